What follows belongs to an exercise in optimizing a design on an open flow for small area; a production flow would make more cautious choices.
At most, simulation tests tie the RTL to the original design; equivalence was not proved.
Runs are listed by start time; runs that overlapped did not see each other's results, and the first one shown may already differ from the original design.
The series may have gaps, and a smaller design here may also do less where the tests do not look.
No functional check of the RTL was part of runs 11 and 12.
No driver is modelled on the clock port, so clocking that relies on it looks cheaper here than on a real chip.
No activity file was given, so power comes from the tool's default toggle rates.

==> flow/design.v <==
module exam1(rst,key_in,clk,rw,rs,en,data,intr_n,cs_n,rd_n,wr_n,data_reg,adata,key);
 input clk,rst;
 input[7:0] adata;
 input intr_n;
 output cs_n,rd_n,wr_n;
 output rs,en,rw;
 output reg[7:0] data;
 output reg[7:0] data_reg;
 input [1:0]key_in;
 output key;
 assign key=1'b0;
 localparam LCD_DIV = 5;
 localparam SEC_DIV = 4;
 reg rs,en_sel;
 reg [7:0] shi,fen,miao;
 reg [31:0]count,count1; 
 reg lcd_clk;
 wire lcd_tick;
 wire [7:0] one_1,one_2,one_3,one_4,one_5,one_6,one_7,one_8,one_9,one_10,one_12,one_15,one_16;
 reg  [7:0] one_11,one_13,one_14;
 wire [7:0] two_1,two_2,two_3,two_4,two_5,two_6,two_9,two_12,two_15,two_16;
 reg  [7:0] two_7,two_8,two_10,two_11,two_13,two_14;
 reg [7:0] next;
 localparam [1:0] idle=2'd0, start=2'd1, start_wait=2'd2, convert=2'd3;
 reg[1:0] acurrent_state,anext_state;
 reg[15:0] delay;
 reg cs_n,rd_n,wr_n;
 reg read_flag;
 integer xval; 
 reg flag;
 reg flag_now;
 parameter state0  =8'h00,
    state1  =8'h01, 
    state2  =8'h02,
    state3  =8'h03,  
    state4  =8'h04,  
    state5  =8'h05, 
    scan =8'h06,  
    nul  =8'h07; 
 parameter data0  =8'h10, 
    data1  =8'h11,
    data2  =8'h12,
    data3  =8'h13,
    data4  =8'h14,
    data5  =8'h15,
    data6  =8'h16,
    data7  =8'h17,
    data8  =8'h18,
    data9  =8'h19,
    data10  =8'h20,
    data11  =8'h21,
    data12  =8'h22,
    data13  =8'h23,
    data14  =8'h24,
    data15  =8'h25,
    data16  =8'h26,
    data17 =8'h27,
    data18 =8'h28,
    data19 =8'h29,
    data20 =8'h30,
    data21  =8'h31,
    data22  =8'h32,
    data23  =8'h33,
    data24  =8'h34,
    data25  =8'h35,
    data26  =8'h36,
    data27  =8'h37,
    data28  =8'h38,
    data29  =8'h39,
    data30  =8'h40,
    data31  =8'h41;
 assign one_1="H"; assign one_2="E"; assign one_3="L"; assign one_4="L"; assign one_5="O"; assign one_6=" "; assign one_7="A"; assign one_8="D";
 assign one_9="C"; assign one_10=":"; assign one_12="."; assign one_15="V"; assign one_16=" ";
 assign two_1="C"; assign two_2="l"; assign two_3="o"; assign two_4="c"; assign two_5="k"; assign two_6=":";
 assign two_9="-"; assign two_12="-"; assign two_15=" "; assign two_16=" ";
 assign lcd_tick = (count==LCD_DIV) && !lcd_clk;
   always @ (posedge clk or negedge rst) begin
              if(!rst) begin
                     acurrent_state <= 0;     
                     delay <= 0;
                     data_reg  <= 0;
                     end
              else if(lcd_tick) begin
                     case(acurrent_state)
                            idle: begin
                             if(delay<10) begin
                               delay <= delay+1; end                                  
                              else begin
                                  acurrent_state <= anext_state;                                    
                                  delay <= 0; end
                                          end
                            start:  begin
                                acurrent_state <= anext_state;
                                end
                            start_wait: begin
                               acurrent_state <= anext_state;
                               end
                           convert:  begin
                               if(delay<2) begin
                                 delay <= delay+1; end
                                  else begin
                                    data_reg <= adata;
                                    acurrent_state <= anext_state;
                                    delay <= 0; end
                                    end
                            default: ;
                            endcase
                     end
       end 
       always @ (*) begin
                     cs_n = 1;
                     wr_n = 1;
                     rd_n = 1;
                     read_flag = 0;
                     anext_state = idle;
                     case (acurrent_state)
                            idle: begin
                                   cs_n = 1;
                                   wr_n = 1;
                                   rd_n = 1;
                                   read_flag = 0;
                                   anext_state = start; end
                            start: begin
                                   cs_n = 0;
                                   wr_n = 0;
                                   rd_n = 1;
                                   read_flag = 0;
                                   anext_state = start_wait; end
                            start_wait: begin
                                   wr_n = 1;
                                   cs_n = 1;
                                   rd_n = 1;
                                   read_flag = 0;
                         if(!intr_n)       anext_state = convert;
                           else anext_state = start_wait;
                                   end
                            convert: begin
                                   cs_n = 0;
                                   rd_n = 0;
                                   wr_n = 1;
                                   read_flag = 1;
                                  anext_state = idle; end
                            default: anext_state = idle;
                            endcase
       end 
       always @(posedge clk or negedge rst) begin
        if(!rst) begin
          one_11 <= 8'h30; one_13 <= 8'h30; one_14 <= 8'h30;
        end
        else begin
        xval = data_reg*2;
        case (xval%10) 
0 : one_14 <= 8'h30;
1 : one_14 <= 8'h31;
2 : one_14 <= 8'h32;
3 : one_14 <= 8'h33;
4 : one_14 <= 8'h34;
5 : one_14 <= 8'h35;
6 : one_14 <= 8'h36;
7 : one_14 <= 8'h37;
8 : one_14 <= 8'h38;
9 : one_14 <= 8'h39;
default: ;
endcase
xval = xval/10;
case (xval%10) 
0 : one_13 <= 8'h30;
1 : one_13 <= 8'h31;
2 : one_13 <= 8'h32;
3 : one_13 <= 8'h33;
4 : one_13 <= 8'h34;
5 : one_13 <= 8'h35;
6 : one_13 <= 8'h36;
7 : one_13 <= 8'h37;
8 : one_13 <= 8'h38;
9 : one_13 <= 8'h39;
default: ;
endcase
xval = xval/10;
case (xval%10) 
0 : one_11 <= 8'h30;
1 : one_11 <= 8'h31;
2 : one_11 <= 8'h32;
3 : one_11 <= 8'h33;
4 : one_11 <= 8'h34;
5 : one_11 <= 8'h35;
6 : one_11 <= 8'h36;
7 : one_11 <= 8'h37;
8 : one_11 <= 8'h38;
9 : one_11 <= 8'h39;
default: ;
endcase
        end
end
 always @(posedge clk or negedge rst) 
 begin
  if(!rst)
  begin
   count<=0;
   lcd_clk<=0;
  end
  else
  begin
  count<=count+1;
  if(count==LCD_DIV)
  begin
   count<=0;
   lcd_clk<=~lcd_clk;
  end
  end
 end
 always @(*) begin
   flag_now = flag;
   if(key_in == 2'b10)flag_now = 1; 
   if(key_in == 2'b01)flag_now = 0;
 end
 always @(posedge clk or negedge rst )
 begin
  if(!rst)
  begin
   shi<=0;fen<=0;miao<=0;
   count1<=0;
   flag<=1;
   en_sel<=0;
   two_7<=8'h30; two_8<=8'h30; two_10<=8'h30; two_11<=8'h30; two_13<=8'h30; two_14<=8'h30;
  end
  else
  begin
   en_sel<=1;
   two_7<= (shi/10)+8'b00110000;
   two_8<= (shi%10)+8'b00110000;
   two_10<=(fen/10)+8'b00110000;
   two_11<=(fen%10)+8'b00110000;
   two_13<=(miao/10)+8'b00110000;
   two_14<=(miao%10)+8'b00110000;
   flag<=flag_now;
   if(flag_now)count1<=count1+1'b1;
   if(count1==SEC_DIV)
   begin
    count1<=0;
    miao<=miao+1;
    if(miao==59)
    begin
     miao<=0;
     fen<=fen+1;
     if(fen==59)
     begin
      fen<=0;
      shi<=shi+1;
      if(shi==23)
      begin
       shi<=0;
       end
      end
     end
    end
   end
  end 
 always @(posedge clk or negedge rst)
 begin
  if(!rst)
  begin
   next<=state0; rs<=0; data<=8'h00;
  end
  else if(lcd_tick)
  begin
   case(next)
    state0 :
     begin rs<=0; data<=8'h38; next<=state1; end   
    state1 :
     begin rs<=0; data<=8'h0e; next<=state2; end
    state2 :
     begin rs<=0; data<=8'h06; next<=state3; end
    state3 :
     begin rs<=0; data<=8'h01; next<=state4; end 
    state4 :
     begin rs<=0; data<=8'h80; next<=data0; end 
    data0 :
     begin rs<=1; data<=one_1; next<=data1 ; end
    data1 :
     begin rs<=1; data<=one_2; next<=data2 ; end
    data2 :
     begin rs<=1; data<=one_3; next<=data3 ; end
    data3 :
     begin rs<=1; data<=one_4; next<=data4 ; end
    data4 :
     begin rs<=1; data<=one_5; next<=data5 ; end
    data5 :
     begin rs<=1; data<=one_6; next<=data6 ; end
    data6 :
     begin rs<=1; data<=one_7; next<=data7 ; end
    data7 :
     begin rs<=1; data<=one_8; next<=data8 ; end
    data8 :
     begin rs<=1; data<=one_9; next<=data9 ; end
    data9 :
     begin rs<=1; data<=one_10; next<=data10 ; end
    data10 :
     begin rs<=1; data<=one_11; next<=data11 ; end
    data11 :
     begin rs<=1; data<=one_12; next<=data12 ; end
    data12 :
     begin rs<=1; data<=one_13; next<=data13 ; end
    data13 :
     begin rs<=1; data<=one_14; next<=data14 ; end
    data14 :
     begin rs<=1; data<=one_15; next<=data15 ; end
    data15 :
     begin rs<=1; data<=one_16; next<=state5 ; end
    state5:  
     begin rs<=0;data<=8'hC0; next<=data16; end 
    data16 :
     begin rs<=1; data<=two_1; next<=data17 ; end
    data17 :
     begin rs<=1; data<=two_2; next<=data18 ; end
    data18 :
     begin rs<=1; data<=two_3; next<=data19 ; end
    data19 :
     begin rs<=1; data<=two_4; next<=data20 ; end
    data20 :
     begin rs<=1; data<=two_5; next<=data21 ; end
    data21 :
     begin rs<=1; data<=two_6; next<=data22 ; end
    data22 :
     begin rs<=1; data<=two_7; next<=data23 ; end
    data23 :
     begin rs<=1; data<=two_8; next<=data24 ; end
    data24 :
     begin rs<=1; data<=two_9; next<=data25 ; end
    data25 :
     begin rs<=1; data<=two_10; next<=data26 ; end
    data26 :
     begin rs<=1; data<=two_11; next<=data27 ; end
    data27 :
     begin rs<=1; data<=two_12; next<=data28 ; end
    data28 :
     begin rs<=1; data<=two_13; next<=data29 ; end
    data29 :
     begin rs<=1; data<=two_14; next<=data30 ; end
    data30 :
     begin rs<=1; data<=two_15; next<=data31 ; end
    data31 :
     begin rs<=1; data<=two_16; next<=scan ; end
    scan :  
    begin
     next<=state4;
    end
    default:   next<=state0;
   endcase
  end
 end
 assign en=lcd_clk && en_sel;
 assign rw=0;
endmodule
==> flow/run.sh <==
#!/bin/bash
# synth_recipe.tcl (not shown) runs the flow's synth.tcl, then flattens the netlist and writes it again
# the make line also repeats each setting of config.mk as NAME=value (left out here)
make -C /OpenROAD-flow-scripts/flow DESIGN_CONFIG=/design/flow/config.mk WORK_HOME=/design/flow/orfs CLKGATE_MAP_FILE= SYNTH_SCRIPT=/design/flow/synth_recipe.tcl finish
==> flow/config.mk <==
export PLATFORM = sky130hd
export DESIGN_NAME = exam1
export DESIGN_NICKNAME = exam1
export VERILOG_FILES = /design/flow/design.v
export SDC_FILE = /design/flow/constraint.sdc
export NUM_CORES = 4
export LEC_CHECK = 0
export CAP_MARGIN = 20
export CORE_MARGIN = 2
export CORE_UTILIZATION = 40
export SLEW_MARGIN = 20
==> flow/constraint.sdc <==
create_clock -name core_clock -period 20.0 [get_ports {clk}]
set_input_delay 4.0000 -clock core_clock [delete_from_list [all_inputs] [get_ports {clk}]]
set_output_delay 4.0000 -clock core_clock [all_outputs]
set_load 0.01 [all_outputs]
==> results of run 1 <==
[worst paths after layout]
kind	startpoint	end	slack, ns	depth (start not counted)
worst max register to register	data_reg[5]	one_13[0]	13.47	20
worst max-delay path	data_reg[5]	one_13[0]	13.47	20
worst min register to register	fen[0]	two_11[0]	0.44	0
worst min-delay path	fen[0]	two_11[0]	0.44	0
min in group asynchronous	rst	data_reg[4]	3.58	1
max in group asynchronous	rst	count[6]	15.26	2
[kinds of logic after synthesis]
group                      Yosys count
and+or+nand+nor                    662
AOI/OAI and AO/OA                  426
DFF                                185
buffers and inverters              150
xor gates and xnor gates           111
adders and majority gates           54
muxes                               23
other                                2
[routing by layer]
layer	up-vias	part of all wire	GRT usage
met5	-	0	0
met4	0	0.023	0.0635
met3	48	0.042	0.0326
met2	289	0.46	0.295
met1	5623	0.47	0.252
li1	5803	-	-
[cell usage in the layout, fill, tap and decap left out, types with 33 or more instances in the layout]
cell     Yosys  final
o21ai_0    112    112
nor4_1      33     33
ha_1        41     41
nand4_1     36     36
nand2_1    145    145
nor2_1     173    173
xnor2_1     88     88
inv_1       53     53
nor3_1      47     47
a21oi_1     94     93
nand3_1     59     59
dfrtp_1    175    175
[stage by stage]
step | total power [mW] | instance area, um2 | std cells | setup WS (ns) | utilization
floorplan | 0.488 | 13400 | 1614 | 14.13 | -
global placement | 0.516 | 14000 | 2012 | 13.42 | 0.420
detailed placement | 0.518 | 14000 | 2012 | 13.38 | 0.420
CTS | 0.876 | 14600 | 2044 | 13.55 | 0.438
global route | 0.906 | 14600 | 2044 | 12.99 | 0.438
finish | 0.860 | 14600 | 2044 | 13.47 | 0.438
[cells in the mapped netlist, drive strengths merged (6+ instances only)]
cell | count | area, um2
o311ai | 6 | 52.6
a222oi | 7 | 70.1
nor4 | 34 | 228
a31o | 6 | 52.6
nor3b | 8 | 65.1
and2 | 16 | 103
a221oi | 8 | 70.1
nand4 | 37 | 238
clkbuf | 60 | 225
or2 | 17 | 106
nand2 | 146 | 556
and3 | 23 | 144
inv | 59 | 224
a21boi | 10 | 86.3
ha | 41 | 513
o2111ai | 7 | 61.3
o31ai | 9 | 67.6
o22ai | 7 | 43.8
o21a | 12 | 90.1
o211ai | 6 | 58.8
nor3 | 50 | 265
xor2 | 23 | 201
nand3 | 59 | 295
and4 | 9 | 78.8
xnor2 | 88 | 771
mux2 | 7 | 82.6
a22o | 6 | 52.6
a21o | 12 | 90.1
nor2 | 173 | 649
nand2b | 25 | 156
buf | 29 | 159
a2111oi | 6 | 73.8
a22oi | 12 | 95.1
maj3 | 13 | 131
a211oi | 23 | 210
or3 | 12 | 75.1
dfstp | 10 | 263
dfrtp | 175 | 4380
nor2b | 27 | 169
o21ai | 114 | 571
a31oi | 23 | 150
a21oi | 96 | 488
mux2i | 16 | 164
[worst max-delay path: cells and delay by family (launching register included)]
kind / cells / cell delay [ns]
flip-flops: 1 / 0.55
multiplexers: 1 / 0.32
buffers and inverters: 1 / 0.49
AND/OR/NAND/NOR: 7 / 2.41
AO/OA/AOI/OAI: 8 / 1.85
XOR/XNOR: 1 / 0.20
adder cells (fa/ha/maj): 2 / 0.59
[area by class of cell]
class / count / area [um2] / area share
clock buffers: 19 / 453 / 0.0311
clock inverters: 13 / 151 / 0.0104
inverters: 61 / 231 / 0.0159
multi-input cells: 1279 / 8160 / 0.560
flip-flops and latches: 185 / 4640 / 0.318
well taps: 448 / 561 / 0.0385
repair buffers: 39 / 379 / 0.0260
[report_power, final]
group | switching [mW] | leakage [nW] | internal [mW]
logic | 0.0493 | 3.31 | 0.0419
clock network | 0.165 | 0.296 | 0.185
registers | 0.0280 | 2.45 | 0.392
==> impl_metrics.json, run 1 <==
{
  "status": "no timing/DRC/antenna violations",
  "htree_levels": 4,
  "nets": 1637,
  "post-cts-setup-buffers": 0,
  "cts_buffers": 17,
  "wl_per_cell_um": 15.8,
  "vias_per_cell": 5.75,
  "fin_setup_tns_ns": 0,
  "grt_usage": 0.185,
  "worstPathCellList": "or2_2, ha_1, and2b_1, o221ai_1, or2_1, nor4_1, a221o_1, nand3_1, inv_1, nand4_2, nand2_1, xnor2_1, ha_1, a31oi_1, o211a_1, o311a_1, a31oi_1, a21boi_1, a311o_1, mux2_1",
  "synth_top_family_by_area": "simple AND/OR/NAND/NOR gates",
  "syn_area_per_cell_um2": 8.31,
  "muxShareOfSynthArea": 0.0184,
  "setup_viol": 0,
  "synth_edf_count": 0,
  "grt_pass1_vias": 10900,
  "drt-initial-drc-count": 862,
  "yosys.area_share.simple": 0.251,
  "drt-total-wl_um": 32300,
  "place_congestion": 0.915,
  "cts_root_buffer": "clkbuf_16",
  "arrival_ns": 6.86,
  "postRouteAntennaNets": 0,
  "clk_latency_ns": 0.45,
  "clock_skew_ns": 0.0125,
  "dieHeight_um": 187,
  "synthDistinctLibCells": 107,
  "clk_pin_slew_ns": 0.07,
  "cts_tree": "built",
  "leakagePower_nw": 6.06,
  "crit_type": "flop to flop",
  "area_growth_pct": 8.71,
  "worst_pin_slew_ns": 0.925,
  "period_needed_ns": 6.53,
  "synth_fa_ha_area_frac": 0.0481,
  "clock_sinks": 185,
  "fillers": 3292,
  "crit_path_end_kind": "flop",
  "initial_utilization": 0.403,
  "vias": 11800,
  "port_buffers": 33,
  "syn_inst": 1613,
  "die-area_mm2": 0.0350,
  "rsz0062_at_grt": "false",
  "synth_compound_area_frac": 0.217,
  "p_per_area_mw_per_mm2": 59.0,
  "worstHoldPathType": "flop to flop",
  "hold_slack_ns": 0.443,
  "crit_path_max_incr_delay_ns": 0.55,
  "grt_max_degree": 82,
  "hold_buffers": 0,
  "diodes": 0,
  "max-vdd-ir-drop_mv": 0.0635,
  "slew_violations": 0,
  "ios": 36,
  "remaining_drc_errors": 0,
  "crit_slowest_cell": "dfrtp_1",
  "cp_max_fo": 17,
  "hpwl_um": 22700,
  "die_w_um": 187,
  "hold_viol": 0,
  "cts-resized-gates": 0,
  "dr.pass1.iters": 5,
  "cap_violations": 0,
  "slew_headroom": 0.379,
  "rows": 67,
  "max_clock_freq_mhz": 153,
  "yosysSeqAreaShare": 0.346,
  "synth-xor-area-share": 0.0725,
  "synthFlopType": "dfrtp_1",
  "syn_area_mm2": 0.0134,
  "worstPathRequired_ns": 20.33,
  "ys_ff_latch": 185,
  "antenna_found_initial": 0,
  "core_mm2": 0.0333,
  "grt_pass1_wl_um": 54500,
  "clk_path_buf_depth": 2,
  "finalCritPeriodShare": 0.327,
  "globalRouteOverflowTotal": 0,
  "cp-start-kind": "flop",
  "final_layout_size_suffix_gt1_frac": 0.0683,
  "async_reset_ff_frac": 1.00,
  "synth_warnings": 1
}
==> inputs of run 2 (changes only) <==
==> flow/design.v (replaced) <==
module exam1(rst,key_in,clk,rw,rs,en,data,intr_n,cs_n,rd_n,wr_n,data_reg,adata,key);
 input clk,rst;
 input [7:0] adata;
 input intr_n;
 output cs_n,rd_n,wr_n;
 output rs,en,rw;
 output [7:0] data;
 output reg [7:0] data_reg;
 input [1:0] key_in;
 output key;
 assign key = 1'b0;
 assign rw  = 1'b0;
 reg [2:0] cj;
 reg lcd_clk;
 wire c5 = cj[2] & ~cj[1];
 wire lcd_tick = c5 & ~lcd_clk;
 assign en = lcd_clk;
 always @(posedge clk or negedge rst)
   if (!rst) begin
     cj <= 3'b000;
     lcd_clk <= 1'b0;
   end else begin
     cj <= {cj[1:0], ~cj[2]};
     if (c5) lcd_clk <= ~lcd_clk;
   end
 reg [3:0] ast;
 wire a_start = (ast == 4'd11);
 wire a_wait  = (ast == 4'd12);
 wire a_read  = ast[3] & ast[2] & (ast[1] | ast[0]);
 assign wr_n = ~a_start;
 assign rd_n = ~a_read;
 assign cs_n = ~(a_start | a_read);
 always @(posedge clk or negedge rst)
   if (!rst) begin
     ast <= 4'd0;
     data_reg <= 8'd0;
   end else if (lcd_tick) begin
     if (!(a_wait & intr_n)) ast <= ast + 4'd1;
     if (ast == 4'd15) data_reg <= adata;
   end
 reg flag;
 reg [2:0] cnt;
 reg [3:0] s0, m0, h0;
 reg [2:0] s1, m1;
 reg [1:0] h1;
 wire flag_now = (key_in == 2'b10) ? 1'b1 : (key_in == 2'b01) ? 1'b0 : flag;
 wire inc = (cnt == 3'd5);
 wire s0w = (s0 == 4'd9);
 wire s1w = (s1 == 3'd5);
 wire m0w = (m0 == 4'd9);
 wire m1w = (m1 == 3'd5);
 wire hw  = (h1 == 2'd2) & (h0 == 4'd3);
 always @(posedge clk or negedge rst)
   if (!rst) begin
     flag <= 1'b1;
     cnt <= 3'd0;
     s0 <= 0; s1 <= 0; m0 <= 0; m1 <= 0; h0 <= 0; h1 <= 0;
   end else begin
     flag <= flag_now;
     if (cnt == 3'd4) cnt <= 3'd5;
     else if (cnt == 3'd5) cnt <= {2'b00, flag_now};
     else if (flag_now) cnt <= cnt + 3'd1;
     if (inc) begin
       s0 <= s0w ? 4'd0 : s0 + 4'd1;
       if (s0w) begin
         s1 <= s1w ? 3'd0 : s1 + 3'd1;
         if (s1w) begin
           m0 <= m0w ? 4'd0 : m0 + 4'd1;
           if (m0w) begin
             m1 <= m1w ? 3'd0 : m1 + 3'd1;
             if (m1w) begin
               if (hw) begin
                 h0 <= 4'd0; h1 <= 2'd0;
               end else if (h0 == 4'd9) begin
                 h0 <= 4'd0; h1 <= h1 + 2'd1;
               end else
                 h0 <= h0 + 4'd1;
             end
           end
         end
       end
     end
   end
 wire [8:0] x2 = {data_reg, 1'b0};
 wire [3:0] ad_h = x2 / 9'd100;
 wire [3:0] ad_t = (x2 / 9'd10) % 9'd10;
 wire [3:0] ad_o = x2 % 9'd10;
 reg ln;
 reg [4:0] col;
 reg [3:0] dig;
 always @(posedge clk or negedge rst)
   if (!rst) begin
     ln <= 1'b0;
     col <= 5'd26;
   end else if (lcd_tick) begin
     if ((!ln && col == 5'd15) || (ln && col == 5'd16)) begin
       ln <= ~ln;
       col <= 5'd31;
     end else
       col <= col + 5'd1;
   end
 reg [3:0] dsel;
 always @(*) begin
   case ({ln, col[3:0]})
     5'h09: dsel = ad_h;
     5'h0b: dsel = ad_t;
     5'h0c: dsel = ad_o;
     5'h15: dsel = {2'b00, h1};
     5'h16: dsel = h0;
     5'h18: dsel = {1'b0, m1};
     5'h19: dsel = m0;
     5'h1b: dsel = {1'b0, s1};
     default: dsel = s0;
   endcase
 end
 always @(posedge clk)
   if (lcd_tick) dig <= dsel;
 reg [8:0] rd;   
 always @(*) begin
   rd = {1'b1, 4'h3, dig};
   if (col[4]) begin
     case (col[3:0])
       4'd10: rd = 9'h000;
       4'd11: rd = 9'h038;
       4'd12: rd = 9'h00e;
       4'd13: rd = 9'h006;
       4'd14: rd = 9'h001;
       4'd15: rd = ln ? 9'h0c0 : 9'h080;
       default: rd = 9'h120;
     endcase
   end else if (!ln) begin
     case (col[3:0])
       4'd0: rd = 9'h100 | "H";
       4'd1: rd = 9'h100 | "E";
       4'd2: rd = 9'h100 | "L";
       4'd3: rd = 9'h100 | "L";
       4'd4: rd = 9'h100 | "O";
       4'd5: rd = 9'h100 | " ";
       4'd6: rd = 9'h100 | "A";
       4'd7: rd = 9'h100 | "D";
       4'd8: rd = 9'h100 | "C";
       4'd9: rd = 9'h100 | ":";
       4'd11: rd = 9'h100 | ".";
       4'd14: rd = 9'h100 | "V";
       4'd15: rd = 9'h100 | " ";
       default: ;
     endcase
   end else begin
     case (col[3:0])
       4'd0: rd = 9'h100 | "C";
       4'd1: rd = 9'h100 | "l";
       4'd2: rd = 9'h100 | "o";
       4'd3: rd = 9'h100 | "c";
       4'd4: rd = 9'h100 | "k";
       4'd5: rd = 9'h100 | ":";
       4'd8: rd = 9'h100 | "-";
       4'd11: rd = 9'h100 | "-";
       4'd14: rd = 9'h100 | " ";
       4'd15: rd = 9'h100 | " ";
       default: ;
     endcase
   end
 end
 assign rs = rd[8];
 assign data = rd[7:0];
endmodule
--- a/flow/config.mk
+++ b/flow/config.mk
@@ -5,6 +5,7 @@
 export SDC_FILE = /design/flow/constraint.sdc
 export NUM_CORES = 4
 export LEC_CHECK = 0
+export ABC_AREA = 1
 export CAP_MARGIN = 20
 export CORE_MARGIN = 2
 export CORE_UTILIZATION = 40
==> run 2 against run 1 <==
  * Still clean on timing, DRC and antenna
  * Worst hold slack got worse by 0.083 ns
  * Utilization increased by 2.1 points
  * Area after synthesis decreased by 69%
  * Clock power decreased by 79%
  * Sequential share of layout area decreased by 4.4 points
  * Clock skew decreased by 0.0013 ns
  * Non-clock buffer count decreased by 5
  * Fmax decreased by 9.0%
  * Register-to-register slack improved by 2.0 ns
  * Via count decreased by 67%
  * First-iteration DRC count decreased by 79%
  * Critical path type is now flop to output port
  * Largest power group unchanged
  * Highest routed layer unchanged
==> impl_metrics.json, run 2 <==
{
  "status": "no timing/DRC/antenna violations",
  "slew_violations": 0,
  "fin_total_pwr_mw": 0.265,
  "r2r_start": "col[0]",
  "worstHoldPathType": "flop to flop",
  "clk_latency_ns": 0.31,
  "max-vdd-ir-drop_mv": 0.0370,
  "htree_levels": 2,
  "crit_path_start": "col[1]",
  "drt-total-wl_um": 9900,
  "core_mm2": 0.0101,
  "worst_pin_slew_ns": 0.724,
  "hold_buffers": 0,
  "grt_pass1_vias": 3610,
  "crit_type": "flop to output port",
  "syn_area_per_cell_um2": 6.88,
  "fin_util": 0.459,
  "cts_tree": "built",
  "globalRouteOverflowTotal": 0,
  "rows": 37,
  "cp_max_fo": 5,
  "ios": 36,
  "crit_family": "buffers and inverters",
  "arrival_ns": 3.17,
  "crit_path_max_incr_delay_ns": 0.57,
  "worstPathRequired_ns": 16.00,
  "synth_top_area_frac": 0.256,
  "cts_root_buffer": "clkbuf_8",
  "crit_slowest_cell": "clkdlybuf4s50_1",
  "hpwl_um": 7740,
  "vias_per_cell": 5.03,
  "p_per_area_mw_per_mm2": 57.0,
  "place_congestion": 0.838,
  "synthFlopType": "dfrtp_1",
  "die-area_mm2": 0.0111,
  "final_layout_size_suffix_gt1_frac": 0.114,
  "worstPathCellList": "inv_1, ha_1, inv_1, nor2_1, inv_1, nand2_1, nor2_1, o2111ai_1, nor2_1, nand2_1, nand3_1, nand2_1, a22oi_1, clkdlybuf4s50_1",
  "layout_commonest_cell": "nand2_1",
  "max_clock_freq_mhz": 139,
  "vias": 3851,
  "grt_max_degree": 47,
  "postRouteAntennaNets": 0,
  "finalCritPeriodShare": 0.359,
  "wl_per_cell_um": 12.9,
  "hold_start": "cj[0]",
  "cp-start-kind": "flop",
  "nets": 653,
  "period_needed_ns": 7.17,
  "yosysTopAreaCell": "dfrtp_1",
  "slew_headroom": 0.516,
  "setup_slack_ns": 12.83,
  "pre_cts_ws_ns": 13.21,
  "async_reset_ff_frac": 0.920,
  "rsz0062_at_grt": "false",
  "dieHeight_um": 105,
  "setup_viol": 0,
  "drt-initial-drc-count": 185,
  "synth_area_leaders": "dfrtp_1 26%, nand2_1 10%, inv_1 8.4%, nor2_1 6.4%, nand3_1 6.2%",
  "cts_buffers": 5,
  "grt_usage": 0.180,
  "yosysSeqAreaShare": 0.311,
  "synth_edf_count": 4,
  "leakagePower_nw": 2.22,
  "initial_utilization": 0.405,
  "grt_pass1_wl_um": 16600,
  "diodes": 0,
  "ys_top_cells_by_count": "113 x nand2_1, 92 x inv_1, 70 x nor2_1",
  "die_w_um": 105,
  "dr.pass1.iters": 4,
  "remaining_drc_errors": 0,
  "worst-path-buf-inv": 4,
  "area_growth_pct": 13.3,
  "clock_skew_ns": 0.0112,
  "clk_pin_slew_ns": 0.10,
  "crit_path_end_kind": "output port",
  "largest_reg_flops": 8,
  "cap_violations": 0,
  "syn_inst": 597,
  "ys_ff_latch": 50,
  "yosysMostFrequentCell": "nand2_1",
  "final_cell_mix": "113 x nand2_1, 92 x inv_1, 70 x nor2_1, 51 x nand3_1, 42 x dfrtp_1",
  "post-cts-setup-buffers": 0,
  "hold_viol": 0,
  "port_buffers": 33,
  "clock_sinks": 50,
  "syn_area_mm2": 0.00411,
  "fin_setup_tns_ns": 0,
  "antenna_found_initial": 0,
  "synth_warnings": 1,
  "clk_path_buf_depth": 2,
  "synthDistinctLibCells": 56,
  "cts-resized-gates": 0
}
## run 2: cell families after synthesis
logic type,count (synthesis),share of synthesized area
other,1,0.000912
adder cells (fa/ha/maj),12,0.0365
XOR/XNOR,14,0.0298
multiplexers,1,0.00244
flip-flops,50,0.311
AO/OA/AOI/OAI,105,0.161
AND/OR/NAND/NOR,302,0.348
buffers and inverters,112,0.111
## run 2: routing by layer
layer | share of wire | global-route usage | wire [um]
met1 | 0.50 | 0.252 | 4910
met2 | 0.46 | 0.295 | 4590
met3 | 0.034 | 0.0260 | 335
met4 | 0.0074 | 0.0410 | 73
met5 | 0 | 0 | 0
## run 2: power by group
part	switching, mW	internal, mW
Combinational	0.0442	0.0275
Sequential	0.00769	0.112
Clock	0.0364	0.0376
## run 2: through the flow
stage	instance area (um2)	hold slack, ns	instances
finish	4660	0.360	765
global route	4660	0.374	765
CTS	4650	0.368	765
detailed placement	4540	0.340	757
global placement	4540	0.339	757
floorplan	4110	0.331	598
## run 2: worst register-to-register path: cells and delay by family, from the launching register on
kind	cells	cell delay [ns]
compound gates	1	0.15
fa+ha+maj	3	0.69
simple gates	24	2.79
flops	1	0.41
buf+inv	3	0.28
## run 2: final cells by class
class | instances | area (um2)
fillers | 1024 | 5480
flip-flops and latches | 50 | 1280
repair buffers | 34 | 335
inverters | 101 | 379
well taps | 136 | 170
clock buffers | 5 | 68.8
clock inverters | 3 | 43.8
multi-input cells | 436 | 2380
## run 2: final timing paths
kind	to	cells past startpoint	slack (ns)
worst min register to register	cj[1]	0	0.36
worst max-delay path	data[0]	14	12.83
max in group asynchronous	s1[1]	1	15.89
worst min-delay path	cj[1]	0	0.36
worst max register to register	dig[3]	31	15.42
min in group asynchronous	cj[2]	1	3.69
==> inputs of run 3 (changes only) <==
==> flow/design.v (replaced) <==
module exam1(rst,key_in,clk,rw,rs,en,data,intr_n,cs_n,rd_n,wr_n,data_reg,adata,key);
 input clk,rst;
 input [7:0] adata;
 input intr_n;
 output cs_n,rd_n,wr_n;
 output rs,en,rw;
 output [7:0] data;
 output reg [7:0] data_reg;
 input [1:0] key_in;
 output key;
 assign key = 1'b0;
 assign rw  = 1'b0;
 reg [2:0] cj;
 reg lcd_clk;
 wire c5 = cj[2] & ~cj[1];
 wire lcd_tick = c5 & ~lcd_clk;
 assign en = lcd_clk;
 always @(posedge clk or negedge rst)
   if (!rst) begin
     cj <= 3'b000;
     lcd_clk <= 1'b0;
   end else begin
     cj <= {cj[1:0], ~cj[2]};
     lcd_clk <= lcd_clk ^ c5;
   end
 reg [3:0] ast;
 wire a_start = (ast == 4'd11);
 wire a_wait  = (ast == 4'd12);
 wire a_read  = (ast == 4'd13) | (ast == 4'd14) | (ast == 4'd15);
 assign wr_n = ~a_start;
 assign rd_n = ~a_read;
 assign cs_n = ~(a_start | a_read);
 always @(posedge clk or negedge rst)
   if (!rst) begin
     ast <= 4'd0;
     data_reg <= 8'd0;
   end else if (lcd_tick) begin
     if (!(a_wait & intr_n)) ast <= ast + 4'd1;
     if (ast == 4'd15) data_reg <= adata;
   end
 reg flag;
 reg [2:0] cnt;
 reg [3:0] s0, m0, h0;
 reg [2:0] s1, m1;
 reg [1:0] h1;
 wire flag_now = key_in[1] & ~key_in[0] | flag & ~(~key_in[1] & key_in[0]);
 wire e0 = (cnt == 3'd5);
 wire e1 = e0 & s0[0] & s0[3];
 wire e2 = e1 & s1[0] & s1[2];
 wire e3 = e2 & m0[0] & m0[3];
 wire e4 = e3 & m1[0] & m1[2];
 always @(posedge clk or negedge rst)
   if (!rst) begin
     flag <= 1'b1;
     cnt <= 3'd0;
     s0 <= 0; s1 <= 0; m0 <= 0; m1 <= 0; h0 <= 0; h1 <= 0;
   end else begin
     flag <= flag_now;
     if (cnt == 3'd4) cnt <= 3'd5;
     else if (cnt == 3'd5) cnt <= {2'b00, flag_now};
     else if (flag_now) cnt <= cnt + 3'd1;
     s0[0] <= s0[0] ^ e0;
     s0[1] <= s0[1] ^ (e0 & s0[0] & ~s0[3]);
     s0[2] <= s0[2] ^ (e0 & s0[0] & s0[1]);
     s0[3] <= s0[3] ^ (e0 & s0[0] & (s0[3] | s0[1] & s0[2]));
     s1[0] <= s1[0] ^ e1;
     s1[1] <= s1[1] ^ (e1 & s1[0] & ~s1[2]);
     s1[2] <= s1[2] ^ (e1 & s1[0] & (s1[1] | s1[2]));
     m0[0] <= m0[0] ^ e2;
     m0[1] <= m0[1] ^ (e2 & m0[0] & ~m0[3]);
     m0[2] <= m0[2] ^ (e2 & m0[0] & m0[1]);
     m0[3] <= m0[3] ^ (e2 & m0[0] & (m0[3] | m0[1] & m0[2]));
     m1[0] <= m1[0] ^ e3;
     m1[1] <= m1[1] ^ (e3 & m1[0] & ~m1[2]);
     m1[2] <= m1[2] ^ (e3 & m1[0] & (m1[1] | m1[2]));
     h0[0] <= h0[0] ^ e4;
     h0[1] <= h0[1] ^ (e4 & h0[0] & ~h0[3]);
     h0[2] <= h0[2] ^ (e4 & h0[0] & h0[1] & ~h1[1]);
     h0[3] <= h0[3] ^ (e4 & h0[0] & (h0[3] | h0[1] & h0[2]));
     h1[0] <= h1[0] ^ (e4 & h0[0] & h0[3]);
     h1[1] <= h1[1] ^ (e4 & h0[0] & (h0[3] & h1[0] | h0[1] & h1[1]));
   end
 function [3:0] d5;    
   input [3:0] t;
   d5 = (t >= 4'd5) ? {1'b1, t[2:0] - 3'd5} : {1'b0, t[2:0]};
 endfunction
 function [4:0] d10;   
   input [4:0] t;
   d10 = (t >= 5'd10) ? {1'b1, t[3:0] - 4'd10} : {1'b0, t[3:0]};
 endfunction
 wire [3:0] r5 = d5({1'b0, data_reg[7:5]});
 wire [3:0] r4 = d5({r5[2:0], data_reg[4]});
 wire [3:0] r3 = d5({r4[2:0], data_reg[3]});
 wire [3:0] r2 = d5({r3[2:0], data_reg[2]});
 wire [3:0] r1 = d5({r2[2:0], data_reg[1]});
 wire [3:0] r0 = d5({r1[2:0], data_reg[0]});
 wire [5:0] q = {r5[3], r4[3], r3[3], r2[3], r1[3], r0[3]};
 wire [4:0] u2 = d10({1'b0, q[5:2]});
 wire [4:0] u1 = d10({u2[3:0], q[1]});
 wire [4:0] u0 = d10({u1[3:0], q[0]});
 wire [3:0] ad_h = {1'b0, u2[4], u1[4], u0[4]};
 wire [3:0] ad_t = u0[3:0];
 wire [3:0] ad_o = {r0[2:0], 1'b0};
 reg [5:0] p;
 wire [6:0] pi = {1'b0, p} + 7'd1;
 always @(posedge clk or negedge rst)
   if (!rst) p <= 6'd24;
   else if (lcd_tick) p <= pi[5:0] | (pi[6] ? 6'd29 : 6'd0);
 reg [3:0] dig;
 assign rs = ~((~p[5] & ~p[2]) | (~p[5] & ~p[1]) | (~p[4] & p[3] & p[2] & p[1] & ~p[0]));
 assign data[4] = ~((~p[5] & ~p[0]) | (~p[5] & p[1]) | (~p[3] & ~p[2]) | (~p[4] & ~p[1] & p[0]) | (p[3] & p[2] & p[0]) | (p[3] & p[2] & p[1]) | (~p[4] & ~p[3] & ~p[0]) | (p[4] & ~p[3] & p[1] & p[0]) | (p[4] & p[3] & p[1] & ~p[0]));
 assign data[5] = (~p[3] & p[1] & p[0]) | (p[5] & p[4]) | (p[5] & p[3] & ~p[2]) | (p[5] & p[3] & ~p[1] & p[0]) | (p[3] & ~p[2] & ~p[1] & p[0]);
 assign data[6] = ~((p[3] & ~p[2]) | (p[3] & ~p[1] & p[0]) | (p[5] & p[4] & p[2]) | (~p[4] & ~p[3] & p[1] & p[0]) | (~p[5] & ~p[1]));
 assign data[7] = (~p[5] & p[2] & ~p[1] & p[0]) | (~p[4] & p[3] & p[2] & p[1] & ~p[0]);
 wire isdig = ~((~p[5]) | (~p[4] & ~p[1] & p[0]) | (~p[4] & p[2]) | (~p[3] & ~p[2]) | (~p[3] & ~p[1] & ~p[0]) | (p[3] & p[2] & p[0]) | (p[4] & p[3] & p[1] & ~p[0]) | (~p[3] & p[1] & p[0]));
 wire lo0 = (~p[4] & ~p[3] & p[2] & ~p[0]) | (~p[4] & p[3] & p[1] & p[0]) | (~p[5] & p[2] & p[1] & p[0]) | (p[4] & ~p[3] & p[0]) | (p[5] & ~p[2] & p[1] & ~p[0]) | (~p[5] & p[2] & ~p[1] & ~p[0]);
 wire lo1 = (~p[5] & ~p[2] & p[1]) | (~p[3] & p[1] & ~p[0]) | (p[5] & p[4] & ~p[2] & p[0]) | (~p[4] & p[2] & p[1] & p[0]) | (~p[4] & p[3] & ~p[2]) | (p[4] & ~p[3] & p[2] & ~p[0]) | (p[5] & p[3] & ~p[1] & ~p[0]);
 wire lo2 = (~p[4] & ~p[2] & ~p[0]) | (~p[3] & ~p[1] & p[0]) | (~p[5] & p[1] & p[0]) | (p[3] & ~p[2] & p[1]) | (p[5] & ~p[2] & ~p[1]) | (p[5] & p[3] & ~p[1] & ~p[0]) | (p[4] & ~p[3] & p[2] & p[1]);
 wire lo3 = (~p[4] & ~p[2] & ~p[0]) | (~p[3] & p[2] & p[1] & p[0]) | (~p[2] & ~p[1] & p[0]) | (~p[5] & p[1] & ~p[0]) | (p[4] & ~p[3] & ~p[1]) | (p[5] & p[3] & ~p[2]) | (p[4] & ~p[3] & p[0]);
 assign data[3:0] = isdig ? dig : {lo3, lo2, lo1, lo0};
 wire sel_ad_h = (~p[4] & ~p[3]);
 wire sel_ad_t = (~p[4] & ~p[1]);
 wire sel_ad_o = (~p[4] & ~p[0]);
 wire sel_h1 = (p[2] & ~p[0]);
 wire sel_h0 = (p[2] & ~p[1] & p[0]);
 wire sel_m1 = (p[4] & p[2] & p[1]);
 wire sel_m0 = (p[3] & ~p[1] & ~p[0]);
 wire sel_s1 = (p[4] & p[1] & ~p[0]);
 wire sel_s0 = (p[3] & p[1] & p[0]);
 wire [3:0] dsel = ({4{sel_ad_h}} & ad_h) | ({4{sel_ad_t}} & ad_t) | ({4{sel_ad_o}} & ad_o) | ({4{sel_h1}} & h1) | ({4{sel_h0}} & h0) | ({4{sel_m1}} & m1) | ({4{sel_m0}} & m0) | ({4{sel_s1}} & s1) | ({4{sel_s0}} & s0);
 always @(posedge clk)
   if (lcd_tick) dig <= dsel;
endmodule
==> flow/flow/run.sh (new file) <==
#!/bin/bash
# Own layout flow: the standard ORFS flow, with two changes:
#  - synthesis maps the logic with an area-oriented ABC script (flow/area.abc)
#    and skips the half/full-adder extraction; registers are mapped exactly
#    as in the standard synthesis (same passes, same dfflibmap).
#  - ports are buffered with sky130_fd_sc_hd__buf_1.
set -euo pipefail
W=$PWD
sed 's|log_cmd abc {\*}$abc_args|log_cmd abc {*}[lreplace $abc_args 1 1 $::env(MY_ABC_SCRIPT)]|' \
  "$FLOW_HOME/scripts/synth.tcl" > "$W/my_synth_core.tcl"
grep -q MY_ABC_SCRIPT "$W/my_synth_core.tcl"
sed "s|\$::env(SCRIPTS_DIR)/synth.tcl|$W/my_synth_core.tcl|" synth_recipe.tcl > "$W/my_synth.tcl"
grep -q my_synth_core "$W/my_synth.tcl"
export MY_ABC_SCRIPT="$W/flow/area.abc"
ARGS=(SYNTH_SCRIPT="$W/my_synth.tcl" ADDER_MAP_FILE= "BUFFER_PORTS_ARGS=-buffer_cell sky130_fd_sc_hd__buf_1")
bash standard.sh "${ARGS[@]}" synth > "$W/synth.log" 2>&1
bash standard.sh "${ARGS[@]}" finish > "$W/finish.log" 2>&1
==> flow/flow/area.abc (new file) <==
strash
&get -n
&dch -f
&nf -R 1000
&put
==> flow/standard.sh (new file) <==
#!/bin/bash
# synth_recipe.tcl (not shown) runs the flow's synth.tcl, then flattens the netlist and writes it again
# the make line also repeats each setting of config.mk as NAME=value (left out here)
make -C /OpenROAD-flow-scripts/flow DESIGN_CONFIG=/design/flow/config.mk WORK_HOME=/design/flow/orfs CLKGATE_MAP_FILE= SYNTH_SCRIPT=/design/flow/synth_recipe.tcl "${@:-finish}"
removed: flow/run.sh
==> run 3 against run 2 <==
  * Still clean on timing, DRC and antenna
  * Via count fell by 35%
  * Final cell count fell by 39%
  * Sequential power barely moved
  * Total power fell by 19%
  * Setup slack improved by 0.61 ns
  * First-iteration DRC count fell by 26%
  * Clock skew fell by 0.0043 ns
  * Combinational power fell by 73%
  * Area after synthesis fell by 30%
  * Critical endpoint unchanged
  * Largest cell class unchanged
  * Largest power group unchanged
==> impl_metrics.json, run 3 <==
{
  "yosysMostFrequentCell": "dfrtp_1",
  "grt_max_degree": 47,
  "syn_area_mm2": 0.00289,
  "post-cts-setup-buffers": 0,
  "drt-total-wl_um": 6210,
  "leakagePower_nw": 1.31,
  "grt_pass1_wl_um": 10700,
  "worstHoldPathType": "flop to flop",
  "clock_sinks": 50,
  "max-vdd-ir-drop_mv": 0.0286,
  "grt_usage": 0.173,
  "max_clock_freq_mhz": 152,
  "core_mm2": 0.00691,
  "yosysSeqAreaShare": 0.442,
  "cap_violations": 0,
  "cts_buffers": 5,
  "syn_inst": 328,
  "dr.pass1.iters": 5,
  "p_per_area_mw_per_mm2": 65.8,
  "antenna_found_initial": 0,
  "postRouteAntennaNets": 0,
  "drt-initial-drc-count": 136,
  "cts_root_buffer": "clkbuf_8",
  "clk_path_buf_depth": 2,
  "port_buffers": 33,
  "synth_area_leaders": "dfrtp_1 37%, a21oi_1 5.0%, xnor2_1 4.5%, nand2_1 4.4%, nor2_1 4.4%",
  "worstPathRequired_ns": 16.00,
  "ios": 36,
  "finalCritPeriodShare": 0.328,
  "holdPathStages": 0,
  "nets": 382,
  "layout_commonest_cell": "dfrtp_1",
  "htree_levels": 2,
  "crit_type": "flop to output port",
  "rows": 30,
  "crit_path_end_kind": "output port",
  "clk_latency_ns": 0.31,
  "slew_headroom": 0.542,
  "area_growth_pct": 12.5,
  "globalRouteOverflowTotal": 0,
  "fin_setup_tns_ns": 0,
  "grt_pass1_vias": 2228,
  "cp_max_fo": 24,
  "ys_ff_latch": 50,
  "vias": 2495,
  "period_needed_ns": 6.57,
  "rr_worst_depth": 24,
  "wl_per_cell_um": 13.3,
  "cp-start-kind": "flop",
  "dieHeight_um": 89.0,
  "cts_tree": "built",
  "hpwl_um": 4490,
  "fin_total_pwr_mw": 0.214,
  "synthDistinctLibCells": 43,
  "largest_reg_flops": 8,
  "setup_viol": 0,
  "yosysTopAreaCell": "dfrtp_1",
  "synth_warnings": 1,
  "final_cell_mix": "43 x dfrtp_1, 34 x nand2_1, 34 x nor2_1, 32 x buf_1, 29 x a21oi_1",
  "worst_pin_slew_ns": 0.687,
  "diodes": 0,
  "final_layout_size_suffix_gt1_frac": 0.0378,
  "die_w_um": 89.0,
  "hold_viol": 0,
  "hold_buffers": 0,
  "status": "no timing/DRC/antenna violations",
  "synth_top_area_frac": 0.373,
  "place_congestion": 0.902,
  "initial_utilization": 0.418,
  "rsz0062_at_grt": "false",
  "ys_top_cells_by_count": "43 x dfrtp_1, 34 x nand2_1, 34 x nor2_1",
  "synth_edf_count": 4,
  "slew_violations": 0,
  "clock_skew_ns": 0.00690,
  "clk_pin_slew_ns": 0.10,
  "remaining_drc_errors": 0,
  "die-area_mm2": 0.00791,
  "vias_per_cell": 5.35,
  "async_reset_ff_frac": 0.920,
  "synthFlopType": "dfrtp_1",
  "syn_area_per_cell_um2": 8.80,
  "cts-resized-gates": 0,
  "arrival_ns": 2.57
}
[run 3: cells by family (layout without fill, tap and decap cells)]
family,Yosys count,after routing,synth area share
AND/OR/NAND/NOR,150,150,0.254
AO/OA/AOI/OAI,88,88,0.192
flip-flops,50,50,0.442
XOR/XNOR,19,19,0.0576
multiplexers,10,10,0.0373
buffers and inverters,10,51,0.0156
other,1,2,0.00130
[run 3: path summary, 6_finish.rpt]
| check | start | to | slack, ns |
|---|---|---|---|
| max | p[0] | data[0] | 13.43 |
| min | cj[0] | cj[1] | 0.37 |
| max reg2reg | data_reg[5] | dig[1] | 14.29 |
| min reg2reg | cj[0] | cj[1] | 0.37 |
| max in group asynchronous | rst | p[3] | 15.84 |
| min in group asynchronous | rst | s1[2] | 3.77 |
[run 3: routing by layer]
layer,part of all wire,GRT usage,vias to the layer above
met1,0.52,0.262,1165
met2,0.43,0.256,50
met5,0,0,-
met3,0.039,0.0295,7
li1,-,-,1273
met4,0.013,0.0488,0
[run 3: worst max-delay path: stages, from the launching register on]
cell and delay, ns:
dfrtp_1 0.80, nand2b_1 0.26, o221ai_1 0.18, nor3_1 0.52
mux2_1 0.37, buf_1 0.13
[run 3: where the power goes]
part           leakage [nW]  switching, mW  internal (mW)
Combinational         0.627        0.00997        0.00921
Clock                0.0585         0.0359         0.0375
Sequential            0.622        0.00976          0.112
[run 3: final cells by class]
cell class              instances  area, um2
fillers                       707       3660
multi-input cells             269       1570
flip-flops and latches         50       1270
repair buffers                 35        140
well taps                      96        120
clock buffers                   5       68.8
clock inverters                 3       43.8
inverters                       8       30.0
[run 3: stage by stage]
stage	instance area, um2	util	worst slack [ns]	instances	hold WS, ns
global route	3250	0.470	13.22	466	0.373
CTS	3250	0.470	13.45	466	0.368
detailed placement	3140	0.454	13.81	458	0.336
global placement	3140	0.454	13.86	458	0.337
finish	3250	0.470	13.43	466	0.365
floorplan	2890	-	14.18	329	0.331
==> inputs of run 4 (changes only) <==
--- a/flow/flow/run.sh
+++ b/flow/flow/run.sh
@@ -12,6 +12,6 @@
 sed "s|\$::env(SCRIPTS_DIR)/synth.tcl|$W/my_synth_core.tcl|" synth_recipe.tcl > "$W/my_synth.tcl"
 grep -q my_synth_core "$W/my_synth.tcl"
 export MY_ABC_SCRIPT="$W/flow/area.abc"
-ARGS=(SYNTH_SCRIPT="$W/my_synth.tcl" ADDER_MAP_FILE= "BUFFER_PORTS_ARGS=-buffer_cell sky130_fd_sc_hd__buf_1")
+ARGS=(SYNTH_SCRIPT="$W/my_synth.tcl" ADDER_MAP_FILE= "BUFFER_PORTS_ARGS=-buffer_cell sky130_fd_sc_hd__buf_1" "CTS_ARGS=-sink_clustering_enable -repair_clock_nets -dont_use_dummy_load -sink_clustering_size 64 -sink_clustering_max_diameter 400 -buf_list sky130_fd_sc_hd__clkbuf_8 -root_buf sky130_fd_sc_hd__clkbuf_8")
 bash standard.sh "${ARGS[@]}" synth > "$W/synth.log" 2>&1
 bash standard.sh "${ARGS[@]}" finish > "$W/finish.log" 2>&1
==> run 4 against run 3 <==
  * Routed wire length is 0.15% lower
  * Register-to-register slack better by 0.02 ns
  * Critical path depth stayed put
  * Sequential share of layout area is 0.54 points higher
  * Final cell count is 0.64% lower
  * Non-clock buffer count stayed put
  * Global-route usage is 0.078 points lower
  * Utilization is 0.63 points lower
  * Synthesized cell count stayed put
  * Die area stayed put
  * Highest routed layer unchanged
==> impl_metrics.json, run 4 <==
{
  "status": "no timing/DRC/antenna violations",
  "slew_headroom": 0.550,
  "synthFlopType": "dfrtp_1",
  "clock_skew_ns": 0.0193,
  "crit_type": "flop to output port",
  "hold_viol": 0,
  "port_buffers": 33,
  "dieHeight_um": 89.0,
  "period_needed_ns": 6.53,
  "clk_path_buf_depth": 2,
  "arrival_ns": 2.53,
  "htree_levels": 2,
  "rsz0062_at_grt": "false",
  "ys_ff_latch": 50,
  "async_reset_ff_frac": 0.920,
  "max_clock_freq_mhz": 153,
  "drt-initial-drc-count": 139,
  "rrSetupSlack_ns": 14.31,
  "ys_top_cells_by_count": "43 x dfrtp_1, 34 x nand2_1, 34 x nor2_1",
  "yosysSeqAreaShare": 0.442,
  "layout_commonest_cell": "dfrtp_1",
  "area_growth_pct": 11.0,
  "worst_pin_slew_ns": 0.674,
  "place_congestion": 0.902,
  "fin_setup_tns_ns": 0,
  "clk_pin_slew_ns": 0.10,
  "initial_utilization": 0.418,
  "hold_start": "cj[0]",
  "cap_violations": 0,
  "hold_end": "cj[1]",
  "synth_area_leaders": "dfrtp_1 37%, a21oi_1 5.0%, xnor2_1 4.5%, nand2_1 4.4%, nor2_1 4.4%",
  "grt_pass1_wl_um": 10700,
  "rows": 30,
  "drt-total-wl_um": 6200,
  "dr.pass1.iters": 4,
  "remaining_drc_errors": 0,
  "diodes": 0,
  "largest_reg_flops": 8,
  "slew_violations": 0,
  "grt_pass1_vias": 2215,
  "synth_edf_count": 4,
  "postRouteAntennaNets": 0,
  "cts-resized-gates": 0,
  "post-cts-setup-buffers": 0,
  "synth_warnings": 1,
  "holdPathStages": 0,
  "vias": 2510,
  "synth_top_area_frac": 0.373,
  "rr_worst_depth": 24,
  "final_layout_size_suffix_gt1_frac": 0.0300,
  "globalRouteOverflowTotal": 0,
  "syn_area_mm2": 0.00289,
  "yosysTopAreaCell": "dfrtp_1",
  "synthDistinctLibCells": 43,
  "worstPathRequired_ns": 16.00,
  "leakagePower_nw": 1.28,
  "rr_endpoint": "dig[1]",
  "max-vdd-ir-drop_mv": 0.0278,
  "clock_sinks": 50,
  "hold_buffers": 0,
  "vias_per_cell": 5.42,
  "cp-start-kind": "flop",
  "hpwl_um": 4490,
  "dp.cells": 458,
  "ios": 36,
  "yosysMostFrequentCell": "dfrtp_1",
  "cts_tree": "built",
  "cts_buffers": 5,
  "final_cell_mix": "43 x dfrtp_1, 34 x nand2_1, 34 x nor2_1, 32 x buf_1, 29 x a21oi_1",
  "wl_per_cell_um": 13.4,
  "finalCritPeriodShare": 0.327,
  "grt_usage": 0.173,
  "crit_path_end_kind": "output port",
  "antenna_found_initial": 0,
  "syn_area_per_cell_um2": 8.80,
  "grt_max_degree": 47,
  "syn_inst": 328,
  "die_w_um": 89.0,
  "stdcell_count": 463,
  "r2r_start": "data_reg[6]",
  "cp_max_fo": 24,
  "clk_latency_ns": 0.31,
  "worstHoldPathType": "flop to flop",
  "cts_root_buffer": "clkbuf_8",
  "p_per_area_mw_per_mm2": 60.7,
  "core_mm2": 0.00691,
  "setup_viol": 0,
  "die-area_mm2": 0.00791,
  "nets": 382
}
run 4: critical path, stage by stage (launching register included):
cell	delay [ns]
dfrtp_1	0.79
nand2b_1	0.25
o221ai_1	0.18
nor3_1	0.50
mux2_1	0.37
buf_1	0.13
run 4: routing by layer:
layer / vias up / global-route usage / part of all wire
li1: 1277 / - / -
met1: 1152 / 0.260 / 0.51
met2: 72 / 0.256 / 0.42
met3: 9 / 0.0295 / 0.047
met4: 0 / 0.0488 / 0.017
met5: - / 0 / 0
run 4: report_power, final:
group	switching (mW)	internal (mW)	total (mW)
Clock	0.0313	0.0227	0.0540
Combinational	0.0101	0.00921	0.0193
Sequential	0.00974	0.112	0.121
Total	0.0511	0.143	0.195
run 4: cell type report:
type | instances | area (um2)
inverter | 8 | 30.0
sequential | 50 | 1270
fill | 713 | 3700
timing repair buffer | 35 | 140
clock buffer | 5 | 68.8
multi-input combinational | 269 | 1570
tap | 96 | 120
run 4: worst max-delay path by stage:
| stage | from | endpoint | slack, ns |
|---|---|---|---|
| finish | p[0] | data[0] | 13.47 |
| global route | p[0] | data[0] | 13.22 |
| CTS | p[0] | data[0] | 13.45 |
| detailed placement | p[0] | data[0] | 13.81 |
| global placement | p[0] | data[0] | 13.86 |
| floorplan | p[4] | data[0] | 14.18 |
run 4: cell families (layout without fill, tap and decap cells):
kind of cell | after synthesis | count (layout) | share of synthesized area
AND/OR/NAND/NOR | 150 | 150 | 0.254
buffers and inverters | 10 | 48 | 0.0156
XOR/XNOR | 19 | 19 | 0.0576
AO/OA/AOI/OAI | 88 | 88 | 0.192
other | 1 | 2 | 0.00130
multiplexers | 10 | 10 | 0.0373
flip-flops | 50 | 50 | 0.442
run 4: through the flow:
step                cell area [um2]  setup slack (ns)  utilization  power, mW  hold WS [ns]
floorplan                      2890             14.18            -      0.135         0.331
global placement               3140             13.86        0.454      0.142         0.337
detailed placement             3140             13.81        0.454      0.143         0.336
CTS                            3210             13.45        0.464      0.198         0.365
global route                   3210             13.22        0.464      0.206         0.370
finish                         3210             13.47        0.464      0.195         0.362
==> inputs of run 5 (changes only) <==
==> flow/flow/run.sh (replaced) <==
#!/bin/bash
# Own layout flow: the standard ORFS flow, with these changes:
#  - synthesis maps the logic with an area-oriented ABC script (flow/area.abc)
#    and skips the half/full-adder extraction; registers are mapped exactly
#    as in the standard synthesis (same passes, same dfflibmap).
#  - ports are buffered with sky130_fd_sc_hd__buf_1.
#  - the clock reaches all flip-flops through a single clock buffer
#    (flow/cts1.tcl) instead of the CTS H-tree.
set -euo pipefail
W=$PWD
sed 's|log_cmd abc {\*}$abc_args|log_cmd abc {*}[lreplace $abc_args 1 1 $::env(MY_ABC_SCRIPT)]|' \
  "$FLOW_HOME/scripts/synth.tcl" > "$W/my_synth_core.tcl"
grep -q MY_ABC_SCRIPT "$W/my_synth_core.tcl"
sed "s|\$::env(SCRIPTS_DIR)/synth.tcl|$W/my_synth_core.tcl|" synth_recipe.tcl > "$W/my_synth.tcl"
grep -q my_synth_core "$W/my_synth.tcl"
export MY_ABC_SCRIPT="$W/flow/area.abc"
export MY_CLK_BUF=${MY_CLK_BUF:-sky130_fd_sc_hd__clkbuf_8}
export MY_CLK_K=${MY_CLK_K:-3}
ARGS=(SYNTH_SCRIPT="$W/my_synth.tcl" ADDER_MAP_FILE= "BUFFER_PORTS_ARGS=-buffer_cell sky130_fd_sc_hd__buf_1")
bash standard.sh "${ARGS[@]}" synth > "$W/synth.log" 2>&1
bash standard.sh "${ARGS[@]}" place > "$W/place.log" 2>&1
R=$W/orfs/results/sky130hd/exam1/base
export RESULTS_DIR=$R
export LIB_FILES=$FLOW_HOME/platforms/sky130hd/lib/sky130_fd_sc_hd__tt_025C_1v80.lib
export PLATFORM_DIR=$FLOW_HOME/platforms/sky130hd
openroad -no_init -exit "$W/flow/cts1.tcl" > "$W/cts1.log" 2>&1
bash standard.sh "${ARGS[@]}" finish > "$W/finish.log" 2>&1
==> flow/flow/cts1.tcl (new file) <==
set R $::env(RESULTS_DIR)
read_liberty $::env(LIB_FILES)
read_db $R/3_place.odb
read_sdc $R/3_place.sdc
source $::env(PLATFORM_DIR)/setRC.tcl
set K $::env(MY_CLK_K)
set block [ord::get_db_block]
set net [$block findNet clk]
set dbu [[ord::get_db_tech] getDbUnitsPerMicron]
set pins {}
set pts {}
foreach it [$net getITerms] {
  set inst [$it getInst]
  set loc [$inst getLocation]
  lappend pins "[$inst getName]/[[$it getMTerm] getName]"
  lappend pts [list [expr {double([lindex $loc 0]) / $dbu}] [expr {double([lindex $loc 1]) / $dbu}]]
}
set n [llength $pts]
# k-means, initial centres spread along x
set order [lsort -real -index 0 [lmap p $pts {set p}]]
set cs {}
for {set k 0} {$k < $K} {incr k} {
  lappend cs [lindex $order [expr {int(($k + 0.5) * $n / $K)}]]
}
for {set iter 0} {$iter < 50} {incr iter} {
  set asg {}
  foreach p $pts {
    set best 0; set bd 1e18
    for {set k 0} {$k < $K} {incr k} {
      set c [lindex $cs $k]
      set d [expr {pow([lindex $p 0] - [lindex $c 0], 2) + pow([lindex $p 1] - [lindex $c 1], 2)}]
      if {$d < $bd} { set bd $d; set best $k }
    }
    lappend asg $best
  }
  set ncs {}
  for {set k 0} {$k < $K} {incr k} {
    set sx 0; set sy 0; set m 0
    foreach p $pts a $asg {
      if {$a == $k} { set sx [expr {$sx + [lindex $p 0]}]; set sy [expr {$sy + [lindex $p 1]}]; incr m }
    }
    if {$m > 0} { lappend ncs [list [expr {$sx / $m}] [expr {$sy / $m}]] } else { lappend ncs [lindex $cs $k] }
  }
  set cs $ncs
}
for {set k 0} {$k < $K} {incr k} {
  set lp {}
  foreach pn $pins a $asg { if {$a == $k} { lappend lp [get_pins $pn] } }
  if {[llength $lp] == 0} continue
  puts "cluster $k: [llength $lp] sinks at [lindex $cs $k]"
  insert_buffer -buffer_cell $::env(MY_CLK_BUF) -load_pins $lp -location [lindex $cs $k] -buffer_name clkbuf_leaf_$k -net_name clknet_leaf_$k
}
set_propagated_clock [all_clocks]
detailed_placement
check_placement -verbose
estimate_parasitics -placement
report_clock_skew
report_checks -path_delay min
report_checks -path_delay max
report_check_types -max_slew -max_capacitance -violators
write_db $R/4_1_cts.odb
write_db $R/4_cts.odb
write_sdc $R/4_cts.sdc
==> run 5 against run 4 <==
  * Non-clock buffer count is the same
  * Critical path type unchanged
  * Global-route usage shrank 1.1 points
  * Sequential share of layout area grew 0.34 points
  * Still clean
  * Utilization shrank 0.40 points
  * Synthesized cell count is the same
  * Total power shrank 7.8%
  * First-iteration DRC count grew 5.8%
  * Die area is the same
==> impl_metrics.json, run 5 <==
{
  "synth_top_area_frac": 0.373,
  "initial_utilization": 0.418,
  "status": "no timing/DRC/antenna violations",
  "die-area_mm2": 0.00791,
  "grt_max_degree": 47,
  "antenna_found_initial": 0,
  "rows": 30,
  "max_clock_freq_mhz": 156,
  "ios": 36,
  "grt_usage": 0.162,
  "nets": 380,
  "setup_viol": 0,
  "grt_pass1_vias": 2190,
  "clk_pin_slew_ns": 0.10,
  "pre_cts_ws_ns": 13.81,
  "rsz0062_at_grt": "false",
  "fin_setup_tns_ns": 0,
  "stdcell_count": 461,
  "globalRouteOverflowTotal": 0,
  "place_congestion": 0.902,
  "worstPathRequired_ns": 16.00,
  "crit_slowest_cell": "dfstp_2",
  "async_reset_ff_frac": 0.920,
  "clock_skew_ns": 0.0110,
  "top_usage_layer": "met1",
  "largest_reg_flops": 8,
  "dieHeight_um": 89.0,
  "dp.cells": 458,
  "leakagePower_nw": 1.27,
  "diodes": 0,
  "synth_warnings": 1,
  "fin_total_pwr_mw": 0.179,
  "grtUsageMet1": 0.259,
  "cp_max_fo": 22,
  "syn_inst": 328,
  "yosysTopAreaCell": "dfrtp_1",
  "fin_util": 0.460,
  "ys_ff_latch": 50,
  "synth_compound_area_frac": 0.192,
  "slew_headroom": 0.545,
  "cp-start-kind": "flop",
  "synth_area_leaders": "dfrtp_1 37%, a21oi_1 5.0%, xnor2_1 4.5%, nand2_1 4.4%, nor2_1 4.4%",
  "arrival_ns": 2.42,
  "slew_violations": 0,
  "period_needed_ns": 6.42,
  "synth-xor-area-share": 0.0576,
  "clk_latency_ns": 0.16,
  "setup_slack_ns": 13.58,
  "synth_edf_count": 4,
  "drt-initial-drc-count": 147,
  "crit_family": "simple AND/OR/NAND/NOR gates",
  "dr.pass1.iters": 4,
  "syn_area_per_cell_um2": 8.80,
  "crit_type": "flop to output port",
  "remaining_drc_errors": 0,
  "grt_pass1_wl_um": 10500,
  "yosysSeqAreaShare": 0.442,
  "worstHoldPathType": "flop to flop",
  "crit_path_end_kind": "output port",
  "vias_per_cell": 5.40,
  "final_layout_size_suffix_gt1_frac": 0.0247,
  "port_buffers": 33,
  "syn_area_mm2": 0.00289,
  "use_met3": 0.00831,
  "area_growth_pct": 10.1,
  "synth_fa_ha_area_frac": 0,
  "worst-path-buf-inv": 1,
  "layout_commonest_cell": "dfrtp_1",
  "finalCritPeriodShare": 0.321,
  "muxShareOfSynthArea": 0.0373,
  "drt-total-wl_um": 6140,
  "vias": 2488,
  "worst_pin_slew_ns": 0.681,
  "yosysMostFrequentCell": "dfrtp_1",
  "crit_path_max_incr_delay_ns": 0.78,
  "met2_usage": 0.252,
  "ys_top_cells_by_count": "43 x dfrtp_1, 34 x nand2_1, 34 x nor2_1",
  "max-vdd-ir-drop_mv": 0.0502,
  "hpwl_um": 4490,
  "synthFlopType": "dfrtp_1",
  "synthDistinctLibCells": 43,
  "core_mm2": 0.00691,
  "die_w_um": 89.0,
  "p_per_area_mw_per_mm2": 56.4,
  "postRouteAntennaNets": 0,
  "worstPathCellList": "and2_0, o22ai_1, nor3_1, mux2_1, buf_1",
  "yosys.area_share.simple": 0.254,
  "wl_per_cell_um": 13.3,
  "cap_violations": 0,
  "hold_viol": 0,
  "final_cell_mix": "43 x dfrtp_1, 34 x nand2_1, 34 x nor2_1, 32 x buf_1, 29 x a21oi_1",
  "synth_top_family_by_area": "simple AND/OR/NAND/NOR gates"
}
## run 5: worst register-to-register path, cell delays in order, from the launching register on
cell	delay [ns]
dfrtp_1	0.43
o21ai_0	0.41
xnor2_1	0.21
nor2_1	0.08
o21ai_0	0.37
nand2_1	0.13
nand2_1	0.12
nor2_1	0.08
o21a_1	0.24
xnor2_1	0.16
nor2_1	0.23
clkinv_1	0.10
a21o_1	0.25
xor2_1	0.25
nor2_1	0.10
o21ai_0	0.52
xnor2_1	0.15
or2_0	0.26
and2_0	0.16
or2_0	0.28
xnor2_1	0.19
o31ai_1	0.09
a221o_1	0.29
a221oi_1	0.24
nand3_1	0.13
## run 5: layout make-up
| type | instances | area [um2] |
|---|---|---|
| clock buffers | 3 | 41.3 |
| fillers | 715 | 3730 |
| inverters | 8 | 30.0 |
| multi-input cells | 269 | 1570 |
| flip-flops and latches | 50 | 1270 |
| well taps | 96 | 120 |
| repair buffers | 35 | 140 |
## run 5: per-layer routing
metal	routed length (um)	part of all wire	vias up
met1	3130	0.51	1151
li1	-	-	1271
met2	2660	0.43	60
met3	265	0.043	6
met5	0	0	-
met4	80	0.013	0
## run 5: logic make-up (layout without fill, tap and decap cells)
group                     count (synthesis)  in the layout
DFF                                      50             50
buffers and inverters                    10             46
and+or+nand+nor                         150            150
AOI/OAI and AO/OA                        88             88
xor gates and xnor gates                 19             19
muxes                                    10             10
other                                     1              2
## run 5: stage by stage
stage	hold WS, ns	area (um2)
2_1_floorplan	0.331	2890
5_1_grt	0.376	3180
6_report	0.367	3180
3_5_place_dp	0.336	3140
3_3_place_gp	0.337	3140
## run 5: power by group
part	switching (mW)	total (mW)	internal [mW]
Combinational	0.0100	0.0193	0.00921
Clock	0.0250	0.0389	0.0139
Sequential	0.00966	0.121	0.112
Total	0.0447	0.179	0.135
## run 5: final timing paths
path / cells after the start / endpoint / slack [ns] / startpoint
min in group asynchronous: 2 / s1[2] / 3.92 / rst
max in group asynchronous: 2 / data_reg[3] / 15.69 / rst
min reg2reg: 0 / cj[1] / 0.37 / cj[0]
max reg2reg: 24 / dig[1] / 14.29 / data_reg[6]
min: 0 / cj[1] / 0.37 / cj[0]
max: 5 / data[0] / 13.58 / p[4]
==> inputs of run 6 (changes only) <==
--- a/flow/flow/run.sh
+++ b/flow/flow/run.sh
@@ -14,8 +14,8 @@
 sed "s|\$::env(SCRIPTS_DIR)/synth.tcl|$W/my_synth_core.tcl|" synth_recipe.tcl > "$W/my_synth.tcl"
 grep -q my_synth_core "$W/my_synth.tcl"
 export MY_ABC_SCRIPT="$W/flow/area.abc"
-export MY_CLK_BUF=${MY_CLK_BUF:-sky130_fd_sc_hd__clkbuf_8}
-export MY_CLK_K=${MY_CLK_K:-3}
+export MY_CLK_BUF=${MY_CLK_BUF:-sky130_fd_sc_hd__clkbuf_16}
+export MY_CLK_K=${MY_CLK_K:-2}
 ARGS=(SYNTH_SCRIPT="$W/my_synth.tcl" ADDER_MAP_FILE= "BUFFER_PORTS_ARGS=-buffer_cell sky130_fd_sc_hd__buf_1")
 bash standard.sh "${ARGS[@]}" synth > "$W/synth.log" 2>&1
 bash standard.sh "${ARGS[@]}" place > "$W/place.log" 2>&1
==> run 6 against run 5 <==
  * Utilization up 0.13 points
  * Combinational power about the same
  * Cell area up 0.28%
  * Critical path depth unchanged
  * Setup slack better by 0.014 ns
  * Area after synthesis unchanged
  * Clock power up 12%
  * First-iteration DRC count down 18%
  * Sequential share of layout area down 0.11 points
  * Fmax up 0.21%
  * Critical path type unchanged
==> impl_metrics.json, run 6 <==
{
  "vias_per_cell": 5.38,
  "drt-total-wl_um": 6120,
  "synth_edf_count": 4,
  "clock_skew_ns": 0.0337,
  "drt-initial-drc-count": 120,
  "syn_area_per_cell_um2": 8.80,
  "p_sw_frac": 0.244,
  "place_congestion": 0.902,
  "hold_viol": 0,
  "use_met3": 0.00831,
  "antenna_found_initial": 0,
  "crit_path_end_kind": "output port",
  "dieHeight_um": 89.0,
  "syn_inst": 328,
  "layout_commonest_cell": "dfrtp_1",
  "yosysSeqAreaShare": 0.442,
  "status": "no timing/DRC/antenna violations",
  "top_usage_layer": "met1",
  "r2r_start": "data_reg[6]",
  "rr_endpoint": "dig[1]",
  "final_cell_mix": "43 x dfrtp_1, 34 x nand2_1, 34 x nor2_1, 32 x buf_1, 29 x a21oi_1",
  "grt_max_degree": 47,
  "internal_power_mw": 0.139,
  "synth_top_area_frac": 0.373,
  "vias": 2476,
  "die_w_um": 89.0,
  "slew_violations": 0,
  "ys_ff_latch": 50,
  "dr.pass1.iters": 4,
  "leakagePower_nw": 1.27,
  "period_needed_ns": 6.41,
  "clkPwrFrac": 0.236,
  "arrival_ns": 2.41,
  "hold_start": "cj[0]",
  "largest_reg_flops": 8,
  "yosysMostFrequentCell": "dfrtp_1",
  "rr_worst_depth": 24,
  "rows": 30,
  "worst_pin_slew_ns": 0.674,
  "finalCritPeriodShare": 0.320,
  "grtUsageMet1": 0.260,
  "nets": 379,
  "cp_max_fo": 24,
  "dp.cells": 458,
  "worstHoldPathType": "flop to flop",
  "multi_input_area_mm2": 0.00157,
  "max-vdd-ir-drop_mv": 0.0488,
  "switching_power_mw": 0.0450,
  "max_clock_freq_mhz": 156,
  "regArea_mm2": 0.00127,
  "clk_latency_ns": 0.17,
  "clk_pin_slew_ns": 0.11,
  "fin_setup_tns_ns": 0,
  "cp-start-kind": "flop",
  "setup_viol": 0,
  "crit_type": "flop to output port",
  "grt_usage": 0.161,
  "met2_usage": 0.250,
  "slew_headroom": 0.551,
  "pwr-share-seq": 0.659,
  "postRouteAntennaNets": 0,
  "synth_warnings": 1,
  "stdcell_count": 460,
  "core_mm2": 0.00691,
  "holdPathStages": 0,
  "rsz0062_at_grt": "false",
  "async_reset_ff_frac": 0.920,
  "rrSetupSlack_ns": 14.33,
  "ios": 36,
  "synthDistinctLibCells": 43,
  "diodes": 0,
  "area_growth_pct": 10.4,
  "syn_area_mm2": 0.00289,
  "yosysTopAreaCell": "dfrtp_1",
  "p_per_area_mw_per_mm2": 57.8,
  "power_frac_comb": 0.105,
  "synth_area_leaders": "dfrtp_1 37%, a21oi_1 5.0%, xnor2_1 4.5%, nand2_1 4.4%, nor2_1 4.4%",
  "hold_end": "cj[1]",
  "die-area_mm2": 0.00791,
  "remaining_drc_errors": 0,
  "ys_top_cells_by_count": "43 x dfrtp_1, 34 x nand2_1, 34 x nor2_1",
  "grt_pass1_wl_um": 10500,
  "worstPathRequired_ns": 16.00,
  "globalRouteOverflowTotal": 0,
  "hpwl_um": 4490,
  "synthFlopType": "dfrtp_1",
  "port_buffers": 33,
  "grt_pass1_vias": 2184,
  "cap_violations": 0,
  "final_layout_size_suffix_gt1_frac": 0.0220,
  "wl_per_cell_um": 13.3,
  "fillers": 712,
  "initial_utilization": 0.418
}
-- run 6: cell counts after synthesis --
No cell type changed its count.
-- run 6: layer usage --
layer / up-vias / wire length (um)
met5: - / 0
met4: 0 / 59
met3: 4 / 284
met2: 63 / 2590
met1: 1137 / 3190
li1: 1272 / -
-- run 6: stage by stage --
step                      worst slack, ns  area, um2  hold WS [ns]  utilization  power [mW]
after global placement              13.86       3140         0.337        0.454       0.142
after detailed placement            13.81       3140         0.336        0.454       0.143
after floorplan                     14.18       2890         0.331            -       0.135
after global routing                13.35       3190         0.368        0.461       0.195
final                               13.59       3190         0.361        0.461       0.184
-- run 6: worst max-delay path: stages, from the launching register on --
cell and delay, ns:
dfrtp_1 0.79, nand2b_1 0.26, o221ai_1 0.18, nor3_1 0.50, mux2_1 0.37, buf_1 0.13
-- run 6: layout make-up --
type | instances | share of cell area
Inverter | 8 | 0.00942
Clock buffer | 2 | 0.0157
Multi-Input combinational cell | 269 | 0.493
Sequential cell | 50 | 0.400
Tap cell | 96 | 0.0377
Timing Repair Buffer | 35 | 0.0440
-- run 6: worst max path at each step --
stage / cells after the start / from / to
final: 5 / p[0] / data[0]
after global routing: 5 / p[0] / data[0]
after detailed placement: 5 / p[0] / data[0]
after global placement: 5 / p[0] / data[0]
after floorplan: 4 / p[4] / data[0]
-- run 6: logic make-up (layout without fill, tap and decap cells) --
logic type / after synthesis / count (layout) / synth area share
and+or+nand+nor: 150 / 150 / 0.254
AOI/OAI and AO/OA: 88 / 88 / 0.192
DFF: 50 / 50 / 0.442
xor gates and xnor gates: 19 / 19 / 0.0576
muxes: 10 / 10 / 0.0373
buffers and inverters: 10 / 45 / 0.0156
other: 1 / 2 / 0.00130
-- run 6: power by group through the flow --
stage,logic (mW),clock network [mW],registers [mW]
3_3_place_gp,0.0190,0,0.123
5_1_grt,0.0225,0.0491,0.123
6_report,0.0193,0.0434,0.121
3_5_place_dp,0.0197,0,0.123
2_1_floorplan,0.0151,0,0.120
==> inputs of run 7 (changes only) <==
--- a/flow/flow/run.sh
+++ b/flow/flow/run.sh
@@ -14,8 +14,8 @@
 sed "s|\$::env(SCRIPTS_DIR)/synth.tcl|$W/my_synth_core.tcl|" synth_recipe.tcl > "$W/my_synth.tcl"
 grep -q my_synth_core "$W/my_synth.tcl"
 export MY_ABC_SCRIPT="$W/flow/area.abc"
-export MY_CLK_BUF=${MY_CLK_BUF:-sky130_fd_sc_hd__clkbuf_16}
-export MY_CLK_K=${MY_CLK_K:-2}
+export MY_CLK_BUF=${MY_CLK_BUF:-sky130_fd_sc_hd__clkbuf_8}
+export MY_CLK_K=${MY_CLK_K:-3}
 ARGS=(SYNTH_SCRIPT="$W/my_synth.tcl" ADDER_MAP_FILE= "BUFFER_PORTS_ARGS=-buffer_cell sky130_fd_sc_hd__buf_1")
 bash standard.sh "${ARGS[@]}" synth > "$W/synth.log" 2>&1
 bash standard.sh "${ARGS[@]}" place > "$W/place.log" 2>&1
--- a/flow/config.mk
+++ b/flow/config.mk
@@ -8,5 +8,5 @@
 export ABC_AREA = 1
 export CAP_MARGIN = 20
 export CORE_MARGIN = 2
-export CORE_UTILIZATION = 40
+export CORE_UTILIZATION = 70
 export SLEW_MARGIN = 20
==> run 7 against run 6 <==
  * Still clean
  * Clock skew rose by 0.0011 ns
  * Area after synthesis stayed put
  * Utilization is 32 points higher
  * Combinational power increased by 5%
  * Fmax fell by 0.62%
  * Clock-buffer cell count rose by 1
  * Sequential share of layout area is 0.85 points higher
  * Synthesized cell count did not move
  * Die area decreased by 41%
  * Non-clock buffer count unchanged
==> impl_metrics.json, run 7 <==
{
  "final_cell_mix": "43 x dfrtp_1, 34 x nand2_1, 34 x nor2_1, 32 x buf_1, 29 x a21oi_1",
  "max-vdd-ir-drop_mv": 0.0650,
  "grt_pass1_vias": 2374,
  "crit_type": "flop to output port",
  "status": "no timing/DRC/antenna violations",
  "nets": 380,
  "diodes": 0,
  "syn_area_per_cell_um2": 8.80,
  "synth_edf_count": 4,
  "multi_input_area_mm2": 0.00157,
  "finalCritPeriodShare": 0.322,
  "cap_violations": 0,
  "fillers": 273,
  "drt-total-wl_um": 6390,
  "rr_endpoint": "dig[1]",
  "rows": 23,
  "synth_warnings": 1,
  "regArea_mm2": 0.00127,
  "drt-initial-drc-count": 331,
  "grt_usage": 0.285,
  "port_buffers": 33,
  "hold_viol": 0,
  "core_mm2": 0.00397,
  "grt_pass1_wl_um": 10400,
  "rrSetupSlack_ns": 14.37,
  "r2r_start": "data_reg[5]",
  "synth_area_leaders": "dfrtp_1 37%, a21oi_1 5.0%, xnor2_1 4.5%, nand2_1 4.4%, nor2_1 4.4%",
  "yosysTopAreaCell": "dfrtp_1",
  "worst_pin_slew_ns": 0.687,
  "hpwl_um": 4650,
  "p_per_area_mw_per_mm2": 57.8,
  "place_congestion": 0.919,
  "worstHoldPathType": "flop to flop",
  "clk_pin_slew_ns": 0.11,
  "async_reset_ff_frac": 0.920,
  "remaining_drc_errors": 0,
  "dpl-instance-area_mm2": 0.00308,
  "slew_violations": 0,
  "clk_latency_ns": 0.17,
  "synth_top_area_frac": 0.373,
  "crit_path_end_kind": "output port",
  "worstPathRequired_ns": 16.00,
  "final_layout_size_suffix_gt1_frac": 0.0247,
  "cp-start-kind": "flop",
  "synthDistinctLibCells": 43,
  "postRouteAntennaNets": 0,
  "final_area_mm2": 0.00312,
  "period_needed_ns": 6.45,
  "leakagePower_nw": 1.27,
  "slew_headroom": 0.537,
  "die-area_mm2": 0.00466,
  "syn_area_mm2": 0.00289,
  "hold_start": "cj[0]",
  "ys_top_cells_by_count": "43 x dfrtp_1, 34 x nand2_1, 34 x nor2_1",
  "globalRouteOverflowTotal": 0,
  "vias": 2598,
  "synthFlopType": "dfrtp_1",
  "largest_reg_flops": 8,
  "yosysMostFrequentCell": "dfrtp_1",
  "rsz0062_at_grt": "false",
  "arrival_ns": 2.45,
  "hold_end": "cj[1]",
  "dr.pass1.iters": 5,
  "rr_worst_depth": 24,
  "clock_skew_ns": 0.0348,
  "holdPathStages": 0,
  "fin_setup_tns_ns": 0,
  "crit_path_max_incr_delay_ns": 0.81,
  "crit_slowest_cell": "dfrtp_1",
  "wl_per_cell_um": 15.4,
  "ios": 36,
  "yosysSeqAreaShare": 0.442,
  "grt_max_degree": 47,
  "max_clock_freq_mhz": 155,
  "syn_inst": 328,
  "area_growth_pct": 8.06,
  "worstPathCellList": "nand2b_1, o221ai_1, nor3_1, mux2_1, buf_1",
  "cp_max_fo": 24,
  "vias_per_cell": 6.26,
  "ys_ff_latch": 50,
  "layout_commonest_cell": "dfrtp_1",
  "setup_viol": 0,
  "die_w_um": 68.2,
  "initial_utilization": 0.727,
  "dieHeight_um": 68.2,
  "antenna_found_initial": 0
}
## run 7: area by class of cell
type	instances	share of cell area
multi-input combinational	269	0.504
sequential	50	0.409
timing repair buffer	35	0.0449
tap	50	0.0200
clock buffer	3	0.0132
inverter	8	0.00962
## run 7: how the worst max path moves through the flow
stage,slack [ns],to,from,cells after the start
2_1_floorplan,14.18,data[0],p[4],4
3_3_place_gp,13.80,data[0],p[0],5
3_5_place_dp,13.78,data[0],p[0],5
5_1_grt,13.28,data[0],p[0],5
6_report,13.55,data[0],p[0],5
## run 7: worst max-delay path: cells and delay by family, from the launching register on
family / cells / cell delay, ns
flip-flops: 1 / 0.81
buffers and inverters: 1 / 0.13
multiplexers: 1 / 0.37
AND/OR/NAND/NOR: 2 / 0.77
AO/OA/AOI/OAI: 1 / 0.21
## run 7: layer usage
metal | vias to the layer above | routed length, um | track usage
li1 | 1267 | - | -
met1 | 1228 | 2830 | 0.414
met2 | 92 | 3150 | 0.488
met3 | 11 | 331 | 0.0132
met4 | 0 | 75 | 0.0400
met5 | - | 0 | 0
## run 7: logic make-up after synthesis
kind of cell | Yosys count | synth area share
mux | 10 | 0.0373
xor+xnor | 19 | 0.0576
compound gates | 88 | 0.192
other cells | 1 | 0.00130
simple gates | 150 | 0.254
buf+inv | 10 | 0.0156
flops | 50 | 0.442
## run 7: per-stage QoR
step           hold slack, ns  cells  setup WS (ns)   util  power, mW
6_report                0.364    415          13.55  0.786      0.180
5_1_grt                 0.373    415          13.28  0.786      0.189
3_5_place_dp            0.352    412          13.78  0.775      0.143
3_3_place_gp            0.333    412          13.80  0.775      0.141
2_1_floorplan           0.331    329          14.18      -      0.135
## run 7: report_power, final
part | internal (mW) | total, mW | switching (mW) | leakage, nW
registers | 0.112 | 0.121 | 0.00943 | 0.622
clock network | 0.0139 | 0.0390 | 0.0250 | 0.0216
logic | 0.00923 | 0.0203 | 0.0111 | 0.627
total | 0.135 | 0.180 | 0.0456 | 1.27
==> inputs of run 8 (changes only) <==
--- a/flow/design.v
+++ b/flow/design.v
@@ -80,27 +80,29 @@
      h1[0] <= h1[0] ^ (e4 & h0[0] & h0[3]);
      h1[1] <= h1[1] ^ (e4 & h0[0] & (h0[3] & h1[0] | h0[1] & h1[1]));
    end
- function [3:0] d5;    
-   input [3:0] t;
-   d5 = (t >= 4'd5) ? {1'b1, t[2:0] - 3'd5} : {1'b0, t[2:0]};
- endfunction
  function [4:0] d10;   
    input [4:0] t;
    d10 = (t >= 5'd10) ? {1'b1, t[3:0] - 4'd10} : {1'b0, t[3:0]};
  endfunction
- wire [3:0] r5 = d5({1'b0, data_reg[7:5]});
- wire [3:0] r4 = d5({r5[2:0], data_reg[4]});
- wire [3:0] r3 = d5({r4[2:0], data_reg[3]});
- wire [3:0] r2 = d5({r3[2:0], data_reg[2]});
- wire [3:0] r1 = d5({r2[2:0], data_reg[1]});
- wire [3:0] r0 = d5({r1[2:0], data_reg[0]});
- wire [5:0] q = {r5[3], r4[3], r3[3], r2[3], r1[3], r0[3]};
+ wire k5 = ~((~data_reg[7]) | (~data_reg[6] & ~data_reg[5]));
+ wire [2:0] v5 = {(data_reg[7] & ~data_reg[6] & ~data_reg[5]), ~((~data_reg[6]) | (data_reg[7] & ~data_reg[5])), (~data_reg[7] & data_reg[5]) | (data_reg[7] & ~data_reg[5])};
+ wire k4 = ~((~v5[2] & ~v5[1]) | (~v5[0] & ~data_reg[4]));
+ wire [2:0] v4 = {(v5[2] & data_reg[4]) | (v5[1] & ~v5[0] & ~data_reg[4]), ~((~v5[0]) | (v5[2] & data_reg[4]) | (v5[1] & ~data_reg[4])), ~((~v5[2] & ~v5[1] & ~data_reg[4]) | (v5[1] & data_reg[4]))};
+ wire k3 = ~((~v4[2] & ~v4[1]) | (~v4[0] & ~data_reg[3]));
+ wire [2:0] v3 = {(v4[2] & data_reg[3]) | (v4[1] & ~v4[0] & ~data_reg[3]), ~((~v4[0]) | (v4[2] & data_reg[3]) | (v4[1] & ~data_reg[3])), ~((~v4[2] & ~v4[1] & ~data_reg[3]) | (v4[1] & data_reg[3]))};
+ wire k2 = ~((~v3[2] & ~v3[1]) | (~v3[0] & ~data_reg[2]));
+ wire [2:0] v2 = {(v3[2] & data_reg[2]) | (v3[1] & ~v3[0] & ~data_reg[2]), ~((~v3[0]) | (v3[2] & data_reg[2]) | (v3[1] & ~data_reg[2])), ~((~v3[2] & ~v3[1] & ~data_reg[2]) | (v3[1] & data_reg[2]))};
+ wire k1 = ~((~v2[2] & ~v2[1]) | (~v2[0] & ~data_reg[1]));
+ wire [2:0] v1 = {(v2[2] & data_reg[1]) | (v2[1] & ~v2[0] & ~data_reg[1]), ~((~v2[0]) | (v2[2] & data_reg[1]) | (v2[1] & ~data_reg[1])), ~((~v2[2] & ~v2[1] & ~data_reg[1]) | (v2[1] & data_reg[1]))};
+ wire k0 = ~((~v1[2] & ~v1[1]) | (~v1[0] & ~data_reg[0]));
+ wire [2:0] v0 = {(v1[2] & data_reg[0]) | (v1[1] & ~v1[0] & ~data_reg[0]), ~((~v1[0]) | (v1[2] & data_reg[0]) | (v1[1] & ~data_reg[0])), (v1[2] & ~data_reg[0]) | (~v1[2] & ~v1[1] & data_reg[0]) | (v1[1] & v1[0] & ~data_reg[0])};
+ wire [5:0] q = {k5, k4, k3, k2, k1, k0};
  wire [4:0] u2 = d10({1'b0, q[5:2]});
  wire [4:0] u1 = d10({u2[3:0], q[1]});
  wire [4:0] u0 = d10({u1[3:0], q[0]});
  wire [3:0] ad_h = {1'b0, u2[4], u1[4], u0[4]};
  wire [3:0] ad_t = u0[3:0];
- wire [3:0] ad_o = {r0[2:0], 1'b0};
+ wire [3:0] ad_o = {v0, 1'b0};
  reg [5:0] p;
  wire [6:0] pi = {1'b0, p} + 7'd1;
  always @(posedge clk or negedge rst)
==> flow/flow/area.abc (replaced) <==
strash
&get -n
&deepsyn -I 4 -J 50
&dch -f
&nf -R 1000
&put
--- a/flow/config.mk
+++ b/flow/config.mk
@@ -8,5 +8,5 @@
 export ABC_AREA = 1
 export CAP_MARGIN = 20
 export CORE_MARGIN = 2
-export CORE_UTILIZATION = 70
+export CORE_UTILIZATION = 40
 export SLEW_MARGIN = 20
==> run 8 against run 7 <==
  * Routed wire length decreased by 6.6%
  * Via count fell by 7.0%
  * Cell area shrank 2.0%
  * Sequential share of layout area grew 0.84 points
  * Final cell count grew 4.1%
  * Setup slack lost 0.015 ns
  * Global-route usage decreased by 12 points
  * First-iteration DRC count down 65%
  * Die area is 64% higher
  * Total power grew 10%
  * Utilization is 33 points lower
  * Critical endpoint is now data[1]
==> impl_metrics.json, run 8 <==
{
  "grt_max_degree": 47,
  "hold_viol": 0,
  "rsz0062_at_grt": "false",
  "area_growth_pct": 9.69,
  "r2r_start": "data_reg[7]",
  "crit_slowest_cell": "dfrtp_1",
  "crit_family": "simple AND/OR/NAND/NOR gates",
  "yosysTopAreaCell": "dfrtp_1",
  "syn_area_per_cell_um2": 8.85,
  "dr.pass1.iters": 4,
  "drt-total-wl_um": 5970,
  "internal_power_mw": 0.142,
  "synthFlopType": "dfrtp_1",
  "rrSetupSlack_ns": 16.24,
  "stdcell_count": 432,
  "cap_violations": 0,
  "ys_top_cells_by_count": "53 x nor2_1, 43 x dfrtp_1, 32 x nand2_1",
  "yosys.area_share.simple": 0.248,
  "async_reset_ff_frac": 0.920,
  "final_layout_size_suffix_gt1_frac": 0.0256,
  "clk_pin_slew_ns": 0.12,
  "fin_setup_tns_ns": 0,
  "diodes": 0,
  "yosysSeqAreaShare": 0.457,
  "pwr-share-seq": 0.606,
  "synth_top_family_by_area": "simple AND/OR/NAND/NOR gates",
  "die_w_um": 87.5,
  "grt_pass1_wl_um": 10200,
  "worst_pin_slew_ns": 0.585,
  "largest_reg_flops": 8,
  "p_sw_frac": 0.283,
  "die-area_mm2": 0.00765,
  "cp-start-kind": "flop",
  "port_buffers": 33,
  "antenna_found_initial": 0,
  "worstPathRequired_ns": 16.00,
  "synth_compound_area_frac": 0.192,
  "remaining_drc_errors": 0,
  "initial_utilization": 0.413,
  "clk_latency_ns": 0.18,
  "max_clock_freq_mhz": 155,
  "holdPathStages": 0,
  "power_frac_comb": 0.198,
  "hold_start": "cj[0]",
  "hold_end": "cj[1]",
  "postRouteAntennaNets": 0,
  "hpwl_um": 4400,
  "crit_path_max_incr_delay_ns": 0.61,
  "muxShareOfSynthArea": 0.0319,
  "clkPwrFrac": 0.196,
  "drt-initial-drc-count": 116,
  "leakagePower_nw": 1.26,
  "synthDistinctLibCells": 45,
  "clock_skew_ns": 0.0289,
  "grt_usage": 0.160,
  "worstPathCellList": "clkinv_1, nor2_1, nand2_1, a21o_1, and4_1, nand3_1, o211ai_1, o21a_1, buf_1",
  "arrival_ns": 2.46,
  "vias": 2416,
  "slew_violations": 0,
  "crit_type": "flop to output port",
  "ios": 36,
  "yosysMostFrequentCell": "nor2_1",
  "crit_path_end_kind": "output port",
  "switching_power_mw": 0.0563,
  "core_mm2": 0.00676,
  "p_per_area_mw_per_mm2": 65.0,
  "setup_slack_ns": 13.54,
  "grt_pass1_vias": 2174,
  "syn_area_mm2": 0.00279,
  "dp.cells": 429,
  "synth_edf_count": 4,
  "syn_inst": 315,
  "rr_endpoint": "dig[1]",
  "fillers": 690,
  "worst-path-buf-inv": 2,
  "ys_ff_latch": 50,
  "cp_max_fo": 15,
  "wl_per_cell_um": 13.8,
  "synth_fa_ha_area_frac": 0,
  "synth-xor-area-share": 0.0534,
  "place_congestion": 0.861,
  "nets": 367,
  "dieHeight_um": 87.5,
  "vias_per_cell": 5.59,
  "rr_worst_depth": 18,
  "layout_commonest_cell": "nor2_1",
  "worstHoldPathType": "flop to flop",
  "pre_cts_ws_ns": 13.73,
  "globalRouteOverflowTotal": 0,
  "final_cell_mix": "53 x nor2_1, 43 x dfrtp_1, 32 x nand2_1, 32 x buf_1, 24 x a21oi_1",
  "setup_viol": 0,
  "synth_area_leaders": "dfrtp_1 39%, nor2_1 7.1%, a21oi_1 4.3%, edfxtp_1 4.3%, nand2_1 4.3%",
  "period_needed_ns": 6.46,
  "max-vdd-ir-drop_mv": 0.0649,
  "finalCritPeriodShare": 0.323,
  "slew_headroom": 0.610,
  "hold_slack_ns": 0.368,
  "status": "no timing/DRC/antenna violations",
  "synth_warnings": 1,
  "synth_top_area_frac": 0.386,
  "rows": 30
}
==> run 8: worst max path at each step <==
stage | from | end | slack (ns) | depth (start not counted)
floorplan | p[1] | data[3] | 14.06 | 8
global placement | p[1] | data[3] | 13.83 | 9
detailed placement | p[1] | data[3] | 13.73 | 9
global route | p[1] | data[0] | 13.23 | 9
finish | p[1] | data[1] | 13.54 | 9
==> run 8: area by class of cell <==
cell class / instances / area (um2) / area share
Inverter: 8 / 30.0 / 0.00982
Multi-Input combinational cell: 256 / 1470 / 0.481
Sequential cell: 50 / 1270 / 0.417
Timing Repair Buffer: 35 / 140 / 0.0458
Clock buffer: 3 / 41.3 / 0.0135
Tap cell: 80 / 100 / 0.0327
==> run 8: cells by family after synthesis <==
group,count (synthesis)
AND/OR/NAND/NOR,146
AO/OA/AOI/OAI,83
flip-flops,50
XOR/XNOR,17
buffers and inverters,10
multiplexers,8
other,1
==> run 8: metal layers <==
layer  share of wire  wire (um)  vias up  track usage
met5               0          0        -            0
met4           0.021        125        0       0.0294
met3           0.040        237       11      0.00758
met2            0.45       2710       58        0.258
met1            0.49       2900     1131        0.241
li1                -          -     1216            -
==> run 8: metrics by stage <==
stage               utilization  total power, mW  area [um2]
global placement          0.446            0.161        3020
finish                    0.453            0.199        3060
floorplan                     -            0.150        2790
detailed placement        0.446            0.162        3020
global route              0.453            0.213        3060
==> run 8: power by group through the flow <==
stage / Clock [mW] / Combinational, mW / Sequential (mW)
after floorplan: 0 / 0.0305 / 0.120
after global placement: 0 / 0.0386 / 0.122
after detailed placement: 0 / 0.0394 / 0.123
after global routing: 0.0454 / 0.0455 / 0.122
final: 0.0390 / 0.0393 / 0.120
==> inputs of run 9 (changes only) <==
--- a/flow/flow/run.sh
+++ b/flow/flow/run.sh
@@ -15,7 +15,7 @@
 grep -q my_synth_core "$W/my_synth.tcl"
 export MY_ABC_SCRIPT="$W/flow/area.abc"
 export MY_CLK_BUF=${MY_CLK_BUF:-sky130_fd_sc_hd__clkbuf_8}
-export MY_CLK_K=${MY_CLK_K:-3}
+export MY_CLK_K=${MY_CLK_K:-4}
 ARGS=(SYNTH_SCRIPT="$W/my_synth.tcl" ADDER_MAP_FILE= "BUFFER_PORTS_ARGS=-buffer_cell sky130_fd_sc_hd__buf_1")
 bash standard.sh "${ARGS[@]}" synth > "$W/synth.log" 2>&1
 bash standard.sh "${ARGS[@]}" place > "$W/place.log" 2>&1
--- a/flow/config.mk
+++ b/flow/config.mk
@@ -6,7 +6,7 @@
 export NUM_CORES = 4
 export LEC_CHECK = 0
 export ABC_AREA = 1
-export CAP_MARGIN = 20
+export CAP_MARGIN = 0
 export CORE_MARGIN = 2
 export CORE_UTILIZATION = 40
-export SLEW_MARGIN = 20
+export SLEW_MARGIN = 0
==> run 9 against run 8 <==
  * Global-route usage rose by 0.099 points
  * Setup slack better by 0.018 ns
  * Critical path depth did not move
  * Still clean
  * Combinational power about the same
  * Synthesized cell count unchanged
  * Highest routed layer unchanged
==> impl_metrics.json, run 9 <==
{
  "place_congestion": 0.861,
  "grt_max_degree": 47,
  "cp-start-kind": "flop",
  "remaining_drc_errors": 0,
  "final_layout_size_suffix_gt1_frac": 0.0283,
  "clkPwrFrac": 0.217,
  "r2r_start": "data_reg[7]",
  "crit_path_start": "p[1]",
  "initial_utilization": 0.413,
  "ios": 36,
  "hpwl_um": 4400,
  "regArea_mm2": 0.00127,
  "max-vdd-ir-drop_mv": 0.0582,
  "fin_setup_tns_ns": 0,
  "yosysMostFrequentCell": "nor2_1",
  "synthDistinctLibCells": 45,
  "cap_violations": 0,
  "rr_worst_depth": 18,
  "slew_violations": 0,
  "crit_path_max_incr_delay_ns": 0.61,
  "nets": 368,
  "dr.pass1.iters": 4,
  "clk_latency_ns": 0.16,
  "die_w_um": 87.5,
  "synth_area_leaders": "dfrtp_1 39%, nor2_1 7.1%, a21oi_1 4.3%, edfxtp_1 4.3%, nand2_1 4.3%",
  "core_mm2": 0.00676,
  "cp_max_fo": 15,
  "port_buffers": 33,
  "hold_viol": 0,
  "status": "no timing/DRC/antenna violations",
  "p_sw_frac": 0.280,
  "syn_area_per_cell_um2": 8.85,
  "power_frac_comb": 0.192,
  "ys_ff_latch": 50,
  "holdPathStages": 0,
  "route.met2.wl_um": 2710,
  "clock_skew_ns": 0.0293,
  "vias": 2420,
  "rows": 30,
  "dr.max_layer_used": "met4",
  "grt_usage": 0.161,
  "hold_end": "cj[1]",
  "clk_pin_slew_ns": 0.11,
  "worstHoldPathType": "flop to flop",
  "worstPathCellList": "clkinv_1, nor2_1, nand2_1, a21o_1, and4_1, nand3_1, o211ai_1, o21a_1, buf_1",
  "worst-path-buf-inv": 2,
  "hold_start": "cj[0]",
  "vias_per_cell": 5.59,
  "final_cell_mix": "53 x nor2_1, 43 x dfrtp_1, 32 x nand2_1, 32 x buf_1, 24 x a21oi_1",
  "largest_reg_flops": 8,
  "crit_family": "simple AND/OR/NAND/NOR gates",
  "max_clock_freq_mhz": 155,
  "rsz0062_at_grt": "false",
  "p_per_area_mw_per_mm2": 66.4,
  "area_growth_pct": 10.2,
  "synth_edf_count": 4,
  "crit_path_end_kind": "output port",
  "dieHeight_um": 87.5,
  "syn_area_mm2": 0.00279,
  "arrival_ns": 2.44,
  "crit_type": "flop to output port",
  "rr_endpoint": "dig[1]",
  "grt_pass1_vias": 2180,
  "wl_per_cell_um": 13.9,
  "grt_pass1_wl_um": 10300,
  "fillers": 689,
  "multi_input_area_mm2": 0.00147,
  "dp.cells": 429,
  "ys_top_cells_by_count": "53 x nor2_1, 43 x dfrtp_1, 32 x nand2_1",
  "synth_warnings": 1,
  "layout_commonest_cell": "nor2_1",
  "pwr-share-seq": 0.591,
  "period_needed_ns": 6.44,
  "slew_headroom": 0.609,
  "antenna_found_initial": 0,
  "rrSetupSlack_ns": 16.24,
  "yosysSeqAreaShare": 0.457,
  "worstPathRequired_ns": 16.00,
  "syn_inst": 315,
  "wl_met3_um": 260,
  "stdcell_count": 433,
  "yosysTopAreaCell": "dfrtp_1",
  "worst_pin_slew_ns": 0.586,
  "postRouteAntennaNets": 0,
  "switching_power_mw": 0.0571,
  "drt-total-wl_um": 6020,
  "synth_top_area_frac": 0.386,
  "globalRouteOverflowTotal": 0,
  "met1_length_um": 2900,
  "leakagePower_nw": 1.27,
  "setup_viol": 0,
  "die-area_mm2": 0.00765,
  "internal_power_mw": 0.147,
  "finalCritPeriodShare": 0.322,
  "async_reset_ff_frac": 0.920,
  "diodes": 0,
  "synthFlopType": "dfrtp_1",
  "crit_slowest_cell": "dfrtp_1",
  "drt-initial-drc-count": 143
}
## run 9: changes by cell type in the layout (fill, tap and decap cells not counted), sizes merged
cell	previous run	this run
clkbuf	4	5
## run 9: cells by family (layout without fill, tap and decap cells)
group | after synthesis | count (layout) | synth area share
and+or+nand+nor | 146 | 146 | 0.248
DFF | 50 | 50 | 0.457
xor gates and xnor gates | 17 | 17 | 0.0534
muxes | 8 | 8 | 0.0319
AOI/OAI and AO/OA | 83 | 83 | 0.192
other | 1 | 2 | 0.00135
buffers and inverters | 10 | 47 | 0.0162
## run 9: final cells by class
| cell class | instances | area share |
|---|---|---|
| multi-input cells | 256 | 0.479 |
| flip-flops and latches | 50 | 0.415 |
| repair buffers | 35 | 0.0456 |
| well taps | 80 | 0.0326 |
| clock buffers | 4 | 0.0179 |
| inverters | 8 | 0.00978 |
## run 9: how the worst max path moves through the flow
stage                   end  slack (ns)  cells past startpoint
floorplan           data[3]       14.06                      8
global route        data[0]       13.26                      9
global placement    data[3]       13.83                      9
detailed placement  data[3]       13.73                      9
finish              data[1]       13.56                      9
## run 9: per-layer routing
metal,up-vias,global-route usage
met4,0,0.0280
met2,57,0.258
met1,1133,0.241
met5,-,0
li1,1218,-
met3,12,0.0133
## run 9: per-stage QoR
stage	hold WS, ns	setup WS [ns]	total power [mW]	cell area [um2]	util
2_1_floorplan	0.331	14.06	0.150	2790	-
3_3_place_gp	0.333	13.83	0.161	3020	0.446
3_5_place_dp	0.341	13.73	0.162	3020	0.446
5_1_grt	0.392	13.26	0.217	3070	0.455
6_report	0.363	13.56	0.204	3070	0.455
## run 9: power groups by stage
stage	combinational (mW)	clock, mW	sequential [mW]
detailed placement	0.0394	0	0.123
floorplan	0.0305	0	0.120
global route	0.0455	0.0498	0.122
finish	0.0392	0.0443	0.121
global placement	0.0386	0	0.122
==> inputs of run 10 (changes only) <==
--- a/flow/flow/cts1.tcl
+++ b/flow/flow/cts1.tcl
@@ -16,32 +16,34 @@
   lappend pts [list [expr {double([lindex $loc 0]) / $dbu}] [expr {double([lindex $loc 1]) / $dbu}]]
 }
 set n [llength $pts]
-# k-means, initial centres spread along x
-set order [lsort -real -index 0 [lmap p $pts {set p}]]
+# balanced clusters: split the sinks recursively along the longer side of
+# their bounding box, in proportion to the number of buffers on each side
+proc split_sinks {idx pts k} {
+  if {$k <= 1} { return [list $idx] }
+  set xs {}; set ys {}
+  foreach i $idx { lappend xs [lindex $pts $i 0]; lappend ys [lindex $pts $i 1] }
+  set xs [lsort -real $xs]; set ys [lsort -real $ys]
+  set axis [expr {([lindex $xs end] - [lindex $xs 0]) >= ([lindex $ys end] - [lindex $ys 0]) ? 0 : 1}]
+  set keyed {}
+  foreach i $idx { lappend keyed [list [lindex $pts $i $axis] $i] }
+  set srt {}
+  foreach e [lsort -real -index 0 $keyed] { lappend srt [lindex $e 1] }
+  set k1 [expr {$k / 2}]
+  set n1 [expr {int(round(double([llength $idx]) * $k1 / $k))}]
+  return [concat [split_sinks [lrange $srt 0 [expr {$n1 - 1}]] $pts $k1] \
+                 [split_sinks [lrange $srt $n1 end] $pts [expr {$k - $k1}]]]
+}
+set idxs {}
+for {set i 0} {$i < $n} {incr i} { lappend idxs $i }
+set groups [split_sinks $idxs $pts $K]
+set asg [lrepeat $n 0]
 set cs {}
-for {set k 0} {$k < $K} {incr k} {
-  lappend cs [lindex $order [expr {int(($k + 0.5) * $n / $K)}]]
-}
-for {set iter 0} {$iter < 50} {incr iter} {
-  set asg {}
-  foreach p $pts {
-    set best 0; set bd 1e18
-    for {set k 0} {$k < $K} {incr k} {
-      set c [lindex $cs $k]
-      set d [expr {pow([lindex $p 0] - [lindex $c 0], 2) + pow([lindex $p 1] - [lindex $c 1], 2)}]
-      if {$d < $bd} { set bd $d; set best $k }
-    }
-    lappend asg $best
-  }
-  set ncs {}
-  for {set k 0} {$k < $K} {incr k} {
-    set sx 0; set sy 0; set m 0
-    foreach p $pts a $asg {
-      if {$a == $k} { set sx [expr {$sx + [lindex $p 0]}]; set sy [expr {$sy + [lindex $p 1]}]; incr m }
-    }
-    if {$m > 0} { lappend ncs [list [expr {$sx / $m}] [expr {$sy / $m}]] } else { lappend ncs [lindex $cs $k] }
-  }
-  set cs $ncs
+set k 0
+foreach g $groups {
+  set sx 0; set sy 0
+  foreach i $g { lset asg $i $k; set sx [expr {$sx + [lindex $pts $i 0]}]; set sy [expr {$sy + [lindex $pts $i 1]}] }
+  lappend cs [list [expr {$sx / [llength $g]}] [expr {$sy / [llength $g]}]]
+  incr k
 }
 for {set k 0} {$k < $K} {incr k} {
   set lp {}
--- a/flow/config.mk
+++ b/flow/config.mk
@@ -6,7 +6,7 @@
 export NUM_CORES = 4
 export LEC_CHECK = 0
 export ABC_AREA = 1
-export CAP_MARGIN = 0
+export CAP_MARGIN = 20
 export CORE_MARGIN = 2
 export CORE_UTILIZATION = 40
-export SLEW_MARGIN = 0
+export SLEW_MARGIN = 20
==> run 10 against run 9 <==
  * Global-route usage grew 0.080 points
  * Highest routed layer unchanged
  * Total power is essentially flat
  * Clock skew shrank 0.018 ns
==> impl_metrics.json, run 10 <==
{
  "max_clock_freq_mhz": 155,
  "yosysSeqAreaShare": 0.457,
  "cap_violations": 0,
  "period_needed_ns": 6.46,
  "remaining_drc_errors": 0,
  "diodes": 0,
  "crit_end": "data[1]",
  "stdcell_count": 433,
  "grt_usage": 0.162,
  "final_layout_size_suffix_gt1_frac": 0.0283,
  "layout_commonest_cell": "nor2_1",
  "fin_setup_tns_ns": 0,
  "syn_area_mm2": 0.00279,
  "cp_max_fo": 15,
  "vias": 2428,
  "rrSetupSlack_ns": 16.25,
  "r2r_start": "data_reg[7]",
  "setup_slack_ns": 13.54,
  "crit_path_end_kind": "output port",
  "arrival_ns": 2.46,
  "slew_violations": 0,
  "hold_slack_ns": 0.356,
  "clk_pin_slew_ns": 0.08,
  "synth_top_area_frac": 0.386,
  "ys_ff_latch": 50,
  "setup_viol": 0,
  "rr_endpoint": "dig[1]",
  "clk_latency_ns": 0.15,
  "syn_inst": 315,
  "slew_headroom": 0.610,
  "worstHoldPathType": "flop to flop",
  "crit_path_start": "p[1]",
  "die-area_mm2": 0.00765,
  "synth_edf_count": 4,
  "postRouteAntennaNets": 0,
  "ios": 36,
  "grt_pass1_vias": 2193,
  "yosysTopAreaCell": "dfrtp_1",
  "pre_cts_ws_ns": 13.73,
  "fillers": 692,
  "drt-total-wl_um": 6040,
  "drt-initial-drc-count": 127,
  "worstPathRequired_ns": 16.00,
  "globalRouteOverflowTotal": 0,
  "port_buffers": 33,
  "leakagePower_nw": 1.27,
  "largest_reg_flops": 8,
  "ys_top_cells_by_count": "53 x nor2_1, 43 x dfrtp_1, 32 x nand2_1",
  "core_mm2": 0.00676,
  "crit_type": "flop to output port",
  "grt_max_degree": 47,
  "final_area_mm2": 0.00307,
  "vias_per_cell": 5.61,
  "dpl-instance-area_mm2": 0.00302,
  "wl_per_cell_um": 14.0,
  "area_growth_pct": 10.2,
  "cp-start-kind": "flop",
  "antenna_found_initial": 0,
  "rsz0062_at_grt": "false",
  "max-vdd-ir-drop_mv": 0.0484,
  "die_w_um": 87.5,
  "initial_utilization": 0.413,
  "rows": 30,
  "rr_worst_depth": 18,
  "synth_warnings": 1,
  "synthDistinctLibCells": 45,
  "fin_util": 0.455,
  "synth_area_leaders": "dfrtp_1 39%, nor2_1 7.1%, a21oi_1 4.3%, edfxtp_1 4.3%, nand2_1 4.3%",
  "hpwl_um": 4400,
  "p_per_area_mw_per_mm2": 66.5,
  "dr.pass1.iters": 4,
  "grt_pass1_wl_um": 10300,
  "finalCritPeriodShare": 0.323,
  "status": "no timing/DRC/antenna violations",
  "async_reset_ff_frac": 0.920,
  "worst_pin_slew_ns": 0.585,
  "nets": 368,
  "dp.cells": 429,
  "dieHeight_um": 87.5,
  "hold_viol": 0,
  "yosysMostFrequentCell": "nor2_1",
  "clock_skew_ns": 0.0109,
  "final_cell_mix": "53 x nor2_1, 43 x dfrtp_1, 32 x nand2_1, 32 x buf_1, 24 x a21oi_1",
  "fin_total_pwr_mw": 0.204,
  "syn_area_per_cell_um2": 8.85,
  "place_congestion": 0.861,
  "synthFlopType": "dfrtp_1"
}
## run 10: area by class of cell
class | count | area (um2) | share of cell area
clock buffer | 4 | 55.1 | 0.0179
inverter | 8 | 30.0 | 0.00978
sequential | 50 | 1270 | 0.415
timing repair buffer | 35 | 140 | 0.0456
tap | 80 | 100 | 0.0326
multi-input combinational | 256 | 1470 | 0.479
## run 10: worst max-delay path: stages, from the launching register on
cell and delay, ns:
dfrtp_1 0.62, clkinv_1 0.24, nor2_1 0.40, nand2_1 0.10
a21o_1 0.19, and4_1 0.19, nand3_1 0.21, o211ai_1 0.12
o21a_1 0.12, buf_1 0.12
## run 10: where the power goes
part | total [mW] | internal [mW] | switching [mW]
sequential | 0.121 | 0.111 | 0.00957
clock | 0.0443 | 0.0184 | 0.0259
combinational | 0.0392 | 0.0174 | 0.0218
## run 10: how the worst min path moves through the flow
stage,start,end,cells past startpoint
floorplan,cj[0],cj[1],0
global placement,cj[0],cj[1],0
detailed placement,cj[0],cj[1],0
global route,cj[0],cj[1],0
finish,cj[0],cj[1],0
## run 10: cell families (layout without fill, tap and decap cells)
kind of cell / Yosys count / after routing / share of synthesized area
xor gates and xnor gates: 17 / 17 / 0.0534
muxes: 8 / 8 / 0.0319
DFF: 50 / 50 / 0.457
buffers and inverters: 10 / 47 / 0.0162
other: 1 / 2 / 0.00135
AOI/OAI and AO/OA: 83 / 83 / 0.192
and+or+nand+nor: 146 / 146 / 0.248
## run 10: per-layer routing
layer  GRT usage  part of all wire  wire, um
met1       0.244              0.49      2930
met2       0.258              0.45      2740
met3      0.0123             0.045       273
met4      0.0280             0.016        96
met5           0                 0         0
==> inputs of run 11 (changes only) <==
--- a/flow/design.v
+++ b/flow/design.v
@@ -40,45 +40,30 @@
    end
  reg flag;
  reg [2:0] cnt;
- reg [3:0] s0, m0, h0;
- reg [2:0] s1, m1;
- reg [1:0] h1;
+ reg [5:0] sec, mins;
+ reg [4:0] hr;
  wire flag_now = key_in[1] & ~key_in[0] | flag & ~(~key_in[1] & key_in[0]);
- wire e0 = (cnt == 3'd5);
- wire e1 = e0 & s0[0] & s0[3];
- wire e2 = e1 & s1[0] & s1[2];
- wire e3 = e2 & m0[0] & m0[3];
- wire e4 = e3 & m1[0] & m1[2];
+ wire e0 = (cnt == 3'd6);
+ wire sw = (sec == 6'd59);
+ wire mw = (mins == 6'd59);
+ wire hw = (hr == 5'd23);
  always @(posedge clk or negedge rst)
    if (!rst) begin
      flag <= 1'b1;
      cnt <= 3'd0;
-     s0 <= 0; s1 <= 0; m0 <= 0; m1 <= 0; h0 <= 0; h1 <= 0;
+     sec <= 0; mins <= 0; hr <= 0;
    end else begin
      flag <= flag_now;
-     if (cnt == 3'd4) cnt <= 3'd5;
-     else if (cnt == 3'd5) cnt <= {2'b00, flag_now};
+     if (cnt == 3'd4) cnt <= 3'd6;
+     else if (cnt == 3'd6) cnt <= {2'b00, flag_now};
      else if (flag_now) cnt <= cnt + 3'd1;
-     s0[0] <= s0[0] ^ e0;
-     s0[1] <= s0[1] ^ (e0 & s0[0] & ~s0[3]);
-     s0[2] <= s0[2] ^ (e0 & s0[0] & s0[1]);
-     s0[3] <= s0[3] ^ (e0 & s0[0] & (s0[3] | s0[1] & s0[2]));
-     s1[0] <= s1[0] ^ e1;
-     s1[1] <= s1[1] ^ (e1 & s1[0] & ~s1[2]);
-     s1[2] <= s1[2] ^ (e1 & s1[0] & (s1[1] | s1[2]));
-     m0[0] <= m0[0] ^ e2;
-     m0[1] <= m0[1] ^ (e2 & m0[0] & ~m0[3]);
-     m0[2] <= m0[2] ^ (e2 & m0[0] & m0[1]);
-     m0[3] <= m0[3] ^ (e2 & m0[0] & (m0[3] | m0[1] & m0[2]));
-     m1[0] <= m1[0] ^ e3;
-     m1[1] <= m1[1] ^ (e3 & m1[0] & ~m1[2]);
-     m1[2] <= m1[2] ^ (e3 & m1[0] & (m1[1] | m1[2]));
-     h0[0] <= h0[0] ^ e4;
-     h0[1] <= h0[1] ^ (e4 & h0[0] & ~h0[3]);
-     h0[2] <= h0[2] ^ (e4 & h0[0] & h0[1] & ~h1[1]);
-     h0[3] <= h0[3] ^ (e4 & h0[0] & (h0[3] | h0[1] & h0[2]));
-     h1[0] <= h1[0] ^ (e4 & h0[0] & h0[3]);
-     h1[1] <= h1[1] ^ (e4 & h0[0] & (h0[3] & h1[0] | h0[1] & h1[1]));
+     if (e0) begin
+       sec <= sw ? 6'd0 : sec + 6'd1;
+       if (sw) begin
+         mins <= mw ? 6'd0 : mins + 6'd1;
+         if (mw) hr <= hw ? 5'd0 : hr + 5'd1;
+       end
+     end
    end
  function [4:0] d10;   
    input [4:0] t;
@@ -120,16 +105,18 @@
  wire lo2 = (~p[4] & ~p[2] & ~p[0]) | (~p[3] & ~p[1] & p[0]) | (~p[5] & p[1] & p[0]) | (p[3] & ~p[2] & p[1]) | (p[5] & ~p[2] & ~p[1]) | (p[5] & p[3] & ~p[1] & ~p[0]) | (p[4] & ~p[3] & p[2] & p[1]);
  wire lo3 = (~p[4] & ~p[2] & ~p[0]) | (~p[3] & p[2] & p[1] & p[0]) | (~p[2] & ~p[1] & p[0]) | (~p[5] & p[1] & ~p[0]) | (p[4] & ~p[3] & ~p[1]) | (p[5] & p[3] & ~p[2]) | (p[4] & ~p[3] & p[0]);
  assign data[3:0] = isdig ? dig : {lo3, lo2, lo1, lo0};
- wire sel_ad_h = (~p[4] & ~p[3]);
- wire sel_ad_t = (~p[4] & ~p[1]);
- wire sel_ad_o = (~p[4] & ~p[0]);
- wire sel_h1 = (p[2] & ~p[0]);
- wire sel_h0 = (p[2] & ~p[1] & p[0]);
- wire sel_m1 = (p[4] & p[2] & p[1]);
- wire sel_m0 = (p[3] & ~p[1] & ~p[0]);
- wire sel_s1 = (p[4] & p[1] & ~p[0]);
- wire sel_s0 = (p[3] & p[1] & p[0]);
- wire [3:0] dsel = ({4{sel_ad_h}} & ad_h) | ({4{sel_ad_t}} & ad_t) | ({4{sel_ad_o}} & ad_o) | ({4{sel_h1}} & h1) | ({4{sel_h0}} & h0) | ({4{sel_m1}} & m1) | ({4{sel_m0}} & m0) | ({4{sel_s1}} & s1) | ({4{sel_s0}} & s0);
+ wire f_h = (p[2] & ~p[1]);
+ wire f_m = (p[4] & p[2] & p[1]) | (p[3] & ~p[1] & ~p[0]);
+ wire f_s = (p[4] & ~p[2] & p[1]);
+ wire f_q = (~p[4] & p[0]);
+ wire p_t = (p[4] & p[1] & ~p[0]) | (p[2] & p[1]) | (p[2] & ~p[0]);
+ wire p_o = (~p[1] & p[0]) | (p[3] & ~p[1]) | (p[3] & p[0]);
+ wire p_a = (~p[4] & ~p[0]);
+ wire [5:0] fv = ({6{f_h}} & {1'b0, hr}) | ({6{f_m}} & mins) | ({6{f_s}} & sec) | ({6{f_q}} & q);
+ wire [4:0] w2 = {~((~fv[5]) | (~fv[4] & ~fv[3])), (fv[5] & ~fv[4] & ~fv[3]), ~((~fv[4]) | (fv[5] & ~fv[3])), (~fv[5] & fv[3]) | (fv[5] & fv[4] & ~fv[3]), (fv[2])};
+ wire [4:0] w1 = {~((~w2[3] & ~w2[2]) | (w2[2] & ~w2[1] & ~w2[0])), (w2[2] & ~w2[1] & ~w2[0]) | (w2[3] & w2[0]), (~w2[2] & w2[1]) | (w2[3] & ~w2[0]) | (w2[1] & w2[0]), (~w2[3] & ~w2[2] & w2[0]) | (w2[3] & ~w2[0]) | (w2[2] & w2[1] & ~w2[0]), (fv[1])};
+ wire [4:0] w0 = {~((~w1[3] & ~w1[2]) | (w1[2] & ~w1[1] & ~w1[0])), (w1[2] & ~w1[1] & ~w1[0]) | (w1[3] & w1[0]), (~w1[2] & w1[1]) | (w1[3] & ~w1[0]) | (w1[1] & w1[0]), (~w1[3] & ~w1[2] & w1[0]) | (w1[3] & ~w1[0]) | (w1[2] & w1[1] & ~w1[0]), (fv[0])};
+ wire [3:0] dsel = ({4{p_t}} & {1'b0, w2[4], w1[4], w0[4]}) | ({4{p_o}} & w0[3:0]) | ({4{p_a}} & ad_o);
  always @(posedge clk)
    if (lcd_tick) dig <= dsel;
 endmodule
==> run 11 against run 10 <==
  * Still clean
  * Utilization down 0.37 points
  * Routed wire length up 0.41%
  * Fmax down 4.1%
  * Area after synthesis down 2.1%
  * Final cell count down 1.2%
  * Flip-flop and latch count down 3
  * Setup slack worse by 0.28 ns
  * Critical path type unchanged
  * Largest cell class unchanged
==> impl_metrics.json, run 11 <==
{
  "status": "no timing/DRC/antenna violations",
  "yosysMostFrequentCell": "nor2_1",
  "worst_pin_slew_ns": 0.651,
  "cp-start-kind": "flop",
  "wl_per_cell_um": 14.2,
  "worstPathRequired_ns": 16.00,
  "fin_util": 0.451,
  "regArea_mm2": 0.00120,
  "async_reset_ff_frac": 0.915,
  "synth_top_area_frac": 0.367,
  "synth_area_leaders": "dfrtp_1 37%, nor2_1 5.9%, a21oi_1 5.7%, edfxtp_1 4.4%, nand2_1 4.3%",
  "grt_max_degree": 44,
  "crit_type": "flop to output port",
  "die-area_mm2": 0.00750,
  "final_cell_mix": "43 x nor2_1, 40 x dfrtp_1, 32 x buf_1, 31 x nand2_1, 31 x a21oi_1",
  "syn_area_per_cell_um2": 8.80,
  "drt-total-wl_um": 6070,
  "switching_power_mw": 0.0526,
  "pwr-share-seq": 0.603,
  "setup_viol": 0,
  "grt_pass1_wl_um": 10600,
  "internal_power_mw": 0.138,
  "dieHeight_um": 86.6,
  "power_frac_comb": 0.165,
  "vias_per_cell": 5.69,
  "cp_max_fo": 22,
  "layout_commonest_cell": "nor2_1",
  "nets": 363,
  "max-vdd-ir-drop_mv": 0.0477,
  "hpwl_um": 4530,
  "slew_headroom": 0.562,
  "port_buffers": 33,
  "ios": 36,
  "remaining_drc_errors": 0,
  "syn_area_mm2": 0.00273,
  "area_growth_pct": 10.4,
  "synth_edf_count": 4,
  "synthDistinctLibCells": 50,
  "postRouteAntennaNets": 0,
  "p_sw_frac": 0.277,
  "ys_top_cells_by_count": "43 x nor2_1, 40 x dfrtp_1, 31 x a21oi_1, 31 x nand2_1, 17 x o21ai_0",
  "yosysSeqAreaShare": 0.440,
  "grt_pass1_vias": 2309,
  "antenna_found_initial": 0,
  "cap_violations": 0,
  "largest_reg_flops": 8,
  "worstHoldPathType": "flop to flop",
  "arrival_ns": 2.74,
  "syn_inst": 310,
  "clk_pin_slew_ns": 0.09,
  "p_per_area_mw_per_mm2": 63.2,
  "multi_input_area_mm2": 0.00149,
  "vias": 2434,
  "synthFlopType": "dfrtp_1",
  "clkPwrFrac": 0.231,
  "rsz0062_at_grt": "false",
  "yosysTopAreaCell": "dfrtp_1",
  "place_congestion": 0.965,
  "hold_viol": 0,
  "die_w_um": 86.6,
  "clock_skew_ns": 0.00885,
  "fillers": 691,
  "globalRouteOverflowTotal": 0,
  "clk_latency_ns": 0.14,
  "period_needed_ns": 6.74,
  "ys_ff_latch": 47,
  "synth_warnings": 1,
  "initial_utilization": 0.408,
  "leakagePower_nw": 1.20,
  "max_clock_freq_mhz": 148,
  "dr.pass1.iters": 7,
  "crit_path_end_kind": "output port",
  "final_layout_size_suffix_gt1_frac": 0.0287,
  "core_mm2": 0.00668,
  "slew_violations": 0,
  "finalCritPeriodShare": 0.337,
  "rows": 30,
  "drt-initial-drc-count": 183,
  "fin_setup_tns_ns": 0,
  "diodes": 0,
  "grt_usage": 0.166
}
run 11: cells by family (layout without fill, tap and decap cells):
group | Yosys count | in the layout | synth area share
AND/OR/NAND/NOR | 138 | 138 | 0.248
AO/OA/AOI/OAI | 96 | 96 | 0.229
flip-flops | 47 | 47 | 0.440
buffers and inverters | 10 | 47 | 0.0165
XOR/XNOR | 9 | 9 | 0.0289
multiplexers | 9 | 9 | 0.0367
other | 1 | 2 | 0.00137
run 11: path summary, 6_finish.rpt:
check                           slack, ns   startpoint       to  depth (start not counted)
worst min register to register       0.35        cj[0]    cj[1]                          0
max in group asynchronous           15.70          rst     p[3]                          2
min in group asynchronous            3.92          rst   cnt[0]                          2
worst max-delay path                13.26         p[0]  data[0]                          8
worst max register to register      15.76  data_reg[7]   dig[1]                         19
worst min-delay path                 0.35        cj[0]    cj[1]                          0
run 11: stage by stage:
| stage | instance area [um2] | hold slack [ns] | worst slack [ns] | cells | total power, mW |
|---|---|---|---|---|---|
| 6_report | 3010 | 0.353 | 13.26 | 428 | 0.190 |
| 5_1_grt | 3010 | 0.363 | 12.97 | 428 | 0.202 |
| 3_5_place_dp | 2960 | 0.347 | 13.46 | 424 | 0.149 |
| 3_3_place_gp | 2960 | 0.337 | 13.57 | 424 | 0.147 |
| 2_1_floorplan | 2730 | 0.331 | 13.76 | 311 | 0.138 |
run 11: layout make-up:
class                      instances  share of cell area
multi-input combinational        254               0.494
sequential                        47               0.398
timing repair buffer              35              0.0465
tap                               80              0.0332
clock buffer                       4              0.0183
inverter                           8             0.00997
run 11: layer usage:
metal	GRT usage	vias up	wire length [um]
met5	0	-	0
met4	0.0398	0	152
met2	0.269	84	2720
li1	-	1205	-
met3	0.0162	17	314
met1	0.241	1128	2880
run 11: power by group through the flow:
stage	clock network (mW)	logic (mW)	registers, mW
global placement	0	0.0307	0.116
finish	0.0441	0.0315	0.115
floorplan	0	0.0239	0.115
global route	0.0480	0.0373	0.117
detailed placement	0	0.0319	0.117
run 11: critical path: stages, from the launching register on:
cell      delay [ns]
dfrtp_1         0.72
nor2b_1         0.16
o21ai_0         0.40
o211ai_1        0.19
o211ai_1        0.24
nand2_1         0.10
or2_0           0.31
mux2_1          0.34
buf_1           0.13
==> inputs of run 12 (changes only) <==
--- a/flow/flow/run.sh
+++ b/flow/flow/run.sh
@@ -15,7 +15,7 @@
 grep -q my_synth_core "$W/my_synth.tcl"
 export MY_ABC_SCRIPT="$W/flow/area.abc"
 export MY_CLK_BUF=${MY_CLK_BUF:-sky130_fd_sc_hd__clkbuf_8}
-export MY_CLK_K=${MY_CLK_K:-4}
+export MY_CLK_K=${MY_CLK_K:-3}
 ARGS=(SYNTH_SCRIPT="$W/my_synth.tcl" ADDER_MAP_FILE= "BUFFER_PORTS_ARGS=-buffer_cell sky130_fd_sc_hd__buf_1")
 bash standard.sh "${ARGS[@]}" synth > "$W/synth.log" 2>&1
 bash standard.sh "${ARGS[@]}" place > "$W/place.log" 2>&1
==> run 12 against run 11 <==
  * Still clean
  * Final cell count decreased by 0.23%
  * Clock power decreased by 11%
  * Die area unchanged
  * Clock-buffer cell count decreased by 1
  * Utilization decreased by 0.21 points
  * Routed wire length increased by 0.15%
  * Total power decreased by 2.6%
  * Highest routed layer unchanged
==> impl_metrics.json, run 12 <==
{
  "fin_total_pwr_mw": 0.185,
  "syn_area_per_cell_um2": 8.80,
  "initial_utilization": 0.408,
  "place_congestion": 0.965,
  "hold_viol": 0,
  "diodes": 0,
  "die-area_mm2": 0.00750,
  "finalCritPeriodShare": 0.339,
  "synth_fa_ha_area_frac": 0,
  "synth_top_area_frac": 0.367,
  "final_layout_size_suffix_gt1_frac": 0.0259,
  "cap_violations": 0,
  "dpl-instance-area_mm2": 0.00296,
  "yosysMostFrequentCell": "nor2_1",
  "vias_per_cell": 5.67,
  "setup_slack_ns": 13.22,
  "synth_compound_area_frac": 0.229,
  "area_growth_pct": 9.90,
  "hold_slack_ns": 0.359,
  "yosysTopAreaCell": "dfrtp_1",
  "muxShareOfSynthArea": 0.0367,
  "ys_ff_latch": 47,
  "max_clock_freq_mhz": 148,
  "clk_pin_slew_ns": 0.10,
  "dp.cells": 424,
  "arrival_ns": 2.78,
  "crit_path_end_kind": "output port",
  "dr.pass1.iters": 5,
  "synth_edf_count": 4,
  "slew_headroom": 0.552,
  "clk_latency_ns": 0.16,
  "cp-start-kind": "flop",
  "dieHeight_um": 86.6,
  "setup_viol": 0,
  "period_needed_ns": 6.78,
  "ys_top_cells_by_count": "43 x nor2_1, 40 x dfrtp_1, 31 x a21oi_1, 31 x nand2_1, 17 x o21ai_0",
  "postRouteAntennaNets": 0,
  "pre_cts_ws_ns": 13.46,
  "fin_setup_tns_ns": 0,
  "max-vdd-ir-drop_mv": 0.0591,
  "die_w_um": 86.6,
  "hpwl_um": 4530,
  "stdcell_count": 427,
  "wl_per_cell_um": 14.2,
  "nets": 362,
  "rows": 30,
  "fin_util": 0.449,
  "syn_area_mm2": 0.00273,
  "synth-xor-area-share": 0.0289,
  "grt_pass1_wl_um": 10600,
  "grt_max_degree": 44,
  "synth_warnings": 1,
  "multi_input_area_mm2": 0.00149,
  "worstPathRequired_ns": 16.00,
  "grt_usage": 0.167,
  "status": "no timing/DRC/antenna violations",
  "crit_type": "flop to output port",
  "synth_top_family_by_area": "simple AND/OR/NAND/NOR gates",
  "clock_skew_ns": 0.00555,
  "core_mm2": 0.00668,
  "synth_area_leaders": "dfrtp_1 37%, nor2_1 5.9%, a21oi_1 5.7%, edfxtp_1 4.4%, nand2_1 4.3%",
  "remaining_drc_errors": 0,
  "cp_max_fo": 22,
  "regArea_mm2": 0.00120,
  "worst_pin_slew_ns": 0.665,
  "leakagePower_nw": 1.20,
  "vias": 2419,
  "slew_violations": 0,
  "grt_pass1_vias": 2304,
  "async_reset_ff_frac": 0.915,
  "largest_reg_flops": 8,
  "drt-initial-drc-count": 152,
  "syn_inst": 310,
  "fillers": 691,
  "synthDistinctLibCells": 50,
  "rsz0062_at_grt": "false",
  "p_per_area_mw_per_mm2": 61.8,
  "synthFlopType": "dfrtp_1",
  "antenna_found_initial": 0,
  "yosys.area_share.simple": 0.248,
  "final_area_mm2": 0.00300,
  "worstHoldPathType": "flop to flop",
  "final_cell_mix": "43 x nor2_1, 40 x dfrtp_1, 32 x buf_1, 31 x nand2_1, 31 x a21oi_1",
  "ios": 36,
  "globalRouteOverflowTotal": 0,
  "layout_commonest_cell": "nor2_1",
  "port_buffers": 33,
  "drt-total-wl_um": 6080,
  "yosysSeqAreaShare": 0.440
}
## run 12: logic make-up after synthesis
family | Yosys count
AND/OR/NAND/NOR | 138
AO/OA/AOI/OAI | 96
flip-flops | 47
buffers and inverters | 10
XOR/XNOR | 9
multiplexers | 9
other | 1
## run 12: cell type report
type                            count  share of cell area
Multi-Input combinational cell    254               0.496
Sequential cell                    47               0.400
Tap cell                           80              0.0334
Inverter                            8              0.0100
Timing Repair Buffer               35              0.0467
Clock buffer                        3              0.0138
## run 12: final timing paths
kind                        startpoint      end  slack (ns)  cells past startpoint
max in group asynchronous          rst     p[3]       15.73                      2
min in group asynchronous          rst   cnt[0]        3.90                      2
setup reg to reg           data_reg[7]   dig[1]       15.74                     19
hold / removal                   cj[0]    cj[1]        0.36                      0
setup / recovery                  p[0]  data[0]       13.22                      8
hold reg to reg                  cj[0]    cj[1]        0.36                      0
## run 12: layer usage
layer	share of wire	vias to the layer above	routed length [um]	GRT usage
li1	-	1206	-	-
met4	0.027	0	163	0.0455
met1	0.48	1114	2910	0.241
met5	0	-	0	0
met3	0.047	19	283	0.0133
met2	0.45	80	2720	0.270
## run 12: power by group
| group | total [mW] | switching (mW) | internal, mW | leakage [nW] |
|---|---|---|---|---|
| combinational | 0.0315 | 0.0179 | 0.0136 | 0.603 |
| clock | 0.0391 | 0.0251 | 0.0140 | 0.0216 |
| sequential | 0.115 | 0.00903 | 0.106 | 0.572 |
| total | 0.185 | 0.0521 | 0.133 | 1.20 |
## run 12: critical path: stages, from the launching register on
cell      delay [ns]
dfrtp_1         0.73
nor2b_1         0.16
o21ai_0         0.41
o211ai_1        0.20
o211ai_1        0.24
nand2_1         0.10
or2_0           0.31
mux2_1          0.34
buf_1           0.13
==> inputs of run 13 (changes only) <==
==> flow/design.v (replaced) <==
module exam1(rst,key_in,clk,rw,rs,en,data,intr_n,cs_n,rd_n,wr_n,data_reg,adata,key);
 input clk,rst;
 input [7:0] adata;
 input intr_n;
 output cs_n,rd_n,wr_n;
 output rs,en,rw;
 output [7:0] data;
 output reg [7:0] data_reg;
 input [1:0] key_in;
 output key;
 assign key = 1'b0;
 assign rw  = 1'b0;
 reg [2:0] cj;
 reg lcd_clk;
 wire c5 = cj[2] & ~cj[1];
 wire lcd_tick = c5 & ~lcd_clk;
 assign en = lcd_clk;
 always @(posedge clk or negedge rst)
   if (!rst) begin
     cj <= 3'b000;
     lcd_clk <= 1'b0;
   end else begin
     cj <= {cj[1:0], ~cj[2]};
     lcd_clk <= lcd_clk ^ c5;
   end
 reg [3:0] ast;
 wire a_start = (ast == 4'd11);
 wire a_wait  = (ast == 4'd12);
 wire a_read  = (ast == 4'd13) | (ast == 4'd14) | (ast == 4'd15);
 assign wr_n = ~a_start;
 assign rd_n = ~a_read;
 assign cs_n = ~(a_start | a_read);
 always @(posedge clk or negedge rst)
   if (!rst) begin
     ast <= 4'd0;
     data_reg <= 8'd0;
   end else if (lcd_tick) begin
     if (!(a_wait & intr_n)) ast <= ast + 4'd1;
     if (ast == 4'd15) data_reg <= adata;
   end
 reg flag;
 reg [2:0] cnt;
 reg [5:0] sec, mins;
 reg [4:0] hr;
 wire flag_now = key_in[1] & ~key_in[0] | flag & ~(~key_in[1] & key_in[0]);
 wire e0 = (cnt == 3'd6);
 wire sw = (sec == 6'd59);
 wire mw = (mins == 6'd59);
 wire hw = (hr == 5'd23);
 always @(posedge clk or negedge rst)
   if (!rst) begin
     flag <= 1'b1;
     cnt <= 3'd0;
     sec <= 0; mins <= 0; hr <= 0;
   end else begin
     flag <= flag_now;
     if (cnt == 3'd4) cnt <= 3'd6;
     else if (cnt == 3'd6) cnt <= {2'b00, flag_now};
     else if (flag_now) cnt <= cnt + 3'd1;
     if (e0) begin
       sec <= sw ? 6'd0 : sec + 6'd1;
       if (sw) begin
         mins <= mw ? 6'd0 : mins + 6'd1;
         if (mw) hr <= hw ? 5'd0 : hr + 5'd1;
       end
     end
   end
 function [4:0] d10;   
   input [4:0] t;
   d10 = (t >= 5'd10) ? {1'b1, t[3:0] - 4'd10} : {1'b0, t[3:0]};
 endfunction
 wire k5 = ~((~data_reg[7]) | (~data_reg[6] & ~data_reg[5]));
 wire [2:0] v5 = {(data_reg[7] & ~data_reg[6] & ~data_reg[5]), ~((~data_reg[6]) | (data_reg[7] & ~data_reg[5])), (~data_reg[7] & data_reg[5]) | (data_reg[7] & data_reg[6] & ~data_reg[5])};
 wire k4 = ~((~v5[2] & ~v5[1]) | (~v5[2] & ~v5[0] & ~data_reg[4]));
 wire [2:0] v4 = {(v5[2] & data_reg[4]) | (v5[1] & ~v5[0] & ~data_reg[4]), (v5[2] & ~data_reg[4]) | (~v5[1] & v5[0]) | (v5[0] & data_reg[4]), (v5[2] & ~data_reg[4]) | (~v5[2] & ~v5[1] & data_reg[4]) | (v5[1] & v5[0] & ~data_reg[4])};
 wire k3 = ~((~v4[2] & ~v4[1]) | (~v4[2] & ~v4[0] & ~data_reg[3]));
 wire [2:0] v3 = {(v4[2] & data_reg[3]) | (v4[1] & ~v4[0] & ~data_reg[3]), (v4[2] & ~data_reg[3]) | (~v4[1] & v4[0]) | (v4[0] & data_reg[3]), (v4[2] & ~data_reg[3]) | (~v4[2] & ~v4[1] & data_reg[3]) | (v4[1] & v4[0] & ~data_reg[3])};
 wire k2 = ~((~v3[2] & ~v3[1]) | (~v3[2] & ~v3[0] & ~data_reg[2]));
 wire [2:0] v2 = {(v3[2] & data_reg[2]) | (v3[1] & ~v3[0] & ~data_reg[2]), (v3[2] & ~data_reg[2]) | (~v3[1] & v3[0]) | (v3[0] & data_reg[2]), (v3[2] & ~data_reg[2]) | (~v3[2] & ~v3[1] & data_reg[2]) | (v3[1] & v3[0] & ~data_reg[2])};
 wire k1 = ~((~v2[2] & ~v2[1]) | (~v2[2] & ~v2[0] & ~data_reg[1]));
 wire [2:0] v1 = {(v2[2] & data_reg[1]) | (v2[1] & ~v2[0] & ~data_reg[1]), (v2[2] & ~data_reg[1]) | (~v2[1] & v2[0]) | (v2[0] & data_reg[1]), (v2[2] & ~data_reg[1]) | (~v2[2] & ~v2[1] & data_reg[1]) | (v2[1] & v2[0] & ~data_reg[1])};
 wire k0 = ~((~v1[2] & ~v1[1]) | (~v1[2] & ~v1[0] & ~data_reg[0]));
 wire [2:0] v0 = {(v1[2] & data_reg[0]) | (v1[1] & ~v1[0] & ~data_reg[0]), (v1[2] & ~data_reg[0]) | (~v1[1] & v1[0]) | (v1[0] & data_reg[0]), (v1[2] & ~data_reg[0]) | (~v1[2] & ~v1[1] & data_reg[0]) | (v1[1] & v1[0] & ~data_reg[0])};
 wire [5:0] q = {k5, k4, k3, k2, k1, k0};
 wire [4:0] u2 = d10({1'b0, q[5:2]});
 wire [4:0] u1 = d10({u2[3:0], q[1]});
 wire [4:0] u0 = d10({u1[3:0], q[0]});
 wire [3:0] ad_h = {1'b0, u2[4], u1[4], u0[4]};
 wire [3:0] ad_t = u0[3:0];
 wire [3:0] ad_o = {v0, 1'b0};
 reg [5:0] p;
 always @(posedge clk or negedge rst)
   if (!rst) p <= 6'd21;
   else if (lcd_tick) p <= (p == 6'd60) ? 6'd26 : p + 6'd1;
 reg [3:0] dig;
 assign rs = ~((~p[5] & ~p[3]) | (~p[5] & ~p[2] & ~p[1]) | (~p[5] & ~p[2] & ~p[0]) | (~p[4] & p[3] & ~p[2] & p[1] & p[0]));
 assign data[4] = ~((~p[4] & ~p[3] & ~p[2]) | (~p[4] & p[1] & ~p[0]) | (p[3] & p[2]) | (p[3] & p[1]) | (p[4] & p[2] & p[1] & p[0]) | (~p[5] & ~p[1]) | (p[4] & ~p[3] & ~p[1] & ~p[0]));
 assign data[5] = ~((~p[5] & p[0]) | (~p[4] & ~p[2] & p[0]) | (~p[4] & ~p[3] & ~p[2] & p[1]) | (~p[4] & p[3] & p[2] & ~p[1] & ~p[0]) | (~p[5] & p[3]));
 assign data[6] = (~p[4] & ~p[2] & p[0]) | (~p[4] & ~p[3] & ~p[2] & p[1]) | (~p[4] & p[3] & p[2]) | (p[4] & ~p[3] & ~p[2] & ~p[1] & ~p[0]) | (~p[5] & p[3] & p[2]) | (~p[5] & ~p[2] & p[1] & p[0]);
 assign data[7] = (~p[5] & ~p[2] & p[1] & ~p[0]) | (~p[4] & p[3] & ~p[2] & p[1] & p[0]);
 wire isdig = ~((~p[5]) | (~p[3] & ~p[2] & ~p[1]) | (p[4] & p[2] & p[1] & p[0]) | (p[3] & p[1]) | (p[2] & ~p[1] & ~p[0]) | (~p[4] & p[1] & ~p[0]) | (~p[4] & p[3] & p[0]) | (~p[4] & ~p[3] & ~p[2]));
 wire lo0 = (~p[4] & ~p[3] & p[0]) | (~p[5] & p[2] & ~p[1] & ~p[0]) | (p[3] & p[2] & p[1] & p[0]) | (p[5] & p[4] & ~p[3] & p[2]) | (~p[4] & p[3] & p[2] & ~p[0]) | (p[4] & ~p[3] & ~p[1] & ~p[0]) | (~p[5] & ~p[2] & ~p[1] & p[0]);
 wire lo1 = ~((p[3] & ~p[2] & p[1]) | (p[2] & ~p[1] & p[0]) | (p[4] & p[2] & ~p[0]) | (~p[4] & ~p[2] & ~p[0]) | (~p[5] & ~p[1] & p[0]) | (p[5] & p[4] & p[1]) | (~p[4] & ~p[3] & ~p[1] & p[0]));
 wire lo2 = ~((p[3] & ~p[2] & p[1]) | (~p[3] & ~p[2] & ~p[1]) | (~p[4] & ~p[1] & ~p[0]) | (~p[4] & p[1] & p[0]) | (p[5] & p[4] & p[3]) | (~p[5] & ~p[3] & ~p[0]) | (~p[3] & ~p[1] & p[0]) | (~p[5] & ~p[2] & p[0]));
 wire lo3 = (p[2] & p[1] & ~p[0]) | (~p[5] & p[1] & p[0]) | (p[5] & p[4] & ~p[3]) | (p[3] & p[2] & ~p[1] & p[0]) | (~p[4] & ~p[3] & p[2]);
 assign data[3:0] = isdig ? dig : {lo3, lo2, lo1, lo0};
 wire f_h = (~p[3] & ~p[2]);
 wire f_m = (p[4] & p[2] & ~p[1]);
 wire f_s = (p[3]) | (p[4] & p[2] & p[1]);
 wire f_q = (~p[4] & ~p[0]);
 wire p_t = ~((p[2] & ~p[1] & p[0]) | (~p[2] & ~p[0]) | (~p[4] & p[1]));
 wire p_o = (p[2] & ~p[1] & p[0]) | (p[1] & ~p[0]) | (p[3]);
 wire p_a = (~p[4] & p[0]);
 wire [5:0] fv = ({6{f_h}} & {1'b0, hr}) | ({6{f_m}} & mins) | ({6{f_s}} & sec) | ({6{f_q}} & q);
 wire [4:0] w2 = {~((~fv[5]) | (~fv[4] & ~fv[3])), (fv[5] & ~fv[4] & ~fv[3]), ~((~fv[4]) | (fv[5] & ~fv[3])), (~fv[5] & fv[3]) | (fv[5] & fv[4] & ~fv[3]), (fv[2])};
 wire [4:0] w1 = {~((~w2[3] & ~w2[2]) | (w2[2] & ~w2[1] & ~w2[0])), (w2[2] & ~w2[1] & ~w2[0]) | (w2[3] & w2[0]), (~w2[2] & w2[1]) | (w2[3] & ~w2[0]) | (w2[1] & w2[0]), (~w2[3] & ~w2[2] & w2[0]) | (w2[3] & ~w2[0]) | (w2[2] & w2[1] & ~w2[0]), (fv[1])};
 wire [4:0] w0 = {~((~w1[3] & ~w1[2]) | (w1[2] & ~w1[1] & ~w1[0])), (w1[2] & ~w1[1] & ~w1[0]) | (w1[3] & w1[0]), (~w1[2] & w1[1]) | (w1[3] & ~w1[0]) | (w1[1] & w1[0]), (~w1[3] & ~w1[2] & w1[0]) | (w1[3] & ~w1[0]) | (w1[2] & w1[1] & ~w1[0]), (fv[0])};
 wire [3:0] dsel = ({4{p_t}} & {1'b0, w2[4], w1[4], w0[4]}) | ({4{p_o}} & w0[3:0]) | ({4{p_a}} & ad_o);
 always @(posedge clk)
   if (lcd_tick) dig <= dsel;
endmodule
==> run 13 against run 12 <==
  * Still clean on timing, DRC and antenna
  * Total power up 8.4%
  * Worst hold slack improved by 0.0060 ns
  * Utilization grew 1.1 points
  * Largest power group unchanged
  * Highest routed layer unchanged
==> impl_metrics.json, run 13 <==
{
  "slew_violations": 0,
  "drt-initial-drc-count": 167,
  "rows": 29,
  "setup_viol": 0,
  "synthDistinctLibCells": 44,
  "vias": 2369,
  "grt_max_degree": 44,
  "max-vdd-ir-drop_mv": 0.0484,
  "syn_inst": 308,
  "grt_pass1_wl_um": 10400,
  "synth_top_area_frac": 0.363,
  "worstHoldPathType": "flop to flop",
  "cp-start-kind": "flop",
  "worst_pin_slew_ns": 0.598,
  "area_growth_pct": 9.92,
  "hpwl_um": 4380,
  "die_w_um": 86.0,
  "ys_top_cells_by_count": "43 x nor2_1, 41 x a21oi_1, 39 x dfrtp_1",
  "period_needed_ns": 6.62,
  "crit_type": "flop to output port",
  "dr.pass1.iters": 5,
  "nets": 360,
  "cp_max_fo": 15,
  "grt_pass1_vias": 2220,
  "synth_area_leaders": "dfrtp_1 36%, a21oi_1 7.6%, nor2_1 6.0%, edfxtp_1 4.5%, dfstp_2 3.9%",
  "status": "no timing/DRC/antenna violations",
  "final_cell_mix": "43 x nor2_1, 41 x a21oi_1, 39 x dfrtp_1, 32 x buf_1, 28 x nand2_1",
  "p_sw_frac": 0.301,
  "initial_utilization": 0.418,
  "clock_skew_ns": 0.00244,
  "setup_slack_ns": 13.38,
  "ys_ff_latch": 47,
  "crit_path_end_kind": "output port",
  "p_per_area_mw_per_mm2": 68.0,
  "drt-total-wl_um": 5970,
  "arrival_ns": 2.62,
  "cap_violations": 0,
  "dpl-instance-area_mm2": 0.00291,
  "r2r_start": "data_reg[5]",
  "internal_power_mw": 0.140,
  "clkPwrFrac": 0.195,
  "async_reset_ff_frac": 0.915,
  "core_mm2": 0.00642,
  "max_clock_freq_mhz": 151,
  "slew_headroom": 0.596,
  "postRouteAntennaNets": 0,
  "synthFlopType": "dfrtp_1",
  "globalRouteOverflowTotal": 0,
  "dp.cells": 419,
  "crit_path_start": "p[4]",
  "clk_pin_slew_ns": 0.10,
  "diodes": 0,
  "syn_area_mm2": 0.00269,
  "fin_setup_tns_ns": 0,
  "yosysTopAreaCell": "dfrtp_1",
  "switching_power_mw": 0.0605,
  "clk_latency_ns": 0.16,
  "rsz0062_at_grt": "false",
  "pwr-share-seq": 0.591,
  "power_frac_comb": 0.214,
  "remaining_drc_errors": 0,
  "fin_total_pwr_mw": 0.201,
  "worstPathRequired_ns": 16.00,
  "syn_area_per_cell_um2": 8.72,
  "antenna_found_initial": 0,
  "ios": 36,
  "hold_viol": 0,
  "dieHeight_um": 86.0,
  "layout_commonest_cell": "nor2_1",
  "yosysMostFrequentCell": "nor2_1",
  "port_buffers": 33,
  "grt_usage": 0.167,
  "largest_reg_flops": 8,
  "die-area_mm2": 0.00739,
  "stdcell_count": 422,
  "place_congestion": 0.847,
  "yosysSeqAreaShare": 0.447,
  "finalCritPeriodShare": 0.331,
  "final_layout_size_suffix_gt1_frac": 0.0290,
  "leakagePower_nw": 1.19,
  "synth_warnings": 1,
  "pre_cts_ws_ns": 13.59,
  "final_area_mm2": 0.00295,
  "vias_per_cell": 5.61,
  "wl_per_cell_um": 14.1,
  "synth_edf_count": 4,
  "hold_start": "cj[0]"
}
run 13: cell types whose count changed in the layout (fill, tap and decap cells not counted), moves of 4 or more:
cell / delta
nor2b_1: -9
o31ai_1: +4
nor3_1: +8
a21oi_1: +10
nand4_1: -5
nand2b_1: -5
run 13: cell type report:
class,instances,area (um2)
well taps,77,96.3
multi-input cells,252,1440
clock buffers,3,41.3
inverters,8,30.0
repair buffers,35,140
fillers,634,3470
flip-flops and latches,47,1200
run 13: cell families (layout without fill, tap and decap cells):
logic type | count (synthesis) | count (layout) | share of synthesized area
other | 1 | 2 | 0.00140
and+or+nand+nor | 129 | 129 | 0.231
AOI/OAI and AO/OA | 101 | 101 | 0.232
muxes | 7 | 7 | 0.0293
buffers and inverters | 10 | 46 | 0.0168
DFF | 47 | 47 | 0.447
xor gates and xnor gates | 13 | 13 | 0.0424
run 13: critical path, cell delays in order, from the launching register on:
cell	delay (ns)
dfstp_2	0.69
nand2b_1	0.27
a21oi_1	0.13
a31oi_1	0.15
o211ai_1	0.12
or4_1	0.66
o21ai_0	0.14
o21a_1	0.14
buf_1	0.15
run 13: power groups by stage:
stage / clock [mW] / sequential, mW / combinational, mW
after detailed placement: 0 / 0.121 / 0.0435
final: 0.0391 / 0.119 / 0.0430
after global routing: 0.0431 / 0.121 / 0.0506
after floorplan: 0 / 0.118 / 0.0343
after global placement: 0 / 0.121 / 0.0423
run 13: routing by layer:
layer	part of all wire	vias up	GRT usage	wire, um
li1	-	1199	-	-
met1	0.49	1098	0.244	2920
met2	0.44	64	0.276	2660
met3	0.045	8	0.00962	271
met4	0.020	0	0.0332	119
met5	0	-	0	0
run 13: per-stage QoR:
step | utilization | hold WS (ns)
global route | 0.460 | 0.372
floorplan | - | 0.331
detailed placement | 0.453 | 0.345
global placement | 0.453 | 0.343
finish | 0.460 | 0.365
run 13: final timing paths:
check                      cells past startpoint  slack (ns)  endpoint
max                                            8       13.38   data[2]
min                                            0        0.36     cj[1]
max reg2reg                                   18       15.82    dig[1]
min reg2reg                                    0        0.36     cj[1]
max in group asynchronous                      2       15.72      flag
min in group asynchronous                      2        3.90    sec[0]
==> inputs of run 14 (changes only) <==
--- a/flow/design.v
+++ b/flow/design.v
@@ -90,27 +90,27 @@
  wire [3:0] ad_o = {v0, 1'b0};
  reg [5:0] p;
  always @(posedge clk or negedge rst)
-   if (!rst) p <= 6'd21;
-   else if (lcd_tick) p <= (p == 6'd60) ? 6'd26 : p + 6'd1;
+   if (!rst) p <= 6'd51;
+   else if (lcd_tick) p <= (p == 6'd26) ? 6'd56 : p + 6'd1;
  reg [3:0] dig;
- assign rs = ~((~p[5] & ~p[3]) | (~p[5] & ~p[2] & ~p[1]) | (~p[5] & ~p[2] & ~p[0]) | (~p[4] & p[3] & ~p[2] & p[1] & p[0]));
- assign data[4] = ~((~p[4] & ~p[3] & ~p[2]) | (~p[4] & p[1] & ~p[0]) | (p[3] & p[2]) | (p[3] & p[1]) | (p[4] & p[2] & p[1] & p[0]) | (~p[5] & ~p[1]) | (p[4] & ~p[3] & ~p[1] & ~p[0]));
- assign data[5] = ~((~p[5] & p[0]) | (~p[4] & ~p[2] & p[0]) | (~p[4] & ~p[3] & ~p[2] & p[1]) | (~p[4] & p[3] & p[2] & ~p[1] & ~p[0]) | (~p[5] & p[3]));
- assign data[6] = (~p[4] & ~p[2] & p[0]) | (~p[4] & ~p[3] & ~p[2] & p[1]) | (~p[4] & p[3] & p[2]) | (p[4] & ~p[3] & ~p[2] & ~p[1] & ~p[0]) | (~p[5] & p[3] & p[2]) | (~p[5] & ~p[2] & p[1] & p[0]);
- assign data[7] = (~p[5] & ~p[2] & p[1] & ~p[0]) | (~p[4] & p[3] & ~p[2] & p[1] & p[0]);
- wire isdig = ~((~p[5]) | (~p[3] & ~p[2] & ~p[1]) | (p[4] & p[2] & p[1] & p[0]) | (p[3] & p[1]) | (p[2] & ~p[1] & ~p[0]) | (~p[4] & p[1] & ~p[0]) | (~p[4] & p[3] & p[0]) | (~p[4] & ~p[3] & ~p[2]));
- wire lo0 = (~p[4] & ~p[3] & p[0]) | (~p[5] & p[2] & ~p[1] & ~p[0]) | (p[3] & p[2] & p[1] & p[0]) | (p[5] & p[4] & ~p[3] & p[2]) | (~p[4] & p[3] & p[2] & ~p[0]) | (p[4] & ~p[3] & ~p[1] & ~p[0]) | (~p[5] & ~p[2] & ~p[1] & p[0]);
- wire lo1 = ~((p[3] & ~p[2] & p[1]) | (p[2] & ~p[1] & p[0]) | (p[4] & p[2] & ~p[0]) | (~p[4] & ~p[2] & ~p[0]) | (~p[5] & ~p[1] & p[0]) | (p[5] & p[4] & p[1]) | (~p[4] & ~p[3] & ~p[1] & p[0]));
- wire lo2 = ~((p[3] & ~p[2] & p[1]) | (~p[3] & ~p[2] & ~p[1]) | (~p[4] & ~p[1] & ~p[0]) | (~p[4] & p[1] & p[0]) | (p[5] & p[4] & p[3]) | (~p[5] & ~p[3] & ~p[0]) | (~p[3] & ~p[1] & p[0]) | (~p[5] & ~p[2] & p[0]));
- wire lo3 = (p[2] & p[1] & ~p[0]) | (~p[5] & p[1] & p[0]) | (p[5] & p[4] & ~p[3]) | (p[3] & p[2] & ~p[1] & p[0]) | (~p[4] & ~p[3] & p[2]);
+ assign rs = ~((p[5] & ~p[3]) | (p[5] & ~p[2] & ~p[1] & ~p[0]) | (~p[4] & p[3] & ~p[2] & ~p[1] & p[0]));
+ assign data[4] = ~((~p[4] & ~p[2] & ~p[1]) | (~p[4] & ~p[1] & ~p[0]) | (p[3] & ~p[2]) | (p[3] & ~p[1]) | (p[3] & ~p[0]) | (p[4] & ~p[2] & p[1] & ~p[0]) | (p[4] & p[2] & ~p[1] & p[0]) | (p[5] & p[1]));
+ assign data[5] = (~p[5] & p[4]) | (p[3] & p[2] & p[1] & ~p[0]) | (~p[4] & p[2] & ~p[1]) | (~p[5] & ~p[2] & p[1] & p[0]) | (~p[4] & ~p[3] & p[1] & ~p[0]) | (~p[5] & p[3] & p[2]) | (p[5] & ~p[3] & ~p[1] & ~p[0]) | (~p[5] & p[3] & ~p[1] & ~p[0]);
+ assign data[6] = (~p[4] & ~p[3] & ~p[2] & ~p[1]) | (~p[4] & ~p[3] & p[2] & p[1] & p[0]) | (p[3] & p[2] & ~p[1]) | (p[5] & p[3] & p[0]) | (~p[4] & p[3] & ~p[2] & p[0]) | (~p[4] & p[3] & p[1] & ~p[0]) | (p[5] & ~p[2] & p[1] & ~p[0]);
+ assign data[7] = (p[5] & ~p[2] & ~p[1] & ~p[0]) | (~p[4] & p[3] & ~p[2] & ~p[1] & p[0]);
+ wire isdig = ~((~p[4] & ~p[2] & ~p[1]) | (~p[4] & ~p[1] & ~p[0]) | (~p[4] & p[2] & p[1] & p[0]) | (p[3]) | (~p[2] & p[1] & ~p[0]) | (p[5]) | (p[4] & p[2] & ~p[1] & p[0]));
+ wire lo0 = ~((~p[5] & p[4] & p[3]) | (p[5] & ~p[3] & ~p[1]) | (p[3] & ~p[2] & ~p[1]) | (~p[5] & p[1] & p[0]) | (~p[4] & ~p[3] & ~p[0]) | (p[5] & p[2] & ~p[0]) | (p[5] & ~p[2] & p[0]));
+ wire lo1 = (~p[4] & p[1] & ~p[0]) | (~p[4] & p[2]) | (p[5] & p[2] & ~p[1] & p[0]) | (~p[4] & ~p[3] & p[0]) | (~p[3] & p[2] & p[1] & ~p[0]);
+ wire lo2 = ~((p[3] & p[2] & p[1]) | (p[3] & ~p[2] & ~p[1]) | (~p[4] & ~p[1] & p[0]) | (~p[4] & p[1] & ~p[0]) | (p[4] & ~p[3] & p[1] & p[0]) | (~p[5] & p[4] & p[3]) | (p[5] & ~p[3] & ~p[1] & ~p[0]));
+ wire lo3 = ~((p[3] & ~p[2] & ~p[0]) | (~p[5] & ~p[2] & ~p[1]) | (p[4] & p[2] & p[1]) | (~p[3] & p[1] & p[0]) | (~p[4] & ~p[1] & p[0]));
  assign data[3:0] = isdig ? dig : {lo3, lo2, lo1, lo0};
- wire f_h = (~p[3] & ~p[2]);
- wire f_m = (p[4] & p[2] & ~p[1]);
- wire f_s = (p[3]) | (p[4] & p[2] & p[1]);
+ wire f_h = (p[3]) | (~p[2] & ~p[1]);
+ wire f_m = (p[4] & ~p[2] & p[1]);
+ wire f_s = (p[4] & p[2]);
  wire f_q = (~p[4] & ~p[0]);
- wire p_t = ~((p[2] & ~p[1] & p[0]) | (~p[2] & ~p[0]) | (~p[4] & p[1]));
- wire p_o = (p[2] & ~p[1] & p[0]) | (p[1] & ~p[0]) | (p[3]);
- wire p_a = (~p[4] & p[0]);
+ wire p_t = (~p[2] & p[1] & ~p[0]) | (p[3]) | (p[4] & p[2] & p[0]);
+ wire p_o = ~((~p[2] & p[1] & ~p[0]) | (p[2] & p[0]));
+ wire p_a = (~p[4] & ~p[3] & p[0]);
  wire [5:0] fv = ({6{f_h}} & {1'b0, hr}) | ({6{f_m}} & mins) | ({6{f_s}} & sec) | ({6{f_q}} & q);
  wire [4:0] w2 = {~((~fv[5]) | (~fv[4] & ~fv[3])), (fv[5] & ~fv[4] & ~fv[3]), ~((~fv[4]) | (fv[5] & ~fv[3])), (~fv[5] & fv[3]) | (fv[5] & fv[4] & ~fv[3]), (fv[2])};
  wire [4:0] w1 = {~((~w2[3] & ~w2[2]) | (w2[2] & ~w2[1] & ~w2[0])), (w2[2] & ~w2[1] & ~w2[0]) | (w2[3] & w2[0]), (~w2[2] & w2[1]) | (w2[3] & ~w2[0]) | (w2[1] & w2[0]), (~w2[3] & ~w2[2] & w2[0]) | (w2[3] & ~w2[0]) | (w2[2] & w2[1] & ~w2[0]), (fv[1])};
==> flow/flow/area.abc (replaced) <==
strash
&get -n
&deepsyn -I 4 -J 50
&dch -f
&nf -R 1000
&put
mfs3 -a -e -H 6 -K 8 -R 4
mfs3 -a -e -H 6 -K 8 -R 4 -r
==> run 14 against run 13 <==
  * Clock power is 2% higher
  * Final cell count decreased by 1.9%
  * Worst hold slack got worse by 0.0019 ns
  * Non-clock buffer count decreased by 1
  * Routed wire length is 5.7% lower
  * Register-to-register slack worse by 0.68 ns
  * Via count decreased by 0.89%
  * Clock skew up 0.0082 ns
  * Critical path depth is 4 higher
  * Flip-flop and latch count stayed put
  * Utilization is 0.50 points lower
==> impl_metrics.json, run 14 <==
{
  "status": "no timing/DRC/antenna violations",
  "drt-initial-drc-count": 193,
  "grt_max_degree": 44,
  "yosysTopAreaCell": "dfrtp_1",
  "grt_pass1_wl_um": 9760,
  "p_per_area_mw_per_mm2": 71.7,
  "slew_headroom": 0.423,
  "vias_per_cell": 5.67,
  "diodes": 0,
  "worstPathRequired_ns": 16.00,
  "vias": 2348,
  "synth_warnings": 1,
  "die-area_mm2": 0.00724,
  "crit_path_end_kind": "output port",
  "rr_endpoint": "dig[1]",
  "worst_pin_slew_ns": 0.858,
  "hold_slack_ns": 0.363,
  "setup_viol": 0,
  "yosysSeqAreaShare": 0.457,
  "dieHeight_um": 85.1,
  "crit_family": "simple AND/OR/NAND/NOR gates",
  "rows": 29,
  "initial_utilization": 0.414,
  "hold_viol": 0,
  "crit_slowest_cell": "dfstp_2",
  "ys_ff_latch": 47,
  "crit_type": "flop to output port",
  "arrival_ns": 3.41,
  "grt_pass1_vias": 2099,
  "globalRouteOverflowTotal": 0,
  "finalCritPeriodShare": 0.371,
  "layout_commonest_cell": "nor2_1",
  "clk_pin_slew_ns": 0.11,
  "clk_latency_ns": 0.16,
  "cp_max_fo": 21,
  "rrSetupSlack_ns": 15.14,
  "async_reset_ff_frac": 0.915,
  "syn_area_per_cell_um2": 8.73,
  "largest_reg_flops": 8,
  "place_congestion": 0.811,
  "grt_usage": 0.156,
  "postRouteAntennaNets": 0,
  "synth_top_area_frac": 0.362,
  "antenna_found_initial": 0,
  "hpwl_um": 4100,
  "drt-total-wl_um": 5630,
  "crit_path_start": "p[0]",
  "syn_area_mm2": 0.00263,
  "r2r_start": "data_reg[5]",
  "core_mm2": 0.00635,
  "crit_path_max_incr_delay_ns": 0.77,
  "die_w_um": 85.1,
  "synth_area_leaders": "dfrtp_1 36%, a21oi_1 6.7%, nor2_1 6.6%, dfstp_2 5.0%, nand2_1 4.7%",
  "rsz0062_at_grt": "false",
  "slew_violations": 0,
  "cp-start-kind": "flop",
  "ios": 36,
  "max-vdd-ir-drop_mv": 0.0492,
  "crit_top_cell": "nor2_1",
  "nets": 352,
  "final_layout_size_suffix_gt1_frac": 0.0297,
  "dr.pass1.iters": 5,
  "synth_edf_count": 4,
  "ys_top_cells_by_count": "46 x nor2_1, 38 x dfrtp_1, 35 x a21oi_1",
  "syn_inst": 301,
  "wl_per_cell_um": 13.6,
  "synthDistinctLibCells": 42,
  "clock_skew_ns": 0.0106,
  "yosysMostFrequentCell": "nor2_1",
  "remaining_drc_errors": 0,
  "worstPathCellList": "clkinv_1, a21oi_1, nor2_1, o21ai_0, nor2_1, nand3b_1, o211ai_1, a21o_1, nor4_1, nor2_1, a32o_1, buf_1",
  "worstHoldPathType": "flop to flop",
  "worst-path-buf-inv": 2,
  "synthFlopType": "dfrtp_1",
  "path_depth": 12,
  "port_buffers": 33,
  "period_needed_ns": 7.41,
  "crit_end": "data[0]",
  "cap_violations": 0,
  "rr_worst_depth": 24,
  "max_clock_freq_mhz": 135,
  "leakagePower_nw": 1.18,
  "fin_setup_tns_ns": 0,
  "fin_total_pwr_mw": 0.207,
  "fin_util": 0.455,
  "area_growth_pct": 9.85,
  "final_cell_mix": "46 x nor2_1, 38 x dfrtp_1, 35 x a21oi_1, 33 x nand2_1, 32 x buf_1"
}
run 14: changes by cell type after synthesis, sizes merged, moves of 3 or more:
cell,delta
and2,-5
a21oi,-6
a21o,+4
nor3,-11
a31oi,-3
nor2,+3
o21a,-4
o31ai,-5
nand3,+10
nand2b,-3
nand2,+5
run 14: through the flow:
step                      std cells  cell area [um2]  setup WS (ns)
final                           414             2890          12.59
after global routing            414             2890          12.29
after detailed placement        411             2850          12.84
after global placement          411             2850          12.97
after floorplan                 302             2630          13.24
run 14: worst min path at each step:
| stage | from | endpoint | slack (ns) | cells after the start |
|---|---|---|---|---|
| after detailed placement | cj[0] | cj[1] | 0.34 | 0 |
| after global placement | cj[0] | cj[1] | 0.34 | 0 |
| after global routing | cj[0] | cj[1] | 0.37 | 0 |
| after floorplan | cj[0] | cj[1] | 0.33 | 0 |
| final | cj[0] | cj[1] | 0.36 | 0 |
run 14: report_power, final:
| group | switching, mW | internal, mW | total (mW) | leakage (nW) |
|---|---|---|---|---|
| logic | 0.0257 | 0.0198 | 0.0455 | 0.595 |
| registers | 0.0123 | 0.110 | 0.122 | 0.562 |
| clock network | 0.0257 | 0.0140 | 0.0397 | 0.0216 |
| total | 0.0638 | 0.143 | 0.207 | 1.18 |
run 14: cells by family (layout without fill, tap and decap cells):
| group | count (synthesis) | after routing | synth area share |
|---|---|---|---|
| AOI/OAI and AO/OA | 90 | 90 | 0.213 |
| xor gates and xnor gates | 13 | 13 | 0.0433 |
| DFF | 47 | 47 | 0.457 |
| and+or+nand+nor | 130 | 130 | 0.228 |
| buffers and inverters | 11 | 46 | 0.0186 |
| muxes | 9 | 9 | 0.0381 |
| other | 1 | 2 | 0.00143 |
run 14: per-layer routing:
metal / share of wire / track usage / up-vias
met4: 0.016 / 0.0231 / 0
met5: 0 / 0 / -
met1: 0.49 / 0.243 / 1097
met2: 0.44 / 0.246 / 76
li1: - / - / 1163
met3: 0.056 / 0.00875 / 12
run 14: area by class of cell:
| class | instances | area (um2) |
|---|---|---|
| fillers | 631 | 3460 |
| inverters | 9 | 33.8 |
| repair buffers | 34 | 133 |
| clock buffers | 3 | 41.3 |
| well taps | 77 | 96.3 |
| flip-flops and latches | 47 | 1200 |
| multi-input cells | 244 | 1380 |
==> inputs of run 15 (changes only) <==
==> flow/flow/area.abc (replaced) <==
strash
&get -n
&deepsyn -I 4 -J 50
&dch -f
&nf -R 1000
&put
mfs3 -a -e -H 6 -K 8 -R 4
mfs3 -a -e -H 6 -K 8 -R 4 -r
strash
&get -n
&deepsyn -I 4 -J 50
&dch -f
&nf -R 1000
&put
mfs3 -a -e -H 6 -K 8 -R 4
mfs3 -a -e -H 6 -K 8 -R 4 -r
==> run 15 against run 14 <==
  * Utilization shrank 0.079 points
  * Largest cell class unchanged
  * Clock-buffer cell count is the same
  * Critical path depth shrank 1
  * Still clean on timing, DRC and antenna
  * Area after synthesis shrank 0.29%
==> impl_metrics.json, run 15 <==
{
  "status": "no timing/DRC/antenna violations",
  "final_layout_size_suffix_gt1_frac": 0.0298,
  "crit_path_max_incr_delay_ns": 0.70,
  "grt_usage": 0.158,
  "crit_path_end_kind": "output port",
  "antenna_found_initial": 0,
  "die_w_um": 85.0,
  "synth_warnings": 1,
  "syn_area_mm2": 0.00262,
  "vias_per_cell": 5.44,
  "yosysSeqAreaShare": 0.459,
  "diodes": 0,
  "ys_ff_latch": 47,
  "p_sw_frac": 0.309,
  "yosys.area_share.simple": 0.238,
  "ys_top_cells_by_count": "48 x nor2_1, 38 x dfrtp_1, 36 x a21oi_1",
  "grt_pass1_wl_um": 9730,
  "grt_max_degree": 44,
  "syn_area_per_cell_um2": 8.74,
  "synth_area_leaders": "dfrtp_1 36%, a21oi_1 6.9%, nor2_1 6.9%, dfstp_2 5.0%, nand2_1 4.7%",
  "slew_headroom": 0.639,
  "fin_util": 0.454,
  "ios": 36,
  "leakagePower_nw": 1.16,
  "worst_pin_slew_ns": 0.541,
  "crit_slowest_cell": "dfstp_2",
  "switching_power_mw": 0.0651,
  "cap_violations": 0,
  "fin_setup_tns_ns": 0,
  "drt-initial-drc-count": 104,
  "die-area_mm2": 0.00722,
  "rsz0062_at_grt": "false",
  "synth_top_family_by_area": "simple AND/OR/NAND/NOR gates",
  "cp_max_fo": 15,
  "synth_fa_ha_area_frac": 0,
  "async_reset_ff_frac": 0.915,
  "worstPathCellList": "a21oi_1, nor2_1, nor2_1, nor3_1, nand2_1, o311ai_0, a21oi_1, and3_1, nand2b_1, o41ai_1, buf_1",
  "p_per_area_mw_per_mm2": 73.1,
  "synth_top_area_frac": 0.363,
  "pwr-share-seq": 0.586,
  "synth_compound_area_frac": 0.194,
  "rows": 29,
  "rrSetupSlack_ns": 15.59,
  "clk_pin_slew_ns": 0.09,
  "synthFlopType": "dfrtp_1",
  "finalCritPeriodShare": 0.344,
  "remaining_drc_errors": 0,
  "synth-xor-area-share": 0.0535,
  "nets": 351,
  "rr_endpoint": "dig[1]",
  "muxShareOfSynthArea": 0.0382,
  "r2r_start": "data_reg[4]",
  "worstHoldPathType": "flop to flop",
  "hpwl_um": 4180,
  "port_buffers": 33,
  "hold_viol": 0,
  "dr.pass1.iters": 4,
  "power_frac_comb": 0.239,
  "dieHeight_um": 85.0,
  "drt-total-wl_um": 5480,
  "final_cell_mix": "48 x nor2_1, 38 x dfrtp_1, 36 x a21oi_1, 33 x nand2_1, 32 x buf_1",
  "initial_utilization": 0.413,
  "wl_per_cell_um": 13.3,
  "syn_inst": 300,
  "cp-start-kind": "flop",
  "postRouteAntennaNets": 0,
  "yosysTopAreaCell": "dfrtp_1",
  "internal_power_mw": 0.146,
  "fillers": 624,
  "hold_slack_ns": 0.376,
  "layout_commonest_cell": "nor2_1",
  "yosysMostFrequentCell": "nor2_1",
  "core_mm2": 0.00635,
  "worstPathRequired_ns": 16.00,
  "holdPathStages": 0,
  "hold_start": "cj[0]",
  "setup_viol": 0,
  "max-vdd-ir-drop_mv": 0.0489,
  "place_congestion": 0.843,
  "synth_edf_count": 4,
  "clock_skew_ns": 0.00261,
  "slew_violations": 0,
  "vias": 2245,
  "hold_end": "cj[1]",
  "crit_type": "flop to output port",
  "synthDistinctLibCells": 42,
  "area_growth_pct": 9.98,
  "max_clock_freq_mhz": 145,
  "clkPwrFrac": 0.176,
  "grt_pass1_vias": 2155,
  "globalRouteOverflowTotal": 0,
  "crit_path_start": "p[1]",
  "clk_latency_ns": 0.15,
  "largest_reg_flops": 8,
  "rr_worst_depth": 22,
  "period_needed_ns": 6.89,
  "arrival_ns": 2.89
}
==> run 15: changes by cell type in the layout (fill, tap and decap cells not counted), moves of 3 or more <==
| cell | change |
|---|---|
| nand3_1 | -10 |
| nor3_1 | +9 |
| a21o_1 | -5 |
| and2_0 | +5 |
| o22ai_1 | -4 |
| nand2b_1 | +3 |
| or3_1 | -3 |
==> run 15: how the worst max path moves through the flow <==
| stage | end | depth (start not counted) |
|---|---|---|
| final | data[0] | 11 |
| after global placement | data[0] | 11 |
| after floorplan | data[0] | 10 |
| after global routing | data[0] | 11 |
| after detailed placement | data[0] | 11 |
==> run 15: layout make-up <==
class	instances	area [um2]	share of cell area
multi-input cells	245	1380	0.479
flip-flops and latches	47	1200	0.417
repair buffers	34	135	0.0469
well taps	77	96.3	0.0334
clock buffers	3	41.3	0.0143
inverters	7	26.3	0.00911
==> run 15: routing by layer <==
layer  share of wire  track usage  routed length, um  up-vias
met5               0            0                  0        -
met4           0.018       0.0245                100        0
met3           0.035       0.0107                194        9
met2            0.45        0.265               2480       50
met1            0.49        0.229               2700     1036
li1                -            -                  -     1150
==> run 15: through the flow <==
step	area (um2)	setup WS (ns)	instances	total power, mW
after floorplan	2630	13.60	301	0.162
after global placement	2840	13.45	410	0.174
after detailed placement	2840	13.36	410	0.176
after global routing	2880	12.86	413	0.226
final	2880	13.11	413	0.211
==> run 15: critical path: cells and delay by family (launching register included) <==
family | cells | cell delay, ns
buffers and inverters | 1 | 0.19
AOI/OAI and AO/OA | 4 | 0.80
and+or+nand+nor | 6 | 1.05
DFF | 1 | 0.70
==> run 15: power groups by stage <==
stage,logic (mW),clock network [mW],registers [mW]
floorplan,0.0401,0,0.122
global placement,0.0488,0,0.125
detailed placement,0.0503,0,0.126
global route,0.0584,0.0419,0.126
finish,0.0503,0.0370,0.123
==> run 15: cell families (layout without fill, tap and decap cells) <==
logic type,count (synthesis),count (layout)
and+or+nand+nor,134,134
AOI/OAI and AO/OA,84,84
DFF,47,47
xor gates and xnor gates,16,16
muxes,9,9
buffers and inverters,9,44
other,1,2

## afterwards: timing with drivers on the ports
How much do the figures lean on ideal ports? The routed layouts below were timed once more, with nothing changed but the port constraints.
Step 1 assumes that a clkbuf_16 drives the clock port and a buf_2 every other input.
Step 2 moves the port delays by t, midway between the first and last clock arrival at a register: inputs arrive t later, outputs are due t later. That takes back most of the time a late clock gives input paths.
Three values: ideal, step 1, step 2; two values: the first two.
run	t, ns	setup slack, ns	worst hold slack (ns)	slew at the worst register clock pin (ns)	worst slew at a driven data input, ns
run 1	0.488	13.470 / 13.470 / 13.407	0.443 / 0.443 / 0.443	0.08 / 0.08	0.04
run 2	0.334	12.826 / 12.795 / 13.129	0.360 / 0.360 / 0.360	0.10 / 0.10	0.04
run 3	0.337	13.434 / 13.404 / 13.741	0.365 / 0.365 / 0.365	0.10 / 0.10	0.03
run 4	0.329	13.466 / 13.436 / 13.765	0.362 / 0.362 / 0.362	0.10 / 0.10	0.03
run 5	0.208	13.580 / 13.528 / 13.735	0.367 / 0.367 / 0.367	0.10 / 0.10	0.03
run 6	0.209	13.593 / 13.541 / 13.750	0.361 / 0.361 / 0.361	0.11 / 0.11	0.03
run 7	0.198	13.553 / 13.506 / 13.704	0.364 / 0.364 / 0.364	0.12 / 0.12	0.03
run 8	0.213	13.538 / 13.487 / 13.699	0.368 / 0.368 / 0.368	0.12 / 0.12	0.03
run 9	0.205	13.556 / 13.498 / 13.702	0.363 / 0.363 / 0.363	0.11 / 0.11	0.03
run 10	0.203	13.542 / 13.482 / 13.684	0.356 / 0.356 / 0.356	0.09 / 0.09	0.03
run 11	0.198	13.264 / 13.206 / 13.404	0.353 / 0.353 / 0.353	0.09 / 0.09	0.03
run 12	0.206	13.223 / 13.173 / 13.379	0.359 / 0.359 / 0.359	0.10 / 0.10	0.03
run 13	0.205	13.380 / 13.331 / 13.536	0.365 / 0.365 / 0.365	0.10 / 0.10	0.04
run 14	0.206	12.590 / 12.543 / 12.748	0.363 / 0.363 / 0.363	0.11 / 0.11	0.03
run 15	0.202	13.111 / 13.061 / 13.263	0.376 / 0.376 / 0.376	0.09 / 0.09	0.03
After both steps setup and hold are still met in every run listed. The setup slack of run 1, which loses most, moves by 0.000 ns with the drivers and by -0.063 ns with both steps.
